This is an optimization exercise on Yosys and OpenROAD, whose aim is small area, not a production implementation. Function was checked by simulation only, so behaviour that the tests miss may differ from the original. Runs are listed by start time; runs that overlapped did not see each other's results, and the first one shown may already differ from the original design. Some runs may be left out. An edit can pass the tests and still lose a function that they never use.

<file path="flow/run.sh">
#!/bin/bash
# synth_recipe.tcl (not shown) runs the flow's synth.tcl, then flattens the netlist and writes it again
# the make line also repeats each setting of config.mk as NAME=value (left out here)
make -C /OpenROAD-flow-scripts/flow DESIGN_CONFIG=/design/flow/config.mk WORK_HOME=/design/flow/orfs CLKGATE_MAP_FILE= SYNTH_SCRIPT=/design/flow/synth_recipe.tcl finish
</file>
<file path="flow/config.mk">
export PLATFORM = sky130hd
export DESIGN_NAME = ARM
export DESIGN_NICKNAME = ARM
export VERILOG_FILES = /design/flow/design.v
export SDC_FILE = /design/flow/constraint.sdc
export NUM_CORES = 4
export LEC_CHECK = 0
export CAP_MARGIN = 20
export CORE_MARGIN = 2
export CORE_UTILIZATION = 40
export SLEW_MARGIN = 20
</file>
<file path="flow/constraint.sdc">
create_clock -name core_clock -period 20.0 [get_ports {CLK}]
set_input_delay 4.0000 -clock core_clock [delete_from_list [all_inputs] [get_ports {CLK}]]
set_output_delay 4.0000 -clock core_clock [all_outputs]
set_load 0.01 [all_outputs]
</file>
<file path="flow/design.v">
module ALU(
    input [31:0] Src_A,
    input [31:0] Src_B,
    input [3:0] ALUControl,
    input C_in,  
    output [31:0] ALUResult,
    output [3:0] ALUFlags
);
    wire N, Z, C, V;
    wire [31:0] A, B, sum;  
    wire c_ALU;
    wire carrier;
    assign A = (ALUControl==4'b0011) ? Src_B : 
                (((ALUControl==4'b0111) && (C_in==1'b0)) ? (Src_B - 1'b1) : 
                (((ALUControl==4'b0111) && (C_in==1'b1 )) ? Src_B : 
                (((ALUControl==4'b0110) && (C_in==1'b0)) ?  (Src_A - 1'b1) : Src_A)));
    assign B = ((ALUControl==4'b0010) || (ALUControl==4'b0110) || (ALUControl==4'b1010)) ? ~Src_B : 
              (((ALUControl==4'b0011) || (ALUControl==4'b0111)) ? ~Src_A : 
              (((ALUControl==4'b1110) || (ALUControl==4'b1111)) ? (~Src_B) : Src_B));
    assign c_ALU = ((ALUControl==4'b0101) || (ALUControl==4'b0110) ||  (ALUControl==4'b0111) ) ? C_in : 
    ((ALUControl==4'b0010) || (ALUControl==4'b1010) || (ALUControl==4'b0011) ? 1'b1 : 0);
    Adder_32 u_Adder_32(
        .a    ( A    ),
        .b    ( B    ),
        .c_in ( c_ALU ),
        .sum  ( sum  ),
        .c_out  ( carrier  )
    );
    assign ALUResult = ((ALUControl==4'b0000) || (ALUControl==4'b1000) || (ALUControl==4'b1110)) ? (A & B) : 
                      (((ALUControl==4'b0001) || (ALUControl==4'b1001)) ? (A ^ B) : 
                      (((ALUControl==4'b1101) || (ALUControl==4'b1111)) ? B : 
                       ((ALUControl==4'b1100) ? (A | B) : sum )));
    assign N = (ALUResult <0);
    assign Z = (ALUResult == 0);
    assign C = ((ALUControl==4'b0010) || (ALUControl==4'b0011) || (ALUControl==4'b0100) || (ALUControl==4'b0101) 
                || (ALUControl==4'b0110) || (ALUControl==4'b0111) || (ALUControl==4'b1010) || (ALUControl==4'b1011)) & carrier;
    assign V = ((ALUResult>0 && A<0) || (ALUResult<0 && A>0)) && 
                (((ALUControl==4'b0010) && ((A>0 && B<0) || (A<0 && B>0))) || 
                ((ALUControl==4'b0100) && ((A>0 && B>0) || (A<0 && B<0))) ||
                ((ALUControl==4'b0011) && ((A>0 && B<0) || (A<0 && B>0))) ||
                ((ALUControl==4'b0101) && ((A>0 && B>0) || (A<0 && B<0))) ||
                ((ALUControl==4'b0110) && ((A>0 && B<0) || (A<0 && B>0))) ||
                ((ALUControl==4'b0111) && ((A>0 && B<0) || (A<0 && B>0))) ||
                ((ALUControl==4'b1010) && ((A>0 && B<0) || (A<0 && B>0))) ||
                ((ALUControl==4'b1011) && ((A>0 && B>0) || (A<0 && B<0))));
    assign ALUFlags = {N, Z, C, V};
endmodule
module Adder_32 (
    input [31:0] a, b,
    input c_in,
    output [31:0] sum,
    output c_out
);
    wire [8:0] carrier;
    genvar i;
    generate
        for(i=0; i<8; i=i+1) begin
            CarrierAheadFullAdder u_CarrierAheadFullAdder4(
                .a    ( a[(4*i+3):i*4]    ),
                .b    ( b[(4*i+3):i*4]    ),
                .c_in ( carrier[i] ),
                .sum  ( sum[(4*i+3):i*4]  ),
                .c_out  ( carrier[i+1]  )
            );
        end
    endgenerate
    assign carrier[0] = c_in;
    assign c_out = carrier[8];
endmodule
module CarrierAheadFullAdder (
    input [3:0] a, b,
    input c_in,
    output [3:0] sum,
    output c_out
);
    wire p0, p1, p2, p3, g0, g1, g2, g3;
    wire c4, c3, c2, c1;
    assign p0 = a[0] ^ b[0],
           p1 = a[1] ^ b[1],
           p2 = a[2] ^ b[2],
           p3 = a[3] ^ b[3];
    assign g0 = a[0] & b[0],
           g1 = a[1] & b[1],
           g2 = a[2] & b[2],
           g3 = a[3] & b[3];
    assign c1 = g0 | ( p0 & c_in ),
           c2 = g1 | ( p1 & g0 ) | ( p1 & p0 & c_in ),
           c3 = g2 | ( p2 & g1 ) | ( p2 & p1 & g0 ) | ( p2 & p1 & p0 & c_in ),
           c4 = g3 | ( p3 & g2 ) | ( p3 & p2 & g1 ) | ( p3 & p2 & p1 & g0 ) | ( p3 & p2 & p1 & p0 & c_in );
    assign sum[0] = p0 ^ c_in,
           sum[1] = p1 ^ c1,
           sum[2] = p2 ^ c2,
           sum[3] = p3 ^ c3;
    assign c_out = c4;
endmodule
module CondLogic(
    input CLK,
    input Reset,
    input PCS,
    input RegW,
    input MemW,
    input [1:0] FlagW,
    input [3:0] Cond,
    input [3:0] ALUFlags,
    input NoWrite,
    input FPUW,
    output FPUWrite,
    input MULW,
    output MULWrite,
    output PCSrc,
    output RegWrite,
    output MemWrite,
    output reg C  
); 
    reg CondEx;
    reg N, Z, V;
    always @(posedge CLK or posedge Reset) begin
        if(Reset) begin
            N <= 0;   
            Z <= 0;
            C <= 0;
            V <= 0;
        end
        else begin   
            N <= (FlagW[1]) ? ALUFlags[3] : N;   
            Z <= (FlagW[1]) ? ALUFlags[2] : Z;
            C <= (FlagW[0]) ? ALUFlags[1] : C;
            V <= (FlagW[0]) ? ALUFlags[0] : V;
        end
    end
    always @* begin
        case(Cond)
            4'd0:  CondEx = Z;
            4'd1:  CondEx = ~Z;
            4'd2:  CondEx = C;
            4'd3:  CondEx = ~C;
            4'd4:  CondEx = N;
            4'd5:  CondEx = ~N;
            4'd6:  CondEx = V;
            4'd7:  CondEx = ~V;
            4'd8:  CondEx = (~Z) & C;
            4'd9:  CondEx = Z | (~C);
            4'd10: CondEx = ~((N & V) | ((~N) & (~V)));
            4'd11: CondEx = (N & V) | ((~N) & (~V));
            4'd12: CondEx = (~Z) & ~((N & V) | ((~N) & (~V)));
            4'd13: CondEx = Z | ((N & V) | ((~N) & (~V)));
            default: CondEx = 1;
        endcase
    end
    assign FPUWrite = FPUW & CondEx;
    assign PCSrc = PCS & CondEx;
    assign RegWrite = RegW & CondEx & (~NoWrite);
    assign MemWrite = MemW & CondEx;
    assign MULWrite = MULW & CondEx;
endmodule
module Decoder(
    input [31:0] Instr,
    output PCS,
    output RegW, 
    output MemW, 
    output MemtoReg,
    output ALUSrc,
    output [1:0] ImmSrc,
    output [1:0] RegSrc,
    output FPUW,
    output FPUSrc,
    output FPUcontrol,
    output Start_MCycle,
    output MCycleOp_MCycle, 
    output reg [3:0] ALUControl,
    output reg [1:0] FlagW,
    output reg NoWrite
); 
    wire [1:0] op;
    wire Branch, DP, MEM;
    wire [3:0] Rd;
    wire [5:0] funct;
    wire S, U, I;  
    assign FPUW = (Instr[27:23] == 5'b11100) && (Instr[11:8] == 4'b1010) && (Instr[6] == 1'b0) && (Instr[4] == 1'b0);
    assign FPUcontrol = (Instr[20] == 1'b1); 
    assign FPUSrc = (op==2'b11) ? 1 : 0; 
    assign Start_MCycle = ((Instr[27:21]==7'b0000000 && Instr[7:4]==4'b1001) || (Instr[27:20]==8'b0111_1111&&Instr[7:4]==4'b1111)) ? 1'b1:1'b0;  
    assign MCycleOp_MCycle = (Instr[7:4]==4'b1001) ? 1'b0:1'b1;
    assign op = Instr[27:26];
    assign Branch = (op==2'b10) ? 1 : 0;
    assign DP = (op==2'b00) ? 1 : 0;
    assign MEM = (op==2'b01) ? 1 : 0;
    assign Rd = Instr[15:12];
    assign funct = Instr[25:20];
    assign U = funct[3];
    assign RegW = DP | (MEM && (funct[0]==1)) | FPUSrc | Start_MCycle;  
    assign MemW = MEM && (funct[0]==0);  
    assign MemtoReg = MEM && (funct[0]==1);  
    assign ALUSrc = (DP && (funct[5]==1)) | MEM | Branch;  
    assign ImmSrc = (DP && (funct[5]==1)) ? 2'b00 : 
                    ((MEM) ? 2'b01 : 
                    ((Branch) ? 2'b10 : 2'b00));
    assign RegSrc = {((MEM && (funct[0]==0)) ? 1'b1 : 1'b0), ((Branch) ? 1'b1 : 1'b0)};
    assign PCS = ((Rd==4'd15) && RegW) | Branch;
    always @* begin
        if(DP==0) begin  
            ALUControl = (MEM) ? ((U==0) ? 4'b0010 : 4'b0100) :  
                                 (4'b0100);  
            FlagW = 2'b00;
            NoWrite = 0;
        end
        else begin
            ALUControl = funct[4:1];
            NoWrite = (funct[4:1]>=4'b1000 && funct[4:1]<=4'b1011) ? 1'b1 : 1'b0; 
            FlagW = (funct[0]) ? (((funct[4:1]>=4'b0010 && funct[4:1]<=4'b0111) || (funct[4:1]>=4'b1010 && funct[4:1]<=4'b1011)) ? 2'b11 : 2'b10) : 2'b00;
        end
    end
endmodule
module Extend(
    input [1:0] ImmSrc,
    input [23:0] InstrImm,
    output reg [31:0] ExtImm
    );  
    always @* begin
        case(ImmSrc)
            2'b00: ExtImm = {{24{1'b0}}, InstrImm[7:0]};
            2'b01: ExtImm = {{20{1'b0}}, InstrImm[11:0]};
            2'b10: ExtImm = {{6{InstrImm[23]}}, InstrImm, {2{1'b0}}};
            default: ExtImm = 32'b0;
        endcase
    end
endmodule
module Shifter_add(
    input [7:0] Shamt8,
    input [23:0] ShIn_Mantissa,
    output [23:0] ShOut_Mantissa
    );
wire [23:0] ShOutLSRA;
wire [23:0] ShOutLSRB;
wire [23:0] ShOutLSRC;
wire [23:0] ShOutLSRD;
wire [23:0] ShOutLSR;
assign ShOutLSRA = (Shamt8[4]==1)?{{16{1'b0}},ShIn_Mantissa[23:16]}:ShIn_Mantissa;
assign ShOutLSRB = (Shamt8[3]==1)?{{8{1'b0}},ShOutLSRA[23:8]}:ShOutLSRA;
assign ShOutLSRC = (Shamt8[2]==1)?{{4{1'b0}},ShOutLSRB[23:4]}:ShOutLSRB;
assign ShOutLSRD = (Shamt8[1]==1)?{{2{1'b0}},ShOutLSRC[23:2]}:ShOutLSRC;
assign ShOutLSR  = (Shamt8[0]==1)?{{1{1'b0}},ShOutLSRD[23:1]}:ShOutLSRD;
assign ShOut_Mantissa = (Shamt8 >= 8'd24) ? 24'd0:ShOutLSR;
endmodule
module Shifter2(
    input [1:0] Sh,
    input [4:0] Shamt5,
    input [31:0] ShIn,
    output [31:0] ShOut
    );
wire [3:0] zero = 4'b0000;
wire [31:0] ShOutLSLA;
wire [31:0] ShOutLSLB;
wire [31:0] ShOutLSLC;
wire [31:0] ShOutLSLD;
wire [31:0] ShOutLSL;
assign ShOutLSLA = (Shamt5[4]==1)?{ShIn[15:0],{16{1'b0}}}:ShIn;
assign ShOutLSLB = (Shamt5[3]==1)?{ShOutLSLA[23:0],{8{1'b0}}}:ShOutLSLA;
assign ShOutLSLC = (Shamt5[2]==1)?{ShOutLSLB[27:0],{4{1'b0}}}:ShOutLSLB;
assign ShOutLSLD = (Shamt5[1]==1)?{ShOutLSLC[29:0],{2{1'b0}}}:ShOutLSLC;
assign ShOutLSL = (Shamt5[0]==1)?{ShOutLSLD[30:0],{1{1'b0}}}:ShOutLSLD;
wire [31:0] ShOutLSRA;
wire [31:0] ShOutLSRB;
wire [31:0] ShOutLSRC;
wire [31:0] ShOutLSRD;
wire [31:0] ShOutLSR;
assign ShOutLSRA = (Shamt5[4]==1)?{{16{1'b0}},ShIn[31:16]}:ShIn;
assign ShOutLSRB = (Shamt5[3]==1)?{{8{1'b0}},ShOutLSRA[31:8]}:ShOutLSRA;
assign ShOutLSRC = (Shamt5[2]==1)?{{4{1'b0}},ShOutLSRB[31:4]}:ShOutLSRB;
assign ShOutLSRD = (Shamt5[1]==1)?{{2{1'b0}},ShOutLSRC[31:2]}:ShOutLSRC;
assign ShOutLSR  = (Shamt5[0]==1)?{{1{1'b0}},ShOutLSRD[31:1]}:ShOutLSRD;
wire [31:0] ShOutASRA;
wire [31:0] ShOutASRB;
wire [31:0] ShOutASRC;
wire [31:0] ShOutASRD;
wire [31:0] ShOutASR;
assign ShOutASRA = (Shamt5[4]==1)?{{16{ShIn[31]}},ShIn[31:16]}:ShIn;
assign ShOutASRB = (Shamt5[3]==1)?{{8{ShIn[31]}},ShOutASRA[31:8]}:ShOutASRA;
assign ShOutASRC = (Shamt5[2]==1)?{{4{ShIn[31]}},ShOutASRB[31:4]}:ShOutASRB;
assign ShOutASRD = (Shamt5[1]==1)?{{2{ShIn[31]}},ShOutASRC[31:2]}:ShOutASRC;
assign ShOutASR  = (Shamt5[0]==1)?{{1{ShIn[31]}},ShOutASRD[31:1]}:ShOutASRD;
wire [31:0] ShOutRORA;
wire [31:0] ShOutRORB;
wire [31:0] ShOutRORC;
wire [31:0] ShOutRORD;
wire [31:0] ShOutROR;
assign ShOutRORA = (Shamt5[4]==1)?{ShIn[15:0],ShIn[31:16]}:ShIn;
assign ShOutRORB = (Shamt5[3]==1)?{ShOutRORA[7:0],ShOutRORA[31:8]}:ShOutRORA;
assign ShOutRORC = (Shamt5[2]==1)?{ShOutRORB[3:0],ShOutRORB[31:4]}:ShOutRORB;
assign ShOutRORD = (Shamt5[1]==1)?{ShOutRORC[1:0],ShOutRORC[31:2]}:ShOutRORC;
assign ShOutROR  = (Shamt5[0]==1)?{ShOutRORD[0],ShOutRORD[31:1]}:ShOutRORD;
reg [31:0] ShOut1;
always @(*) begin
    case(Sh)
    2'b00:ShOut1 = ShOutLSL;
    2'b01:ShOut1 = ShOutLSR;
    2'b10:ShOut1 = ShOutASR;
    2'b11:ShOut1 = ShOutROR; 
    default:ShOut1 <= ShOut;
    endcase
end   
assign ShOut = ShOut1;
endmodule 
module MUL  #(width = 24) 
   (
input [width-1:0] Operand1,  
        input [width-1:0] Operand2,  
        output reg [2*width-1:0] Result_MCycle
    );
    reg [23:0] b0,b1,b2,b3,b4,b5,b6,b7,b8,b9,b10,b11,b12,b13,b14,b15,b16,b17,b18,b19,b20,b21,b22,b23;
    reg [47:0] y0,y1,y2,y3,y4,y5,y6,y7,y8,y9,y10,y11,y12,y13,y14,y15,y16,y17,y18,y19,y20,y21,y22,y23;
 always@(*)  begin
        b0 = {width{Operand2[0]}};
        b1 = {width{Operand2[1]}};
        b2 = {width{Operand2[2]}};
        b3 = {width{Operand2[3]}};
        b4 = {width{Operand2[4]}};
        b5 = {width{Operand2[5]}};
        b6 = {width{Operand2[6]}};
        b7 = {width{Operand2[7]}};
        b8 = {width{Operand2[8]}};
        b9 = {width{Operand2[9]}};
        b10 = {width{Operand2[10]}};
        b11 = {width{Operand2[11]}};
        b12 = {width{Operand2[12]}};
        b13 = {width{Operand2[13]}};
        b14 = {width{Operand2[14]}};
        b15 = {width{Operand2[15]}};
        b16 = {width{Operand2[16]}};
        b17 = {width{Operand2[17]}};
        b18 = {width{Operand2[18]}};
        b19 = {width{Operand2[19]}};
        b20 = {width{Operand2[20]}};
        b21 = {width{Operand2[21]}};
        b22 = {width{Operand2[22]}};
        b23 = {width{Operand2[23]}};
        y0 = {24'b00000000,b0&Operand1};
        y1 = {23'b0000000,b1&Operand1,1'b0};
        y2 = {22'b000000,b2&Operand1,2'b00};
        y3 = {21'b00000,b3&Operand1,3'b000};
        y4 = {20'b0000,b4&Operand1,4'b0000};
        y5 = {19'b000,b5&Operand1,5'b00000};
        y6 = {18'b00,b6&Operand1,6'b000000};
        y7 = {17'b0,b7&Operand1,7'b0000000};
        y8 = {16'b0,b8&Operand1,8'b0000000};
        y9 = {15'b0,b9&Operand1,9'b0000000};
        y10 = {14'b0,b10&Operand1,10'b0000000};
        y11 = {13'b0,b11&Operand1,11'b0000000};
        y12 = {12'b0,b12&Operand1,12'b0000000};
        y13 = {11'b0,b13&Operand1,13'b0000000};
        y14 = {10'b0,b14&Operand1,14'b0000000};
        y15 = {9'b0,b15&Operand1,15'b0000000};
        y16 = {8'b0,b16&Operand1,16'b0000000};
        y17 = {7'b0,b17&Operand1,17'b0000000};
        y18 = {6'b0,b18&Operand1,18'b0000000};
        y19 = {5'b0,b19&Operand1,19'b0000000};
        y20 = {4'b0,b20&Operand1,20'b0000000};
        y21 = {3'b0,b21&Operand1,21'b0000000};
        y22 = {2'b0,b22&Operand1,22'b0000000};
        y23 = {1'b0,b23&Operand1,23'b0000000};
        Result_MCycle = ((y0 + y1) + (y2 + y3)) + ((y4 + y5) + (y6 + y7) + (y8 + y9) + (y10 + y11) + (y12 + y13) + (y14 + y15) + (y16 + y17) + (y18 + y19) + (y20 + y21) + (y22 + y23));
    end
endmodule
module Shifter_mul(
    input [5:0] one_mul,
    input [8:0] mul_Exponent,
    output [8:0] mul_Exponent_shifter
    );
reg [8:0] ShOut;
always @(*) begin
    if(one_mul >= 6'd9) begin
        ShOut = 9'd0;
    end else begin
        case(one_mul)
            5'd1:ShOut = {mul_Exponent[7:0],{1{1'b0}}};
            5'd2:ShOut = {mul_Exponent[6:0],{2{1'b0}}};
            5'd3:ShOut = {mul_Exponent[5:0],{3{1'b0}}};
            5'd4:ShOut = {mul_Exponent[4:0],{4{1'b0}}};
            5'd5:ShOut = {mul_Exponent[3:0],{5{1'b0}}};
            5'd6:ShOut = {mul_Exponent[2:0],{6{1'b0}}};
            5'd7:ShOut = {mul_Exponent[1:0],{7{1'b0}}};
            5'd8:ShOut = {mul_Exponent[0],{8{1'b0}}};
            default:ShOut = 9'd0;
        endcase       
    end
end   
assign mul_Exponent_shifter = ShOut; 
endmodule
module FPU3#(width = 24)(
    input FPUcontrol,  
    input [31:0] FloatingPointa,
    input [31:0] FloatingPointb,
    output [31:0] FloatingPointResult
    );
reg a_sign;
reg [7:0] a_Exponent;
reg [23:0] a_Mantissa;
always @(*) begin
    a_sign = FloatingPointa[31];
    a_Exponent = FloatingPointa[30:23];
    a_Mantissa[22:0] = FloatingPointa[22:0];
    a_Mantissa[23] = 1'b1;
end
reg b_sign;
reg [7:0] b_Exponent;
reg [23:0] b_Mantissa;
always @(*) begin
    b_sign = FloatingPointb[31];
    b_Exponent = FloatingPointb[30:23];
    b_Mantissa[22:0]= FloatingPointb[22:0];
    b_Mantissa[23] = 1'b1;
end   
reg a0;
reg b0;
reg apos;
reg bpos;
reg aneg;
reg bneg;
reg NaN;
reg special_add;
reg special_zero_mul,special_zero_mul_2;
always @(*) begin
    if(a_Exponent==8'b0000_0000 && a_Mantissa==24'b1000_0000_0000_0000_0000_0000) begin
        a0 = 1;
    end else begin
        a0 = 0;
    end
    if(b_Exponent==8'b0000_0000 && b_Mantissa==24'b1000_0000_0000_0000_0000_0000) begin
        b0 = 1;
    end else begin
        b0 = 0;
    end
    if(a_sign==1'b0 && a_Exponent==8'b1111_1111 && a_Mantissa==24'b1000_0000_0000_0000_0000_0000) begin
        apos = 1;
    end else begin
        apos = 0;
    end
    if(b_sign==1'b0 && b_Exponent==8'b1111_1111 && b_Mantissa==24'b1000_0000_0000_0000_0000_0000) begin
        bpos = 1;
    end else begin
        bpos = 0;
    end
    if(a_sign==1'b1 && a_Exponent==8'b1111_1111 && a_Mantissa==24'b1000_0000_0000_0000_0000_0000) begin
        aneg = 1;
    end else begin
        aneg = 0;
    end
    if(b_sign==1'b1 && b_Exponent==8'b1111_1111 && b_Mantissa==24'b1000_0000_0000_0000_0000_0000) begin
        bneg = 1;
    end else begin
        bneg = 0;
    end
    if(a_Exponent==8'b1111_1111 && a_Mantissa!=24'b1000_0000_0000_0000_0000_0000 || b_Exponent==8'b1111_1111 && b_Mantissa!=24'b1000_0000_0000_0000_0000_0000) begin
        NaN = 1;
    end else begin
        NaN = 0;
    end
    special_add = apos|bpos|aneg|bneg|NaN;
    special_zero_mul = (a0&bpos)|(apos&b0)|(a0&bneg)|(aneg&b0);
    special_zero_mul_2 = (a0 | b0) & (~special_zero_mul);
end
reg [7:0] c_Exponent;
reg [23:0] aa_Mantissa;
reg [23:0] bb_Mantissa;
reg [7:0] Shamt8;
reg [23:0] ShIn_Mantissa;
wire [23:0] ShOut_Mantissa;
always @(*) begin
    Shamt8 = 8'd0;
    ShIn_Mantissa = 24'd0;
    if(a_Exponent <= b_Exponent && special_add == 1'b0) begin
        Shamt8 = b_Exponent - a_Exponent;
        ShIn_Mantissa = a_Mantissa;
    end else if(special_add == 1'b0) begin
        Shamt8 = a_Exponent - b_Exponent;
        ShIn_Mantissa = b_Mantissa;
    end
end
Shifter_add u_Shifter_add (
.Shamt8(Shamt8),
.ShIn_Mantissa(ShIn_Mantissa),
.ShOut_Mantissa(ShOut_Mantissa)
);
always @(*) begin
    aa_Mantissa = 24'd0;
    bb_Mantissa = 24'd0;
    c_Exponent = 8'd0;
    if(a_Exponent <= b_Exponent && special_add == 1'b0) begin
        aa_Mantissa = ShOut_Mantissa;
        bb_Mantissa = b_Mantissa;
        c_Exponent = b_Exponent;
    end else if(special_add == 1'b0) begin
        bb_Mantissa = ShOut_Mantissa;
        aa_Mantissa = a_Mantissa;
        c_Exponent = a_Exponent;
    end
end
reg c_sign; 
reg [24:0] c_Mantissa;
always @(*) begin
    c_sign = 1'b0;
    c_Mantissa = 25'd0;
    if(a_sign != b_sign && special_add == 1'b0) begin
        if(aa_Mantissa <= bb_Mantissa && special_add == 1'b0) begin
            c_sign = b_sign;
            c_Mantissa = (~aa_Mantissa + 24'd1) + bb_Mantissa;
        end else if(special_add == 1'b0) begin
            c_sign = a_sign;
            c_Mantissa = (~bb_Mantissa + 24'd1) + aa_Mantissa;
        end
    end else if(special_add == 1'b0) begin 
        c_sign = a_sign;
        c_Mantissa = bb_Mantissa + aa_Mantissa;
    end
end    
wire [4:0] pos_range[0:24];
wire [4:0] one;    
assign    pos_range[0]=24'd0; 
generate
    genvar i;
    for(i=0;i<24;i=i+1)begin
        assign    pos_range[i+1]=(c_Mantissa[i]==1'b1)? (24-1-i):pos_range[i];
    end
endgenerate
assign    one=pos_range[24];
reg [7:0] result_Exponent;
reg [22:0] result_Mantissa;
reg [1:0] start_shifter;
reg [1:0] Sh;
reg [4:0] Shamt5;
reg [31:0] ShIn;
wire [31:0] ShOut;
always @(*) begin
    start_shifter = (a_sign != b_sign) ? 2'b00 : 2'b01;
end
always @(*) begin
    Sh = 2'b00;
    Shamt5 = 5'd0;
    ShIn = 32'd0;
    if(start_shifter == 2'b00) begin
        Sh = 2'b00;
        Shamt5 = one;
        ShIn[31:7] = c_Mantissa;
        ShIn[6:0] = 7'd0;
    end else if(start_shifter == 2'b01) begin
        Sh = 2'b01;
        Shamt5 = 5'd1;
        ShIn[31:7] = c_Mantissa;
        ShIn[6:0] = 7'd0;
    end
end
Shifter2 u_Shifter2 (
.Sh(Sh),
.Shamt5(Shamt5),
.ShIn(ShIn),
.ShOut(ShOut)
);
always @(*) begin
    result_Exponent = 8'd0;
    result_Mantissa = 23'd0;
    if(a_sign != b_sign && special_add == 1'b0) begin
        if(c_Mantissa[23:0]==24'b0000_0000_0000_0000_0000_0000 && special_add == 1'b0) begin
            result_Exponent = 8'd0;
            result_Mantissa = c_Mantissa;
        end else
        if(special_add == 1'b0) begin
            result_Exponent = c_Exponent - one;
            result_Mantissa = ShOut[29:7];
        end
    end else if(special_add == 1'b0) begin
        if(c_Mantissa[24] == 1'b1 && special_add == 1'b0) begin
            result_Exponent = c_Exponent + 8'd1;
            result_Mantissa = ShOut[29:7];
        end else if(special_add == 1'b0) begin
            result_Exponent = c_Exponent;
            result_Mantissa = c_Mantissa;
        end
    end
end
wire mul_result_sign;
assign mul_result_sign = a_sign^b_sign;
wire [8:0] mul_Exponent;
assign mul_Exponent =a_Exponent + b_Exponent -9'd127;
wire [47:0] mul_Mantissa;
wire [47:0] Result_MCycle;
MUL u_MUL (
.Operand1(a_Mantissa),
.Operand2(b_Mantissa),
.Result_MCycle(Result_MCycle)
);
assign mul_Mantissa = Result_MCycle;
wire [5:0] pos_range_mul [0:46];
wire [5:0] one_mul;    
assign    pos_range_mul[0]=46'd0; 
generate
    genvar q;
    for(q=0;q<46;q=q+1)begin
        assign    pos_range_mul[q+1]=(mul_Mantissa[q]==1'b1)? (46-1-q):pos_range_mul[q];
    end
endgenerate
assign    one_mul=pos_range_mul[46];
reg [22:0] mul_result_Mantissa;
reg [7:0] mul_result_Exponent;
reg [47:0] mul_Mantissa_round;
wire [8:0] mul_Exponent_shifter;
Shifter_mul u_Shifter_mul (
.one_mul(one_mul),
.mul_Exponent(mul_Exponent),
.mul_Exponent_shifter(mul_Exponent_shifter)
);
always @(*) begin
    if(mul_Exponent >= 9'd256) begin
        mul_result_Exponent = 8'b1111_1111;
        mul_result_Mantissa = 23'b1111_1111_1111_1111_1111_111;
    end else begin
        if(mul_Mantissa[47]==1'b1 && mul_Exponent != 8'b1111_1111) begin
            mul_result_Exponent = mul_Exponent + 8'd1;
            mul_result_Mantissa = mul_Mantissa[46:24];
        end else if(mul_Mantissa[47]==1'b1 && mul_Exponent == 8'b1111_1111) begin
            mul_result_Exponent = 8'b1111_1111;
            mul_result_Mantissa = 23'b1111_1111_1111_1111_1111_111;
        end else begin
              mul_result_Exponent = mul_Exponent;
            mul_result_Mantissa = mul_Mantissa[45:23];
        end
    end
end
reg [31:0] special_add_result;
always @(*) begin
    special_add_result = {a_sign ^ b_sign, 8'hFF, 23'd0};
    if(NaN==1'b1) begin
        special_add_result = 32'b1111_1111_1111_1111_1111_1111_1111_1111;
    end else if (FPUcontrol == 1'b1) begin
       if(a_sign == b_sign) begin
            if(apos==1'b1 && bneg==1'b1 || aneg==1'b1 && bpos==1'b1) begin
                special_add_result = 32'b1111_1111_1111_1111_1111_1111_1111_1111;
            end else if(apos==1'b1 || bpos==1'b1) begin
                special_add_result = 32'b0111_1111_1000_0000_0000_0000_0000_0000;
            end else if(aneg==1'b1 || bneg==1'b1) begin
                special_add_result = 32'b1111_1111_1000_0000_0000_0000_0000_0000;
            end    
       end else begin
            if(apos==1'b1 && bpos==1'b1 || aneg==1'b1 && bneg==1'b1) begin
                special_add_result = 32'b1111_1111_1111_1111_1111_1111_1111_1111;
            end else if(apos==1'b1 || bneg==1'b1) begin
                special_add_result = 32'b0111_1111_1000_0000_0000_0000_0000_0000;
            end else if(aneg==1'b1 || bpos==1'b1) begin
                special_add_result = 32'b1111_1111_1000_0000_0000_0000_0000_0000;
            end
        end       
    end else begin    
        if(special_zero_mul == 1'b1) begin
            special_add_result = 32'b1111_1111_1111_1111_1111_1111_1111_1111;
        end else if(special_zero_mul_2 == 1'b1) begin
            special_add_result = 32'b0000_0000_0000_0000_0000_0000_0000_0000;
        end
    end
end
reg [31:0] Result;
always @(*) begin
    if(special_add == 1'b1) begin
        Result = special_add_result;
    end else begin
        if(FPUcontrol == 1'b1) begin
            Result[31] = c_sign;
            Result[30:23] = result_Exponent;
            Result[22:0] = result_Mantissa;
        end else begin
            if(special_zero_mul==1'b1) begin
                Result = special_add_result;
            end else if(special_zero_mul_2==1'b1) begin
                Result = special_add_result;
            end else begin
            Result[31] = mul_result_sign;
            Result[30:23] = mul_result_Exponent;
            Result[22:0] = mul_result_Mantissa;
            end
        end
    end
end    
assign FloatingPointResult = Result; 
endmodule
module MCycle #(
    parameter width = 32
)(
    input CLK,  
    input RESET,  
    input Start,  
    input MCycleOp,  
    input [width-1:0] Operand1,  
    input [width-1:0] Operand2,  
    output [width-1:0] Result,  
    output Busy,  
    output Ready
);
    localparam MUL = 1'b0;
    localparam DIV = 1'b1;
    reg Op;
    reg [width-1:0] Operand1_reg, Operand2_reg;
    reg [(2*width-1):0] imm;
    reg [$clog2(width):0] cnt;
    reg d_Busy;
    always @(posedge CLK) begin
        d_Busy <= Busy;
    end
    assign Ready = ({Busy, d_Busy} == 2'b01) ? 1 : 0;
    always @(posedge CLK or posedge RESET) begin
        if(RESET) begin
            Op <= MUL;
            Operand1_reg <= 0;
            Operand2_reg <= 0;
        end
        else if(Start && (cnt==0)) begin
            Op <= MCycleOp;
            Operand1_reg <= Operand1;
            Operand2_reg <= Operand2;
        end
        else begin
            Op <= Op;
            Operand1_reg <= Operand1_reg;
            Operand2_reg <= Operand2_reg;
        end
    end
    always @(posedge CLK or posedge RESET) begin
        if(RESET) cnt <= 0;
        else if(Start && (cnt==0)) cnt <= cnt + 1;
        else if((cnt >0) && (cnt <=width)) cnt <= cnt + 1;
        else if(cnt == width + 1) cnt <= 0;
        else cnt <= 0;
    end
    wire [width:0] alu_out;
    assign alu_out = (Op == MUL) ? (Operand2_reg + imm[(2*width-1):width]) : ({1'b0, imm[(2*width-1):width]} + ~({1'b0, Operand2_reg}) + 1);
    always @(posedge CLK or posedge RESET) begin
        if(RESET) imm <= 0;
        else if(Start && (cnt==0)) imm <= {{(width){1'b0}}, Operand1};
        else if((cnt >0) && (cnt <=width)) begin
            case(Op)
                MUL: imm <= (imm[0]==1) ? ({alu_out, imm[width-1:0]} >> 1) : imm >> 1;
                DIV: imm <= (alu_out[width]==1) ? {imm[(2*width-2):0], 1'b0} : {alu_out[width-2:0], imm[(width-1):0], 1'b1};
            endcase
        end
        else if(cnt == width+1) begin
            case(Op)
                MUL: imm <= imm;
                DIV: imm <= (alu_out[width]==1) ? {imm[(2*width-2):0], 1'b0} : {alu_out[width-2:0], imm[(width-1):0], 1'b1};
            endcase
        end
        else imm <= imm;
    end
    assign Result = imm[(width-1):0];
    assign Busy = ((cnt>0) && (cnt <=width)) || Start;
endmodule
module ProgramCounter(
    input CLK,
    input Reset,
    input PCSrc,
    input [31:0] Result,
    input en,
    output reg [31:0] PC,
    output [31:0] PC_Plus_4
); 
    always @(posedge CLK or posedge Reset) begin
        if(Reset) PC <= 0;
        else if(~en) PC <= PC;
        else PC <= (PCSrc) ? Result : PC_Plus_4;
    end
    assign PC_Plus_4 = PC + 32'd4; 
endmodule
module RegisterFile(
    input CLK,
    input WE3,
    input [3:0] A1,
    input [3:0] A2,
    input [3:0] A3,
    input [31:0] WD3,
    input [31:0] R15,
    input MCycle_WE3,
    input [3:0] MCycle_WA3,
    input [31:0] MCycle_WD3,
    output [31:0] RD1,
    output [31:0] RD2
    );
    reg [31:0] RegBank [14:0];
    integer i;
    always @(posedge CLK) begin
        if(WE3) begin
            for(i=0; i<15; i=i+1) begin
                if(i==A3) RegBank[i] <= WD3;
                else RegBank[i] <= RegBank[i];
            end
        end
        else if(MCycle_WE3)
            for(i=0; i<15; i=i+1) begin
                if(i==MCycle_WA3) RegBank[i] <= MCycle_WD3;
                else RegBank[i] <= RegBank[i];
            end
        else 
            for(i=0; i<15; i=i+1) 
                 RegBank[i] <= RegBank[i];
    end
    assign RD1 = (A1 <= 4'd14) ? ((A3==A1 && WE3) ? WD3 : ((MCycle_WA3==A1 && MCycle_WE3) ? WD3 : RegBank[A1])) : R15;
    assign RD2 = (A2 <= 4'd14) ? ((A3==A2 && WE3) ? WD3 : ((MCycle_WA3==A2 && MCycle_WE3) ? WD3 : RegBank[A2])) : R15;
endmodule
module Shifter(
    input [1:0] Sh,
    input [4:0] Shamt5,
    input [31:0] ShIn,
    output [31:0] ShOut
);
    reg [31:0] ShMid [4:0];
    always @* begin
        case(Sh)
            2'b00: begin
                ShMid[0] = (Shamt5[4]) ? {ShIn[15:0], {16{1'b0}}} : ShIn;
                ShMid[1] = (Shamt5[3]) ? {ShMid[0][23:0], {8{1'b0}}} : ShMid[0];
                ShMid[2] = (Shamt5[2]) ? {ShMid[1][27:0], {4{1'b0}}} : ShMid[1];
                ShMid[3] = (Shamt5[1]) ? {ShMid[2][29:0], {2{1'b0}}} : ShMid[2];
                ShMid[4] = (Shamt5[0]) ? {ShMid[3][30:0], 1'b0     } : ShMid[3];            
            end
            2'b01: begin
                ShMid[0] = (Shamt5[4]) ? {{16{1'b0}}, ShIn[31:16]} : ShIn;
                ShMid[1] = (Shamt5[3]) ? {{8{1'b0}}, ShMid[0][31:8]} : ShMid[0];
                ShMid[2] = (Shamt5[2]) ? {{4{1'b0}}, ShMid[1][31:4]} : ShMid[1];
                ShMid[3] = (Shamt5[1]) ? {{2{1'b0}}, ShMid[2][31:2]} : ShMid[2];
                ShMid[4] = (Shamt5[0]) ? {  {1'b0} , ShMid[3][31:1]} : ShMid[3];            
            end
            2'b10: begin
                ShMid[0] = (Shamt5[4]) ? {{16{ShIn[31]}}, ShIn[31:16]} : ShIn;
                ShMid[1] = (Shamt5[3]) ? {{8{ShIn[31]}}, ShMid[0][31:8]} : ShMid[0];
                ShMid[2] = (Shamt5[2]) ? {{4{ShIn[31]}}, ShMid[1][31:4]} : ShMid[1];
                ShMid[3] = (Shamt5[1]) ? {{2{ShIn[31]}}, ShMid[2][31:2]} : ShMid[2];
                ShMid[4] = (Shamt5[0]) ? {  {ShIn[31]} , ShMid[3][31:1]} : ShMid[3];             
            end
            2'b11: begin
                ShMid[0] = (Shamt5[4]) ? {ShIn[15:0], ShIn[31:16]} : ShIn;
                ShMid[1] = (Shamt5[3]) ? {ShMid[0][7:0], ShMid[0][31:8]} : ShMid[0];
                ShMid[2] = (Shamt5[2]) ? {ShMid[1][3:0], ShMid[1][31:4]} : ShMid[1];
                ShMid[3] = (Shamt5[1]) ? {ShMid[2][1:0], ShMid[2][31:2]} : ShMid[2];
                ShMid[4]  = (Shamt5[0]) ? {ShMid[3][0]  , ShMid[3][31:1]} : ShMid[3];         
            end
        endcase 
    end
    assign ShOut = ShMid[4];
endmodule 
module hazard(
    output StallF,
    input [3:0] RA1D,
    input [3:0] RA2D,
    input [3:0] WA3D,
    output StallD,
    output FlushD,
    input [3:0] RA1E,
    input [3:0] RA2E,
    input [3:0] WA3E,
    input MemtoRegE,
    input MemWriteE,
    input PCSrcE,
    input RegWriteE, 
    output [1:0] ForwardAE,
    output [1:0] ForwardBE,
    output FlushE,
    output StallE,
    input [3:0] WA3M, 
    input [3:0] RA2M,
    input RegWriteM,
    input MemWriteM,
    output ForwardM,
    output StallM,
    input MemtoRegM,
    input cache_ready,
    input [3:0] WA3W,
    input RegWriteW,
    input MemtoRegW,
    input Busy_MCycle_E, 
    input Ready_MCycle_E,
    input [3:0] WA3_MCycle_E,
    output MUL_halt
);
    wire Match_1D_E, Match_2D_E;
    wire Match_1D_M, Match_2D_M;
    wire Match_1E_M, Match_2E_M;
    wire Match_1E_W, Match_2E_W;
    wire FlushE1, FlushE2;
    wire LDRstall;
    wire LDRstall_cache_read_miss;
    wire STRstall_cache_write_miss;
    wire Match_1D_E_MCycle, Match_2D_E_MCycle, Match_WA3D_E_MCycle, MCyclestall;
    assign Match_1D_E = (RA1D == WA3E);
    assign Match_2D_E = (RA2D == WA3E);
    assign Match_1D_M = (RA1D == WA3M);
    assign Match_2D_M = (RA2D == WA3M);
    assign Match_1E_M = (RA1E == WA3M);
    assign Match_2E_M = (RA2E == WA3M);
    assign Match_1E_W = (RA1E == WA3W);
    assign Match_2E_W = (RA2E == WA3W);
    assign Match_1D_E_MCycle = (RA1D == WA3_MCycle_E);
    assign Match_2D_E_MCycle = (RA2D == WA3_MCycle_E);
    assign Match_WA3D_E_MCycle = (WA3D == WA3_MCycle_E);
    assign ForwardAE = (Match_1E_M && RegWriteM) ? 2'b10 : 
                       ((Match_1E_W && RegWriteW) ? 2'b01 : 2'b00);
    assign ForwardBE = (Match_2E_M && RegWriteM) ? 2'b10 : 
                       ((Match_2E_W && RegWriteW) ? 2'b01 : 2'b00);
    assign LDRstall = (Match_1D_E || Match_2D_E) & MemtoRegE & RegWriteE;  
    assign LDRstall_cache_read_miss = MemtoRegM & ~cache_ready;
    assign STRstall_cache_write_miss = MemWriteM & ~cache_ready ;  
    assign MCyclestall = (Match_1D_E_MCycle || Match_2D_E_MCycle || Match_WA3D_E_MCycle) & Busy_MCycle_E;
    assign StallF = LDRstall | LDRstall_cache_read_miss | STRstall_cache_write_miss | MCyclestall;
    assign StallD = LDRstall | LDRstall_cache_read_miss | STRstall_cache_write_miss | MCyclestall;
    assign StallE = LDRstall_cache_read_miss | STRstall_cache_write_miss;
    assign StallM = LDRstall_cache_read_miss | STRstall_cache_write_miss;
    assign FlushE1 = (LDRstall | MCyclestall) && ~StallE;
    assign FlushD = PCSrcE;
    assign FlushE = FlushE1;
    assign MUL_halt = Match_WA3D_E_MCycle & Busy_MCycle_E & ~MCyclestall;
endmodule
module Branch_Predictor#(
    parameter ENTRY_BITS = 4
)(
    input clk,
    input RESET,
    input [31:0] PC_F,  
    output [31:0] PrALUResult_F,
    output PrPCSrc_F,
    input [ENTRY_BITS-1:0] PC_E,
    input WE_PrPCSrc,  
    input WE_PrALUResult,  
    input [31:0] ALUResult_E,
    input PCSrc_E
);
    localparam PRD_BITS = 2;  
    localparam ENTRIES = 2 ** ENTRY_BITS;
    reg [PRD_BITS-1:0] EntryPB  [ENTRIES-1:0];
    reg [31:0]         EntryTA  [ENTRIES-1:0];  
    wire [ENTRY_BITS-1:0]  set_addr_F, set_addr_E;
    wire [31:0]         set_TA_F,   set_TA_E;
    wire [PRD_BITS-1:0] set_PB_F,   set_PB_E;
    wire taken_F, taken_E;
    always @(posedge clk or posedge RESET) begin
        if(RESET) begin
            for(integer j=0; j<ENTRIES; j=j+1) 
                EntryTA[j] <= 0;
        end
        else if(WE_PrALUResult) EntryTA[set_addr_E] <= ALUResult_E;
    end 
    always @(posedge clk or posedge RESET) begin
        if(RESET) 
            for(integer j=0; j<ENTRIES; j=j+1) 
                EntryPB[j] <= 2'b10;
        else if(WE_PrPCSrc) begin  
            case(set_PB_E)
                2'b00: EntryPB[set_addr_E] <= (taken_E) ? 2'b01 : 2'b00;
                2'b01: EntryPB[set_addr_E] <= (taken_E) ? 2'b11 : 2'b00;
                2'b10: EntryPB[set_addr_E] <= (taken_E) ? 2'b11 : 2'b00;
                2'b11: EntryPB[set_addr_E] <= (taken_E) ? 2'b11 : 2'b10;
            endcase
        end
    end
    assign set_addr_F = PC_F[(ENTRY_BITS+1):2];
    assign set_addr_E = PC_E;
    assign set_TA_F  = EntryTA[set_addr_F];
    assign set_PB_F  = EntryPB[set_addr_F];       
    assign set_TA_E  = EntryTA[set_addr_E];
    assign set_PB_E  = EntryPB[set_addr_E];
    assign taken_F = (set_PB_F >= 2'b10);
    assign taken_E = PCSrc_E;
    assign PrALUResult_F = (taken_F) ? set_TA_F : 32'd0;
    assign PrPCSrc_F = (taken_F) ? 1'b1 : 1'b0;
endmodule
module ARM(
    input CLK,
    input Reset,
    input [31:0] Instr,
    input [31:0] ReadData,  
    output [31:0] PC,
    output [31:0] ALUResult,  
    output [31:0] WriteData,
    output cpu_op,  
    output cpu_valid,
    input cache_busy,
    input cache_ready  
); 
    wire [3:0] ALUFlags;
    wire PCS_D;  reg PCS_E; wire PCSrc_E;
    wire [31:0] PC_Plus_4_F, PC_Plus_8_D; reg [31:0] PC_Plus_4_D, PC_Plus_4_E;
    wire [31:0] Result_W;
    reg [31:0] PC_D, PC_E;
    wire [31:0] PrALUResult_F;  reg [31:0] PrALUResult_D, PrALUResult_E;
    wire PrPCSrc_F;      reg PrPCSrc_D, PrPCSrc_E;
    wire BTA_MP;
    wire Branch_MP;
    wire [31:0] PC_BP;
    wire WE_PrPCSrc;  
    wire WE_PrALUResult;  
    wire MemtoReg_D; reg MemtoReg_E, MemtoReg_M, MemtoReg_W;
    wire ALUSrc_D; reg ALUSrc_E;
    wire [1:0] ImmSrc_D;
    wire RegW_D; reg RegW_E;
    wire RegWrite_E; reg RegWrite_M, RegWrite_W;
    wire [1:0] RegSrc_D;
    wire [3:0] ALUControl_D; reg [3:0] ALUControl_E;	
    wire [3:0] RA1_D; reg [3:0] RA1_E;
    wire [3:0] RA2_D; reg [3:0] RA2_E;
    wire [3:0] WA3_D; reg [3:0] WA3_E, WA3_M, WA3_W;
    wire [31:0] R15;
    wire [31:0] RD1_D; reg [31:0] RD1_E;
    wire [31:0] RD2_D; reg [31:0] RD2_E;
    wire [31:0] RD2_shifted_D; reg [31:0] RD2_shifted_E, RD2_shifted_M;
    wire [31:0] SrcA_E;
    wire [31:0] SrcB_E;
    wire [31:0] ExtImm_D; reg [31:0] ExtImm_E;
    wire MemW_D; reg MemW_E;
    wire MemWrite_E; reg MemWrite_M;
    wire NoWrite_D;  reg NoWrite_E;
    wire [1:0] FlagW_D; reg [1:0] FlagW_E;
    wire carrier;
    wire [3:0] Cond_D; reg [3:0] Cond_E;
    wire [31:0] Instr_F;  reg [31:0] Instr_D; reg [1:0] op_E;
    wire [31:0] ALUResult_E; reg [31:0] ALUResult_M, ALUResult_W;
    wire [31:0] WriteData_E; reg [31:0] WriteData_M;
    wire [31:0] ReadData_M;  reg [31:0] ReadData_W;
    wire [31:0] SrcB_RD2;
    wire Stall_F, Stall_D, Stall_E, Stall_M;
    wire Flush_D, Flush_E;
    wire [1:0] ForwardA_E;
    wire [1:0] ForwardB_E;
    wire Forward_M;
    wire [31:0] FloatingPointResult_E;
    wire FPUcontrol_D; reg FPUcontrol_E; 
    wire FPUSrc_D; reg FPUSrc_E;
    wire FPUW_D; reg FPUW_E;
    wire FPUWrite_E;
    wire Start_MCycle_D, Start_MCycle_E1, MCycleOp_MCycle_D;
    reg  Start_MCycle_E, MCycleOp_MCycle_E;
    wire [31:0] Result_MCycle_E;
    wire Busy_MCycle_E, Ready_MCycle_E;
    reg [3:0] WA3_MUL_E;
    wire MUL_halt;
    always @(posedge CLK or posedge Reset) begin
        if(Reset) WA3_MUL_E <= 0;
        else if(Start_MCycle_E1) WA3_MUL_E <= WA3_E;
        else WA3_MUL_E <= WA3_MUL_E;
    end 
    ProgramCounter u_ProgramCounter(
        .CLK    ( CLK    ),
        .Reset  ( Reset  ),
        .PCSrc  ( PrPCSrc_F | BTA_MP | Branch_MP ), 
        .Result ( PC_BP ),
        .en     ( ~Stall_F ),  
        .PC     ( PC     ),
        .PC_Plus_4  ( PC_Plus_4_F  )
    );
    FPU3 u_FPU3(
        .FPUcontrol( FPUcontrol_E ),
        .FloatingPointa( SrcA_E ),
        .FloatingPointb( SrcB_E ),
        .FloatingPointResult( FloatingPointResult_E )
        );
    MCycle#(
        .width    ( 32 )
    )u_MCycle(
        .CLK      ( CLK      ),
        .RESET    ( Reset ),
        .Start    ( Start_MCycle_E1    ),
        .MCycleOp ( MCycleOp_MCycle_E ),
        .Operand1 ( SrcA_E ),
        .Operand2 ( SrcB_E ),
        .Result   ( Result_MCycle_E   ),
        .Busy     ( Busy_MCycle_E     ),
        .Ready    ( Ready_MCycle_E    )
    );
    Decoder u_Decoder(
        .Instr      ( Instr_D ),
        .FPUW( FPUW_D ),
        .FPUSrc( FPUSrc_D ),
        .FPUcontrol( FPUcontrol_D ),
        .Start_MCycle(Start_MCycle_D),
        .MCycleOp_MCycle(MCycleOp_MCycle_D),
        .PCS        ( PCS_D ),
        .RegW       ( RegW_D ),
        .MemW       ( MemW_D ),
        .MemtoReg   ( MemtoReg_D ),
        .ALUSrc     ( ALUSrc_D ),
        .ImmSrc     ( ImmSrc_D ),
        .RegSrc     ( RegSrc_D ),
        .ALUControl ( ALUControl_D ),
        .NoWrite    ( NoWrite_D ),
        .FlagW      ( FlagW_D )
    );
    CondLogic u_CondLogic(
        .CLK      ( CLK ),
        .Reset    ( Reset ),
        .PCS      ( PCS_E ),
        .RegW     ( RegW_E ),
        .MemW     ( MemW_E ),
        .FlagW    ( FlagW_E ),
        .Cond     ( Cond_E ),
        .ALUFlags ( ALUFlags ),
        .NoWrite  ( NoWrite_E ),
        .PCSrc    ( PCSrc_E ),
        .FPUW( FPUW_E ),
        .FPUWrite( FPUWrite_E ),
        .MULW  (Start_MCycle_E),
        .MULWrite (Start_MCycle_E1),
        .RegWrite ( RegWrite_E ),
        .MemWrite ( MemWrite_E  ),
        .C        ( carrier )
    );
    RegisterFile u_RegisterFile(
        .CLK ( CLK ),
        .WE3 ( RegWrite_W ),
        .A1  ( RA1_D  ),
        .A2  ( RA2_D  ),
        .A3  ( WA3_W  ),
        .WD3 ( Result_W ),
        .R15 ( PC_Plus_8_D ),
        .MCycle_WE3 ( Ready_MCycle_E ),
        .MCycle_WA3 ( WA3_MUL_E ),
        .MCycle_WD3 ( Result_MCycle_E ),
        .RD1 ( RD1_D ),
        .RD2  ( RD2_D  )
    );
    Shifter u_Shifter(
        .Sh     ( Instr_D[6:5] ),
        .Shamt5 ( Instr_D[11:7] ),
        .ShIn   ( RD2_D ),
        .ShOut  ( RD2_shifted_D )
    );
    ALU u_ALU(
        .Src_A      ( SrcA_E ),
        .Src_B      ( SrcB_E ),
        .C_in       ( carrier ),
        .ALUControl ( ALUControl_E ),
        .ALUResult  ( ALUResult_E  ),
        .ALUFlags   ( ALUFlags   )
    );
    Extend u_Extend(
        .ImmSrc   ( ImmSrc_D   ),
        .InstrImm ( Instr_D[23:0]   ),
        .ExtImm   ( ExtImm_D   )
    );
    hazard u_hazard(
        .StallF    ( Stall_F    ),
        .RA1D      ( RA1_D      ),
        .RA2D      ( RA2_D      ),
        .WA3D      ( WA3_D      ),
        .StallD    ( Stall_D    ),
        .FlushD    ( Flush_D    ),
        .RA1E      ( RA1_E      ),
        .RA2E      ( RA2_E      ),
        .WA3E      ( WA3_E      ),
        .MemtoRegE ( MemtoReg_E ),
        .MemWriteE ( MemWrite_E ),
        .PCSrcE    ( PCSrc_E    ),
        .RegWriteE ( RegWrite_E ),
        .ForwardAE ( ForwardA_E ),
        .ForwardBE ( ForwardB_E ),
        .FlushE    ( Flush_E    ),
        .StallE    ( Stall_E ),
        .WA3M      ( WA3_M      ),
        .RA2M      ( RD2_shifted_M  ),
        .RegWriteM ( RegWrite_M ),
        .MemWriteM ( MemWrite_M ),
        .ForwardM  ( Forward_M  ),
        .StallM    ( Stall_M ), 
        .MemtoRegM ( MemtoReg_M ),
        .cache_ready ( cache_ready ),
        .WA3W      ( WA3_W      ),
        .RegWriteW  ( RegWrite_W  ),
        .MemtoRegW ( MemtoReg_W ),
        .WA3_MCycle_E   (WA3_MUL_E),
        .Ready_MCycle_E (Ready_MCycle_E),
        .Busy_MCycle_E  (Busy_MCycle_E),
        .MUL_halt       (MUL_halt)
    );
    Branch_Predictor #(
        .ENTRY_BITS(4)
    ) u_Branch_Predictor(
        .clk            ( CLK            ),
        .RESET           ( Reset         ),
        .PC_F           ( PC             ),
        .PrALUResult_F  ( PrALUResult_F  ),  
        .PrPCSrc_F      ( PrPCSrc_F     ),
        .PC_E           ( PC_E[5:2]      ),
        .WE_PrPCSrc     ( WE_PrPCSrc     ),
        .WE_PrALUResult ( WE_PrALUResult ),
        .ALUResult_E    ( ALUResult_E    ),
        .PCSrc_E        ( PCSrc_E        )
    );
    assign BTA_MP = (ALUResult_E != PrALUResult_E) && PCSrc_E;  
    assign Branch_MP = (PrPCSrc_E ^ PCSrc_E);  
    assign PC_BP = (BTA_MP | Branch_MP) ? ((PrPCSrc_E && ~(PCSrc_E)) ? PC_Plus_4_E : ALUResult_E) : PrALUResult_F;
    assign WE_PrPCSrc = Branch_MP;
    assign WE_PrALUResult = BTA_MP;
    assign cpu_op = (MemWrite_M) ? 1'b0 : 1'b1;
    assign cpu_valid = MemWrite_M || MemtoReg_M;
    assign Cond_D = Instr_D[31:28];
    assign Instr_F = Instr;
    assign PC_Plus_8_D = PC_Plus_4_F;
    assign ALUResult = ALUResult_M;  
    assign ReadData_M = ReadData;
    assign SrcA_E = (ForwardA_E==2'b10) ? ALUResult_M : 
                     ((ForwardA_E==2'b01) ? Result_W : 
                     ((PrPCSrc_E && PCSrc_E) ? (PC_E+8) : RD1_E));
    assign SrcB_RD2 = (ForwardB_E==2'b10) ? ALUResult_M : 
                     ((ForwardB_E==2'b01) ? Result_W : ((FPUSrc_E|Start_MCycle_E1) ? RD2_E : RD2_shifted_E));
    assign WriteData_E = SrcB_RD2;
    assign SrcB_E = (ALUSrc_E) ? ExtImm_E : SrcB_RD2;
    assign WriteData = WriteData_M;  
    assign Result_W = (MemtoReg_W) ? ReadData_W : ALUResult_W;
    assign RA1_D = (Start_MCycle_D) ? Instr_D[11:8]: ((RegSrc_D[0]) ? 4'd15 : Instr_D[19:16]);
    assign RA2_D = (Start_MCycle_D) ? Instr_D[3:0]: ((RegSrc_D[1]) ? Instr_D[15:12] : Instr_D[3:0]);
    assign WA3_D = (Start_MCycle_D) ? Instr_D[19:16]:Instr_D[15:12];
    always @(posedge CLK or posedge Reset) begin
        if(Reset) begin
            Instr_D <= 0;
            PC_Plus_4_D <= 0;
            PC_D <= 0;
            PrALUResult_D <= 0;
            PrPCSrc_D <= 0;
        end 
        else if(Stall_D) begin
            Instr_D <= Instr_D;
            PC_Plus_4_D <= PC_Plus_4_D;
            PC_D <= PC_D;
            PrALUResult_D <= PrALUResult_D;
            PrPCSrc_D <= PrPCSrc_D;
        end
        else if((BTA_MP | Branch_MP)) begin 
            Instr_D <= 0;
            PC_Plus_4_D <= 0;
            PC_D <= 0;
            PrALUResult_D <= 0;
            PrPCSrc_D <= 0;
        end 
        else begin
            Instr_D <= Instr_F;
            PC_Plus_4_D <= PC_Plus_4_F;
            PC_D <= PC;
            PrALUResult_D <= PrALUResult_F;
            PrPCSrc_D <= PrPCSrc_F;
        end
    end
    always @(posedge CLK or posedge Reset) begin
        if(Reset) begin
            PCS_E <= 0;   RegW_E <= 0;  
            MemW_E <= 0;  FlagW_E <= 0;  
            ALUControl_E <= 0;  MemtoReg_E <= 0;  
            ALUSrc_E <= 0;  Cond_E <= 0;
            RD1_E <= 0;  RD2_shifted_E <= 0;
            WA3_E <= 0;  ExtImm_E <= 0;
            RA1_E <= 0;  RA2_E <= 0;
            NoWrite_E <= 0;
            PC_Plus_4_E <= 0;
            PC_E <= 0;
            PrALUResult_E <= 0;
            PrPCSrc_E <= 0;
            op_E <= 0;
            RD2_E <= 0;
            FPUSrc_E <= 0;
            FPUcontrol_E <= 0;
            FPUW_E <= 0;
            Start_MCycle_E <= 0;
        end
        else if(Flush_E || ((BTA_MP | Branch_MP))) begin
            PCS_E <= 0;   RegW_E <= 0;  
            MemW_E <= 0;  FlagW_E <= 0;  
            ALUControl_E <= 0;  MemtoReg_E <= 0;  
            ALUSrc_E <= 0;  Cond_E <= 0;
            RD1_E <= 0;  RD2_shifted_E <= 0;
            WA3_E <= 0;  ExtImm_E <= 0;
            RA1_E <= 0;  RA2_E <= 0;
            NoWrite_E <= 0;
            PC_Plus_4_E <= 0;
            PC_E <= 0;
            PrALUResult_E <= 0;
            PrPCSrc_E <= 0;
            op_E <= 0;
            RD2_E <= 0;
            FPUSrc_E <= 0;
            FPUcontrol_E <= 0;
            FPUW_E <= 0;
            Start_MCycle_E <= 0;
        end
        else if(Stall_E) begin
            PCS_E <= PCS_E;   RegW_E <= RegW_E;  
            MemW_E <= MemW_E;  FlagW_E <= FlagW_E;  
            ALUControl_E <= ALUControl_E;  MemtoReg_E <= MemtoReg_E;  
            ALUSrc_E <= ALUSrc_E;  Cond_E <= Cond_E;
            RD1_E <= RD1_E;  RD2_shifted_E <= RD2_shifted_E;
            WA3_E <= WA3_E;  ExtImm_E <= ExtImm_E;
            RA1_E <= RA1_E;  RA2_E <= RA2_E;
            NoWrite_E <= NoWrite_E;
            PC_Plus_4_E <= PC_Plus_4_E;
            PC_E <= PC_E;
            PrALUResult_E <= PrALUResult_E;
            PrPCSrc_E <= PrPCSrc_E;
            op_E <= op_E;
            RD2_E <= RD2_E;
            FPUSrc_E <= FPUSrc_E;
            FPUcontrol_E <= FPUcontrol_E;
            FPUW_E <= FPUW_E;
            Start_MCycle_E <= Start_MCycle_E;
        end
        else begin
            PCS_E <= PCS_D;   RegW_E <= RegW_D;  
            MemW_E <= MemW_D;  FlagW_E <= FlagW_D;  
            ALUControl_E <= ALUControl_D;  MemtoReg_E <= MemtoReg_D;  
            ALUSrc_E <= ALUSrc_D;  Cond_E <= Cond_D;
            RD1_E <= RD1_D;  RD2_shifted_E <= RD2_shifted_D;
            WA3_E <= WA3_D;  ExtImm_E <= ExtImm_D;
            RA1_E <= RA1_D;  RA2_E <= RA2_D;
            NoWrite_E <= NoWrite_D;
            PC_Plus_4_E <= PC_Plus_4_D;
            PC_E <= PC_D;
            PrALUResult_E <= PrALUResult_D;
            PrPCSrc_E <= PrPCSrc_D;
            op_E <= Instr_D[28:27];
            RD2_E <= RD2_D;
            FPUSrc_E <= FPUSrc_D;
            FPUcontrol_E <= FPUcontrol_D;
            FPUW_E <= FPUW_D;
            Start_MCycle_E <= Start_MCycle_D;
            MCycleOp_MCycle_E <= (Busy_MCycle_E == 1'b1) ? MCycleOp_MCycle_E:MCycleOp_MCycle_D;
        end
    end
    always @(posedge CLK or posedge Reset) begin
        if(Reset) begin
            RegWrite_M <= 0;
            MemWrite_M <= 0;
            MemtoReg_M <= 0;
            ALUResult_M <= 0;
            WriteData_M <= 0;
            WA3_M <= 0;
            RD2_shifted_M <= 0;
        end
        else if(Stall_M) begin
            RegWrite_M <= RegWrite_M;
            MemWrite_M <= MemWrite_M;
            MemtoReg_M <= MemtoReg_M;
            ALUResult_M <= ALUResult_M;
            WriteData_M <= WriteData_M;
            WA3_M <= WA3_M;
            RD2_shifted_M <= RD2_shifted_M;
        end
        else begin
            RegWrite_M <= (FPUSrc_E) ? FPUWrite_E : RegWrite_E;
            MemWrite_M <= MemWrite_E;
            MemtoReg_M <= MemtoReg_E;
            ALUResult_M <=  (FPUSrc_E) ? FloatingPointResult_E : ALUResult_E;
            WriteData_M <= WriteData_E;
            WA3_M <= WA3_E;
            RD2_shifted_M <= RD2_shifted_E;
        end
    end
    always @(posedge CLK or posedge Reset) begin
        if(Reset) begin
            RegWrite_W <= 0;
            MemtoReg_W <= 0;
            ReadData_W <= 0;
            ALUResult_W <= 0;
            WA3_W <= 0;
        end
        else begin
            RegWrite_W <= RegWrite_M;
            MemtoReg_W <= MemtoReg_M;
            ReadData_W <= ReadData_M;
            ALUResult_W <= ALUResult_M;
            WA3_W <= WA3_M;
        end
    end
endmodule
</file>
==> flow_summary.toml, run 1 <==
[cts]
cts-root-buf = "clkbuf_16"
clk_pin_slew_ns = 0.07
post-cts-setup-buffer-count = 0
tritoncts = "done"
cts_made_buffers = 188
cts.sinks = 1684
cts.path.max_buffers = 4
postCtsHoldBufs = 0
cts_resized = 0
clk_latency_ns = 0.95
cts_max_level = 4

[final_layout]
finish.instance_area_um2 = 136000
reg.largest.list = "u_Branch_Predictor.EntryTA: 512 flops, u_RegisterFile.RegBank: 480 flops, u_MCycle.imm: 64 flops"
fin_nets = 13481
drive_gt1_share_pct = 13.6
largest_register_ffs = 512
fillers = 29136
syn2layout_area_growth_pct = 11.3
top_register = "u_Branch_Predictor.EntryTA"

[drt]
drtIter0Drc = 16381
vias_per_cell = 6.49
num_vias = 108211
ant_nets = 0
wire_per_inst_um = 32.3
drc_errors = 0
dr.pass1.iters = 9
wirelength_mm = 538

[timing]
finalSetupTns_ns = 0
finalMaxSlewViolations = 0
fin_hold_ws_ns = 0.439
setup_viol = 0
period_minus_slack_ns = 16.85
worstMarginPinSlew_ns = 1.27
finalHoldViolations = 0
clock.fmax_ghz = 0.0593
finalCritPeriodShare_pct = 84.2
relSlewSlack_pct = 15.0
final.setup_skew_ns = 0.102
rsz0062_at_grt = "false"

[outcome]
outcome = "timing/DRC/antenna clean"

[critical_path]
critical_path.top_delay_family = "compound AO/OA/AOI/OAI gates"
r2r-start = "Cond_E[0]"
cp-end-kind = "register"
setup.worst_path.start_class = "register"
cp.required_ns = 20.80
path_buf_inv = 10
critical_path_class = "reg -> reg"
reg2reg_slack_ns = 3.15
worstPathArrival_ns = 17.65
reg2reg_depth = 57
critPathLaunch = "Cond_E[0]"
reg2reg_to = "ALUResult_M[29]"
path_depth = 57
max_stage_delay_ns = 0.72
path_max_fanout = 48
worst_path_max_delay_cell = "nand2b_2"

[yosys]
ys_dominant_reg_cell = "dfrtp_1"
syn_area_um2 = 122000
ys_types = 124
ys_ff_latch = 1684
synthArstFlopShare_pct = 71.4
ys_seq_area_share_pct = 36.5
synthCells = 12690
avgSynthCellArea_um2 = 9.63
yosys_warnings = 18
synth_fp_nets = 13669
synth_edf_count = 481

[grt]
grt_pass1_vias = 102190
use_met3_pct = 9.11
overflow = 0
grtUsageMet1_pct = 44.5
grt_max_degree = 208
grt_use_total_pct = 33.9
antenna_found_initial = 33
grt.busiest_layer = "met2"
grt_pass1_wl_mm = 764
use_met2_pct = 49.0

[floorplan]
ios = 166
start_util_pct = 40.3
coreArea_um2 = 303000
die_width_um = 557
die_area_um2 = 310000
chipHeight_um = 557
rows = 202

[run]
max_cap_violations = 0

[place]
gp_congestion = 1.01
hpwlAfterDp_mm = 365
dpl_cell_area_um2 = 129000
port_buffers = 164

[min_path]
hp-start = "MemtoReg_M"
whs_path_depth = 0
hold_class = "reg -> reg"
min_to = "MemtoReg_W"
-- area by class of cell --
type	count	area, um2	area share, %
Clock inverter	103	1450	1.07
Multi-Input combinational cell	9275	71800	52.8
Tap cell	3978	4980	3.66
Timing Repair Buffer	611	5070	3.72
Sequential cell	1684	44600	32.8
Clock buffer	245	5320	3.91
Inverter	742	2790	2.05
Antenna cell	23	57.6	0.0423
-- worst max-delay path by stage --
stage	end	slack, ns
final	ALUResult_M[29]	3.15
after global routing	ALUResult_M[29]	2.21
after CTS	ALUResult_M[29]	3.44
after detailed placement	ALUResult_M[29]	3.47
after global placement	ALUResult_M[29]	3.54
after floorplan	ALUControl_E[0]	-0.59
-- cells in the mapped netlist, drive strengths merged, types with 27 or more instances --
cell type	number	area, um2
a211o	35	307
a211oi	148	1110
a21boi	29	218
a21o	118	887
a21oi	729	3670
a221oi	47	429
a222oi	75	751
a22o	261	2290
a22oi	507	3810
a31oi	118	744
and2	120	751
and3	71	444
buf	288	1670
clkbuf	693	2600
dfrtp	1186	29700
edfxtp	481	14400
fa	502	10000
ha	409	5120
inv	725	2720
mux2	666	8530
mux2i	378	3780
mux4	28	631
nand2	1436	5390
nand2b	101	632
nand3	251	1270
nand4	175	1100
nor2	959	3600
nor2b	60	375
nor3	195	1090
nor4	66	434
o211ai	132	991
o21a	68	510
o21ai	528	2650
o21bai	35	263
o221ai	52	474
o22a	27	236
o22ai	106	663
o2bb2ai	48	420
o31ai	93	703
or2	34	213
or3	39	244
xnor2	199	1770
xor2	66	578
-- cell usage in the layout (no fill, tap or decap), types with 249 or more instances in the layout --
cell         n
a21oi_1    704
a22o_1     261
a22oi_1    507
buf_4      438
dfrtp_1   1175
edfxtp_1   481
fa_1       502
ha_1       407
inv_1      713
mux2_2     319
mux2_4     274
mux2i_1    373
nand2_1   1433
nand3_1    249
nor2_1     920
o21ai_0    492
-- stage by stage --
stage          cells  worst slack [ns]  utilization, %
2_1_floorplan  12690            -0.591               -
3_3_place_gp   16282              3.54            42.6
3_5_place_dp   16283              3.47            42.6
4_1_cts        16631              3.44            44.8
5_1_grt        16639              2.21            44.8
6_report       16661              3.15            44.8
-- cells by family after synthesis --
logic type | after synthesis | synth area share [%]
simple gates | 3605 | 13.4
flops | 1684 | 36.5
fa+ha+maj | 911 | 12.4
compound gates | 3422 | 19.4
buf+inv | 1731 | 5.83
xor+xnor | 265 | 1.92
mux | 1072 | 10.6
-- routing by layer --
layer	vias up	part of all wire [%]
met5	-	0.023
met4	20	8.0
met3	1612	12
met2	7132	42
met1	53920	38
li1	45527	-
Power of run 1 is left out: the tool's default activity adds up to more than one toggle a clock period on the data nets, which glitch-free logic cannot reach.
==> run 2: too many edits to list; what changed since run 1 <==
flow/design.v: 1371 -> 2051 lines; modules unchanged: 0
  FPMul: new, 1683 lines, shown in part
  FPU3: edited, 294 -> 52 lines
  ARM: edited, 403 -> 316 lines
  removed: ALU, Adder_32, CarrierAheadFullAdder, CondLogic, Decoder, Extend, Shifter_add, Shifter2, MUL, Shifter_mul, MCycle, ProgramCounter, RegisterFile, Shifter, hazard, Branch_Predictor
==> module FPMul as of run 2, first 64 of 1683 lines <==
module FPMul(input [23:0] ma, input [23:0] mb, output [24:0] p);
wire pp1 = ma[0] & mb[0];
wire pp2 = ma[0] & mb[1];
wire pp3 = ma[0] & mb[2];
wire pp4 = ma[0] & mb[3];
wire pp5 = ma[0] & mb[4];
wire pp6 = ma[0] & mb[5];
wire pp7 = ma[0] & mb[6];
wire pp8 = ma[0] & mb[7];
wire pp9 = ma[0] & mb[8];
wire pp10 = ma[0] & mb[9];
wire pp11 = ma[0] & mb[10];
wire pp12 = ma[0] & mb[11];
wire pp13 = ma[0] & mb[12];
wire pp14 = ma[0] & mb[13];
wire pp15 = ma[0] & mb[14];
wire pp16 = ma[0] & mb[15];
wire pp17 = ma[0] & mb[16];
wire pp18 = ma[0] & mb[17];
wire pp19 = ma[0] & mb[18];
wire pp20 = ma[0] & mb[19];
wire pp21 = ma[0] & mb[20];
wire pp22 = ma[0] & mb[21];
wire pp23 = ma[0] & mb[22];
wire pp24 = ma[0] & mb[23];
wire pp25 = ma[1] & mb[0];
wire pp26 = ma[1] & mb[1];
wire pp27 = ma[1] & mb[2];
wire pp28 = ma[1] & mb[3];
wire pp29 = ma[1] & mb[4];
wire pp30 = ma[1] & mb[5];
wire pp31 = ma[1] & mb[6];
wire pp32 = ma[1] & mb[7];
wire pp33 = ma[1] & mb[8];
wire pp34 = ma[1] & mb[9];
wire pp35 = ma[1] & mb[10];
wire pp36 = ma[1] & mb[11];
wire pp37 = ma[1] & mb[12];
wire pp38 = ma[1] & mb[13];
wire pp39 = ma[1] & mb[14];
wire pp40 = ma[1] & mb[15];
wire pp41 = ma[1] & mb[16];
wire pp42 = ma[1] & mb[17];
wire pp43 = ma[1] & mb[18];
wire pp44 = ma[1] & mb[19];
wire pp45 = ma[1] & mb[20];
wire pp46 = ma[1] & mb[21];
wire pp47 = ma[1] & mb[22];
wire pp48 = ma[1] & mb[23];
wire pp49 = ma[2] & mb[0];
wire pp50 = ma[2] & mb[1];
wire pp51 = ma[2] & mb[2];
wire pp52 = ma[2] & mb[3];
wire pp53 = ma[2] & mb[4];
wire pp54 = ma[2] & mb[5];
wire pp55 = ma[2] & mb[6];
wire pp56 = ma[2] & mb[7];
wire pp57 = ma[2] & mb[8];
wire pp58 = ma[2] & mb[9];
wire pp59 = ma[2] & mb[10];
wire pp60 = ma[2] & mb[11];
wire pp61 = ma[2] & mb[12];
wire pp62 = ma[2] & mb[13];
wire pp63 = ma[2] & mb[14];
==> module FPU3 as of run 2 <==
module FPU3(
    input FPUcontrol,                  
    input [31:0] FloatingPointa,
    input [31:0] FloatingPointb,
    output [31:0] FloatingPointResult
);
    wire [31:0] a = FloatingPointa;
    wire [31:0] b = FloatingPointb;
    wire as = a[31], bs = b[31];
    wire [7:0] ae = a[30:23], be = b[30:23];
    wire [22:0] af = a[22:0], bf = b[22:0];
    wire afz = ~|af, bfz = ~|bf;
    wire aemax = &ae, bemax = &be;
    wire a0 = ~|ae & afz, b0 = ~|be & bfz;
    wire ainf = aemax & afz, binf = bemax & bfz;
    wire nan = (aemax & ~afz) | (bemax & ~bfz);
    wire special = aemax | bemax;
    wire zinf = (a0 & binf) | (ainf & b0);
    wire agt = a[30:0] > b[30:0];
    wire [7:0] bigE = agt ? ae : be;
    wire [7:0] smlE = agt ? be : ae;
    wire [22:0] bigF = agt ? af : bf;
    wire [22:0] smlF = agt ? bf : af;
    wire [7:0] d = bigE - smlE;
    wire [23:0] smlM = {1'b1, smlF};
    wire [23:0] sh = (d >= 8'd24) ? 24'd0 : (smlM >> d[4:0]);
    wire sub = as ^ bs;
    wire [24:0] cM = sub ? ({1'b0, 1'b1, bigF} - {1'b0, sh}) : ({1'b0, 1'b1, bigF} + {1'b0, sh});
    wire cS = agt ? as : bs;
    reg [4:0] lz;
    integer i;
    always @* begin
        lz = 5'd0;
        for (i = 0; i < 24; i = i + 1)
            if (cM[i]) lz = 23 - i;
    end
    wire [22:0] nrm = cM[22:0] << lz;
    wire czero = ~|cM[24:0];
    wire [7:0] addE = cM[24] ? (bigE + 8'd1) : (czero ? 8'd0 : (bigE - {3'b000, lz}));
    wire [22:0] addM = cM[24] ? cM[23:1] : nrm;
    wire [24:0] p;   
    FPMul u_FPMul(.ma({1'b1, af}), .mb({1'b1, bf}), .p(p));
    wire [8:0] me = {1'b0, ae} + {1'b0, be} - 9'd127;
    wire movf = me[8] | (p[24] & (&me[7:0]));
    wire [7:0] mulE = movf ? 8'hFF : (me[7:0] + {7'd0, p[24]});
    wire [22:0] mulM = movf ? 23'h7FFFFF : (p[24] ? p[23:1] : p[22:0]);
    assign FloatingPointResult =
        special ? ((nan | (~FPUcontrol & zinf)) ? 32'hFFFFFFFF :
                   {(FPUcontrol ? as : sub), 8'hFF, 23'd0}) :
        FPUcontrol ? {cS, addE, addM} :
        (a0 | b0) ? 32'd0 : {sub, mulE, mulM};
endmodule
==> module ARM as of run 2 <==
module ARM(
    input CLK,
    input Reset,
    input [31:0] Instr,
    input [31:0] ReadData,
    output [31:0] PC,
    output [31:0] ALUResult,
    output [31:0] WriteData,
    output cpu_op,
    output cpu_valid,
    input cache_busy,
    input cache_ready
);
    reg [31:0] PC_F;
    reg [31:0] Instr_D;
    reg [31:0] PC_D;
    reg [31:0] PrTA_D;          
    reg        PrPCSrc_D;
    reg        Valid_E;         
    reg [31:0] Instr_E;
    reg [31:0] RD1_E, RD2_E;
    reg [31:0] PC_E;
    reg [31:0] PrTA_E;
    reg        PrPCSrc_E;
    reg        MCycleOp_E;
    reg        RegWrite_M, MemWrite_M, MemtoReg_M;
    reg [31:0] ALUResult_M, WriteData_M;
    reg [3:0]  WA3_M;
    reg        RegWrite_W;
    reg [31:0] Result_W;
    reg [3:0]  WA3_W;
    reg FlagZ, FlagC;
    reg [31:0] RegBank [0:14];
    reg [31:0] EntryTA [0:15];
    reg [15:0] EntryTAv;        
    reg [31:0] EntryPB;         
    reg [3:0]  WA3_MUL;
    reg [5:0]  cnt;
    reg        MOp;
    reg [31:0] MOp2;
    reg [63:0] imm;
    reg        d_Busy;
    wire [31:0] PC_Plus_4 = PC_F + 32'd4;
    wire [3:0]  idxF = PC_F[5:2];
    wire        PrPCSrc_F = EntryPB[{idxF, 1'b1}];
    wire [31:0] TA_F = EntryTAv[idxF] ? EntryTA[idxF] : 32'd0;
    wire [31:0] PrALUResult_F = PrPCSrc_F ? TA_F : 32'd0;
    wire Start_D = (Instr_D[27:21] == 7'b0000000 && Instr_D[7:4] == 4'b1001) ||
                   (Instr_D[27:20] == 8'b01111111 && Instr_D[7:4] == 4'b1111);
    wire Branch_D = Instr_D[27:26] == 2'b10;
    wire Str_D = (Instr_D[27:26] == 2'b01) & ~Instr_D[20];
    wire [3:0] RA1_D = Start_D ? Instr_D[11:8] : (Branch_D ? 4'd15 : Instr_D[19:16]);
    wire [3:0] RA2_D = Start_D ? Instr_D[3:0]  : (Str_D ? Instr_D[15:12] : Instr_D[3:0]);
    wire [3:0] WA3_D = Start_D ? Instr_D[19:16] : Instr_D[15:12];
    wire MCycleOp_D = Instr_D[7:4] != 4'b1001;
    wire Ready;
    wire Busy;
    wire byp1 = (RA1_D == WA3_W && RegWrite_W) || (RA1_D == WA3_MUL && Ready);
    wire byp2 = (RA2_D == WA3_W && RegWrite_W) || (RA2_D == WA3_MUL && Ready);
    wire [31:0] RD1_D = (RA1_D == 4'd15) ? PC_Plus_4 : (byp1 ? Result_W : RegBank[RA1_D]);
    wire [31:0] RD2_D = (RA2_D == 4'd15) ? PC_Plus_4 : (byp2 ? Result_W : RegBank[RA2_D]);
    wire [31:0] IE = Instr_E;
    wire [1:0] opE = IE[27:26];
    wire DP_E  = opE == 2'b00;
    wire MEM_E = opE == 2'b01;
    wire Br_E  = opE == 2'b10;
    wire FP_E  = opE == 2'b11;
    wire StartRaw_E = (IE[27:21] == 7'b0000000 && IE[7:4] == 4'b1001) ||
                      (IE[27:20] == 8'b01111111 && IE[7:4] == 4'b1111);
    wire RegWRaw_E = DP_E | (MEM_E & IE[20]) | FP_E | StartRaw_E;
    wire FPUSrc_E  = Valid_E & FP_E;
    wire FPUW_E    = Valid_E & (IE[27:23] == 5'b11100) & (IE[11:8] == 4'b1010) & ~IE[6] & ~IE[4];
    wire Start_E   = Valid_E & StartRaw_E;
    wire RegW_E    = Valid_E & RegWRaw_E;
    wire MemW_E    = Valid_E & MEM_E & ~IE[20];
    wire MemtoReg_E = Valid_E & MEM_E & IE[20];
    wire ALUSrc_E  = Valid_E & ((DP_E & IE[25]) | MEM_E | Br_E);
    wire PCS_E     = Valid_E & (((IE[15:12] == 4'd15) & RegWRaw_E) | Br_E);
    wire [3:0] ALUControl_E = ~Valid_E ? 4'b0000 :
                              DP_E ? IE[24:21] :
                              (MEM_E & ~IE[23]) ? 4'b0010 : 4'b0100;
    wire NoWrite_E = DP_E & (IE[24:23] == 2'b10);
    wire FlagW1_E  = Valid_E & DP_E & IE[20];
    wire FlagW0_E  = FlagW1_E & ((IE[24:21] >= 4'b0010 && IE[24:21] <= 4'b0111) ||
                                 (IE[24:21] == 4'b1010) || (IE[24:21] == 4'b1011));
    wire [3:0] RA1_E = ~Valid_E ? 4'd0 : StartRaw_E ? IE[11:8] : (Br_E ? 4'd15 : IE[19:16]);
    wire [3:0] RA2_E = ~Valid_E ? 4'd0 : StartRaw_E ? IE[3:0] :
                       ((MEM_E & ~IE[20]) ? IE[15:12] : IE[3:0]);
    wire [3:0] WA3_E = StartRaw_E ? IE[19:16] : IE[15:12];
    wire [31:0] ExtImm_E = DP_E  ? {24'd0, IE[7:0]} :
                           MEM_E ? {20'd0, IE[11:0]} :
                                   {{6{IE[23]}}, IE[23:0], 2'b00};
    reg CondEx;
    always @* begin
        case (IE[31:28])
            4'd0:  CondEx = FlagZ;
            4'd1:  CondEx = ~FlagZ;
            4'd2:  CondEx = FlagC;
            4'd3:  CondEx = ~FlagC;
            4'd4:  CondEx = 1'b0;
            4'd5:  CondEx = 1'b1;
            4'd6:  CondEx = 1'b0;
            4'd7:  CondEx = 1'b1;
            4'd8:  CondEx = ~FlagZ & FlagC;
            4'd9:  CondEx = FlagZ | ~FlagC;
            4'd10: CondEx = 1'b0;
            4'd11: CondEx = 1'b1;
            4'd12: CondEx = 1'b0;
            default: CondEx = 1'b1;
        endcase
    end
    wire PCSrc_E    = PCS_E & CondEx;
    wire RegWrite_E = RegW_E & CondEx & ~NoWrite_E;
    wire MemWrite_E = MemW_E & CondEx;
    wire FPUWrite_E = FPUW_E & CondEx;
    wire Start_E1   = Start_E & CondEx;
    wire fA_M = (RA1_E == WA3_M) & RegWrite_M;
    wire fA_W = (RA1_E == WA3_W) & RegWrite_W;
    wire fB_M = (RA2_E == WA3_M) & RegWrite_M;
    wire fB_W = (RA2_E == WA3_W) & RegWrite_W;
    wire [31:0] PC_E_Plus_8 = PC_E + 32'd8;
    wire [31:0] PC_E_Plus_4 = PC_E + 32'd4;
    wire [31:0] SrcA_E = fA_M ? ALUResult_M :
                         fA_W ? Result_W :
                         (PrPCSrc_E & PCSrc_E) ? PC_E_Plus_8 :
                         (Valid_E ? RD1_E : 32'd0);
    wire [1:0] Sh = IE[6:5];
    wire [4:0] Shamt = IE[11:7];
    wire [4:0] ramt = (Sh == 2'b00) ? (5'd0 - Shamt) : Shamt;
    wire [63:0] rot_sh = {RD2_E, RD2_E} >> ramt;
    wire [31:0] rotr = rot_sh[31:0];
    wire [31:0] rmask = 32'hFFFFFFFF >> Shamt;
    reg  [31:0] lmask;
    integer k;
    always @* for (k = 0; k < 32; k = k + 1) lmask[k] = rmask[31-k];
    wire [31:0] smask = (Sh == 2'b00) ? lmask : ((Sh == 2'b11) ? 32'hFFFFFFFF : rmask);
    wire sfill = (Sh == 2'b10) & RD2_E[31];
    wire [31:0] RD2_shifted_E = (rotr & smask) | ({32{sfill}} & ~smask);
    wire [31:0] SrcB_RD2 = fB_M ? ALUResult_M :
                           fB_W ? Result_W :
                           (FPUSrc_E | Start_E1) ? RD2_E : RD2_shifted_E;
    wire [31:0] SrcB_E = ALUSrc_E ? ExtImm_E : SrcB_RD2;
    wire [3:0] ac = ALUControl_E;
    wire swapAB = (ac == 4'b0011) | (ac == 4'b0111);
    wire decA   = ((ac == 4'b0111) | (ac == 4'b0110)) & ~FlagC;
    wire invB   = (ac == 4'b0010) | (ac == 4'b0110) | (ac == 4'b1010) |
                  (ac == 4'b0011) | (ac == 4'b0111) | (ac == 4'b1110) | (ac == 4'b1111);
    wire [31:0] Xa = swapAB ? SrcB_E : SrcA_E;
    wire [31:0] Xb = swapAB ? SrcA_E : SrcB_E;
    wire [31:0] A  = Xa - {31'd0, decA};
    wire [31:0] B  = invB ? ~Xb : Xb;
    wire cin = ((ac == 4'b0101) | (ac == 4'b0110) | (ac == 4'b0111)) ? FlagC :
               ((ac == 4'b0010) | (ac == 4'b1010) | (ac == 4'b0011));
    wire [32:0] sum = {1'b0, A} + {1'b0, B} + {32'd0, cin};
    reg [31:0] ALUResult_E;
    always @* begin
        case (ac)
            4'b0000, 4'b1000, 4'b1110: ALUResult_E = A & B;
            4'b0001, 4'b1001:          ALUResult_E = A ^ B;
            4'b1101, 4'b1111:          ALUResult_E = B;
            4'b1100:                   ALUResult_E = A | B;
            default:                   ALUResult_E = sum[31:0];
        endcase
    end
    wire ZeroE = ~|ALUResult_E;
    wire CarryFlag = ((ac[3:1] == 3'b001) | (ac[3:1] == 3'b010) | (ac[3:1] == 3'b011) |
                      (ac[3:1] == 3'b101)) & sum[32];
    always @(posedge CLK or posedge Reset) begin
        if (Reset) begin
            FlagZ <= 1'b0;
            FlagC <= 1'b0;
        end else begin
            if (FlagW1_E) FlagZ <= ZeroE;
            if (FlagW0_E) FlagC <= CarryFlag;
        end
    end
    wire [31:0] FPResult_E;
    FPU3 u_FPU3(
        .FPUcontrol(IE[20]),
        .FloatingPointa(SrcA_E),
        .FloatingPointb(SrcB_E),
        .FloatingPointResult(FPResult_E)
    );
    wire BTA_MP = PCSrc_E & (PrPCSrc_E ? (ALUResult_E != PrTA_E) : ~ZeroE);
    wire Branch_MP = PrPCSrc_E ^ PCSrc_E;
    wire MP = BTA_MP | Branch_MP;
    wire [31:0] PC_BP = MP ? ((PrPCSrc_E & ~PCSrc_E) ? PC_E_Plus_4 : ALUResult_E) : TA_F;
    wire LDRstall = ((RA1_D == WA3_E) | (RA2_D == WA3_E)) & MemtoReg_E & RegWrite_E;
    wire MemStall = (MemtoReg_M | MemWrite_M) & ~cache_ready;
    wire MCyclestall = ((RA1_D == WA3_MUL) | (RA2_D == WA3_MUL) | (WA3_D == WA3_MUL)) & Busy;
    wire StallD = LDRstall | MemStall | MCyclestall;
    wire FlushE = (LDRstall | MCyclestall) & ~MemStall;
    always @(posedge CLK or posedge Reset) begin
        if (Reset) PC_F <= 32'd0;
        else if (~StallD) PC_F <= (PrPCSrc_F | MP) ? PC_BP : PC_Plus_4;
    end
    always @(posedge CLK or posedge Reset) begin
        if (Reset) begin
            Instr_D <= 32'd0;
            PrPCSrc_D <= 1'b0;
        end else if (~StallD) begin
            Instr_D <= MP ? 32'd0 : Instr;
            PrPCSrc_D <= ~MP & PrPCSrc_F;
        end
    end
    always @(posedge CLK) begin
        if (~StallD) begin
            PC_D <= PC_F;
            PrTA_D <= TA_F;
        end
    end
    wire FlushE_all = FlushE | MP;
    always @(posedge CLK or posedge Reset) begin
        if (Reset) begin
            Valid_E <= 1'b0;
            PrPCSrc_E <= 1'b0;
        end else if (FlushE_all) begin
            Valid_E <= 1'b0;
            PrPCSrc_E <= 1'b0;
        end else if (~MemStall) begin
            Valid_E <= 1'b1;
            PrPCSrc_E <= PrPCSrc_D;
        end
    end
    always @(posedge CLK) begin
        if (~FlushE_all & ~MemStall) begin
            Instr_E <= Instr_D;
            RD1_E <= RD1_D;
            RD2_E <= RD2_D;
            PC_E <= PC_D;
            PrTA_E <= PrTA_D;
            if (~Busy) MCycleOp_E <= MCycleOp_D;
        end
    end
    always @(posedge CLK or posedge Reset) begin
        if (Reset) begin
            RegWrite_M <= 1'b0;
            MemWrite_M <= 1'b0;
            MemtoReg_M <= 1'b0;
        end else if (~MemStall) begin
            RegWrite_M <= FPUSrc_E ? FPUWrite_E : RegWrite_E;
            MemWrite_M <= MemWrite_E;
            MemtoReg_M <= MemtoReg_E;
        end
    end
    always @(posedge CLK) begin
        if (~MemStall) begin
            ALUResult_M <= FPUSrc_E ? FPResult_E : ALUResult_E;
            WriteData_M <= SrcB_RD2;
            WA3_M <= WA3_E;
        end
    end
    always @(posedge CLK or posedge Reset) begin
        if (Reset) RegWrite_W <= 1'b0;
        else RegWrite_W <= RegWrite_M;
    end
    always @(posedge CLK) begin
        Result_W <= MemtoReg_M ? ReadData : ALUResult_M;
        WA3_W <= WA3_M;
    end
    wire [3:0]  rf_wa = RegWrite_W ? WA3_W : WA3_MUL;
    wire [31:0] rf_wd = RegWrite_W ? Result_W : imm[31:0];
    wire        rf_we = (RegWrite_W | Ready) & (rf_wa != 4'd15);
    always @(posedge CLK) begin
        if (rf_we) RegBank[rf_wa] <= rf_wd;
    end
    wire [3:0] idxE = PC_E[5:2];
    always @(posedge CLK) begin
        if (BTA_MP) EntryTA[idxE] <= ALUResult_E;
    end
    always @(posedge CLK or posedge Reset) begin
        if (Reset) EntryTAv <= 16'd0;
        else if (BTA_MP) EntryTAv[idxE] <= 1'b1;
    end
    wire [1:0] PB_E = {EntryPB[{idxE, 1'b1}], EntryPB[{idxE, 1'b0}]};
    wire PB_E_hi_new = PCSrc_E ? (PB_E[1] | PB_E[0]) : (PB_E[1] & PB_E[0]);
    always @(posedge CLK or posedge Reset) begin
        if (Reset) EntryPB <= {16{2'b10}};
        else if (Branch_MP) begin
            EntryPB[{idxE, 1'b1}] <= PB_E_hi_new;
            EntryPB[{idxE, 1'b0}] <= PCSrc_E;
        end
    end
    wire cnt_run = (cnt != 6'd0) && (cnt != 6'd33);    
    assign Busy = cnt_run | Start_E1;
    assign Ready = ~Busy & d_Busy;
    wire mc_load = Start_E1 & (cnt == 6'd0);
    always @(posedge CLK) d_Busy <= Busy;
    always @(posedge CLK or posedge Reset) begin
        if (Reset) begin
            cnt <= 6'd0;
            WA3_MUL <= 4'd0;
        end else begin
            if (mc_load | cnt_run) cnt <= cnt + 6'd1;
            else cnt <= 6'd0;
            if (Start_E1) WA3_MUL <= WA3_E;
        end
    end
    wire [31:0] hi = imm[63:32];
    wire [32:0] alu_out = {1'b0, hi} + ({1'b0, MOp2} ^ {33{MOp}}) + {32'd0, MOp};
    always @(posedge CLK) begin
        if (mc_load) begin
            MOp <= MCycleOp_E;
            MOp2 <= SrcB_E;
            imm <= {32'd0, SrcA_E};
        end else if (cnt_run | ((cnt == 6'd33) & MOp)) begin
            if (~MOp) imm <= imm[0] ? {alu_out, imm[31:1]} : {1'b0, imm[63:1]};
            else imm <= alu_out[32] ? {imm[62:0], 1'b0} : {alu_out[30:0], imm[31:0], 1'b1};
        end
    end
    assign PC = PC_F;
    assign ALUResult = ALUResult_M;
    assign WriteData = WriteData_M;
    assign cpu_op = ~MemWrite_M;
    assign cpu_valid = MemWrite_M | MemtoReg_M;
endmodule
--- a/flow/config.mk
+++ b/flow/config.mk
@@ -7,2 +7,3 @@
 export LEC_CHECK = 0
+export ABC_AREA = 1
 export CAP_MARGIN = 20
==> flow_summary.toml, run 2 <==
[outcome]
outcome = "timing/DRC/antenna clean"

[final_layout]
largest_register_ffs = 512
drive_gt1_share_pct = 7.15
layout_common_cells = "nand2_1 (2216), inv_1 (1431), edfxtp_1 (1350), nor2_1 (1350), o21ai_0 (1277)"
fin_nets = 13075
syn2layout_area_growth_pct = 11.3
final_common_cell = "nand2_1"
reg.largest.list = "EntryTA: 512 flops, RegBank: 480 flops, imm: 64 flops"
instances_no_fill = 15914
top_register = "EntryTA"
finish.instance_area_um2 = 117000

[timing]
final.setup_skew_ns = 0.0544
worstMarginPinSlew_ns = 1.21
setup_ws_ns = 0.817
setup_viol = 0
period_minus_slack_ns = 19.18
clock.fmax_ghz = 0.0521
relSlewSlack_pct = 18.1
finalSetupTns_ns = 0
finalCritPeriodShare_pct = 95.9
finalMaxSlewViolations = 0
rsz0062_at_grt = "false"
finalHoldViolations = 0

[drt]
ant_nets = 0
drc_errors = 0
dr.pass1.iters = 7
num_vias = 95350
wire_per_inst_um = 28.4
drtIter0Drc = 13363
vias_per_cell = 5.99
wirelength_mm = 452

[cts]
cts.path.max_buffers = 4
cts_made_buffers = 179
cts.sinks = 1550
clk_latency_ns = 0.88
cts_max_level = 4
tritoncts = "done"
postCtsHoldBufs = 0
cts-root-buf = "clkbuf_16"
clk_pin_slew_ns = 0.07

[critical_path]
setup.worst_path.start_class = "register"
r2r-start = "FlagC"
reg2reg_to = "ALUResult_M[30]"
max_stage_delay_ns = 0.66
reg2reg_slack_ns = 0.82
reg2reg_depth = 73
worst_path_most_repeated_cell = "fa_1"
path_max_fanout = 9
cp-end-kind = "register"
critical_path_class = "reg -> reg"
cp.required_ns = 20.57
worstPathArrival_ns = 19.75
worst_path_max_delay_cell = "dfrtp_1"

[grt]
antenna_found_initial = 28
overflow = 0
grt_use_total_pct = 33.0
grt_pass1_vias = 89990
grt_pass1_wl_mm = 638
grt_max_degree = 156

[yosys]
synth.top_cells.by_count = "nand2_1 (2224), inv_1 (1439), nor2_1 (1382)"
ys_ff_latch = 1550
synth_fp_nets = 13099
yosysMostFrequentCell = "nand2_1"
synth_top_area_share_pct = 38.4
synth_edf_count = 1350
synth_top_area_cell = "edfxtp_1"
yosys_warnings = 2
ys_seq_area_share_pct = 42.9
syn_area_um2 = 105000
ys_types = 84
synthArstFlopShare_pct = 8.45
synthTopCellsByArea = "edfxtp_1 (38%), fa_1 (9.7%), nand2_1 (7.9%), o21ai_0 (6.2%), inv_1 (5.1%)"
synthCells = 12276
avgSynthCellArea_um2 = 8.59
ys_dominant_reg_cell = "edfxtp_1"

[min_path]
hold_class = "reg -> reg"
min_to = "WA3_W[2]"
hp-start = "WA3_M[2]"
whs_path_depth = 0

[floorplan]
die_width_um = 517
start_util_pct = 40.2
coreArea_um2 = 262000
ios = 166
chipHeight_um = 517
die_area_um2 = 268000
rows = 188

[place]
place_inst = 15584
dpl_cell_area_um2 = 112000
hpwlAfterDp_mm = 322
gp_congestion = 1.05
dp_slack_ns = 0.740
port_buffers = 164

[run]
max_cap_violations = 0
-- run 2: cell types whose count changed after synthesis, sizes merged, moves of 166 or more --
cell / change
edfxtp: +869
a22o: -247
mux2i: -377
nand2: +839
inv: +772
nor2: +438
dfrtp: -1071
o21ai: +851
a22oi: -472
a21oi: -290
nand3: +594
ha: -166
mux2: -666
-- run 2: critical path: cells and delay by family (launching register included) --
kind	cells	cell delay, ns
flip-flops	1	0.66
buffers and inverters	12	1.34
XOR/XNOR	1	0.13
adder cells (fa/ha/maj)	32	12.40
AO/OA/AOI/OAI	7	0.87
AND/OR/NAND/NOR	21	3.46
-- run 2: layer usage --
| layer | up-vias | share of wire (%) | track usage, % |
|---|---|---|---|
| li1 | 41378 | - | - |
| met1 | 46753 | 38 | 43.0 |
| met2 | 5892 | 44 | 49.9 |
| met3 | 1311 | 11 | 6.91 |
| met4 | 16 | 7.4 | 20.7 |
| met5 | - | 0.020 | 0 |
-- run 2: through the flow --
stage,util (%),hold WS [ns]
after floorplan,-,0.348
after global placement,42.6,0.363
after detailed placement,42.6,0.360
after CTS,44.7,0.373
after global routing,44.7,0.380
final,44.7,0.376
-- run 2: repair_timing --
action                                  4_1_cts  5_1_grt
setup buffers                                 0        0
gates resized for setup                       0        3
endpoints found under the setup margin        0        4
-- run 2: worst max-delay path by stage --
| stage | startpoint | endpoint | slack [ns] | depth (start not counted) |
|---|---|---|---|---|
| 2_1_floorplan | Instr_E[31] | ALUResult_M[30] | 2.13 | 74 |
| 3_3_place_gp | FlagC | ALUResult_M[30] | 0.79 | 73 |
| 6_report | FlagC | ALUResult_M[30] | 0.82 | 73 |
| 5_1_grt | Instr_E[6] | ALUResult_M[30] | 0.08 | 74 |
| 3_5_place_dp | FlagC | ALUResult_M[30] | 0.74 | 71 |
| 4_1_cts | FlagC | ALUResult_M[30] | 0.74 | 71 |
-- run 2: area by class of cell --
| class | count | area (um2) |
|---|---|---|
| fill | 25306 | 145000 |
| multi-input combinational | 8497 | 52000 |
| sequential | 1550 | 45200 |
| inverter | 1523 | 5760 |
| clock buffer | 222 | 4730 |
| tap | 3515 | 4400 |
| timing repair buffer | 501 | 4320 |
| clock inverter | 91 | 825 |
| antenna | 15 | 37.5 |
-- run 2: cell families after synthesis --
family,after synthesis,share of synthesized area (%)
flops,1550,42.9
simple gates,4807,19.2
mux,1,0.00949
compound gates,2639,14.6
xor+xnor,294,2.48
buf+inv,2229,8.23
fa+ha+maj,756,12.6
Power of run 2 is left out for the same reason.
==> run 3: changes to the inputs <==
--- a/flow/config.mk
+++ b/flow/config.mk
@@ -11,2 +11,3 @@
 export CORE_UTILIZATION = 40
+export CTS_BUF_LIST = sky130_fd_sc_hd__clkbuf_4
 export SLEW_MARGIN = 20
==> flow_summary.toml, run 3 <==
[min_path]
hold_class = "reg -> reg"

[cts]
clk_pin_slew_ns = 0.07
cts.path.max_buffers = 4
clk_latency_ns = 1.35
postCtsHoldBufs = 0
cts.sinks = 1550
cts_made_buffers = 421
cts_max_level = 5
cts-root-buf = "clkbuf_4"
tritoncts = "done"

[grt]
grt_pass1_wl_mm = 643
overflow = 0
grt_use_total_pct = 33.2
grt_max_degree = 156
antenna_found_initial = 30
grt_pass1_vias = 92118

[drt]
drtIter0Drc = 13361
wl_met2_mm = 199
drc_errors = 0
num_vias = 97230
vias_per_cell = 5.95
wirelength_mm = 455
drt-met1-wl_mm = 173
wl_met3_mm = 50.6
ant_nets = 0
dr.pass1.iters = 7
routed.top_layer = "met5"
wire_per_inst_um = 27.9

[timing]
final.setup_skew_ns = 0.166
setup_viol = 0
period_minus_slack_ns = 19.34
worstMarginPinSlew_ns = 1.23
fin_hold_ws_ns = 0.364
finalCritPeriodShare_pct = 96.7
relSlewSlack_pct = 17.4
clock.fmax_ghz = 0.0517
rsz0062_at_grt = "false"
finalSetupTns_ns = 0
finalMaxSlewViolations = 0
finalHoldViolations = 0

[yosys]
synth_edf_count = 1350
ys_types = 84
ys_dominant_reg_cell = "edfxtp_1"
syn_area_um2 = 105000
synthArstFlopShare_pct = 8.45
avgSynthCellArea_um2 = 8.59
synth_fp_nets = 13099
synth_top_area_cell = "edfxtp_1"
ys_ff_latch = 1550
synth_top_area_share_pct = 38.4
synth.top_cells.by_count = "nand2_1 (2224), inv_1 (1439), nor2_1 (1382)"
synthCells = 12276
ys_seq_area_share_pct = 42.9
yosysMostFrequentCell = "nand2_1"
synthTopCellsByArea = "edfxtp_1 (38%), fa_1 (9.7%), nand2_1 (7.9%), o21ai_0 (6.2%), inv_1 (5.1%)"
yosys_warnings = 2

[final_layout]
finish.instance_area_um2 = 117000
largest_register_ffs = 512
fin_nets = 13318
top_register = "EntryTA"
drive_gt1_share_pct = 10.2
reg.largest.list = "EntryTA: 512 flops, RegBank: 480 flops, imm: 64 flops"
final_common_cell = "nand2_1"
layout_common_cells = "nand2_1 (2216), inv_1 (1432), edfxtp_1 (1350), nor2_1 (1350), o21ai_0 (1277)"
instances_no_fill = 16348
syn2layout_area_growth_pct = 11.1

[floorplan]
chipHeight_um = 517
start_util_pct = 40.2
die_width_um = 517
die_area_um2 = 268000
rows = 188
ios = 166
coreArea_um2 = 262000

[critical_path]
reg2reg_depth = 71
cp-end-kind = "register"
setup.worst_path.start_class = "register"
crit_path_end = "ALUResult_M[30]"
worstPathArrival_ns = 20.30
max_stage_delay_ns = 0.68
worst_path_most_repeated_cell = "fa_1"
cp.required_ns = 20.96
r2r-start = "FlagC"
path_max_fanout = 9
reg2reg_to = "ALUResult_M[30]"
critPathLaunch = "FlagC"
critical_path_class = "reg -> reg"
worst_path_max_delay_cell = "dfrtp_1"
reg2reg_slack_ns = 0.66

[place]
dpl_cell_area_um2 = 112000
port_buffers = 164
place_inst = 15584
hpwlAfterDp_mm = 322
gp_congestion = 1.05

[run]
max_cap_violations = 0

[outcome]
outcome = "timing/DRC/antenna clean"
-- run 3: cell counts after synthesis --
Identical to the previous run, type by type.
-- run 3: metrics by stage --
step | setup slack, ns | util [%]
after floorplan | 2.13 | -
final | 0.660 | 44.7
after global placement | 0.787 | 42.6
after detailed placement | 0.740 | 42.6
after global routing | 0.00292 | 44.6
after CTS | 0.702 | 44.6
-- run 3: layout make-up --
cell class                      instances  area [um2]
Antenna cell                           22        55.1
Clock buffer                          627        4710
Clock inverter                        112         622
Fill cell                           25651      145000
Inverter                             1523        5760
Multi-Input combinational cell       8497       52000
Sequential cell                      1550       45200
Tap cell                             3515        4400
Timing Repair Buffer                  502        4340
-- run 3: metal layers --
metal / vias up / global-route usage, %
met1: 47476 / 42.9
met3: 1332 / 7.36
met4: 16 / 20.9
met5: - / 0
li1: 42144 / -
met2: 6262 / 50.3
-- run 3: how the worst min path moves through the flow --
stage	start	to	slack, ns	cells past startpoint
global route	WA3_M[2]	WA3_W[2]	0.38	0
CTS	PC_D[26]	PC_E[26]	0.36	0
global placement	WA3_M[2]	WA3_W[2]	0.36	0
detailed placement	WA3_M[2]	WA3_W[2]	0.36	0
floorplan	WA3_M[2]	WA3_W[2]	0.35	0
finish	PC_D[26]	PC_E[26]	0.36	0
-- run 3: timing repair --
action                     4_1_cts  5_1_grt
gates resized for setup          0        2
setup endpoints to repair        0        4
buffers inserted                 0        0
-- run 3: critical path: cells and delay by family (launching register included) --
family | cells | cell delay (ns)
AND/OR/NAND/NOR | 20 | 3.55
buffers and inverters | 11 | 1.25
flip-flops | 1 | 0.68
AO/OA/AOI/OAI | 7 | 0.87
adder cells (fa/ha/maj) | 32 | 12.54
XOR/XNOR | 1 | 0.13
-- run 3: logic make-up (layout without fill, tap and decap cells) --
kind of cell               Yosys count  in the layout  synth area share, %
and+or+nand+nor                   4807           4807                 19.2
AOI/OAI and AO/OA                 2639           2639                 14.6
buffers and inverters             2229           2764                 8.23
DFF                               1550           1550                 42.9
adders and majority gates          756            756                 12.6
xor gates and xnor gates           294            294                 2.48
muxes                                1              1              0.00949
other                                0             22                    0
Power of run 3 is left out for the same reason.
==> run 4: too many edits to list; what changed since run 3 <==
flow/design.v: 2051 -> 6276 lines; modules unchanged: 0
  FPMul: edited, 1683 -> 5848 lines, shown in part
  FPU3: edited, 52 -> 68 lines
  ARM: edited, 316 -> 360 lines
==> module FPMul as of run 4, first 83 of 5848 lines <==
module FPMul(ma, mb, p);
  input [23:0] ma;
  wire [23:0] ma;
  input [23:0] mb;
  wire [23:0] mb;
  output [24:0] p;
  wire [24:0] p;
  wire [0:0] bw_0;
  wire [0:0] bw_1;
  wire [0:0] bw_10;
  wire [0:0] bw_100;
  wire [0:0] bw_1000;
  wire [0:0] bw_1001;
  wire [0:0] bw_1002;
  wire [0:0] bw_1003;
  wire [0:0] bw_1004;
  wire [0:0] bw_1005;
  wire [0:0] bw_1006;
  wire [0:0] bw_1007;
  wire [0:0] bw_1008;
  wire [0:0] bw_1009;
  wire [0:0] bw_101;
  wire [0:0] bw_1010;
  wire [0:0] bw_1011;
  wire [0:0] bw_1012;
  wire [0:0] bw_1013;
  wire [0:0] bw_1014;
  wire [0:0] bw_1015;
  wire [0:0] bw_1016;
  wire [0:0] bw_1017;
  wire [0:0] bw_1018;
  wire [0:0] bw_1019;
  wire [0:0] bw_102;
  wire [0:0] bw_1020;
  wire [0:0] bw_1021;
  wire [0:0] bw_1022;
  wire [0:0] bw_1023;
  wire [0:0] bw_1024;
  wire [0:0] bw_1025;
  wire [0:0] bw_1026;
  wire [0:0] bw_1027;
  wire [0:0] bw_1028;
  wire [0:0] bw_1029;
  wire [0:0] bw_103;
  wire [0:0] bw_1030;
  wire [0:0] bw_1031;
  wire [0:0] bw_1032;
  wire [0:0] bw_1033;
  wire [0:0] bw_1034;
  wire [0:0] bw_1035;
  wire [0:0] bw_1036;
  wire [0:0] bw_1037;
  wire [0:0] bw_1038;
  wire [0:0] bw_1039;
  wire [0:0] bw_104;
  wire [0:0] bw_1040;
  wire [0:0] bw_1041;
  wire [0:0] bw_1042;
  wire [0:0] bw_1043;
  wire [0:0] bw_1044;
  wire [0:0] bw_1045;
  wire [0:0] bw_1046;
  wire [0:0] bw_1047;
  wire [0:0] bw_1048;
  wire [0:0] bw_1049;
  wire [0:0] bw_105;
  wire [0:0] bw_1050;
  wire [0:0] bw_1051;
  wire [0:0] bw_1052;
  wire [0:0] bw_1053;
  wire [0:0] bw_1054;
  wire [0:0] bw_1055;
  wire [0:0] bw_1056;
  wire [0:0] bw_1057;
  wire [0:0] bw_1058;
  wire [0:0] bw_1059;
  wire [0:0] bw_106;
  wire [0:0] bw_1060;
  wire [0:0] bw_1061;
  wire [0:0] bw_1062;
  wire [0:0] bw_1063;
  wire [0:0] bw_1064;
  wire [0:0] bw_1065;
==> module FPU3, changes in run 4 <==
@@ -6,2 +6,16 @@
 );
+    function [32:0] rca;
+        input [31:0] a, b;
+        input ci;
+        integer i;
+        reg c;
+        begin
+            c = ci;
+            for (i = 0; i < 32; i = i + 1) begin
+                rca[i] = a[i] ^ b[i] ^ c;
+                c = (a[i] & b[i]) | (c & (a[i] ^ b[i]));
+            end
+            rca[32] = c;
+        end
+    endfunction
     wire [31:0] a = FloatingPointa;
@@ -25,3 +39,3 @@
     wire [23:0] smlM = {1'b1, smlF};
-    wire [23:0] sh = (d >= 8'd24) ? 24'd0 : (smlM >> d[4:0]);
+    wire [23:0] sh = ((|d[7:5]) | (d[4] & d[3])) ? 24'd0 : (smlM >> d[4:0]);
     wire sub = as ^ bs;
@@ -42,5 +56,7 @@
     FPMul u_FPMul(.ma({1'b1, af}), .mb({1'b1, bf}), .p(p));
-    wire [8:0] me = {1'b0, ae} + {1'b0, be} - 9'd127;
+    wire [32:0] esum = rca({24'd0, ae}, {24'd0, be}, 1'b1);       
+    wire [8:0] me = {esum[8:7] - 2'd1, esum[6:0]};             
     wire movf = me[8] | (p[24] & (&me[7:0]));
-    wire [7:0] mulE = movf ? 8'hFF : (me[7:0] + {7'd0, p[24]});
+    wire [32:0] minc = rca({24'd0, me[7:0]}, 32'd0, p[24]);
+    wire [7:0] mulE = movf ? 8'hFF : minc[7:0];
     wire [22:0] mulM = movf ? 23'h7FFFFF : (p[24] ? p[23:1] : p[22:0]);
==> module ARM, changes in run 4 <==
@@ -16,3 +16,2 @@
     reg [31:0] PC_D;
-    reg [31:0] PrTA_D;          
     reg        PrPCSrc_D;
@@ -22,3 +21,2 @@
     reg [31:0] PC_E;
-    reg [31:0] PrTA_E;
     reg        PrPCSrc_E;
@@ -42,3 +40,38 @@
     reg        d_Busy;
-    wire [31:0] PC_Plus_4 = PC_F + 32'd4;
+    function [32:0] rca;
+        input [31:0] a, b;
+        input ci;
+        integer i;
+        reg c;
+        begin
+            c = ci;
+            for (i = 0; i < 32; i = i + 1) begin
+                rca[i] = a[i] ^ b[i] ^ c;
+                c = (a[i] & b[i]) | (c & (a[i] ^ b[i]));
+            end
+            rca[32] = c;
+        end
+    endfunction
+    function [32:0] cla;
+        input [31:0] a, b;
+        input ci;
+        integer i, j;
+        reg [31:0] p, g;
+        reg c;
+        reg [3:0] cc;
+        begin
+            p = a ^ b; g = a & b; c = ci;
+            for (i = 0; i < 32; i = i + 4) begin
+                cc[0] = c;
+                cc[1] = g[i] | (p[i] & c);
+                cc[2] = g[i+1] | (p[i+1] & g[i]) | (p[i+1] & p[i] & c);
+                cc[3] = g[i+2] | (p[i+2] & g[i+1]) | (p[i+2] & p[i+1] & g[i]) | (p[i+2] & p[i+1] & p[i] & c);
+                for (j = 0; j < 4; j = j + 1) cla[i+j] = p[i+j] ^ cc[j];
+                c = g[i+3] | (p[i+3] & g[i+2]) | (p[i+3] & p[i+2] & g[i+1]) | (p[i+3] & p[i+2] & p[i+1] & g[i]) | (p[i+3] & p[i+2] & p[i+1] & p[i] & c);
+            end
+            cla[32] = c;
+        end
+    endfunction
+    wire [32:0] pc_inc = rca({2'b00, PC_F[31:2]}, 32'd0, 1'b1);
+    wire [31:0] PC_Plus_4 = {pc_inc[29:0], PC_F[1:0]};
     wire [3:0]  idxF = PC_F[5:2];
@@ -46,3 +79,2 @@
     wire [31:0] TA_F = EntryTAv[idxF] ? EntryTA[idxF] : 32'd0;
-    wire [31:0] PrALUResult_F = PrPCSrc_F ? TA_F : 32'd0;
     wire Start_D = (Instr_D[27:21] == 7'b0000000 && Instr_D[7:4] == 4'b1001) ||
@@ -120,4 +152,6 @@
     wire fB_W = (RA2_E == WA3_W) & RegWrite_W;
-    wire [31:0] PC_E_Plus_8 = PC_E + 32'd8;
-    wire [31:0] PC_E_Plus_4 = PC_E + 32'd4;
+    wire [32:0] pce_inc4 = rca({2'b00, PC_E[31:2]}, 32'd0, 1'b1);
+    wire [32:0] pce_inc8 = rca({3'b000, PC_E[31:3]}, 32'd0, 1'b1);
+    wire [31:0] PC_E_Plus_4 = {pce_inc4[29:0], PC_E[1:0]};
+    wire [31:0] PC_E_Plus_8 = {pce_inc8[28:0], PC_E[2:0]};
     wire [31:0] SrcA_E = fA_M ? ALUResult_M :
@@ -128,3 +162,4 @@
     wire [4:0] Shamt = IE[11:7];
-    wire [4:0] ramt = (Sh == 2'b00) ? (5'd0 - Shamt) : Shamt;
+    wire [32:0] nshamt = rca({27'd0, ~Shamt}, 32'd0, 1'b1);
+    wire [4:0] ramt = (Sh == 2'b00) ? nshamt[4:0] : Shamt;
     wire [63:0] rot_sh = {RD2_E, RD2_E} >> ramt;
@@ -149,3 +184,3 @@
     wire [31:0] Xb = swapAB ? SrcA_E : SrcB_E;
-    wire [31:0] A  = Xa - {31'd0, decA};
+    wire [31:0] A  = Xa;      
     wire [31:0] B  = invB ? ~Xb : Xb;
@@ -153,3 +188,10 @@
                ((ac == 4'b0010) | (ac == 4'b1010) | (ac == 4'b0011));
-    wire [32:0] sum = {1'b0, A} + {1'b0, B} + {32'd0, cin};
+    wire [31:0] cs_s = Xa ^ B ^ {32{decA}};
+    wire [32:0] cs_c = {(Xa & B) | (Xa & {32{decA}}) | (B & {32{decA}}), cin};
+    wire [32:0] csum = cla(cs_s, cs_c[31:0], 1'b0);
+    wire co31 = csum[32];
+    wire T32 = cs_c[32] ^ co31;
+    wire T33 = cs_c[32] & co31;
+    wire XaZero = ~|Xa;
+    wire [32:0] sum = {decA ? (XaZero ? T32 : T33) : T32, csum[31:0]};
     reg [31:0] ALUResult_E;
@@ -183,3 +225,3 @@
     );
-    wire BTA_MP = PCSrc_E & (PrPCSrc_E ? (ALUResult_E != PrTA_E) : ~ZeroE);
+    wire BTA_MP = PCSrc_E & (PrPCSrc_E ? (ALUResult_E != PC_D) : ~ZeroE);
     wire Branch_MP = PrPCSrc_E ^ PCSrc_E;
@@ -208,3 +250,2 @@
             PC_D <= PC_F;
-            PrTA_D <= TA_F;
         end
@@ -225,3 +266,3 @@
     always @(posedge CLK) begin
-        if (~FlushE_all & ~MemStall) begin
+        if (~MemStall) begin
             Instr_E <= Instr_D;
@@ -230,6 +271,7 @@
             PC_E <= PC_D;
-            PrTA_E <= PrTA_D;
-            if (~Busy) MCycleOp_E <= MCycleOp_D;
         end
     end
+    always @(posedge CLK) begin
+        if (~FlushE_all & ~MemStall & ~Busy) MCycleOp_E <= MCycleOp_D;
+    end
     always @(posedge CLK or posedge Reset) begin
@@ -287,2 +329,3 @@
     wire mc_load = Start_E1 & (cnt == 6'd0);
+    wire [32:0] cnt_inc = rca({26'd0, cnt}, 32'd0, 1'b1);
     always @(posedge CLK) d_Busy <= Busy;
@@ -293,3 +336,3 @@
         end else begin
-            if (mc_load | cnt_run) cnt <= cnt + 6'd1;
+            if (mc_load | cnt_run) cnt <= cnt_inc[5:0];
             else cnt <= 6'd0;
@@ -299,3 +342,4 @@
     wire [31:0] hi = imm[63:32];
-    wire [32:0] alu_out = {1'b0, hi} + ({1'b0, MOp2} ^ {33{MOp}}) + {32'd0, MOp};
+    wire [32:0] mc_sum = rca(hi, MOp2 ^ {32{MOp}}, MOp);
+    wire [32:0] alu_out = {mc_sum[32] ^ MOp, mc_sum[31:0]};
     always @(posedge CLK) begin
--- a/flow/config.mk
+++ b/flow/config.mk
@@ -11,3 +11,2 @@
 export CORE_UTILIZATION = 40
-export CTS_BUF_LIST = sky130_fd_sc_hd__clkbuf_4
 export SLEW_MARGIN = 20
==> flow_summary.toml, run 4 <==
[grt]
overflow = 0
antenna_found_initial = 34
grt_use_total_pct = 33.2
grt_pass1_wl_mm = 617
grt_max_degree = 150
grt_pass1_vias = 85036

[cts]
cts-root-buf = "clkbuf_16"
cts.path.max_buffers = 3
cts_made_buffers = 163
postCtsHoldBufs = 0
cts.sinks = 1486
post-cts-setup-buffer-count = 0
tritoncts = "done"
cts_max_level = 4
cts_resized = 0
clk_pin_slew_ns = 0.07
clk_latency_ns = 0.86

[timing]
finalMaxSlewViolations = 0
finalHoldViolations = 0
relSlewSlack_pct = 17.7
rsz0062_at_grt = "false"
finalCritPeriodShare_pct = 89.4
period_minus_slack_ns = 17.88
setup_viol = 0
final.setup_skew_ns = 0.0902
finalSetupTns_ns = 0
worstMarginPinSlew_ns = 1.22
clock.fmax_ghz = 0.0559

[yosys]
synthTopCellsByArea = "edfxtp_1 (38%), nand2_1 (7.4%), fa_1 (6.9%), o21ai_0 (6.7%), ha_1 (5.3%)"
synth_top_area_cell = "edfxtp_1"
synth_top_area_share_pct = 38.3
avgSynthCellArea_um2 = 8.78
syn_area_um2 = 101000
synth_edf_count = 1286
synthArstFlopShare_pct = 8.82
ys_types = 77
ys_ff_latch = 1486
synth.top_cells.by_count = "nand2_1 (1989), o21ai_0 (1356), edfxtp_1 (1286)"
ys_dominant_reg_cell = "edfxtp_1"
ys_seq_area_share_pct = 43.0
synth_fp_nets = 12312
synthCells = 11476
yosys_warnings = 2
yosysMostFrequentCell = "nand2_1"

[floorplan]
start_util_pct = 40.2
rows = 184
die_area_um2 = 256000
chipHeight_um = 506
die_width_um = 506
coreArea_um2 = 251000
ios = 166

[critical_path]
critical_path.top_delay_family = "adder cells"
cp-end-kind = "register"
reg2reg_depth = 98
worst_path_most_repeated_cell = "ha_1"
path_depth = 98
cp.required_ns = 20.68
path_max_fanout = 31
setup.worst_path.start_class = "register"
path_buf_inv = 9
worst_path_max_delay_cell = "edfxtp_1"
max_stage_delay_ns = 0.69
worstPathArrival_ns = 18.56
critical_path_class = "reg -> reg"

[drt]
num_vias = 89762
dr.pass1.iters = 7
drtIter0Drc = 12231
wire_per_inst_um = 29.4
ant_nets = 0
drc_errors = 0
wirelength_mm = 436
vias_per_cell = 6.06

[final_layout]
largest_register_ffs = 512
drive_gt1_share_pct = 7.14
reg.largest.list = "EntryTA: 512 flops, RegBank: 480 flops, imm: 64 flops"
fin_nets = 12159
layout_common_cells = "nand2_1 (1980), o21ai_0 (1342), edfxtp_1 (1286), inv_1 (1067), nor2_1 (906)"
syn2layout_area_growth_pct = 10.9
final_common_cell = "nand2_1"
top_register = "EntryTA"

[outcome]
outcome = "timing/DRC/antenna clean"

[min_path]
hold_class = "reg -> reg"
whs_path_depth = 0

[place]
gp_congestion = 1.06
port_buffers = 164
hpwlAfterDp_mm = 308

[run]
max_cap_violations = 0
## run 4: worst paths after layout
check | startpoint | end | slack (ns)
worst max-delay path | PC_E[3] | ALUResult_M[30] | 2.12
worst min-delay path | Instr_D[3] | Instr_E[3] | 0.44
worst max register to register | PC_E[3] | ALUResult_M[30] | 2.12
worst min register to register | Instr_D[3] | Instr_E[3] | 0.44
max in group asynchronous | Reset | PC_F[4] | 15.02
min in group asynchronous | Reset | Instr_D[10] | 3.67
## run 4: area by class of cell
cell class	count	area (um2)
Fill cell	24302	139000
Multi-Input combinational cell	8097	50700
Sequential cell	1486	43300
Inverter	1128	4270
Clock buffer	194	4220
Tap cell	3348	4190
Timing Repair Buffer	447	3820
Clock inverter	106	1330
Antenna cell	13	32.5
## run 4: per-stage QoR
stage / area, um2 / cells / hold slack, ns / utilization, % / setup slack [ns]
final: 112000 / 14819 / 0.445 / 44.6 / 2.12
after global routing: 112000 / 14807 / 0.461 / 44.6 / 1.03
after CTS: 112000 / 14805 / 0.446 / 44.5 / 2.41
after detailed placement: 106000 / 14505 / 0.434 / 42.3 / 2.49
after global placement: 106000 / 14504 / 0.427 / 42.3 / 2.40
after floorplan: 101000 / 11476 / 0.386 / - / 5.83
## run 4: kinds of logic after synthesis
kind of cell             after synthesis  synth area share (%)
AND/OR/NAND/NOR                     4058                  17.1
AO/OA/AOI/OAI                       2806                  16.4
buffers and inverters               1893                  7.32
flip-flops                          1486                  43.0
adder cells (fa/ha/maj)              770                  12.1
XOR/XNOR                             463                  4.07
## run 4: routing by layer
layer	vias up	share of wire (%)	track usage, %
met5	-	0.050	0
met4	14	7.1	19.8
met3	1030	9.6	6.31
met2	5161	44	50.5
met1	44014	40	43.9
li1	39543	-	-
Power of run 4 is left out for the same reason.
==> run 5: changes to the inputs <==
--- a/flow/design.v
+++ b/flow/design.v
@@ -5868,2 +5868,22 @@
     endfunction
+    function [32:0] cla;
+        input [31:0] a, b;
+        input ci;
+        integer i, j;
+        reg [31:0] p, g;
+        reg c;
+        reg [3:0] cc;
+        begin
+            p = a ^ b; g = a & b; c = ci;
+            for (i = 0; i < 32; i = i + 4) begin
+                cc[0] = c;
+                cc[1] = g[i] | (p[i] & c);
+                cc[2] = g[i+1] | (p[i+1] & g[i]) | (p[i+1] & p[i] & c);
+                cc[3] = g[i+2] | (p[i+2] & g[i+1]) | (p[i+2] & p[i+1] & g[i]) | (p[i+2] & p[i+1] & p[i] & c);
+                for (j = 0; j < 4; j = j + 1) cla[i+j] = p[i+j] ^ cc[j];
+                c = g[i+3] | (p[i+3] & g[i+2]) | (p[i+3] & p[i+2] & g[i+1]) | (p[i+3] & p[i+2] & p[i+1] & g[i]) | (p[i+3] & p[i+2] & p[i+1] & p[i] & c);
+            end
+            cla[32] = c;
+        end
+    endfunction
     wire [31:0] a = FloatingPointa;
@@ -5880,3 +5900,4 @@
     wire zinf = (a0 & binf) | (ainf & b0);
-    wire agt = a[30:0] > b[30:0];
+    wire [32:0] cmp = cla({1'b0, a[30:0]}, {1'b0, ~b[30:0]}, 1'b0);
+    wire agt = cmp[31];    
     wire [7:0] bigE = agt ? ae : be;
@@ -5885,3 +5906,4 @@
     wire [22:0] smlF = agt ? bf : af;
-    wire [7:0] d = bigE - smlE;
+    wire [32:0] dsub = rca({24'd0, bigE}, {24'd0, ~smlE}, 1'b1);
+    wire [7:0] d = dsub[7:0];
     wire [23:0] smlM = {1'b1, smlF};
@@ -5889,3 +5911,4 @@
     wire sub = as ^ bs;
-    wire [24:0] cM = sub ? ({1'b0, 1'b1, bigF} - {1'b0, sh}) : ({1'b0, 1'b1, bigF} + {1'b0, sh});
+    wire [32:0] msum = cla({8'd0, 1'b1, bigF}, {8'd0, sh ^ {24{sub}}}, sub);
+    wire [24:0] cM = {msum[24] & ~sub, msum[23:0]};
     wire cS = agt ? as : bs;
@@ -5900,3 +5923,4 @@
     wire czero = ~|cM[24:0];
-    wire [7:0] addE = cM[24] ? (bigE + 8'd1) : (czero ? 8'd0 : (bigE - {3'b000, lz}));
+    wire [32:0] eadj = rca({24'd0, bigE}, {24'd0, cM[24] ? 8'd1 : ~{3'b000, lz}}, ~cM[24]);
+    wire [7:0] addE = (~cM[24] & czero) ? 8'd0 : eadj[7:0];
     wire [22:0] addM = cM[24] ? cM[23:1] : nrm;
@@ -5994,3 +6018,9 @@
     wire        PrPCSrc_F = EntryPB[{idxF, 1'b1}];
-    wire [31:0] TA_F = EntryTAv[idxF] ? EntryTA[idxF] : 32'd0;
+    reg [31:0] TA_F;
+    integer t;
+    always @* begin
+        TA_F = 32'd0;
+        for (t = 0; t < 16; t = t + 1)
+            TA_F = TA_F | ({32{(idxF == t) & EntryTAv[t]}} & EntryTA[t]);
+    end
     wire Start_D = (Instr_D[27:21] == 7'b0000000 && Instr_D[7:4] == 4'b1001) ||
@@ -6007,4 +6037,14 @@
     wire byp2 = (RA2_D == WA3_W && RegWrite_W) || (RA2_D == WA3_MUL && Ready);
-    wire [31:0] RD1_D = (RA1_D == 4'd15) ? PC_Plus_4 : (byp1 ? Result_W : RegBank[RA1_D]);
-    wire [31:0] RD2_D = (RA2_D == 4'd15) ? PC_Plus_4 : (byp2 ? Result_W : RegBank[RA2_D]);
+    reg [31:0] rf1, rf2;
+    integer r;
+    always @* begin
+        rf1 = 32'd0;
+        rf2 = 32'd0;
+        for (r = 0; r < 15; r = r + 1) begin
+            rf1 = rf1 | ({32{RA1_D == r}} & RegBank[r]);
+            rf2 = rf2 | ({32{RA2_D == r}} & RegBank[r]);
+        end
+    end
+    wire [31:0] RD1_D = (RA1_D == 4'd15) ? PC_Plus_4 : (byp1 ? Result_W : rf1);
+    wire [31:0] RD2_D = (RA2_D == 4'd15) ? PC_Plus_4 : (byp2 ? Result_W : rf2);
     wire [31:0] IE = Instr_E;
==> flow_summary.toml, run 5 <==
[outcome]
outcome = "timing/DRC/antenna clean"

[yosys]
ys_types = 77
synthTopCellsByArea = "edfxtp_1 (41%), nand2_1 (8.8%), fa_1 (7.5%), ha_1 (5.5%), inv_1 (4.2%)"
synth_top_area_cell = "edfxtp_1"
yosysMostFrequentCell = "nand2_1"
yosys_warnings = 2
synth_edf_count = 1286
synthArstFlopShare_pct = 8.82
synth.top_cells.by_count = "nand2_1 (2223), edfxtp_1 (1286), inv_1 (1053)"
avgSynthCellArea_um2 = 9.36
ys_seq_area_share_pct = 45.7
synth_top_area_share_pct = 40.7
syn_area_um2 = 94800
synthCells = 10132
ys_ff_latch = 1486
synth_fp_nets = 10975
ys_dominant_reg_cell = "edfxtp_1"

[timing]
worstMarginPinSlew_ns = 1.36
setup_viol = 0
final.setup_skew_ns = 0.101
clock.fmax_ghz = 0.0539
period_minus_slack_ns = 18.54
finalHoldViolations = 0
finalCritPeriodShare_pct = 92.7
finalSetupTns_ns = 0
rsz0062_at_grt = "false"
relSlewSlack_pct = 8.42
finalMaxSlewViolations = 0

[critical_path]
path_max_fanout = 22
r2r-start = "PC_E[5]"
path_buf_inv = 14
worst_path_most_repeated_cell = "ha_1"
critical_path_class = "reg -> reg"
cp-end-kind = "register"
max_stage_delay_ns = 0.67
worst_path_max_delay_cell = "o311ai_1"
worstPathArrival_ns = 19.03
cp.required_ns = 20.49
critical_path.top_delay_family = "adder cells"
setup.worst_path.start_class = "register"
critPathLaunch = "PC_E[5]"

[drt]
drtIter0Drc = 11789
num_vias = 81988
wirelength_mm = 398
wire_per_inst_um = 29.5
drc_errors = 0
ant_nets = 0
vias_per_cell = 6.08
dr.pass1.iters = 7

[place]
place_inst = 13176
dpl_cell_area_um2 = 101000
port_buffers = 164
hpwlAfterDp_mm = 279
gp_congestion = 1.02

[final_layout]
reg.largest.list = "EntryTA: 512 flops, RegBank: 480 flops, imm: 64 flops"
final_common_cell = "nand2_1"
finish.instance_area_um2 = 107000
drive_gt1_share_pct = 7.86
top_register = "EntryTA"
instances_no_fill = 13489
fin_nets = 11036
syn2layout_area_growth_pct = 12.4
layout_common_cells = "nand2_1 (2218), edfxtp_1 (1286), inv_1 (1049), o21ai_0 (706), nand3_1 (535)"
fillers = 22232
largest_register_ffs = 512

[cts]
clk_pin_slew_ns = 0.06
clk_latency_ns = 0.90
tritoncts = "done"
cts.path.max_buffers = 3
cts-root-buf = "clkbuf_16"
cts_made_buffers = 164
post-cts-setup-buffer-count = 0
cts.sinks = 1486
cts_max_level = 4

[grt]
grt_pass1_vias = 78007
grt_use_total_pct = 32.0
antenna_found_initial = 25
grt_max_degree = 107
overflow = 0
grt_pass1_wl_mm = 561

[floorplan]
ios = 166
die_width_um = 491
start_util_pct = 40.3
coreArea_um2 = 235000
chipHeight_um = 491
rows = 178
die_area_um2 = 241000

[min_path]
hp-start = "WA3_M[2]"
hold_class = "reg -> reg"

[run]
max_cap_violations = 0
## run 5: cell count changes after synthesis, sizes merged, moves of 128 or more
cell    delta
a221oi   +231
clkbuf   -128
nand2    +209
nand3    -190
nor2     -473
o21ai    -579
## run 5: worst reg2reg max path: cells and delay by family, from the launching register on
family | cells | cell delay (ns)
AOI/OAI and AO/OA | 15 | 2.77
xor gates and xnor gates | 2 | 0.52
DFF | 1 | 0.59
adders and majority gates | 42 | 9.24
buffers and inverters | 14 | 1.11
and+or+nand+nor | 31 | 3.96
## run 5: layout make-up
class                      count  area, um2  share of cell area [%]
antenna                        9       22.5                  0.0211
sequential                  1486      43300                    40.6
tap                         3150       3940                    3.70
multi-input combinational   6989      45800                    42.9
clock buffer                 205       4360                    4.09
clock inverter                98       1200                    1.13
timing repair buffer         466       3930                    3.69
inverter                    1086       4090                    3.83
## run 5: cells by family (layout without fill, tap and decap cells)
| family | Yosys count | in the layout | share of synthesized area, % |
|---|---|---|---|
| muxes | 5 | 5 | 0.0528 |
| adders and majority gates | 776 | 776 | 13.0 |
| xor gates and xnor gates | 441 | 441 | 4.10 |
| and+or+nand+nor | 3559 | 3559 | 15.7 |
| other | 0 | 9 | 0 |
| AOI/OAI and AO/OA | 2208 | 2208 | 14.7 |
| DFF | 1486 | 1486 | 45.7 |
| buffers and inverters | 1657 | 1855 | 6.72 |
## run 5: what timing repair did
| item | 4_1_cts | 5_1_grt |
|---|---|---|
| endpoints found under the setup margin | 0 | 1 |
| gates resized for setup | 0 | 1 |
| hold buffers | 0 | 0 |
| hold endpoints to repair | 0 | 0 |
## run 5: routing by layer
layer  routed length [um]  track usage (%)
met1               149000             41.2
met2               174000             48.6
met3                48500             8.70
met4                26700             18.2
met5                  197                0
## run 5: worst paths after layout
path                              endpoint  depth (start not counted)  slack, ns
setup / recovery           ALUResult_M[30]                        104       1.46
hold / removal                    WA3_W[2]                          0       0.41
setup reg to reg           ALUResult_M[30]                        104       1.46
hold reg to reg                   WA3_W[2]                          0       0.41
max in group asynchronous      EntryPB[28]                          3      14.67
min in group asynchronous      Instr_D[27]                          2       3.93
## run 5: stage by stage
stage	utilization, %	worst slack [ns]	hold WS (ns)
CTS	45.3	1.39	0.408
global placement	42.9	1.56	0.403
finish	45.3	1.46	0.408
global route	45.3	0.229	0.408
floorplan	-	4.07	0.365
detailed placement	42.9	1.49	0.410
Power of run 5 is left out for the same reason.
==> run 6: changes to the inputs <==
--- a/flow/design.v
+++ b/flow/design.v
@@ -6109,3 +6109,3 @@
     wire [32:0] pce_inc4 = rca({2'b00, PC_E[31:2]}, 32'd0, 1'b1);
-    wire [32:0] pce_inc8 = rca({3'b000, PC_E[31:3]}, 32'd0, 1'b1);
+    wire [32:0] pce_inc8 = cla({3'b000, PC_E[31:3]}, 32'd0, 1'b1);    
     wire [31:0] PC_E_Plus_4 = {pce_inc4[29:0], PC_E[1:0]};
==> flow_summary.toml, run 6 <==
[timing]
relSlewSlack_pct = 4.70
setup_viol = 0
clock.fmax_ghz = 0.0585
finalCritPeriodShare_pct = 85.5
period_minus_slack_ns = 17.10
finalSetupTns_ns = 0
worstMarginPinSlew_ns = 1.42
setup_ws_ns = 2.90
rsz0062_at_grt = "false"
finalMaxSlewViolations = 0
finalHoldViolations = 0
final.setup_skew_ns = 0.0747

[yosys]
ys_dominant_reg_cell = "edfxtp_1"
synth_fp_nets = 11037
synthArstFlopShare_pct = 8.82
synthAdderAreaFrac_pct = 12.7
yosys_warnings = 2
syn_area_um2 = 95000
synthTopCellsByArea = "edfxtp_1 (41%), nand2_1 (9.0%), fa_1 (7.5%), ha_1 (5.2%), inv_1 (4.1%)"
synth_compound_area_share_pct = 14.3
synth_top_family_by_area = "simple AND/OR/NAND/NOR gates"
synthSimpleGateAreaFrac_pct = 16.4
ys_ff_latch = 1486
synth_edf_count = 1286
muxShareOfSynthArea_pct = 0.0105
synth_xor_area_share_pct = 4.18
avgSynthCellArea_um2 = 9.30
synth_top_area_share_pct = 40.6
ys_types = 86
synth_top_area_cell = "edfxtp_1"
synthCells = 10216
synth.top_cells.by_count = "nand2_1 (2279), edfxtp_1 (1286), inv_1 (1042)"
ys_seq_area_share_pct = 45.6
yosysMostFrequentCell = "nand2_1"

[final_layout]
fillers = 22361
final_common_cell = "nand2_1"
largest_register_ffs = 512
reg.largest.list = "EntryTA: 512 flops, RegBank: 480 flops, imm: 64 flops"
post-route-util_pct = 45.3
syn2layout_area_growth_pct = 12.4
instances_no_fill = 13562
layout_common_cells = "nand2_1 (2275), edfxtp_1 (1286), inv_1 (1036), o21ai_0 (707), nand3_1 (582)"
top_register = "EntryTA"
fin_nets = 11100
drive_gt1_share_pct = 8.07

[floorplan]
die_width_um = 491
start_util_pct = 40.3
coreArea_um2 = 236000
rows = 178
ios = 166
chipHeight_um = 491
die_area_um2 = 242000

[grt]
grt_max_degree = 97
overflow = 0
antenna_found_initial = 26
grt_pass1_wl_mm = 573
grt_use_total_pct = 32.8
grt_pass1_vias = 78251

[run]
max_cap_violations = 0

[drt]
num_vias = 82652
wirelength_mm = 407
drtIter0Drc = 11349
ant_nets = 0
vias_per_cell = 6.09
dr.pass1.iters = 7
drc_errors = 0
wire_per_inst_um = 30.0

[cts]
cts-root-buf = "clkbuf_16"
tritoncts = "done"
clk_latency_ns = 0.84
clk_pin_slew_ns = 0.07
cts_max_level = 4
post-cts-setup-buffer-count = 0
postCtsHoldBufs = 0
cts.sinks = 1486
cts_resized = 0
cts_made_buffers = 152
cts.path.max_buffers = 3

[min_path]
hold_class = "reg -> reg"

[place]
dp_slack_ns = 3.11
place_inst = 13271
port_buffers = 164
gp_congestion = 1.05
hpwlAfterDp_mm = 291

[critical_path]
setup.worst_path.start_class = "register"
worst_path_max_delay_cell = "inv_1"
path_max_fanout = 30
max_stage_delay_ns = 0.94
critical_path_class = "reg -> reg"
cp-end-kind = "register"
cp.required_ns = 20.53
worstPathArrival_ns = 17.63
worst_path_most_repeated_cell = "nand2_1"

[outcome]
outcome = "timing/DRC/antenna clean"
run 6: changes by cell type in the layout (fill, tap and decap cells not counted), moves of 15 or more:
cell       delta
o311ai_0     -17
nand4_1      +21
buf_4        +17
nand3_1      +47
a221oi_1     -19
o22ai_1      +15
nand2_1      +57
ha_1         -22
a21oi_1      -52
bufinv_16    +15
a31oi_1      +29
run 6: critical path: cells and delay by family, from the launching register on:
kind            cells  cell delay, ns
flops               1            0.36
buf+inv            16            3.83
compound gates     15            3.73
simple gates       30            5.14
fa+ha+maj           7            2.99
xor+xnor            3            0.54
run 6: cells by family (layout without fill, tap and decap cells):
logic type	Yosys count	after routing
AND/OR/NAND/NOR	3704	3704
AO/OA/AOI/OAI	2158	2158
buffers and inverters	1662	1850
flip-flops	1486	1486
adder cells (fa/ha/maj)	754	754
XOR/XNOR	451	451
multiplexers	1	1
other	0	8
run 6: through the flow:
| stage | hold WS [ns] | instance area, um2 |
|---|---|---|
| global route | 0.396 | 107000 |
| finish | 0.399 | 107000 |
| CTS | 0.411 | 107000 |
| global placement | 0.410 | 101000 |
| detailed placement | 0.399 | 101000 |
| floorplan | 0.370 | 95000 |
run 6: layout make-up:
cell class	count	area, um2	area share [%]
Clock buffer	182	3960	3.70
Multi-Input combinational cell	7068	46000	43.0
Clock inverter	97	1460	1.37
Antenna cell	8	20.0	0.0187
Inverter	1085	4090	3.83
Sequential cell	1486	43300	40.5
Tap cell	3150	3940	3.69
Timing Repair Buffer	486	4110	3.85
run 6: layer usage:
| layer | part of all wire [%] | global-route usage, % | vias up |
|---|---|---|---|
| met1 | 39 | 44.4 | 40766 |
| met3 | 12 | 9.32 | 959 |
| met5 | 0.038 | 0 | - |
| met2 | 42 | 47.7 | 5211 |
| met4 | 6.2 | 17.1 | 20 |
| li1 | - | - | 35696 |
run 6: path summary, 6_finish.rpt:
kind	startpoint	to	slack, ns	cells after the start
hold reg to reg	MCycleOp_E	MOp	0.40	0
max in group asynchronous	Reset	PC_F[27]	14.93	3
setup reg to reg	Instr_E[20]	ALUResult_M[11]	2.90	71
hold / removal	MCycleOp_E	MOp	0.40	0
min in group asynchronous	Reset	Instr_D[25]	3.66	2
setup / recovery	Instr_E[20]	ALUResult_M[11]	2.90	71
Power of run 6 is left out for the same reason.
==> run 7: changes to the inputs <==
--- a/flow/config.mk
+++ b/flow/config.mk
@@ -11,2 +11,4 @@
 export CORE_UTILIZATION = 40
+export CTS_CLUSTER_DIAMETER = 60
+export CTS_CLUSTER_SIZE = 20
 export SLEW_MARGIN = 20
==> flow_summary.toml, run 7 <==
[floorplan]
chipHeight_um = 491
coreArea_um2 = 236000
die_area_um2 = 242000
ios = 166
die_width_um = 491
rows = 178
start_util_pct = 40.3

[timing]
period_minus_slack_ns = 17.11
final.setup_skew_ns = 0.0787
finalMaxSlewViolations = 0
worstMarginPinSlew_ns = 1.35
finalCritPeriodShare_pct = 85.5
setup_ws_ns = 2.89
relSlewSlack_pct = 9.13
finalSetupTns_ns = 0
setup_viol = 0
rsz0062_at_grt = "false"
clock.fmax_ghz = 0.0585
finalHoldViolations = 0

[drt]
drt-met1-wl_mm = 162
ant_nets = 0
num_vias = 82238
wire_per_inst_um = 30.1
drtIter0Drc = 11579
vias_per_cell = 6.10
routed.top_layer = "met5"
wirelength_mm = 406
drc_errors = 0
wl_met2_mm = 170
wl_met3_mm = 48.2
dr.pass1.iters = 6

[final_layout]
syn2layout_area_growth_pct = 10.4
top_register = "EntryTA"
seq_area_um2 = 43300
largest_register_ffs = 512
multiInputGateArea_um2 = 46000
finish.instance_area_um2 = 105000
fin_nets = 11054
final_common_cell = "nand2_1"
drive_gt1_share_pct = 7.55
layout_common_cells = "nand2_1 (2275), edfxtp_1 (1286), inv_1 (1036), o21ai_0 (708), nand3_1 (582)"
fillers = 22564
reg.largest.list = "EntryTA: 512 flops, RegBank: 480 flops, imm: 64 flops"

[run]
max_cap_violations = 0

[cts]
cts-root-buf = "clkbuf_16"
post-cts-setup-buffer-count = 0
cts.sinks = 1486
postCtsHoldBufs = 0
cts_made_buffers = 107
cts.path.max_buffers = 3
cts_resized = 0
clk_pin_slew_ns = 0.08
cts_max_level = 3
clk_latency_ns = 0.83
tritoncts = "done"

[yosys]
synthTopCellsByArea = "edfxtp_1 (41%), nand2_1 (9.0%), fa_1 (7.5%), ha_1 (5.2%), inv_1 (4.1%)"
synth_top_area_cell = "edfxtp_1"
ys_seq_area_share_pct = 45.6
synth_top_area_share_pct = 40.6
ys_ff_latch = 1486
synth.top_cells.by_count = "nand2_1 (2279), edfxtp_1 (1286), inv_1 (1042)"
ys_dominant_reg_cell = "edfxtp_1"
avgSynthCellArea_um2 = 9.30
yosysMostFrequentCell = "nand2_1"
syn_area_um2 = 95000
synth_edf_count = 1286
synth_fp_nets = 11037
ys_types = 86
yosys_warnings = 2
synthCells = 10216
synthArstFlopShare_pct = 8.82

[critical_path]
reg2reg_to = "ALUResult_M[2]"
cp.required_ns = 20.48
path_max_fanout = 30
reg2reg_depth = 71
setup.worst_path.start_class = "register"
worst_path_most_repeated_cell = "nand2_1"
reg2reg_slack_ns = 2.89
worst_path_max_delay_cell = "inv_1"
r2r-start = "Instr_E[20]"
cp-end-kind = "register"
max_stage_delay_ns = 0.91
critPathLaunch = "Instr_E[20]"
critical_path_class = "reg -> reg"
crit_path_end = "ALUResult_M[2]"
worstPathArrival_ns = 17.59

[place]
dpl_cell_area_um2 = 101000
dp_slack_ns = 3.11
hpwlAfterDp_mm = 291
port_buffers = 164
gp_congestion = 1.05

[grt]
antenna_found_initial = 32
grt_pass1_vias = 77925
overflow = 0
grt_pass1_wl_mm = 571
grt_max_degree = 97
grt_use_total_pct = 32.6

[min_path]
hold_class = "reg -> reg"

[outcome]
outcome = "timing/DRC/antenna clean"
-- run 7: logic make-up (layout without fill, tap and decap cells) --
kind of cell,Yosys count,count (layout),share of synthesized area [%]
fa+ha+maj,754,754,12.7
mux,1,1,0.0105
xor+xnor,451,451,4.18
flops,1486,1486,45.6
buf+inv,1662,1755,6.83
simple gates,3704,3704,16.4
other cells,0,13,0
compound gates,2158,2158,14.3
-- run 7: routing by layer --
| layer | GRT usage, % | up-vias |
|---|---|---|
| met1 | 44.4 | 40573 |
| met5 | 0 | - |
| met2 | 47.4 | 5140 |
| met3 | 8.84 | 952 |
| li1 | - | 35555 |
| met4 | 17.0 | 18 |
-- run 7: how the worst min path moves through the flow --
stage	startpoint	endpoint	slack (ns)	depth (start not counted)
2_1_floorplan	WA3_M[0]	WA3_W[0]	0.37	0
4_1_cts	RegWrite_M	RegWrite_W	0.43	0
3_3_place_gp	WA3_M[0]	WA3_W[0]	0.41	0
5_1_grt	RegWrite_M	RegWrite_W	0.43	0
3_5_place_dp	WA3_M[0]	WA3_W[0]	0.40	0
6_report	RegWrite_M	RegWrite_W	0.43	0
-- run 7: cell type report --
| type | instances | share of cell area [%] |
|---|---|---|
| antenna | 13 | 0.0310 |
| timing repair buffer | 485 | 3.90 |
| tap | 3150 | 3.75 |
| clock buffer | 126 | 2.65 |
| sequential | 1486 | 41.2 |
| multi-input combinational | 7068 | 43.8 |
| inverter | 1085 | 3.90 |
| clock inverter | 59 | 0.740 |
-- run 7: stage by stage --
step                      hold slack [ns]  util (%)  std cells
after floorplan                     0.370         -      10216
after global placement              0.410      42.9      13270
after detailed placement            0.399      42.9      13271
after CTS                           0.427      44.4      13456
after global routing                0.429      44.5      13459
final                               0.433      44.5      13472
-- run 7: critical path, delay by kind of cell (launching register included) --
family,cells,cell delay (ns)
adder cells (fa/ha/maj),7,2.99
AND/OR/NAND/NOR,27,4.73
AO/OA/AOI/OAI,18,4.18
XOR/XNOR,3,0.53
flip-flops,1,0.37
buffers and inverters,16,3.82
Power of run 7 is left out for the same reason.
==> run 8: changes to the inputs <==
--- a/flow/config.mk
+++ b/flow/config.mk
@@ -12,3 +12,3 @@
 export CTS_CLUSTER_DIAMETER = 60
-export CTS_CLUSTER_SIZE = 20
+export CTS_CLUSTER_SIZE = 24
 export SLEW_MARGIN = 20
==> flow_summary.toml, run 8 <==
[outcome]
outcome = "timing/DRC/antenna clean"

[yosys]
synth_edf_count = 1286
ys_dominant_reg_cell = "edfxtp_1"
synth.top_cells.by_count = "nand2_1 (2279), edfxtp_1 (1286), inv_1 (1042)"
synth_xor_area_share_pct = 4.18
synth_fp_nets = 11037
synth_top_area_share_pct = 40.6
synthArstFlopShare_pct = 8.82
synthAdderAreaFrac_pct = 12.7
synth_top_area_cell = "edfxtp_1"
synthCells = 10216
synthSimpleGateAreaFrac_pct = 16.4
ys_seq_area_share_pct = 45.6
ys_ff_latch = 1486
ys_types = 86
synth_compound_area_share_pct = 14.3
muxShareOfSynthArea_pct = 0.0105
synth_top_family_by_area = "simple AND/OR/NAND/NOR gates"
yosysMostFrequentCell = "nand2_1"
yosys_warnings = 2
avgSynthCellArea_um2 = 9.30
syn_area_um2 = 95000
synthTopCellsByArea = "edfxtp_1 (41%), nand2_1 (9.0%), fa_1 (7.5%), ha_1 (5.2%), inv_1 (4.1%)"

[place]
place_inst = 13271
gp_congestion = 1.05
hpwlAfterDp_mm = 291
port_buffers = 164
dp_slack_ns = 3.11

[floorplan]
ios = 166
rows = 178
chipHeight_um = 491
coreArea_um2 = 236000
start_util_pct = 40.3
die_area_um2 = 242000
die_width_um = 491

[cts]
cts_resized = 0
cts_made_buffers = 104
postCtsHoldBufs = 0
cts_max_level = 3
clk_pin_slew_ns = 0.09
tritoncts = "done"
clk_latency_ns = 0.82
cts.sinks = 1486
post-cts-setup-buffer-count = 0
cts.path.max_buffers = 3
cts-root-buf = "clkbuf_16"

[critical_path]
max_stage_delay_ns = 0.89
path_max_fanout = 30
critical_path_class = "reg -> reg"
worst_path_max_delay_cell = "inv_1"
setup.worst_path.start_class = "register"
worst_path_most_repeated_cell = "nand2_1"
cp.required_ns = 20.48
cp-end-kind = "register"
worstPathArrival_ns = 17.55

[drt]
drtIter0Drc = 11499
num_vias = 82166
drc_errors = 0
dr.pass1.iters = 7
ant_nets = 0
wirelength_mm = 405
wire_per_inst_um = 30.1
vias_per_cell = 6.10

[final_layout]
final_common_cell = "nand2_1"
top_register = "EntryTA"
reg.largest.list = "EntryTA: 512 flops, RegBank: 480 flops, imm: 64 flops"
fin_nets = 11051
drive_gt1_share_pct = 7.72
largest_register_ffs = 512
multiInputGateArea_um2 = 46000
seq_area_um2 = 43300
layout_common_cells = "nand2_1 (2275), edfxtp_1 (1286), inv_1 (1036), o21ai_0 (707), nand3_1 (582)"
fillers = 22498
syn2layout_area_growth_pct = 10.7
instances_no_fill = 13477

[timing]
finalHoldViolations = 0
finalSetupTns_ns = 0
relSlewSlack_pct = 9.24
period_minus_slack_ns = 17.07
clock.fmax_ghz = 0.0586
worstMarginPinSlew_ns = 1.35
rsz0062_at_grt = "false"
setup_ws_ns = 2.93
finalMaxSlewViolations = 0
setup_viol = 0
finalCritPeriodShare_pct = 85.4
final.setup_skew_ns = 0.0570

[grt]
grt_use_total_pct = 32.6
grt_pass1_vias = 77928
antenna_found_initial = 25
overflow = 0
grt_pass1_wl_mm = 571
grt_max_degree = 97

[run]
max_cap_violations = 0

[min_path]
hold_class = "reg -> reg"
## run 8: final cells by class
type | instances | share of cell area [%]
antenna | 14 | 0.0333
clock buffer | 108 | 2.51
clock inverter | 81 | 1.07
inverter | 1085 | 3.89
multi-input combinational | 7068 | 43.7
sequential | 1486 | 41.2
tap | 3150 | 3.75
timing repair buffer | 485 | 3.89
## run 8: cells by family (layout without fill, tap and decap cells)
| family | count (synthesis) | count (layout) |
|---|---|---|
| compound gates | 2158 | 2158 |
| simple gates | 3704 | 3704 |
| xor+xnor | 451 | 451 |
| mux | 1 | 1 |
| buf+inv | 1662 | 1759 |
| other cells | 0 | 14 |
| flops | 1486 | 1486 |
| fa+ha+maj | 754 | 754 |
## run 8: metal layers
metal  vias to the layer above  track usage [%]  routed length, um
li1                      35545                -                  -
met3                       933             9.04              48300
met2                      5065             47.6             171000
met5                         -                0                140
met1                     40603             44.3             161000
met4                        20             16.6              24700
## run 8: worst paths after layout
kind / from / to / slack [ns] / cells after the start
worst max register to register: Instr_E[20] / ALUResult_M[11] / 2.93 / 71
worst min-delay path: RegWrite_M / RegWrite_W / 0.43 / 0
worst max-delay path: Instr_E[20] / ALUResult_M[11] / 2.93 / 71
worst min register to register: RegWrite_M / RegWrite_W / 0.43 / 0
min in group asynchronous: Reset / Instr_D[25] / 3.71 / 2
max in group asynchronous: Reset / PC_F[20] / 14.93 / 3
## run 8: per-stage QoR
step | hold slack (ns) | utilization, % | area, um2
final | 0.431 | 44.6 | 105000
after global routing | 0.430 | 44.6 | 105000
after CTS | 0.421 | 44.5 | 105000
after detailed placement | 0.399 | 42.9 | 101000
after global placement | 0.410 | 42.9 | 101000
after floorplan | 0.370 | - | 95000
## run 8: critical path: cells and delay by family (launching register included)
| kind | cells | cell delay [ns] |
|---|---|---|
| AND/OR/NAND/NOR | 30 | 5.15 |
| XOR/XNOR | 3 | 0.53 |
| adder cells (fa/ha/maj) | 7 | 2.99 |
| AO/OA/AOI/OAI | 15 | 3.70 |
| buffers and inverters | 16 | 3.82 |
| flip-flops | 1 | 0.37 |
Power of run 8 is left out for the same reason.
==> run 9: changes to the inputs <==
--- a/flow/config.mk
+++ b/flow/config.mk
@@ -10,5 +10,5 @@
 export CORE_MARGIN = 2
-export CORE_UTILIZATION = 40
+export CORE_UTILIZATION = 55
 export CTS_CLUSTER_DIAMETER = 60
-export CTS_CLUSTER_SIZE = 24
+export CTS_CLUSTER_SIZE = 20
 export SLEW_MARGIN = 20
==> flow_summary.toml, run 9 <==
[outcome]
outcome = "timing/DRC/antenna clean"

[floorplan]
ios = 166
coreArea_um2 = 172000
start_util_pct = 55.3
die_width_um = 420
die_area_um2 = 176000
rows = 152
chipHeight_um = 420

[critical_path]
worstPathArrival_ns = 17.94
worst_path_most_repeated_cell = "nand2_1"
cp.required_ns = 20.55
path_max_fanout = 54
max_stage_delay_ns = 0.48
cp-end-kind = "register"
worst_path_max_delay_cell = "o21ai_0"
critical_path_class = "reg -> reg"
setup.worst_path.start_class = "register"

[drt]
vias_per_cell = 6.61
ant_nets = 0
num_vias = 83436
drc_errors = 0
wirelength_mm = 387
dr.pass1.iters = 9
drtIter0Drc = 13622
wire_per_inst_um = 30.7

[timing]
final.setup_skew_ns = 0.0928
relSlewSlack_pct = 13.3
rsz0062_at_grt = "false"
setup_viol = 0
period_minus_slack_ns = 17.39
finalMaxSlewViolations = 0
worstMarginPinSlew_ns = 1.28
clock.fmax_ghz = 0.0575
finalCritPeriodShare_pct = 86.9
finalHoldViolations = 0
finalSetupTns_ns = 0

[cts]
cts_max_level = 3
clk_pin_slew_ns = 0.08
cts_resized = 0
post-cts-setup-buffer-count = 0
cts.path.max_buffers = 3
cts.sinks = 1486
tritoncts = "done"
postCtsHoldBufs = 0
cts-root-buf = "clkbuf_16"
clk_latency_ns = 0.83
cts_made_buffers = 113

[place]
gp_congestion = 1.04
port_buffers = 164
hpwlAfterDp_mm = 268
dpl_cell_area_um2 = 99900

[grt]
overflow = 0
grt_pass1_vias = 77559
grt.busiest_layer = "met2"
use_met3_pct = 13.3
grt_use_total_pct = 43.3
antenna_found_initial = 26
grt_pass1_wl_mm = 546
grtUsageMet1_pct = 58.1
use_met2_pct = 62.5
grt_max_degree = 81

[yosys]
yosys_warnings = 2
ys_dominant_reg_cell = "edfxtp_1"
ys_types = 86
synth_edf_count = 1286
syn_area_um2 = 95000
synth_fp_nets = 11037
synth_top_area_share_pct = 40.6
yosysMostFrequentCell = "nand2_1"
ys_ff_latch = 1486
synth.top_cells.by_count = "nand2_1 (2279), edfxtp_1 (1286), inv_1 (1042)"
avgSynthCellArea_um2 = 9.30
ys_seq_area_share_pct = 45.6
synthCells = 10216
synth_top_area_cell = "edfxtp_1"
synthTopCellsByArea = "edfxtp_1 (41%), nand2_1 (9.0%), fa_1 (7.5%), ha_1 (5.2%), inv_1 (4.1%)"
synthArstFlopShare_pct = 8.82

[run]
max_cap_violations = 0

[final_layout]
drive_gt1_share_pct = 7.35
final_common_cell = "nand2_1"
fin_nets = 11033
top_register = "EntryTA"
syn2layout_area_growth_pct = 9.28
largest_register_ffs = 512
fillers = 14770
layout_common_cells = "nand2_1 (2274), edfxtp_1 (1286), inv_1 (1039), o21ai_0 (718), nand3_1 (583)"
finish.instance_area_um2 = 104000
reg.largest.list = "EntryTA: 512 flops, RegBank: 480 flops, imm: 64 flops"

[min_path]
hold_class = "reg -> reg"
[run 9: final cells by class]
class	instances	area, um2	area share [%]
well taps	2310	2890	2.78
clock inverters	70	922	0.888
flip-flops and latches	1486	43300	41.7
diodes	12	30.0	0.0289
inverters	1085	4090	3.94
repair buffers	458	3870	3.72
clock buffers	131	2930	2.82
multi-input cells	7068	45800	44.1
[run 9: worst max-delay path, delay by kind of cell, from the launching register on]
family | cells | cell delay, ns
compound gates | 15 | 3.63
xor+xnor | 3 | 0.81
fa+ha+maj | 17 | 4.59
buf+inv | 16 | 2.10
flops | 1 | 0.32
simple gates | 53 | 5.57
[run 9: per-layer routing]
metal  wire length [um]  part of all wire [%]  vias to the layer above
met5                173                 0.045                        -
met4              26500                   6.9                       18
met3              54800                    14                     1296
met2             162000                    42                     6250
met1             143000                    37                    40350
li1                   -                     -                    35522
[run 9: path summary, 6_finish.rpt]
kind	from	to	slack, ns	depth (start not counted)
worst max register to register	Instr_E[7]	ALUResult_M[30]	2.61	104
max in group asynchronous	Reset	RegWrite_W	14.89	3
worst max-delay path	Instr_E[7]	ALUResult_M[30]	2.61	104
min in group asynchronous	Reset	EntryPB[0]	3.73	2
worst min register to register	WA3_M[1]	WA3_W[1]	0.42	0
worst min-delay path	WA3_M[1]	WA3_W[1]	0.42	0
[run 9: logic make-up after synthesis]
kind of cell	share of synthesized area, %
fa+ha+maj	12.7
xor+xnor	4.18
simple gates	16.4
flops	45.6
buf+inv	6.83
compound gates	14.3
mux	0.0105
[run 9: metrics by stage]
step	utilization (%)	setup slack [ns]	hold slack (ns)	std cells
floorplan	-	5.51	0.370	10216
global placement	58.2	2.94	0.386	12403
detailed placement	58.2	2.93	0.400	12404
CTS	60.4	2.90	0.419	12605
global route	60.5	1.45	0.430	12608
finish	60.5	2.61	0.419	12620
Power of run 9 is left out for the same reason.

-- static timing again, ports no longer ideal --
No port has a modelled driver above. Below, the same layouts with a new extraction and two added sets of constraints.
Step 1, drivers: a clkbuf_16 drives CLK and a buf_2 each remaining input, both assumed.
Step 2 times the ports against the registers' clock, not the clock port: input delays grow and output delays shrink by t, the midpoint of the rising clock arrivals with the driver on.
a / b / c = ideal ports / drivers / drivers and shift; a / b = the first two.
run | t, ns | setup WS [ns] | hold WS [ns] | worst data-port slew with drivers (ns)
run 1 | 0.998 | 3.151 / 3.151 / 3.151 | 0.439 / 0.439 / 0.439 | 0.07
run 2 | 0.957 | 0.817 / 0.817 / 0.817 | 0.376 / 0.376 / 0.376 | 0.09
run 3 | 1.369 | 0.660 / 0.660 / 0.660 | 0.364 / 0.364 / 0.364 | 0.09
run 4 | 0.903 | 2.124 / 2.124 / 2.124 | 0.445 / 0.445 / 0.445 | 0.10
run 5 | 0.931 | 1.458 / 1.458 / 1.458 | 0.408 / 0.408 / 0.408 | 0.07
run 6 | 0.904 | 2.901 / 2.901 / 2.901 | 0.399 / 0.399 / 0.399 | 0.06
run 7 | 0.898 | 2.892 / 2.892 / 2.892 | 0.433 / 0.433 / 0.433 | 0.06
run 8 | 0.889 | 2.928 / 2.928 / 2.928 | 0.431 / 0.431 / 0.431 | 0.06
run 9 | 0.867 | 2.614 / 2.614 / 2.614 | 0.419 / 0.419 / 0.419 | 0.10
After both steps every run listed still meets setup and hold.
